This design comes from an exercise in tuning for small area and a short achievable clock period on the open sky130 flow, not from production work.
Where RTL was checked, it was by simulation tests only, not by an equivalence proof against the original.
Runs are listed by start time; runs that overlapped did not see each other's results, and the first one shown may already differ from the original design.
Some runs may be left out. An edit can pass the tests and still lose a function that they never use.
Function not checked in run 20: the RTL went through the layout flow alone.
In runs 9 to 13 and 15 to 21 the design's own scripts or RTL, not TritonCTS, make the clock network.
The clock port is modelled as an ideal driver, which makes a skipped or thinned clock tree look cheaper than it is; a real chip needs a root buffer or a tree.
Power is estimated from default activity; no workload was simulated.

==> design.v <==
module fir_filter #(parameter N = 101) (
    input wire clk,
    input wire reset,
    input wire signed [15:0] x_in,
    output reg signed [15:0] y_out
);
    reg signed [15:0] delay_line [0:N-1];   
    reg signed [15:0] acc;
    integer i, j;
    always @(*) begin
        acc = 16'd0;
        for (j = 0; j < N; j = j + 1) begin
            if (j % 2 == 0) begin
                acc = acc + delay_line[j];   
            end else begin
                acc = acc - delay_line[j];   
            end
        end
    end
    always @(posedge clk or posedge reset) begin
        if (reset) begin
            for (i = 0; i < N; i = i + 1) begin
                delay_line[i] <= 16'd0;
            end
            y_out <= 16'd0;
        end else begin
            for (i = N-1; i > 0; i = i - 1) begin
                delay_line[i] <= delay_line[i-1];
            end
            delay_line[0] <= x_in;
            y_out <= acc;
        end
    end
endmodule
==> run.sh <==
#!/bin/bash
# synth_recipe.tcl (not shown) runs the flow's synth.tcl, then flattens the netlist and writes it again
# the make line also repeats each setting of config.mk as NAME=value (left out here)
make -C /OpenROAD-flow-scripts/flow DESIGN_CONFIG=/design/flow/config.mk WORK_HOME=/design/flow/orfs CLKGATE_MAP_FILE= SYNTH_SCRIPT=/design/flow/synth_recipe.tcl finish
==> config.mk <==
export PLATFORM = sky130hd
export DESIGN_NAME = fir_filter
export DESIGN_NICKNAME = fir_filter
export VERILOG_FILES = /design/flow/design.v
export SDC_FILE = /design/flow/constraint.sdc
export NUM_CORES = 4
export LEC_CHECK = 0
export CAP_MARGIN = 20
export CORE_MARGIN = 2
export CORE_UTILIZATION = 45
export SLEW_MARGIN = 20
==> constraint.sdc <==
create_clock -name core_clock -period 12.0 [get_ports {clk}]
set_input_delay 2.4000 -clock core_clock [delete_from_list [all_inputs] [get_ports {clk}]]
set_output_delay 2.4000 -clock core_clock [all_outputs]
set_load 0.01 [all_outputs]
==> results.ini, run 1 <==
[status]
status=no timing/DRC/antenna violations

[timing]
layout_worst_path_cycle_share_pct=76.8
final_max_slew_viol_count=0
grt_setup_unrepaired=no
fin_setup_tns_ns=0
fmax_ghz=0.108
setup_viol=0
finClkSkew_ns=0.0426
period_needed_ns=9.22
tightest_slew_ns=1.00
report.final.hold_viol_count=0
slew_margin_rel_pct=33.2

[clock_network]
cts-root-buf=sky130_fd_sc_hd__clkbuf_16
clk_transition_reported_paths_ns=0.06
cts_tree=built
cts_buffer_depth=3
cts.sink_count=1632
htree_num_levels=4
post-cts-setup-buffer-count=0
hold_bufs_inserted_after_cts=0
cts_resized=0
numCtsBuffers=172
skew_pair_late_insertion_delay_ns=0.81

[layout]
layout-area-overhead-vs-synth_pct=12.0
layout.nets=6826
share_of_cells_above_drive_strength_1_pct=5.44

[worst_setup_path]
criticalPathCategory=reg2reg
cpMaxStageDelayCell=sky130_fd_sc_hd__fa_1
capturing_element_type_of_the_critical_path=register
setup.worst_path.start_class=register
worst-endpoint-required_ns=12.65
reg2reg_from=delay_line[52][2]$_DFF_PP0_
crit_fanout=2
cpPeakStageDelay_ns=0.56
worstSetupStartpoint=delay_line[52][2]$_DFF_PP0_
arrival_ns=9.87
reg2reg_slack_ns=2.78
critical_path.most_common_cell=sky130_fd_sc_hd__fa_1

[drt]
drtIter0Drc=1523
detail-route-antenna-nets=0
first_pass_iters=4
wl_um=150000
avgViaCountPerCell=4.23
drc_violations_left=0
wl_per_cell_um=19.3
via_count=32900

[floorplan]
starting_density_of_the_core_pct=45.2
design.die.area_mm2=0.177
die_height_um=421
placement_rows=153
io_pins=34
fp.coreArea_mm2=0.173
floorplan.die.width_um=421

[synthesis]
yosys_register_bits=1632
synth_top_area_share_pct=52.1
xor_xnor_portion_of_the_synthesized_cell_area_pct=2.32
synth.yosys.warnings=2
most_frequent_cell_after_synthesis=sky130_fd_sc_hd__inv_1
mappedNetlistNets=6601
synth_area_mm2=0.0784
dominant_combinational_cell_family_by_area_after_synthesis=adder cells
post_synth_mux_area_share_pct=0.0128
sequential_element_share_of_the_synthesized_area_pct=52.1
ys_async_sr_fraction_pct=100
synth_cell_type_count=24
synth_area_in_simple_gates_pct=0.136
synth_area_per_cell_um2=15.4
ys_dominant_reg_cell=sky130_fd_sc_hd__dfrtp_1
netlist.top_cell.by_area=sky130_fd_sc_hd__dfrtp_1
yosys-top-cells-count=sky130_fd_sc_hd__inv_1 (1746), sky130_fd_sc_hd__dfrtp_1 (1632), sky130_fd_sc_hd__fa_1 (1389)
post_synth_edffs=0
number_of_cells_produced_by_synthesis=5104
synth-compound-area-share_pct=0.129
ys_top_cells_by_area=sky130_fd_sc_hd__dfrtp_1 (52%), sky130_fd_sc_hd__fa_1 (35%), sky130_fd_sc_hd__inv_1 (8.4%)
synth_fa_ha_area_share_pct=36.9

[place]
buffers_added_on_ports=33
post-dp-hpwl_um=121000
gp_congestion=0.814

[grt]
globalRouteMet1Util_pct=22.1
grt_busiest_layer=met2
global_route.overflow_total=0
grt.total_usage_pct=18.6
grtUsageMet2_pct=35.1
antenna_found_initial=0
pin_count_of_the_biggest_net_entering_global_routing=186
wire_length_of_the_first_global_routing_pass_um=246000
grt_use_met3_pct=2.68
first_global_vias=41600

[worst_hold_path]
hold_path_class=reg2reg
timing.hold.worst.start=delay_line[19][2]$_DFF_PP0_

[flow_run]
maxCapViolations=0

worst max-delay path, delay by kind of cell (launching register included):
family                     cells  cell delay (ns)
xor gates and xnor gates       1             0.13
DFF                            1             0.38
adders and majority gates     13             6.08
and+or+nand+nor                1             0.14
buffers and inverters          9             0.55
AOI/OAI and AO/OA              7             1.79
sequential cells by signal, summed over array words and instances, names as in the netlist:
name / count
delay_line: 1616
y_out: 16
cells in the final DEF (no fill, tap or decap), types with 3 or more instances in the layout:
master and n:
sky130_fd_sc_hd__buf_4 12, sky130_fd_sc_hd__fa_1 1389, sky130_fd_sc_hd__clkinv_8 5, sky130_fd_sc_hd__clkinvlp_4 5, sky130_fd_sc_hd__dfrtp_1 1632, sky130_fd_sc_hd__bufinv_16 15, sky130_fd_sc_hd__nor2_1 7, sky130_fd_sc_hd__clkinv_16 9
sky130_fd_sc_hd__xnor2_1 186, sky130_fd_sc_hd__xor2_1 22, sky130_fd_sc_hd__inv_1 1745, sky130_fd_sc_hd__clkinv_2 30, sky130_fd_sc_hd__clkbuf_1 31, sky130_fd_sc_hd__buf_12 6, sky130_fd_sc_hd__clkdlybuf4s50_1 33, sky130_fd_sc_hd__clkbuf_16 172
sky130_fd_sc_hd__o21ai_0 5, sky130_fd_sc_hd__a21oi_1 5, sky130_fd_sc_hd__nor4_1 3, sky130_fd_sc_hd__nand2_1 3, sky130_fd_sc_hd__ha_1 90, sky130_fd_sc_hd__clkbuf_8 39
path summary, 6_finish.rpt:
kind	endpoint	cells after the start
hold reg to reg	delay_line[20][2]$_DFF_PP0_	0
setup reg to reg	y_out[15]$_DFF_PP0_	31
min in group asynchronous	delay_line[0][12]$_DFF_PP0_	2
hold / removal	delay_line[20][2]$_DFF_PP0_	0
setup / recovery	y_out[15]$_DFF_PP0_	31
max in group asynchronous	delay_line[19][4]$_DFF_PP0_	5
cell type report:
type / count / area, µm²
Timing Repair Buffer: 51 / 541
Tap cell: 2325 / 2910
Fill cell: 14600 / 85700
Multi-Input combinational cell: 1726 / 31000
Inverter: 1746 / 6560
Sequential cell: 1632 / 40800
Antenna cell: 1 / 2.50
Clock buffer: 242 / 4960
Clock inverter: 66 / 1010
kinds of logic (layout without fill, tap and decap cells):
logic type | after synthesis | in the layout
buf+inv | 1746 | 2105
flops | 1632 | 1632
fa+ha+maj | 1479 | 1479
xor+xnor | 208 | 208
simple gates | 21 | 21
compound gates | 17 | 17
mux | 1 | 1
other cells | 0 | 1
through the flow:
| stage | instances | util (%) | setup WS [ns] | hold WS, ns | instance area (µm²) |
|---|---|---|---|---|---|
| CTS | 7788 | 50.6 | 2.64 | 0.347 | 87800 |
| floorplan | 5104 | - | -13.02 | 0.354 | 78400 |
| detailed placement | 7480 | 47.2 | 2.70 | 0.358 | 81800 |
| finish | 7789 | 50.6 | 2.78 | 0.351 | 87800 |
| global placement | 7480 | 47.2 | 2.71 | 0.355 | 81800 |
| global route | 7788 | 50.6 | 2.17 | 0.361 | 87800 |
per-layer routing:
metal  routed length [µm]  part of all wire [%]  up-vias
met3                 3570                   2.4      226
met1                56000                    37    17900
met4                 3940                   2.6        0
li1                     -                     -    14500
met2                87000                    58      312
met5                    0                     0        -
Power of run 1 is not shown: default switching activity piles up to over one toggle a cycle in this logic, so the estimate is an artifact.
==> run 2, diff against run 1 <==
==> design.v (replaced) <==
module fir_filter #(parameter N = 101) (
    input wire clk,
    input wire reset,
    input wire signed [15:0] x_in,
    output reg signed [15:0] y_out
);
    reg signed [15:0] d0;                   
    reg signed [15:0] dl [1:N-1];           
    reg signed [15:0] d101;                 
    reg [6:0] cnt;                          
    integer i;
    wire full = (cnt == N);
    always @(posedge clk) begin
        dl[1] <= d0;
        for (i = 2; i < N; i = i + 1)
            dl[i] <= dl[i-1];
    end
    always @(posedge clk or posedge reset) begin
        if (reset) begin
            d0 <= 16'd0;
            d101 <= 16'd0;
            y_out <= 16'd0;
            cnt <= 7'd0;
        end else begin
            d0 <= x_in;
            d101 <= full ? dl[N-1] : 16'd0;
            y_out <= d0 + d101 - y_out;
            if (!full)
                cnt <= cnt + 7'd1;
        end
    end
endmodule
==> run 2 against run 1 <==
Against the previous run: still clean on timing, DRC and antenna; global-route usage decreased by 8.2 points; critical path depth down 30; routed wire length shrank 74%; die area fell by 55%; clock-buffer cell count shrank 28; register-to-register slack gained 6.5 ns; highest routed layer unchanged.
==> results.ini, run 2 <==
[clock_network]
hold_bufs_inserted_after_cts=0
clk_transition_reported_paths_ns=0.06
post-cts-setup-buffer-count=0
cts_buffer_depth=3
cts.sink_count=1655
cts_resized=0
cts_tree=built
htree_num_levels=4
cts-root-buf=sky130_fd_sc_hd__clkbuf_16
numCtsBuffers=146
skew_pair_late_insertion_delay_ns=0.71

[timing]
tightest_slew_ns=0.973
slew_margin_rel_pct=35.1
setup_slack_ns=7.75
final_max_slew_viol_count=0
setup_viol=0
grt_setup_unrepaired=no
report.final.hold_viol_count=0
fin_setup_tns_ns=0
layout_worst_path_cycle_share_pct=35.4
finClkSkew_ns=0.0211
period_needed_ns=4.25
fmax_ghz=0.235

[synthesis]
ys_dominant_reg_cell=sky130_fd_sc_hd__dfxtp_1
netlist.top_cell.by_area=sky130_fd_sc_hd__dfxtp_1
post_synth_edffs=0
synth_cell_type_count=39
synth.yosys.warnings=2
number_of_cells_produced_by_synthesis=1870
yosys_register_bits=1655
ys_async_sr_fraction_pct=3.32
ys_top_cells_by_area=sky130_fd_sc_hd__dfxtp_1 (92%), sky130_fd_sc_hd__dfrtp_1 (3.9%), sky130_fd_sc_hd__fa_1 (0.86%)
most_frequent_cell_after_synthesis=sky130_fd_sc_hd__dfxtp_1
synth_area_per_cell_um2=18.7
synth_area_mm2=0.0350
mappedNetlistNets=1921
synth_top_area_share_pct=91.6
sequential_element_share_of_the_synthesized_area_pct=95.6
yosys-top-cells-count=sky130_fd_sc_hd__dfxtp_1 (1600), sky130_fd_sc_hd__inv_1 (62), sky130_fd_sc_hd__dfrtp_1 (55)

[place]
dpl-instance-area_mm2=0.0366
buffers_added_on_ports=33
pre_cts_ws_ns=8.41
post-dp-hpwl_um=19400
place_inst=2939
gp_congestion=0.733

[worst_setup_path]
reg2reg_slack_ns=9.28
crit_chain=clkdlybuf4s50_1
cpPeakStageDelay_ns=0.61
timing.critical_path.max_delay_family=buffers and inverters
worst-endpoint-required_ns=9.60
setup.worst_path.start_class=register
criticalPathCategory=reg2out
capturing_element_type_of_the_critical_path=output pin
cpMaxStageDelayCell=sky130_fd_sc_hd__clkdlybuf4s50_1
arrival_ns=1.85
crit_fanout=2
cp.buffers_inverters=1

[layout]
flip_flop_count_of_the_largest_register_after_layout=1600
final_area_mm2=0.0415
final_common_cell=sky130_fd_sc_hd__dfxtp_1
final_util_pct=53.8
top_register=dl
layout-area-overhead-vs-synth_pct=18.7
final_cell_mix=sky130_fd_sc_hd__dfxtp_1 (1600), sky130_fd_sc_hd__clkbuf_16 (147), sky130_fd_sc_hd__inv_1 (61)
share_of_cells_above_drive_strength_1_pct=11.3
layout.nets=2098
antenna_cells=0
final-instance-count-excl-fill=3207

[flow_run]
maxCapViolations=0

[drt]
wl_um=38900
via_count=12200
detail-route-antenna-nets=0
wl_per_cell_um=12.1
avgViaCountPerCell=3.81
first_pass_iters=4
drtIter0Drc=693
drc_violations_left=0

[grt]
antenna_found_initial=0
global_route.overflow_total=0
first_global_vias=12900
wire_length_of_the_first_global_routing_pass_um=65100
grt.total_usage_pct=10.4
pin_count_of_the_biggest_net_entering_global_routing=56

[power]
power.density_mw_per_mm2=262
leakage_nw=17.3
max-vdd-ir-drop_mv=0.153

[floorplan]
fp.coreArea_mm2=0.0772
die_height_um=283
starting_density_of_the_core_pct=45.3
io_pins=34
design.die.area_mm2=0.0799
floorplan.die.width_um=283
placement_rows=102

[worst_hold_path]
hold_path_class=reg2reg

[status]
status=no timing/DRC/antenna violations

==> run 2: cell count changes in the layout (fill, tap and decap cells not counted), moves of 8 or more <==
| cell | change |
|---|---|
| sky130_fd_sc_hd__buf_4 | -11 |
| sky130_fd_sc_hd__and2_1 | +16 |
| sky130_fd_sc_hd__a21oi_1 | +9 |
| sky130_fd_sc_hd__clkbuf_16 | -25 |
| sky130_fd_sc_hd__clkinv_16 | -8 |
| sky130_fd_sc_hd__ha_1 | -72 |
| sky130_fd_sc_hd__fa_1 | -1374 |
| sky130_fd_sc_hd__dfxtp_1 | +1600 |
| sky130_fd_sc_hd__dfrtp_1 | -1577 |
| sky130_fd_sc_hd__nand2_1 | +9 |
| sky130_fd_sc_hd__xnor2_1 | -170 |
| sky130_fd_sc_hd__inv_1 | -1684 |
| sky130_fd_sc_hd__xor2_1 | -16 |
==> run 2: cell families after synthesis <==
group | share of synthesized area [%]
buffers and inverters | 0.737
and+or+nand+nor | 0.841
adders and majority gates | 1.50
muxes | 0.0286
AOI/OAI and AO/OA | 0.787
DFF | 95.6
xor gates and xnor gates | 0.551
==> run 2: path summary, 6_finish.rpt <==
path	start	end	cells after the start
setup / recovery	y_out[12]$_DFF_PP0_	y_out[12]	1
hold / removal	dl[37][5]$_DFF_P_	dl[38][5]$_DFF_P_	0
setup reg to reg	d101[0]$_DFF_PP0_	y_out[8]$_DFF_PP0_	11
hold reg to reg	dl[37][5]$_DFF_P_	dl[38][5]$_DFF_P_	0
max in group asynchronous	reset	d0[5]$_DFF_PP0_	3
min in group asynchronous	reset	d0[14]$_DFF_PP0_	3
==> run 2: cell type report <==
class | count | area (µm²)
fill | 5995 | 35700
sequential | 1655 | 33400
clock buffer | 214 | 4260
multi-input combinational | 148 | 1310
tap | 1040 | 1300
clock inverter | 54 | 668
timing repair buffer | 34 | 338
inverter | 62 | 233
==> run 2: per-stage QoR <==
stage                     power (W)  hold WS [ns]
after floorplan             0.00615         0.310
after global placement      0.00635         0.310
after detailed placement    0.00637         0.312
after CTS                    0.0110         0.310
after global routing         0.0113         0.316
final                        0.0109         0.308
==> run 2: routing by layer <==
metal | global-route usage [%] | up-vias | share of wire, %
li1 | - | 6144 | -
met1 | 15.0 | 5764 | 53
met2 | 13.6 | 200 | 39
met3 | 3.41 | 100 | 5.2
met4 | 5.77 | 0 | 2.9
met5 | 0 | - | 0
==> run 2: where the power goes <==
part,total [W],switching [W],leakage (nW),internal (W)
clock,0.00461,0.00192,2.44,0.00269
sequential,0.00574,0.0000683,13.9,0.00567
combinational,0.000506,0.000294,0.942,0.000212
==> run 3, diff against run 2 <==
--- a/design.v
+++ b/design.v
@@ -7,6 +7,7 @@
     reg signed [15:0] d0;                   
     reg signed [15:0] dl [1:N-1];           
     reg signed [15:0] d101;                 
+    reg full_q;                             
     reg [6:0] cnt;                          
     integer i;
     wire full = (cnt == N);
@@ -14,17 +15,18 @@
         dl[1] <= d0;
         for (i = 2; i < N; i = i + 1)
             dl[i] <= dl[i-1];
+        d101 <= dl[N-1];
     end
     always @(posedge clk or posedge reset) begin
         if (reset) begin
             d0 <= 16'd0;
-            d101 <= 16'd0;
+            full_q <= 1'b0;
             y_out <= 16'd0;
             cnt <= 7'd0;
         end else begin
             d0 <= x_in;
-            d101 <= full ? dl[N-1] : 16'd0;
-            y_out <= d0 + d101 - y_out;
+            full_q <= full;
+            y_out <= d0 + (full_q ? d101 : 16'sd0) - y_out;
             if (!full)
                 cnt <= cnt + 7'd1;
         end
==> flow/run.sh (new file) <==
#!/bin/bash
set -euo pipefail
export CTS_ARGS="-sink_clustering_enable -repair_clock_nets -dont_use_dummy_load -buf_list {sky130_fd_sc_hd__clkbuf_8 sky130_fd_sc_hd__clkbuf_16} -sink_clustering_size 30 -sink_clustering_max_diameter 80"
export BUFFER_PORTS_ARGS="-buffer_cell sky130_fd_sc_hd__buf_4"
export SETUP_SLACK_MARGIN=8.6
bash standard.sh > flow_standard.log 2>&1
==> standard.sh (new file) <==
#!/bin/bash
# synth_recipe.tcl (not shown) runs the flow's synth.tcl, then flattens the netlist and writes it again
# the make line also repeats each setting of config.mk as NAME=value (left out here)
make -C /OpenROAD-flow-scripts/flow DESIGN_CONFIG=/design/flow/config.mk WORK_HOME=/design/flow/orfs CLKGATE_MAP_FILE= SYNTH_SCRIPT=/design/flow/synth_recipe.tcl "${@:-finish}"
removed: run.sh
==> run 3 against run 2 <==
Against the previous run: setup slack improved by 0.64 ns; sequential power barely moved; first-iteration DRC count down 29%; final cell count fell by 6.5%; synthesized area is 0.45% lower; non-clock buffer count rose by 18; total power is 21% lower; fmax is 18% higher; critical path type unchanged; critical endpoint is now y_out[1].
==> results.ini, run 3 <==
[status]
status=no timing/DRC/antenna violations

[layout]
flip_flop_count_of_the_largest_register_after_layout=1600
layout.nets=2019
final_common_cell=sky130_fd_sc_hd__dfxtp_1
layout-area-overhead-vs-synth_pct=9.34
final_util_pct=49.9
top_register=dl
final_cell_mix=sky130_fd_sc_hd__dfxtp_1 (1616), sky130_fd_sc_hd__clkbuf_16 (61), sky130_fd_sc_hd__inv_1 (45)
fillCellCount=6168
share_of_cells_above_drive_strength_1_pct=5.95

[clock_network]
htree_num_levels=2
cts.sink_count=1656
numCtsBuffers=61
hold_bufs_inserted_after_cts=0
cts-root-buf=sky130_fd_sc_hd__clkbuf_16
cts_buffer_depth=3
skew_pair_late_insertion_delay_ns=0.65
clk_transition_reported_paths_ns=0.10
cts_tree=built

[drt]
wl_per_cell_um=12.0
detail-route-antenna-nets=0
via_count=11500
drc_violations_left=0
avgViaCountPerCell=3.84
drtIter0Drc=489
first_pass_iters=4
wl_um=35900

[synthesis]
post_synth_mux_area_share_pct=0.0575
sequential_element_share_of_the_synthesized_area_pct=95.8
synth_fa_ha_area_share_pct=1.51
mappedNetlistNets=1908
synth-compound-area-share_pct=0.856
number_of_cells_produced_by_synthesis=1857
ys_dominant_reg_cell=sky130_fd_sc_hd__dfxtp_1
synth.yosys.warnings=2
ys_async_sr_fraction_pct=2.42
ys_top_cells_by_area=sky130_fd_sc_hd__dfxtp_1 (93%), sky130_fd_sc_hd__dfrtp_1 (2.9%), sky130_fd_sc_hd__fa_1 (0.86%)
dominant_combinational_cell_family_by_area_after_synthesis=adder cells
synth_area_per_cell_um2=18.7
most_frequent_cell_after_synthesis=sky130_fd_sc_hd__dfxtp_1
yosys_register_bits=1656
yosys-top-cells-count=sky130_fd_sc_hd__dfxtp_1 (1616), sky130_fd_sc_hd__inv_1 (46), sky130_fd_sc_hd__dfrtp_1 (40)
synth_top_area_share_pct=93.0
netlist.top_cell.by_area=sky130_fd_sc_hd__dfxtp_1
xor_xnor_portion_of_the_synthesized_cell_area_pct=0.493
synth_area_in_simple_gates_pct=0.705
synth_area_mm2=0.0348
synth_cell_type_count=39
post_synth_edffs=0

[timing]
grt_setup_unrepaired=yes
slew_margin_rel_pct=35.4
layout_worst_path_cycle_share_pct=30.1
fmax_ghz=0.277
setup_viol=0
finClkSkew_ns=0.0533
fin_setup_tns_ns=0
period_needed_ns=3.61
final_max_slew_viol_count=0
report.final.hold_viol_count=0
fin_hold_ws_ns=0.283
tightest_slew_ns=0.968

[flow_run]
maxCapViolations=0

[worst_setup_path]
worst-endpoint-required_ns=9.60
reg2reg_to=y_out[12]$_DFF_PP0_
crit_fanout=2
crit_chain=buf_6
reg2reg_from=full_q$_DFF_PP0_
cpPeakStageDelay_ns=0.42
arrival_ns=1.21
cpMaxStageDelayCell=sky130_fd_sc_hd__dfrtp_1
cp.buffers_inverters=1
setup.worst_path.start_class=register
reg2regPathDepth=9
capturing_element_type_of_the_critical_path=output pin
timing.critical_path.max_delay_family=flip-flops
criticalPathCategory=reg2out
reg2reg_slack_ns=8.95

[place]
buffers_added_on_ports=33
post-dp-hpwl_um=19100
gp_congestion=0.721

[floorplan]
floorplan.die.width_um=282
fp.coreArea_mm2=0.0762
die_height_um=282
starting_density_of_the_core_pct=45.7
io_pins=34
design.die.area_mm2=0.0796
placement_rows=101

[grt]
first_global_vias=11700
pin_count_of_the_biggest_net_entering_global_routing=41
grt.total_usage_pct=9.26
wire_length_of_the_first_global_routing_pass_um=59800
global_route.overflow_total=0
antenna_found_initial=0

[power]
power.density_mw_per_mm2=226
max-vdd-ir-drop_mv=0.127
leakage_nw=15.6

[worst_hold_path]
holdPathStages=0
hold_path_class=reg2reg
timing.hold.worst.start=dl[96][11]$_DFF_P_
hold_end=dl[97][11]$_DFF_P_

## run 3: changes by cell type after synthesis, sizes merged, moves of 3 or more
cell and delta:
o211ai -3, nand2 +18, and2 -16, a21o +3, dfrtp -15, inv -16
xnor2 -5, o21ai +4, a21oi -3, dfxtp +16
## run 3: how the worst max path moves through the flow
stage | start | end | slack (ns) | cells after the start
5_1_grt | y_out[10]$_DFF_PP0_ | y_out[10] | 8.32 | 1
6_report | y_out[1]$_DFF_PP0_ | y_out[1] | 8.39 | 1
4_1_cts | y_out[1]$_DFF_PP0_ | y_out[1] | 8.33 | 1
2_1_floorplan | reset | cnt[0]$_DFFE_PP0N_ | 8.68 | 1
3_3_place_gp | reset | y_out[5]$_DFF_PP0_ | 8.70 | 2
3_5_place_dp | reset | d0[6]$_DFF_PP0_ | 8.63 | 2
## run 3: layer usage
layer | vias up | wire length [µm] | GRT usage (%) | share of wire [%]
li1 | 5876 | - | - | -
met1 | 5443 | 20300 | 14.5 | 57
met2 | 125 | 12900 | 12.1 | 36
met3 | 77 | 1660 | 2.38 | 4.6
met4 | 0 | 960 | 3.40 | 2.7
met5 | - | 0 | 0 | 0
## run 3: cells by family (layout without fill, tap and decap cells)
logic type | count (synthesis) | after routing
buffers and inverters | 50 | 159
other | 0 | 1
flip-flops | 1656 | 1656
multiplexers | 2 | 2
adder cells (fa/ha/maj) | 33 | 33
XOR/XNOR | 18 | 18
AND/OR/NAND/NOR | 53 | 53
AO/OA/AOI/OAI | 45 | 45
## run 3: timing repair
| action | 4_1_cts | 5_1_grt |
|---|---|---|
| hold endpoints to repair | 0 | 0 |
| resized for setup | 16 | 0 |
| setup buffers | 16 | 3 |
| cloned | 0 | 0 |
| setup endpoints to repair | 16 | 16 |
| pin swaps | 0 | 0 |
## run 3: final cells by class
| cell class | count | area [µm²] | area share (%) |
|---|---|---|---|
| sequential | 1656 | 33400 | 87.6 |
| clock buffer | 61 | 1530 | 4.01 |
| tap | 1030 | 1290 | 3.39 |
| multi-input combinational | 151 | 1260 | 3.31 |
| timing repair buffer | 52 | 450 | 1.18 |
| inverter | 46 | 173 | 0.454 |
| antenna | 1 | 2.50 | 0.00658 |
## run 3: power by group
part	switching [W]	leakage, nW	internal, W	total [W]
registers	0.0000551	13.8	0.00567	0.00573
clock network	0.00143	0.752	0.000913	0.00234
logic	0.000300	1.07	0.000250	0.000551
## run 3: stage by stage
step	worst slack [ns]	std cells	total power (W)	cell area [µm²]
after CTS	8.33	2993	0.00871	38000
after floorplan	8.68	1857	0.00615	34800
after global routing	8.32	2996	0.00898	38100
final	8.39	2997	0.00862	38100
after global placement	8.70	2916	0.00632	36300
after detailed placement	8.63	2916	0.00633	36300
==> run 4, diff against run 3 <==
==> run.sh (new file) <==
#!/bin/bash
# synth_recipe.tcl (not shown) runs the flow's synth.tcl, then flattens the netlist and writes it again
# the make line also repeats each setting of config.mk as NAME=value (left out here)
make -C /OpenROAD-flow-scripts/flow DESIGN_CONFIG=/design/flow/config.mk WORK_HOME=/design/flow/orfs CLKGATE_MAP_FILE= SYNTH_SCRIPT=/design/flow/synth_recipe.tcl finish
--- a/config.mk
+++ b/config.mk
@@ -7,5 +7,8 @@
 export LEC_CHECK = 0
 export CAP_MARGIN = 20
 export CORE_MARGIN = 2
-export CORE_UTILIZATION = 45
+export CORE_UTILIZATION = 60
+export CTS_BUF_LIST = sky130_fd_sc_hd__clkbuf_8 sky130_fd_sc_hd__clkbuf_16
+export CTS_CLUSTER_DIAMETER = 80
+export CTS_CLUSTER_SIZE = 30
 export SLEW_MARGIN = 20
removed: flow/run.sh
removed: standard.sh
==> run 4 against run 3 <==
Against the previous run: sequential cell count is the same; sequential share of layout area rose by 0.74 points; clock-buffer cell count up 3; clock skew decreased by 0.040 ns; still clean on timing, DRC and antenna; routed wire length shrank 5.1%; largest power group unchanged; non-clock buffer count down 19; critical path depth unchanged.
==> results.ini, run 4 <==
[status]
status=no timing/DRC/antenna violations

[worst_setup_path]
crit_fanout=2
cp.buffers_inverters=1
worstSetupStartpoint=y_out[5]$_DFF_PP0_
timing.critical_path.max_delay_family=buffers and inverters
setup.worst_path.start_class=register
worst-endpoint-required_ns=9.60
crit_chain=clkdlybuf4s50_1
reg2reg_slack_ns=8.79
reg2reg_to=y_out[14]$_DFF_PP0_
reg2reg_from=full_q$_DFF_PP0_
capturing_element_type_of_the_critical_path=output pin
cpMaxStageDelayCell=sky130_fd_sc_hd__clkdlybuf4s50_1
reg2regPathDepth=9
arrival_ns=1.71
criticalPathCategory=reg2out
cpPeakStageDelay_ns=0.58

[timing]
period_needed_ns=4.11
slew_margin_rel_pct=38.9
setup_viol=0
finClkSkew_ns=0.0132
layout_worst_path_cycle_share_pct=34.2
report.final.hold_viol_count=0
tightest_slew_ns=0.916
fin_setup_tns_ns=0
fmax_ghz=0.244
grt_setup_unrepaired=no
final_max_slew_viol_count=0

[synthesis]
ys_async_sr_fraction_pct=2.42
post_synth_edffs=0
ys_top_cells_by_area=sky130_fd_sc_hd__dfxtp_1 (93%), sky130_fd_sc_hd__dfrtp_1 (2.9%), sky130_fd_sc_hd__fa_1 (0.86%)
sequential_element_share_of_the_synthesized_area_pct=95.8
yosys_register_bits=1656
ys_dominant_reg_cell=sky130_fd_sc_hd__dfxtp_1
number_of_cells_produced_by_synthesis=1857
netlist.top_cell.by_area=sky130_fd_sc_hd__dfxtp_1
synth_cell_type_count=39
yosys-top-cells-count=sky130_fd_sc_hd__dfxtp_1 (1616), sky130_fd_sc_hd__inv_1 (46), sky130_fd_sc_hd__dfrtp_1 (40)
mappedNetlistNets=1908
synth.yosys.warnings=2
synth_area_per_cell_um2=18.7
synth_area_mm2=0.0348
most_frequent_cell_after_synthesis=sky130_fd_sc_hd__dfxtp_1
synth_top_area_share_pct=93.0

[grt]
global_route.overflow_total=0
pin_count_of_the_biggest_net_entering_global_routing=41
wire_length_of_the_first_global_routing_pass_um=57700
first_global_vias=11400
antenna_found_initial=0
grt.total_usage_pct=11.9

[power]
leakage_nw=15.6
power.density_mw_per_mm2=228
max-vdd-ir-drop_mv=0.175

[floorplan]
design.die.area_mm2=0.0599
floorplan.die.width_um=245
fp.coreArea_mm2=0.0575
die_height_um=245
starting_density_of_the_core_pct=60.6
io_pins=34
placement_rows=88

[drt]
via_count=11400
first_pass_iters=4
drc_violations_left=0
avgViaCountPerCell=4.18
detail-route-antenna-nets=0
wl_per_cell_um=12.5
wl_um=34000
drtIter0Drc=445

[clock_network]
cts_resized=0
numCtsBuffers=61
htree_num_levels=2
skew_pair_late_insertion_delay_ns=0.63
cts.sink_count=1656
cts_tree=built
post-cts-setup-buffer-count=0
cts-root-buf=sky130_fd_sc_hd__clkbuf_16
cts_buffer_depth=3
clk_transition_reported_paths_ns=0.10
hold_bufs_inserted_after_cts=0

[layout]
final_common_cell=sky130_fd_sc_hd__dfxtp_1
final_cell_mix=sky130_fd_sc_hd__dfxtp_1 (1616), sky130_fd_sc_hd__clkbuf_16 (63), sky130_fd_sc_hd__inv_1 (55)
flip_flop_count_of_the_largest_register_after_layout=1600
antenna_cells=0
layout.nets=2000
top_register=dl
layout-area-overhead-vs-synth_pct=8.42
final_area_mm2=0.0377
share_of_cells_above_drive_strength_1_pct=3.62

[worst_hold_path]
holdPathStages=0
hold_end=dl[20][3]$_DFF_P_
timing.hold.worst.start=dl[19][3]$_DFF_P_
hold_path_class=reg2reg

[place]
gp_congestion=0.758
post-dp-hpwl_um=17900
buffers_added_on_ports=33
dpl-instance-area_mm2=0.0361

[flow_run]
maxCapViolations=0

[run 4: cells by family (layout without fill, tap and decap cells)]
family          after synthesis  after routing  synth area share (%)
xor+xnor                     18             18                 0.493
mux                           2              2                0.0575
buf+inv                      50            156                 0.550
flops                      1656           1656                  95.8
fa+ha+maj                    33             33                  1.51
simple gates                 53             53                 0.705
compound gates               45             45                 0.856
[run 4: layout make-up]
cell class / count / area (µm²)
Fill cell: 4040 / 19700
Tap cell: 765 / 957
Inverter: 46 / 173
Multi-Input combinational cell: 151 / 1260
Clock buffer: 64 / 1590
Clock inverter: 13 / 71.3
Sequential cell: 1656 / 33400
Timing Repair Buffer: 33 / 330
[run 4: through the flow]
stage               util [%]  hold WS [ns]  cells  power (W)  setup WS, ns
floorplan                  -         0.310   1857    0.00615          8.68
global placement        62.8         0.312   2651    0.00632          8.41
detailed placement      62.8         0.312   2651    0.00633          8.36
CTS                     65.7         0.321   2728    0.00871          7.84
global route            65.7         0.322   2728    0.00898          7.80
finish                  65.7         0.318   2728    0.00859          7.89
[run 4: worst max path at each step]
stage               cells past startpoint  slack (ns)                 end
finish                                  1        7.89            y_out[5]
global placement                        2        8.41    d0[14]$_DFF_PP0_
CTS                                     1        7.84            y_out[5]
detailed placement                      2        8.36    d0[14]$_DFF_PP0_
global route                            1        7.80            y_out[7]
floorplan                               1        8.68  cnt[0]$_DFFE_PP0N_
[run 4: worst register-to-register path, delay by kind of cell (launching register included)]
family,cells,cell delay [ns]
adders and majority gates,2,0.98
AOI/OAI and AO/OA,3,0.84
DFF,1,0.79
and+or+nand+nor,2,0.33
xor gates and xnor gates,1,0.15
buffers and inverters,1,0.07
[run 4: where the power goes]
| part | leakage [nW] | switching, W | internal [W] |
|---|---|---|---|
| Combinational | 0.930 | 0.000255 | 0.000208 |
| Sequential | 13.8 | 0.0000581 | 0.00567 |
| Clock | 0.853 | 0.00144 | 0.000958 |
| Total | 15.6 | 0.00176 | 0.00684 |
[run 4: per-layer routing]
layer  vias up  track usage, %  share of wire, %
met2       106            15.5                37
li1       5856               -                 -
met3        71            2.51               3.8
met1      5368            19.2                56
met5         -               0                 0
met4         0            4.61               3.1
==> run 5, diff against run 4 <==
==> flow/run.sh (new file) <==
#!/bin/bash
set -euo pipefail
export CTS_ARGS="-sink_clustering_enable -repair_clock_nets -dont_use_dummy_load -buf_list {sky130_fd_sc_hd__clkbuf_8} -sink_clustering_size 20 -sink_clustering_max_diameter 60"
export BUFFER_PORTS_ARGS="-buffer_cell sky130_fd_sc_hd__buf_4"
export SETUP_SLACK_MARGIN=9.0
bash standard.sh MATCH_CELL_FOOTPRINT=0 finish > flow_standard.log 2>&1
==> standard.sh (new file) <==
#!/bin/bash
# synth_recipe.tcl (not shown) runs the flow's synth.tcl, then flattens the netlist and writes it again
# the make line also repeats each setting of config.mk as NAME=value (left out here)
make -C /OpenROAD-flow-scripts/flow DESIGN_CONFIG=/design/flow/config.mk WORK_HOME=/design/flow/orfs CLKGATE_MAP_FILE= SYNTH_SCRIPT=/design/flow/synth_recipe.tcl "${@:-finish}"
--- a/config.mk
+++ b/config.mk
@@ -8,7 +8,4 @@
 export CAP_MARGIN = 20
 export CORE_MARGIN = 2
 export CORE_UTILIZATION = 60
-export CTS_BUF_LIST = sky130_fd_sc_hd__clkbuf_8 sky130_fd_sc_hd__clkbuf_16
-export CTS_CLUSTER_DIAMETER = 80
-export CTS_CLUSTER_SIZE = 30
 export SLEW_MARGIN = 20
removed: run.sh
==> run 5 against run 4 <==
Against the previous run: clock power decreased by 12%; sequential share of layout area rose by 0.48 points; first-iteration DRC count decreased by 0.45%; critical path depth stayed put; synthesized cell count unchanged; critical path type unchanged; highest routed layer unchanged; register-to-register slack better by 0.31 ns.
==> results.ini, run 5 <==
[status]
status=no timing/DRC/antenna violations

[worst_setup_path]
cp.buffers_inverters=1
crit_chain=buf_6
arrival_ns=1.24
worst-endpoint-required_ns=9.60
timing.critical_path.max_delay_family=flip-flops
setup.worst_path.start_class=register
crit_fanout=2
criticalPathCategory=reg2out
capturing_element_type_of_the_critical_path=output pin
cpPeakStageDelay_ns=0.42
cpMaxStageDelayCell=sky130_fd_sc_hd__dfrtp_1

[flow_run]
maxCapViolations=0

[place]
pre_cts_ws_ns=8.79
gp_congestion=0.718
buffers_added_on_ports=33
post-dp-hpwl_um=17700

[layout]
fillCellCount=4060
multi_input_comb_area_mm2=0.00127
layout.nets=2055
regArea_mm2=0.0334
top_register=dl
final_common_cell=sky130_fd_sc_hd__dfxtp_1
flip_flop_count_of_the_largest_register_after_layout=1600
final_cell_mix=sky130_fd_sc_hd__dfxtp_1 (1616), sky130_fd_sc_hd__clkbuf_8 (93), sky130_fd_sc_hd__inv_1 (45)
layout-area-overhead-vs-synth_pct=7.84
final_util_pct=65.3
share_of_cells_above_drive_strength_1_pct=7.79

[timing]
setup_slack_ns=8.36
grt_setup_unrepaired=yes
fmax_ghz=0.275
layout_worst_path_cycle_share_pct=30.3
setup_viol=0
tightest_slew_ns=0.392
report.final.hold_viol_count=0
final_max_slew_viol_count=0
slew_margin_rel_pct=73.7
finClkSkew_ns=0.0512
fin_setup_tns_ns=0
fin_hold_ws_ns=0.303
period_needed_ns=3.64

[synthesis]
synth_area_per_cell_um2=18.7
ys_top_cells_by_area=sky130_fd_sc_hd__dfxtp_1 (93%), sky130_fd_sc_hd__dfrtp_1 (2.9%), sky130_fd_sc_hd__fa_1 (0.86%)
netlist.top_cell.by_area=sky130_fd_sc_hd__dfxtp_1
sequential_element_share_of_the_synthesized_area_pct=95.8
yosys-top-cells-count=sky130_fd_sc_hd__dfxtp_1 (1616), sky130_fd_sc_hd__inv_1 (46), sky130_fd_sc_hd__dfrtp_1 (40)
synth_cell_type_count=39
yosys_register_bits=1656
ys_dominant_reg_cell=sky130_fd_sc_hd__dfxtp_1
most_frequent_cell_after_synthesis=sky130_fd_sc_hd__dfxtp_1
post_synth_edffs=0
synth_top_area_share_pct=93.0
synth_area_mm2=0.0348
ys_async_sr_fraction_pct=2.42
synth.yosys.warnings=2
number_of_cells_produced_by_synthesis=1857
mappedNetlistNets=1908

[clock_network]
cts_tree=built
skew_pair_late_insertion_delay_ns=0.70
hold_bufs_inserted_after_cts=0
cts-root-buf=sky130_fd_sc_hd__clkbuf_8
cts_buffer_depth=3
numCtsBuffers=93
cts.sink_count=1656
clk_transition_reported_paths_ns=0.10
htree_num_levels=3

[drt]
via_count=11700
drc_violations_left=0
avgViaCountPerCell=4.21
wl_per_cell_um=12.4
detail-route-antenna-nets=0
first_pass_iters=4
drtIter0Drc=443
wl_um=34300

[floorplan]
design.die.area_mm2=0.0599
floorplan.die.width_um=245
starting_density_of_the_core_pct=60.6
io_pins=34
fp.coreArea_mm2=0.0575
placement_rows=88
die_height_um=245

[grt]
grt.total_usage_pct=12.2
antenna_found_initial=1
first_global_vias=11600
pin_count_of_the_biggest_net_entering_global_routing=41
wire_length_of_the_first_global_routing_pass_um=58400
global_route.overflow_total=0

[worst_hold_path]
hold_path_class=reg2reg

[power]
p_sw_w=0.00176
cellInternalPower_w=0.00663
totalPowerFinal_w=0.00838
p_comb_share_pct=6.5
leakage_nw=15.6
clkPwrFrac_pct=25.2
power.share.switching_pct=20.9
max-vdd-ir-drop_mv=0.139
power_frac_seq_pct=68.3
power.density_mw_per_mm2=223

## run 5: cell types whose count changed in the layout (fill, tap and decap cells not counted), moves of 2 or more
cell / delta
sky130_fd_sc_hd__diode_2: +2
sky130_fd_sc_hd__buf_4: +39
sky130_fd_sc_hd__clkbuf_16: -63
sky130_fd_sc_hd__buf_6: +16
sky130_fd_sc_hd__clkbuf_8: +92
sky130_fd_sc_hd__clkdlybuf4s50_1: -33
sky130_fd_sc_hd__inv_1: -10
## run 5: cells by family (layout without fill, tap and decap cells)
logic type               after synthesis  after routing  share of synthesized area, %
multiplexers                           2              2                        0.0575
AND/OR/NAND/NOR                       53             53                         0.705
flip-flops                          1656           1656                          95.8
XOR/XNOR                              18             18                         0.493
adder cells (fa/ha/maj)               33             33                          1.51
other                                  0              2                             0
AO/OA/AOI/OAI                         45             45                         0.856
buffers and inverters                 50            195                         0.550
## run 5: power by group through the flow
| stage | Combinational [W] | Clock (W) | Sequential (W) |
|---|---|---|---|
| 4_1_cts | 0.000530 | 0.00223 | 0.00573 |
| 6_report | 0.000544 | 0.00211 | 0.00572 |
| 2_1_floorplan | 0.000299 | 0 | 0.00585 |
| 3_5_place_dp | 0.000463 | 0 | 0.00586 |
| 5_1_grt | 0.000605 | 0.00242 | 0.00575 |
| 3_3_place_gp | 0.000455 | 0 | 0.00585 |
## run 5: final timing paths
check                                    start                  end  slack, ns  cells past startpoint
setup reg to reg            y_out[1]$_DFF_PP0_  y_out[14]$_DFF_PP0_       9.10                     10
hold / removal               dl[24][4]$_DFF_P_    dl[25][4]$_DFF_P_       0.30                      0
max in group asynchronous                reset   y_out[6]$_DFF_PP0_       9.85                      3
hold reg to reg              dl[24][4]$_DFF_P_    dl[25][4]$_DFF_P_       0.30                      0
min in group asynchronous                reset     d0[12]$_DFF_PP0_       1.64                      2
setup / recovery           y_out[12]$_DFF_PP0_            y_out[12]       8.36                      1
## run 5: routing by layer
metal  GRT usage, %  routed length, µm  up-vias
met5              0                  0        -
met4           4.77               1090        0
met3           3.78               1730       87
met2           15.1              12100      157
met1           19.5              19300     5466
li1               -                  -     5941
## run 5: timing repair
item                                    4_1_cts  5_1_grt
buffers inserted                             15        7
endpoints found under the setup margin       20       20
resized for setup                            16        4
pin swaps                                     0        1
## run 5: stage by stage
stage | std cells | area, µm²
CTS | 2759 | 37400
detailed placement | 2651 | 36000
floorplan | 1857 | 34800
global placement | 2651 | 36000
finish | 2769 | 37500
global route | 2768 | 37500
## run 5: final cells by class
cell class	instances	area share (%)
diodes	2	0.0133
clock buffers	93	3.41
inverters	46	0.470
multi-input cells	151	3.37
flip-flops and latches	1656	88.9
well taps	765	2.55
repair buffers	56	1.31
==> run 6, diff against run 5 <==
==> flow/run.sh (replaced) <==
#!/bin/bash
set -euo pipefail
here=$(cd "$(dirname "$0")" && pwd)
export CTS_ARGS="-sink_clustering_enable -repair_clock_nets -dont_use_dummy_load -buf_list {sky130_fd_sc_hd__clkbuf_16} -sink_clustering_size 30 -sink_clustering_max_diameter 80"
export BUFFER_PORTS_ARGS="-buffer_cell sky130_fd_sc_hd__buf_4"
export SETUP_SLACK_MARGIN=${SETUP_SLACK_MARGIN:-9.0}
export POST_CTS_TCL=$here/post_cts.tcl
bash standard.sh MATCH_CELL_FOOTPRINT=0 finish > flow_standard.log 2>&1
==> flow/post_cts.tcl (new file) <==
# Runs at the end of ORFS's CTS step.

set clk_net [get_nets -of_objects [get_ports clk]]
set root_pins [get_pins -of_objects $clk_net -filter "direction == input"]
if {[llength $root_pins] == 1} {
  set root [get_cells -of_objects [lindex $root_pins 0]]
  set root_out [get_nets -of_objects [get_pins -of_objects $root -filter "direction == output"]]
  set loads [get_pins -of_objects $root_out -filter "direction == input"]
  puts "clock root [get_full_name $root] drives [llength $loads] pins"
  if {[llength $loads] <= 4} {
    set names {}
    foreach p $loads { lappend names [get_full_name $p] }
    set clk_name [get_full_name $clk_net]
    set out_name [get_full_name $root_out]
    foreach p $names {
      disconnect_pin $out_name $p
      connect_pin $clk_name $p
    }
    disconnect_pin $clk_name [get_full_name [lindex $root_pins 0]]
    delete_instance [get_full_name $root]
    delete_net $out_name
    puts "removed clock root buffer"
  }
}

# Faster flops on the output and the adder's mask.
foreach c [get_cells {y_out*}] {
  if {[get_property [get_lib_cells -of_objects $c] name] eq "sky130_fd_sc_hd__dfrtp_1"} {
    replace_cell [get_full_name $c] sky130_fd_sc_hd__dfrtp_4
  }
}
foreach c [get_cells {full_q*}] {
  replace_cell [get_full_name $c] sky130_fd_sc_hd__dfrtp_4
}

detailed_placement
estimate_parasitics -placement
repair_timing -setup -setup_margin $::env(SETUP_SLACK_MARGIN) -repair_tns 100 -verbose
detailed_placement
check_placement -verbose
estimate_parasitics -placement
report_clock_latency
report_checks -path_delay max -group_path_count 3
==> run 6 against run 5 <==
Against the previous run: the flow now stops in clock tree synthesis (4_1_cts); synthesized cell count is the same; synthesized area is the same.
==> results.ini, run 6 <==
[status]
status=did not finish
lastStage=clock tree synthesis (4_1_cts)
error=[ERROR STA-0100] unsupported object type Port.

[floorplan]
die_height_um=245
floorplan.die.width_um=245
io_pins=34
placement_rows=88
starting_density_of_the_core_pct=60.6

[synthesis]
ys_async_sr_fraction_pct=2.42
netlist.top_cell.by_area=sky130_fd_sc_hd__dfxtp_1
synth-compound-area-share_pct=0.856
xor_xnor_portion_of_the_synthesized_cell_area_pct=0.493
synth_fa_ha_area_share_pct=1.51
synth_cell_type_count=39
synth_area_in_simple_gates_pct=0.705
yosys_register_bits=1656
synth_area_per_cell_um2=18.7
post_synth_mux_area_share_pct=0.0575
sequential_element_share_of_the_synthesized_area_pct=95.8
ys_top_cells_by_area=sky130_fd_sc_hd__dfxtp_1 (93%), sky130_fd_sc_hd__dfrtp_1 (2.9%), sky130_fd_sc_hd__fa_1 (0.86%)
synth_top_area_share_pct=93.0
post_synth_edffs=0
most_frequent_cell_after_synthesis=sky130_fd_sc_hd__dfxtp_1
mappedNetlistNets=1908
number_of_cells_produced_by_synthesis=1857
dominant_combinational_cell_family_by_area_after_synthesis=adder cells
ys_dominant_reg_cell=sky130_fd_sc_hd__dfxtp_1
synth.yosys.warnings=2
yosys-top-cells-count=sky130_fd_sc_hd__dfxtp_1 (1616), sky130_fd_sc_hd__inv_1 (46), sky130_fd_sc_hd__dfrtp_1 (40)
synth_area_mm2=0.0348

[place]
buffers_added_on_ports=33
dpl-instance-area_mm2=0.0360
gp_congestion=0.718
pre_cts_ws_ns=8.79
post-dp-hpwl_um=17700

[clock_network]
cts.sink_count=1656

run 6: cell counts after synthesis:
No cell type changed its count.
run 6: stage by stage:
stage | hold slack [ns] | std cells | util, %
3_3_place_gp | 0.310 | 2651 | 62.6
2_1_floorplan | 0.310 | 1857 | -
3_5_place_dp | 0.312 | 2651 | 62.6
run 6: worst min-delay path by stage:
stage	start	end	slack (ns)
3_5_place_dp	dl[100][7]$_DFF_P_	d101[7]$_DFF_P_	0.31
2_1_floorplan	dl[100][0]$_DFF_P_	d101[0]$_DFF_P_	0.31
3_3_place_gp	dl[4][15]$_DFF_P_	dl[5][15]$_DFF_P_	0.31
run 6: cell families after synthesis:
| group | count (synthesis) |
|---|---|
| mux | 2 |
| buf+inv | 50 |
| simple gates | 53 |
| xor+xnor | 18 |
| compound gates | 45 |
| fa+ha+maj | 33 |
| flops | 1656 |
==> run 7, diff against run 6 <==
--- a/flow/post_cts.tcl
+++ b/flow/post_cts.tcl
@@ -1,6 +1,6 @@
 # Runs at the end of ORFS's CTS step.
 
-set clk_net [get_nets -of_objects [get_ports clk]]
+set clk_net [get_nets [[[[ord::get_db_block] findBTerm clk] getNet] getName]]
 set root_pins [get_pins -of_objects $clk_net -filter "direction == input"]
 if {[llength $root_pins] == 1} {
   set root [get_cells -of_objects [lindex $root_pins 0]]
@@ -23,16 +23,6 @@
   }
 }
 
-# Faster flops on the output and the adder's mask.
-foreach c [get_cells {y_out*}] {
-  if {[get_property [get_lib_cells -of_objects $c] name] eq "sky130_fd_sc_hd__dfrtp_1"} {
-    replace_cell [get_full_name $c] sky130_fd_sc_hd__dfrtp_4
-  }
-}
-foreach c [get_cells {full_q*}] {
-  replace_cell [get_full_name $c] sky130_fd_sc_hd__dfrtp_4
-}
-
 detailed_placement
 estimate_parasitics -placement
 repair_timing -setup -setup_margin $::env(SETUP_SLACK_MARGIN) -repair_tns 100 -verbose
==> run 7 against run 6 <==
Against the previous run: now clean on timing, DRC and antenna; synthesized area unchanged; synthesized cell count unchanged.
==> results.ini, run 7 <==
[power]
power.density_mw_per_mm2=227
leakage_nw=15.7
max-vdd-ir-drop_mv=0.142

[clock_network]
cts.sink_count=1656
skew_pair_late_insertion_delay_ns=0.46
clk_transition_reported_paths_ns=0.11

[drt]
via_count=11500
avgViaCountPerCell=4.19
drtIter0Drc=459
wl_per_cell_um=12.3
drc_violations_left=0
detail-route-antenna-nets=0
first_pass_iters=6
wl_um=33800

[layout]
final_common_cell=sky130_fd_sc_hd__dfxtp_1
share_of_cells_above_drive_strength_1_pct=6.48
top_register=dl
layout-area-overhead-vs-synth_pct=8.62
flip_flop_count_of_the_largest_register_after_layout=1600
layout.nets=2028
final_cell_mix=sky130_fd_sc_hd__dfxtp_1 (1616), sky130_fd_sc_hd__clkbuf_16 (60), sky130_fd_sc_hd__inv_1 (45), sky130_fd_sc_hd__buf_4 (45), sky130_fd_sc_hd__dfrtp_1 (39)

[synthesis]
mappedNetlistNets=1908
number_of_cells_produced_by_synthesis=1857
netlist.top_cell.by_area=sky130_fd_sc_hd__dfxtp_1
ys_async_sr_fraction_pct=2.42
post_synth_edffs=0
sequential_element_share_of_the_synthesized_area_pct=95.8
synth.yosys.warnings=2
yosys_register_bits=1656
synth_cell_type_count=39
ys_top_cells_by_area=sky130_fd_sc_hd__dfxtp_1 (93%), sky130_fd_sc_hd__dfrtp_1 (2.9%), sky130_fd_sc_hd__fa_1 (0.86%)
yosys-top-cells-count=sky130_fd_sc_hd__dfxtp_1 (1616), sky130_fd_sc_hd__inv_1 (46), sky130_fd_sc_hd__dfrtp_1 (40)
synth_top_area_share_pct=93.0
most_frequent_cell_after_synthesis=sky130_fd_sc_hd__dfxtp_1
ys_dominant_reg_cell=sky130_fd_sc_hd__dfxtp_1
synth_area_mm2=0.0348
synth_area_per_cell_um2=18.7

[worst_setup_path]
capturing_element_type_of_the_critical_path=output pin
cpPeakStageDelay_ns=0.43
reg2reg_slack_ns=9.09
arrival_ns=1.04
crit_chain=buf_6
timing.critical_path.max_delay_family=flip-flops
reg2reg_from=y_out[2]$_DFF_PP0_
crit_fanout=2
reg2reg_to=y_out[14]$_DFF_PP0_
reg2regPathDepth=11
cpMaxStageDelayCell=sky130_fd_sc_hd__dfrtp_1
cp.buffers_inverters=1
worst-endpoint-required_ns=9.60
setup.worst_path.start_class=register
criticalPathCategory=reg2out

[floorplan]
die_height_um=245
fp.coreArea_mm2=0.0575
floorplan.die.width_um=245
design.die.area_mm2=0.0599
io_pins=34
placement_rows=88
starting_density_of_the_core_pct=60.6

[timing]
tightest_slew_ns=0.408
final_max_slew_viol_count=0
fin_setup_tns_ns=0
finClkSkew_ns=0.0426
period_needed_ns=3.44
grt_setup_unrepaired=yes
setup_slack_ns=8.56
report.final.hold_viol_count=0
fmax_ghz=0.291
layout_worst_path_cycle_share_pct=28.6
slew_margin_rel_pct=72.7
setup_viol=0

[place]
gp_congestion=0.718
buffers_added_on_ports=33
pre_cts_ws_ns=8.79
post-dp-hpwl_um=17700

[worst_hold_path]
hold_path_class=reg2reg
hold_end=dl[50][4]$_DFF_P_
timing.hold.worst.start=dl[49][4]$_DFF_P_
holdPathStages=0

[grt]
antenna_found_initial=0
global_route.overflow_total=0
grt.total_usage_pct=11.7
first_global_vias=11300
wire_length_of_the_first_global_routing_pass_um=57300
pin_count_of_the_biggest_net_entering_global_routing=41

[flow_run]
maxCapViolations=0

[status]
status=no timing/DRC/antenna violations

[run 7: cell counts after synthesis]
No cell type changed its count.
[run 7: where the power goes]
group | internal (W) | total, W | switching (W)
clock network | 0.000898 | 0.00230 | 0.00140
logic | 0.000261 | 0.000552 | 0.000291
registers | 0.00567 | 0.00572 | 0.0000539
total | 0.00683 | 0.00857 | 0.00174
[run 7: metal layers]
layer / part of all wire [%] / GRT usage, % / vias up
met5: 0 / 0 / -
met4: 2.4 / 3.34 / 0
met3: 4.4 / 2.78 / 67
met2: 35 / 14.8 / 132
met1: 58 / 19.7 / 5394
li1: - / - / 5902
[run 7: cell families (layout without fill, tap and decap cells)]
| group | after synthesis | in the layout | synth area share (%) |
|---|---|---|---|
| flops | 1656 | 1656 | 95.8 |
| simple gates | 53 | 53 | 0.705 |
| xor+xnor | 18 | 18 | 0.493 |
| mux | 2 | 2 | 0.0575 |
| other cells | 0 | 3 | 0 |
| compound gates | 45 | 45 | 0.856 |
| buf+inv | 50 | 168 | 0.550 |
| fa+ha+maj | 33 | 33 | 1.51 |
[run 7: how the worst max path moves through the flow]
stage,from,cells after the start,endpoint,slack (ns)
global route,y_out[12]$_DFF_PP0_,1,y_out[12],8.50
floorplan,y_out[10]$_DFF_PP0_,0,y_out[10],9.20
global placement,reset,2,d0[1]$_DFF_PP0_,8.82
detailed placement,reset,2,y_out[11]$_DFF_PP0_,8.79
finish,y_out[12]$_DFF_PP0_,1,y_out[12],8.56
[run 7: per-stage QoR]
step	hold slack, ns	total power [W]	cells	instance area [µm²]	util, %
finish	0.298	0.00857	2743	37800	65.8
global route	0.299	0.00894	2740	37800	65.8
floorplan	0.310	0.00615	1857	34800	-
detailed placement	0.312	0.00632	2651	36000	62.6
global placement	0.310	0.00631	2651	36000	62.6
[run 7: final cells by class]
type	count	area, µm²
Sequential cell	1656	33400
Fill cell	4022	19700
Clock buffer	60	1500
Multi-Input combinational cell	151	1270
Tap cell	765	957
Timing Repair Buffer	62	538
Inverter	46	176
Antenna cell	3	7.51
==> run 8, diff against run 7 <==
==> flow/clock_inv.tcl (new file) <==
# Rebuild the clock tree's buffers as inverters (same topology, same places):
# one inverter stage is faster and smaller than a two-stage buffer. Only done
# when every register sees an even number of tree stages.
proc clk_tree_levels {} {
  # Returns a dict: buffer instance name -> level (1 = driven by the port),
  # or {} if the tree is not a plain buffer tree with even depth everywhere.
  set block [ord::get_db_block]
  set net [[$block findBTerm clk] getNet]
  set levels [dict create]
  set frontier [list [list $net 0]]
  while {[llength $frontier]} {
    set next {}
    foreach item $frontier {
      lassign $item n lvl
      foreach it [$n getITerms] {
        if {![$it isInputSignal] && [$it getIoType] ne "INPUT"} { continue }
        set inst [$it getInst]
        set m [[$inst getMaster] getName]
        if {[string match "sky130_fd_sc_hd__clkbuf_*" $m]} {
          dict set levels [$inst getName] [expr {$lvl + 1}]
          set out [[$inst findITerm X] getNet]
          lappend next [list $out [expr {$lvl + 1}]]
        } elseif {[$it getMTerm] ne "NULL" && [[$it getMTerm] getSigType] eq "CLOCK" || [[$it getMTerm] getName] eq "CLK"} {
          if {$lvl % 2 != 0} { puts "clock sink [$inst getName] at odd depth $lvl"; return {} }
        } else {
          puts "clock net feeds [$inst getName] ($m) pin [[$it getMTerm] getName]"
          return {}
        }
      }
    }
    set frontier $next
  }
  return $levels
}

proc clk_swap_inst {name cell} {
  set block [ord::get_db_block]
  set inst [$block findInst $name]
  set loc [$inst getLocation]
  set orient [$inst getOrient]
  set a_net [[$inst findITerm A] getNet]
  set x_net [[$inst findITerm X] getNet]
  odb::dbInst_destroy $inst
  set new [odb::dbInst_create $block [[ord::get_db] findMaster $cell] $name]
  [$new findITerm A] connect $a_net
  [$new findITerm Y] connect $x_net
  $new setOrient $orient
  $new setLocation [lindex $loc 0] [lindex $loc 1]
  $new setPlacementStatus PLACED
}

proc clk_tree_to_inverters {cells} {
  # cells: list of inverter cells by level (the last one is used for deeper levels)
  set levels [clk_tree_levels]
  if {[dict size $levels] == 0} { puts "clock tree left as buffers"; return 0 }
  dict for {name lvl} $levels {
    set i [expr {min($lvl, [llength $cells]) - 1}]
    clk_swap_inst $name [lindex $cells $i]
  }
  puts "clock tree: [dict size $levels] buffers replaced by inverters"
  return 1
}
==> run 8 against run 7 <==
Against the previous run: still clean; sequential cell count unchanged; worst hold slack unchanged; core utilization unchanged; combinational power about the same.
==> results.ini, run 8 <==
[status]
status=no timing/DRC/antenna violations

[synthesis]
post_synth_edffs=0
yosys-top-cells-count=sky130_fd_sc_hd__dfxtp_1 (1616), sky130_fd_sc_hd__inv_1 (46), sky130_fd_sc_hd__dfrtp_1 (40)
ys_dominant_reg_cell=sky130_fd_sc_hd__dfxtp_1
synth_top_area_share_pct=93.0
ys_async_sr_fraction_pct=2.42
number_of_cells_produced_by_synthesis=1857
most_frequent_cell_after_synthesis=sky130_fd_sc_hd__dfxtp_1
synth_cell_type_count=39
ys_top_cells_by_area=sky130_fd_sc_hd__dfxtp_1 (93%), sky130_fd_sc_hd__dfrtp_1 (2.9%), sky130_fd_sc_hd__fa_1 (0.86%)
netlist.top_cell.by_area=sky130_fd_sc_hd__dfxtp_1
synth.yosys.warnings=2
yosys_register_bits=1656
synth_area_mm2=0.0348
mappedNetlistNets=1908
sequential_element_share_of_the_synthesized_area_pct=95.8
synth_area_per_cell_um2=18.7

[power]
leakage_nw=15.7
max-vdd-ir-drop_mv=0.142
totalPowerFinal_w=0.00857
power.density_mw_per_mm2=227

[floorplan]
starting_density_of_the_core_pct=60.6
io_pins=34
fp.coreArea_mm2=0.0575
floorplan.die.width_um=245
design.die.area_mm2=0.0599
placement_rows=88
die_height_um=245

[place]
post-dp-hpwl_um=17700
gp_congestion=0.718
buffers_added_on_ports=33
dpl-instance-area_mm2=0.0360

[clock_network]
cts.sink_count=1656
skew_pair_late_insertion_delay_ns=0.46
clk_transition_reported_paths_ns=0.11

[drt]
wl_um=33800
wl_per_cell_um=12.3
detail-route-antenna-nets=0
via_count=11500
avgViaCountPerCell=4.19
first_pass_iters=6
drtIter0Drc=459
drc_violations_left=0

[worst_setup_path]
crit_chain=buf_6
criticalPathCategory=reg2out
timing.critical_path.max_delay_family=flip-flops
cp.buffers_inverters=1
capturing_element_type_of_the_critical_path=output pin
cpMaxStageDelayCell=sky130_fd_sc_hd__dfrtp_1
setup.worst_path.start_class=register
worst-endpoint-required_ns=9.60
arrival_ns=1.04
crit_fanout=2
cpPeakStageDelay_ns=0.43

[grt]
antenna_found_initial=0
wire_length_of_the_first_global_routing_pass_um=57300
first_global_vias=11300
global_route.overflow_total=0
grt.total_usage_pct=11.7
pin_count_of_the_biggest_net_entering_global_routing=41

[timing]
report.final.hold_viol_count=0
slew_margin_rel_pct=72.7
layout_worst_path_cycle_share_pct=28.6
period_needed_ns=3.44
grt_setup_unrepaired=yes
tightest_slew_ns=0.408
fin_setup_tns_ns=0
fmax_ghz=0.291
finClkSkew_ns=0.0426
final_max_slew_viol_count=0
setup_viol=0
fin_hold_ws_ns=0.298

[layout]
share_of_cells_above_drive_strength_1_pct=6.48
final_cell_mix=sky130_fd_sc_hd__dfxtp_1 (1616), sky130_fd_sc_hd__clkbuf_16 (60), sky130_fd_sc_hd__inv_1 (45), sky130_fd_sc_hd__buf_4 (45), sky130_fd_sc_hd__dfrtp_1 (39)
top_register=dl
final_common_cell=sky130_fd_sc_hd__dfxtp_1
final_util_pct=65.8
layout.nets=2028
final_area_mm2=0.0378
flip_flop_count_of_the_largest_register_after_layout=1600
layout-area-overhead-vs-synth_pct=8.62

[worst_hold_path]
hold_path_class=reg2reg

[flow_run]
maxCapViolations=0

==> run 8: cell counts in the layout (fill, tap and decap cells not counted) <==
Identical to the previous run, type by type.
==> run 8: logic make-up after synthesis <==
kind of cell	share of synthesized area, %
flip-flops	95.8
multiplexers	0.0575
AO/OA/AOI/OAI	0.856
XOR/XNOR	0.493
buffers and inverters	0.550
adder cells (fa/ha/maj)	1.51
AND/OR/NAND/NOR	0.705
==> run 8: worst paths after layout <==
kind / slack [ns] / cells past startpoint / startpoint / endpoint
setup reg to reg: 9.09 / 11 / y_out[2]$_DFF_PP0_ / y_out[14]$_DFF_PP0_
min in group asynchronous: 1.88 / 2 / reset / y_out[15]$_DFF_PP0_
hold reg to reg: 0.30 / 0 / dl[49][4]$_DFF_P_ / dl[50][4]$_DFF_P_
setup / recovery: 8.56 / 1 / y_out[12]$_DFF_PP0_ / y_out[12]
max in group asynchronous: 9.63 / 3 / reset / y_out[6]$_DFF_PP0_
hold / removal: 0.30 / 0 / dl[49][4]$_DFF_P_ / dl[50][4]$_DFF_P_
==> run 8: stage by stage <==
stage          instances  setup slack, ns
2_1_floorplan       1857             9.20
3_3_place_gp        2651             8.82
3_5_place_dp        2651             8.79
5_1_grt             2740             8.50
6_report            2743             8.56
==> run 8: power by group <==
group	leakage (nW)	switching [W]	internal, W	total [W]
combinational	1.12	0.000291	0.000261	0.000552
clock	0.739	0.00140	0.000898	0.00230
sequential	13.8	0.0000539	0.00567	0.00572
total	15.7	0.00174	0.00683	0.00857
==> run 8: routing by layer <==
| layer | vias to the layer above | routed length, µm | track usage [%] |
|---|---|---|---|
| li1 | 5902 | - | - |
| met1 | 5394 | 19600 | 19.7 |
| met2 | 132 | 11900 | 14.8 |
| met3 | 67 | 1470 | 2.78 |
| met4 | 0 | 821 | 3.34 |
| met5 | - | 0 | 0 |
==> run 8: cell type report, clock buffers not listed <==
cell class                 count  area (µm²)
sequential                  1656       33400
fill                        4022       19700
multi-input combinational    151        1270
tap                          765         957
timing repair buffer          62         538
inverter                      46         176
antenna                        3        7.51
==> run 9, diff against run 8 <==
==> flow/run.sh (replaced) <==
#!/bin/bash
set -euo pipefail
here=$(cd "$(dirname "$0")" && pwd)
export CTS_ARGS="-sink_clustering_enable -repair_clock_nets -dont_use_dummy_load -buf_list {sky130_fd_sc_hd__clkbuf_16} -sink_clustering_size 40 -sink_clustering_max_diameter 80"
export BUFFER_PORTS_ARGS="-buffer_cell sky130_fd_sc_hd__buf_4"
export SETUP_SLACK_MARGIN=${SETUP_SLACK_MARGIN:-8.6}
export SKIP_CTS_REPAIR_TIMING=1
export POST_CTS_TCL=$here/post_cts.tcl
bash standard.sh MATCH_CELL_FOOTPRINT=0 finish > flow_standard.log 2>&1
--- a/flow/clock_inv.tcl
+++ b/flow/clock_inv.tcl
@@ -60,3 +60,47 @@
   puts "clock tree: [dict size $levels] buffers replaced by inverters"
   return 1
 }
+
+proc clk_leaf_slew {name} {
+  # Largest slew at the clock pins the tree inverter $name drives.
+  set w 0
+  foreach it [[[[[ord::get_db_block] findInst $name] findITerm Y] getNet] getITerms] {
+    if {[$it isInputSignal] || [$it getIoType] eq "INPUT"} {
+      set s [get_property [get_pins [[$it getInst] getName]/[[$it getMTerm] getName]] slew_max]
+      if {$s > $w} { set w $s }
+    }
+  }
+  return $w
+}
+
+proc clk_size_leaves {ladder target rounds} {
+  # Resize the last-level tree inverters along $ladder (weakest first) so the
+  # slew at every register clock pin stays under $target (ns), using the
+  # smallest inverter that does.
+  set leaves {}
+  foreach inst [[ord::get_db_block] getInsts] {
+    set m [[$inst getMaster] getName]
+    if {[lsearch $ladder $m] < 0} continue
+    set drives_reg 0
+    foreach it [[[$inst findITerm Y] getNet] getITerms] {
+      if {[[$it getMTerm] getName] eq "CLK"} { set drives_reg 1; break }
+    }
+    if {$drives_reg} { lappend leaves [$inst getName] }
+  }
+  for {set r 0} {$r < $rounds} {incr r} {
+    estimate_parasitics -placement
+    set changed 0
+    foreach n $leaves {
+      set m [[[[ord::get_db_block] findInst $n] getMaster] getName]
+      set i [lsearch $ladder $m]
+      set s [clk_leaf_slew $n]
+      if {$s > $target && $i < [llength $ladder] - 1} {
+        replace_cell $n [lindex $ladder [expr {$i + 1}]]; incr changed
+      } elseif {$s < 0.8 * $target && $i > 0} {
+        replace_cell $n [lindex $ladder [expr {$i - 1}]]; incr changed
+      }
+    }
+    puts "clock leaf sizing round $r: $changed changed"
+    if {$changed == 0} break
+  }
+}
--- a/flow/post_cts.tcl
+++ b/flow/post_cts.tcl
@@ -23,9 +23,24 @@
   }
 }
 
+source [file join [file dirname [info script]] clock_inv.tcl]
+if {[clk_tree_to_inverters {sky130_fd_sc_hd__inv_16 sky130_fd_sc_hd__inv_12}]} {
+  clk_size_leaves {sky130_fd_sc_hd__inv_8 sky130_fd_sc_hd__inv_12 sky130_fd_sc_hd__inv_16} 0.11 6
+}
+
+# The input ports have plenty of slack: smaller buffers on x_in.
+foreach c [get_cells input*] {
+  set in_net [get_nets -of_objects [get_pins [get_full_name $c]/A]]
+  if {[string match "x_in*" [get_full_name $in_net]]} {
+    replace_cell [get_full_name $c] sky130_fd_sc_hd__buf_2
+  }
+}
+
 detailed_placement
 estimate_parasitics -placement
+repair_design
 repair_timing -setup -setup_margin $::env(SETUP_SLACK_MARGIN) -repair_tns 100 -verbose
+repair_timing -hold -verbose
 detailed_placement
 check_placement -verbose
 estimate_parasitics -placement
==> run 9 against run 8 <==
Against the previous run: synthesized cell count stayed put; global-route usage hardly changed; register-to-register slack worse by 0.12 ns; highest routed layer unchanged; still clean on timing, DRC and antenna.
==> results.ini, run 9 <==
[power]
leakage_nw=15.2
max-vdd-ir-drop_mv=0.208
power.density_mw_per_mm2=220

[drt]
wl_um=33500
wl_per_cell_um=12.4
first_pass_iters=4
drtIter0Drc=505
detail-route-antenna-nets=0
drc_violations_left=0
avgViaCountPerCell=4.17
via_count=11200

[synthesis]
sequential_element_share_of_the_synthesized_area_pct=95.8
ys_top_cells_by_area=sky130_fd_sc_hd__dfxtp_1 (93%), sky130_fd_sc_hd__dfrtp_1 (2.9%), sky130_fd_sc_hd__fa_1 (0.86%)
yosys-top-cells-count=sky130_fd_sc_hd__dfxtp_1 (1616), sky130_fd_sc_hd__inv_1 (46), sky130_fd_sc_hd__dfrtp_1 (40)
ys_dominant_reg_cell=sky130_fd_sc_hd__dfxtp_1
netlist.top_cell.by_area=sky130_fd_sc_hd__dfxtp_1
synth_top_area_share_pct=93.0
number_of_cells_produced_by_synthesis=1857
mappedNetlistNets=1908
synth_cell_type_count=39
yosys_register_bits=1656
most_frequent_cell_after_synthesis=sky130_fd_sc_hd__dfxtp_1
post_synth_edffs=0
synth_area_per_cell_um2=18.7
synth_area_mm2=0.0348
ys_async_sr_fraction_pct=2.42
synth.yosys.warnings=2

[timing]
grt_setup_unrepaired=no
slew_margin_rel_pct=38.2
report.final.hold_viol_count=0
tightest_slew_ns=0.926
finClkSkew_ns=0.0287
period_needed_ns=3.29
fmax_ghz=0.304
fin_setup_tns_ns=0
final_max_slew_viol_count=0
setup_viol=0
layout_worst_path_cycle_share_pct=27.4
setup_slack_ns=8.71

[place]
buffers_added_on_ports=33
pre_cts_ws_ns=8.68
gp_congestion=0.736
post-dp-hpwl_um=18000

[layout]
share_of_cells_above_drive_strength_1_pct=4.30
top_register=dl
final_cell_mix=sky130_fd_sc_hd__dfxtp_1 (1616), sky130_fd_sc_hd__inv_16 (46), sky130_fd_sc_hd__inv_1 (45)
antenna_cells=0
fillCellCount=4121
layout-area-overhead-vs-synth_pct=5.94
final_common_cell=sky130_fd_sc_hd__dfxtp_1
layout.nets=1985
flip_flop_count_of_the_largest_register_after_layout=1600

[worst_setup_path]
timing.critical_path.max_delay_family=flip-flops
reg2reg_from=full_q$_DFF_PP0_
crit_fanout=2
capturing_element_type_of_the_critical_path=output pin
crit_chain=buf_4
arrival_ns=0.89
reg2reg_slack_ns=8.97
setup.worst_path.start_class=register
criticalPathCategory=reg2out
worst-endpoint-required_ns=9.60
cpMaxStageDelayCell=sky130_fd_sc_hd__dfrtp_1
cp.buffers_inverters=1
worstSetupStartpoint=y_out[14]$_DFF_PP0_
cpPeakStageDelay_ns=0.42

[floorplan]
die_height_um=245
placement_rows=88
fp.coreArea_mm2=0.0575
design.die.area_mm2=0.0599
io_pins=34
starting_density_of_the_core_pct=60.6
floorplan.die.width_um=245

[clock_network]
skew_pair_late_insertion_delay_ns=0.29
clk_transition_reported_paths_ns=0.12
cts.sink_count=1656

[grt]
first_global_vias=11200
pin_count_of_the_biggest_net_entering_global_routing=41
grt.total_usage_pct=11.7
global_route.overflow_total=0
antenna_found_initial=0
wire_length_of_the_first_global_routing_pass_um=56900

[status]
status=no timing/DRC/antenna violations

[flow_run]
maxCapViolations=0

[worst_hold_path]
hold_path_class=reg2reg
timing.hold.worst.start=dl[2][1]$_DFF_P_

-- run 9: cell counts after synthesis --
No cell type changed its count.
-- run 9: cells by family after synthesis --
logic type               synth area share, %
multiplexers                          0.0575
AO/OA/AOI/OAI                          0.856
AND/OR/NAND/NOR                        0.705
XOR/XNOR                               0.493
buffers and inverters                  0.550
adder cells (fa/ha/maj)                 1.51
flip-flops                              95.8
-- run 9: path summary, 6_finish.rpt --
kind,end,depth (start not counted)
worst max-delay path,y_out[14],1
worst min-delay path,dl[3][1]$_DFF_P_,0
worst max register to register,y_out[14]$_DFF_PP0_,9
worst min register to register,dl[3][1]$_DFF_P_,0
max in group asynchronous,d0[3]$_DFF_PP0_,2
min in group asynchronous,d0[15]$_DFF_PP0_,2
-- run 9: cell type report --
class	count	area, µm²	area share (%)
inverters	92	1090	2.97
multi-input cells	151	1260	3.42
flip-flops and latches	1656	33400	90.5
well taps	765	957	2.60
repair buffers	33	208	0.563
-- run 9: metrics by stage --
stage	hold WS [ns]	instances	cell area, µm²	total power [W]	util (%)
floorplan	0.310	1857	34800	0.00615	-
global placement	0.311	2651	36000	0.00631	62.6
detailed placement	0.312	2651	36000	0.00632	62.6
global route	0.322	2697	36900	0.00847	64.2
finish	0.312	2697	36900	0.00810	64.2
-- run 9: power by group --
| group | switching (W) | total, W | internal, W |
|---|---|---|---|
| logic | 0.000264 | 0.000458 | 0.000194 |
| clock network | 0.00166 | 0.00191 | 0.000254 |
| registers | 0.0000553 | 0.00573 | 0.00568 |
| total | 0.00198 | 0.00810 | 0.00612 |
-- run 9: per-layer routing --
metal / share of wire (%) / track usage (%)
met5: 0 / 0
met3: 3.7 / 2.45
met2: 37 / 15.5
met4: 2.5 / 3.78
met1: 57 / 19.1
==> run 10, diff against run 9 <==
--- a/config.mk
+++ b/config.mk
@@ -7,5 +7,5 @@
 export LEC_CHECK = 0
 export CAP_MARGIN = 20
 export CORE_MARGIN = 2
-export CORE_UTILIZATION = 60
+export CORE_UTILIZATION = 70
 export SLEW_MARGIN = 20
==> run 10 against run 9 <==
Against the previous run: die area is 14% lower; setup slack gained 0.00077 ns; total power is 0.12% higher; clock skew is 0.0035 ns higher; register-to-register slack worse by 0.15 ns; sequential share of layout area increased by 0.32 points; via count is 0.45% higher; final cell count down 3.7%; synthesized area stayed put; synthesized cell count stayed put; global-route usage increased by 2.1 points; worst hold slack got worse by 0.0070 ns; critical path type unchanged; highest routed layer unchanged.
==> results.ini, run 10 <==
[clock_network]
skew_pair_late_insertion_delay_ns=0.29
clk_transition_reported_paths_ns=0.12
cts.sink_count=1656

[timing]
fin_hold_ws_ns=0.305
slew_margin_rel_pct=38.8
setup_viol=0
report.final.hold_viol_count=0
finClkSkew_ns=0.0322
final_max_slew_viol_count=0
grt_setup_unrepaired=no
tightest_slew_ns=0.918
layout_worst_path_cycle_share_pct=27.4
fmax_ghz=0.304
period_needed_ns=3.29
setup_slack_ns=8.71
fin_setup_tns_ns=0

[worst_setup_path]
worst-endpoint-required_ns=9.60
arrival_ns=0.89
reg2regPathDepth=9
crit_chain=buf_4
reg2reg_to=y_out[14]$_DFF_PP0_
cpPeakStageDelay_ns=0.42
reg2reg_from=full_q$_DFF_PP0_
worstSetupStartpoint=y_out[12]$_DFF_PP0_
cp.buffers_inverters=1
capturing_element_type_of_the_critical_path=output pin
timing.critical_path.max_delay_family=flip-flops
criticalPathCategory=reg2out
cpMaxStageDelayCell=sky130_fd_sc_hd__dfrtp_1
critical_path.endpoint=y_out[12]
crit_fanout=2
setup.worst_path.start_class=register
reg2reg_slack_ns=8.82
cp.depth=1

[floorplan]
design.die.area_mm2=0.0515
placement_rows=81
io_pins=34
floorplan.die.width_um=227
die_height_um=227
starting_density_of_the_core_pct=71.0
fp.coreArea_mm2=0.0491

[synthesis]
synth_area_mm2=0.0348
post_synth_edffs=0
yosys-top-cells-count=sky130_fd_sc_hd__dfxtp_1 (1616), sky130_fd_sc_hd__inv_1 (46), sky130_fd_sc_hd__dfrtp_1 (40)
synth_area_per_cell_um2=18.7
synth_top_area_share_pct=93.0
yosys_register_bits=1656
mappedNetlistNets=1908
sequential_element_share_of_the_synthesized_area_pct=95.8
ys_top_cells_by_area=sky130_fd_sc_hd__dfxtp_1 (93%), sky130_fd_sc_hd__dfrtp_1 (2.9%), sky130_fd_sc_hd__fa_1 (0.86%)
synth_cell_type_count=39
ys_async_sr_fraction_pct=2.42
synth.yosys.warnings=2
netlist.top_cell.by_area=sky130_fd_sc_hd__dfxtp_1
ys_dominant_reg_cell=sky130_fd_sc_hd__dfxtp_1
most_frequent_cell_after_synthesis=sky130_fd_sc_hd__dfxtp_1
number_of_cells_produced_by_synthesis=1857

[layout]
layout.nets=1985
share_of_cells_above_drive_strength_1_pct=4.30
layout-area-overhead-vs-synth_pct=5.57
final_common_cell=sky130_fd_sc_hd__dfxtp_1
final-instance-count-excl-fill=2596
fillCellCount=2964
regArea_mm2=0.0334
final_cell_mix=sky130_fd_sc_hd__dfxtp_1 (1616), sky130_fd_sc_hd__inv_1 (45), sky130_fd_sc_hd__inv_16 (45)
flip_flop_count_of_the_largest_register_after_layout=1600
top_register=dl
multi_input_comb_area_mm2=0.00126
antenna_cells=0

[drt]
drc_violations_left=0
first_pass_iters=4
wl_per_cell_um=13.5
detail-route-antenna-nets=0
drtIter0Drc=534
avgViaCountPerCell=4.35
wl_um=35000
via_count=11300

[grt]
grt.total_usage_pct=13.8
global_route.overflow_total=0
wire_length_of_the_first_global_routing_pass_um=56300
first_global_vias=10900
antenna_found_initial=1
pin_count_of_the_biggest_net_entering_global_routing=41

[worst_hold_path]
holdPathStages=0
hold_path_class=reg2reg

[place]
post-dp-hpwl_um=18500
place_inst=2550
buffers_added_on_ports=33
gp_congestion=0.778
pre_cts_ws_ns=8.72

[power]
leakage_nw=15.2
max-vdd-ir-drop_mv=0.194
power.density_mw_per_mm2=221

[flow_run]
maxCapViolations=0

[status]
status=no timing/DRC/antenna violations

run 10: cell types whose count changed in the layout (fill, tap and decap cells not counted):
cell / delta
sky130_fd_sc_hd__inv_12: +1
sky130_fd_sc_hd__inv_16: -1
run 10: worst min path at each step:
stage | startpoint | endpoint | slack, ns
after global routing | dl[9][0]$_DFF_P_ | dl[10][0]$_DFF_P_ | 0.31
after floorplan | dl[100][0]$_DFF_P_ | d101[0]$_DFF_P_ | 0.31
after detailed placement | dl[9][12]$_DFF_P_ | dl[10][12]$_DFF_P_ | 0.31
final | dl[16][5]$_DFF_P_ | dl[17][5]$_DFF_P_ | 0.31
after global placement | dl[40][8]$_DFF_P_ | dl[41][8]$_DFF_P_ | 0.31
run 10: area by class of cell:
class | count | share of cell area (%)
multi-input cells | 151 | 3.43
well taps | 664 | 2.26
repair buffers | 33 | 0.565
flip-flops and latches | 1656 | 90.8
inverters | 92 | 2.97
run 10: cells by family after synthesis:
logic type / after synthesis / share of synthesized area (%)
AO/OA/AOI/OAI: 45 / 0.856
XOR/XNOR: 18 / 0.493
adder cells (fa/ha/maj): 33 / 1.51
buffers and inverters: 50 / 0.550
flip-flops: 1656 / 95.8
multiplexers: 2 / 0.0575
AND/OR/NAND/NOR: 53 / 0.705
run 10: per-layer routing:
| layer | part of all wire (%) | global-route usage [%] | vias up |
|---|---|---|---|
| li1 | - | - | 5814 |
| met1 | 56 | 22.4 | 5304 |
| met3 | 3.7 | 2.65 | 56 |
| met2 | 38 | 18.9 | 113 |
| met4 | 2.3 | 4.26 | 0 |
| met5 | 0 | 0 | - |
run 10: stage by stage:
| step | area (µm²) | total power, W | utilization [%] |
|---|---|---|---|
| 6_report | 36700 | 0.00811 | 74.9 |
| 5_1_grt | 36700 | 0.00843 | 74.9 |
| 3_5_place_dp | 35900 | 0.00632 | 73.1 |
| 3_3_place_gp | 35900 | 0.00630 | 73.1 |
| 2_1_floorplan | 34800 | 0.00615 | - |
run 10: report_power, final:
group          switching, W  internal [W]  leakage, nW  total [W]
registers         0.0000601       0.00568         13.8    0.00574
clock network       0.00166      0.000252        0.448    0.00191
logic              0.000269      0.000194        0.946   0.000463
total               0.00199       0.00612         15.2    0.00811
==> run 11, diff against run 10 <==
==> design.v (replaced) <==
module fir_filter #(parameter N = 101) (
    input wire clk,
    input wire reset,
    input wire signed [15:0] x_in,
    output reg signed [15:0] y_out
);
    reg signed [15:0] d0;                   
    reg signed [15:0] dl [1:N-1];           
    reg signed [15:0] d101;                 
    reg full_q;                             
    reg [6:0] lfsr;                         
    integer i;
    localparam [6:0] LFSR_N = 7'd119;
    always @(posedge clk) begin
        dl[1] <= d0;
        for (i = 2; i < N; i = i + 1)
            dl[i] <= dl[i-1];
        d101 <= dl[N-1];
    end
    always @(posedge clk or posedge reset) begin
        if (reset) begin
            d0 <= 16'd0;
            full_q <= 1'b0;
            y_out <= 16'd0;
            lfsr <= 7'd1;
        end else begin
            d0 <= x_in;
            y_out <= d0 + (full_q ? d101 : 16'sd0) + ~y_out + 16'sd1;
            lfsr <= {lfsr[5:0], lfsr[6] ^ lfsr[5]};
            if (lfsr == LFSR_N)
                full_q <= 1'b1;
        end
    end
endmodule
==> run 11 against run 10 <==
Against the previous run: sequential power barely moved; via count fell by 2.7%; sequential cell count did not move; clock power barely moved; routed wire length rose by 2.8%; worst hold slack improved by 0.012 ns; setup slack improved by 0.0057 ns; combinational power fell by 2%; die area fell by 0.63%; fmax rose by 0.17%.
==> results.ini, run 11 <==
[synthesis]
number_of_cells_produced_by_synthesis=1800
synth_area_mm2=0.0346
synth.yosys.warnings=2
sequential_element_share_of_the_synthesized_area_pct=96.5
synth_cell_type_count=37
synth_top_area_share_pct=93.6
post_synth_edffs=0
mappedNetlistNets=1849
yosys-top-cells-count=sky130_fd_sc_hd__dfxtp_1 (1616), sky130_fd_sc_hd__dfrtp_1 (39), sky130_fd_sc_hd__inv_1 (24)
ys_top_cells_by_area=sky130_fd_sc_hd__dfxtp_1 (94%), sky130_fd_sc_hd__dfrtp_1 (2.8%), sky130_fd_sc_hd__fa_1 (0.87%)
yosys_register_bits=1656
most_frequent_cell_after_synthesis=sky130_fd_sc_hd__dfxtp_1
ys_async_sr_fraction_pct=2.42
ys_dominant_reg_cell=sky130_fd_sc_hd__dfxtp_1
synth_area_per_cell_um2=19.2
netlist.top_cell.by_area=sky130_fd_sc_hd__dfxtp_1

[drt]
drc_violations_left=0
detail-route-antenna-nets=0
drtIter0Drc=618
wl_um=35900
avgViaCountPerCell=4.32
first_pass_iters=4
wl_per_cell_um=14.1
via_count=11000

[grt]
pin_count_of_the_biggest_net_entering_global_routing=41
wire_length_of_the_first_global_routing_pass_um=57700
first_global_vias=10900
antenna_found_initial=0
global_route.overflow_total=0
grt.total_usage_pct=14.4

[worst_setup_path]
reg2reg_from=full_q$_DFFE_PP0N_
reg2regPathDepth=10
reg2reg_slack_ns=8.93
crit_chain=buf_4
crit_fanout=2
setup.worst_path.start_class=register
cp.buffers_inverters=1
reg2reg_to=y_out[14]$_DFF_PP0_
capturing_element_type_of_the_critical_path=output pin
cpMaxStageDelayCell=sky130_fd_sc_hd__dfrtp_1
criticalPathCategory=reg2out
timing.critical_path.max_delay_family=flip-flops
cpPeakStageDelay_ns=0.45
arrival_ns=0.88
worst-endpoint-required_ns=9.60

[power]
power.density_mw_per_mm2=222
totalPowerFinal_w=0.00811
power.share.switching_pct=24.5
power_frac_seq_pct=70.7
leakage_nw=15.1
p_comb_share_pct=5.6
max-vdd-ir-drop_mv=0.184
cellInternalPower_w=0.00612
clkPwrFrac_pct=23.7
p_sw_w=0.00199

[timing]
period_needed_ns=3.28
report.final.hold_viol_count=0
grt_setup_unrepaired=no
fin_setup_tns_ns=0
setup_viol=0
fmax_ghz=0.305
setup_slack_ns=8.72
slew_margin_rel_pct=37.8
layout_worst_path_cycle_share_pct=27.3
tightest_slew_ns=0.933
finClkSkew_ns=0.0304
final_max_slew_viol_count=0

[layout]
regArea_mm2=0.0334
layout.nets=1929
flip_flop_count_of_the_largest_register_after_layout=1600
share_of_cells_above_drive_strength_1_pct=4.74
fillCellCount=2889
multi_input_comb_area_mm2=0.00113
final_common_cell=sky130_fd_sc_hd__dfxtp_1
final_cell_mix=sky130_fd_sc_hd__dfxtp_1 (1616), sky130_fd_sc_hd__inv_16 (45), sky130_fd_sc_hd__dfrtp_1 (39)
layout-area-overhead-vs-synth_pct=5.64
top_register=dl

[clock_network]
skew_pair_late_insertion_delay_ns=0.29
cts.sink_count=1656
clk_transition_reported_paths_ns=0.12

[floorplan]
floorplan.die.width_um=226
placement_rows=81
die_height_um=226
starting_density_of_the_core_pct=70.8
design.die.area_mm2=0.0512
io_pins=34
fp.coreArea_mm2=0.0488

[place]
gp_congestion=0.756
pre_cts_ws_ns=8.70
buffers_added_on_ports=33
post-dp-hpwl_um=18800

[flow_run]
maxCapViolations=0

[worst_hold_path]
hold_path_class=reg2reg
timing.hold.worst.start=dl[1][6]$_DFF_P_
hold_end=dl[2][6]$_DFF_P_
holdPathStages=0

[status]
status=no timing/DRC/antenna violations

==> run 11: kinds of logic (layout without fill, tap and decap cells) <==
| kind of cell | count (synthesis) | after routing | share of synthesized area, % |
|---|---|---|---|
| xor+xnor | 16 | 16 | 0.405 |
| flops | 1656 | 1656 | 96.5 |
| fa+ha+maj | 31 | 31 | 1.45 |
| compound gates | 38 | 38 | 0.869 |
| buf+inv | 25 | 103 | 0.271 |
| other cells | 0 | 1 | 0 |
| simple gates | 34 | 34 | 0.550 |
==> run 11: power groups by stage <==
| stage | Combinational [W] | Sequential (W) | Clock, W |
|---|---|---|---|
| floorplan | 0.000280 | 0.00584 | 0 |
| global placement | 0.000448 | 0.00585 | 0 |
| finish | 0.000456 | 0.00573 | 0.00192 |
| global route | 0.000494 | 0.00575 | 0.00215 |
| detailed placement | 0.000454 | 0.00585 | 0 |
==> run 11: worst max path at each step <==
stage                         from              end  slack (ns)  depth (start not counted)
2_1_floorplan                reset  d0[0]$_DFF_PP0_        8.68                          1
3_3_place_gp                 reset  d0[4]$_DFF_PP0_        8.73                          2
3_5_place_dp                 reset  d0[1]$_DFF_PP0_        8.70                          2
5_1_grt         y_out[5]$_DFF_PP0_         y_out[5]        8.69                          1
6_report       y_out[14]$_DFF_PP0_        y_out[14]        8.72                          1
==> run 11: layout make-up <==
| class | instances | area share (%) |
|---|---|---|
| Antenna cell | 1 | 0.00685 |
| Inverter | 70 | 2.74 |
| Multi-Input combinational cell | 119 | 3.10 |
| Sequential cell | 1656 | 91.3 |
| Tap cell | 664 | 2.27 |
| Timing Repair Buffer | 33 | 0.569 |
==> run 11: metrics by stage <==
| step | instance area, µm² | std cells | hold slack, ns | util, % |
|---|---|---|---|---|
| after floorplan | 34600 | 1800 | 0.310 | - |
| after global placement | 35700 | 2496 | 0.310 | 73.0 |
| after detailed placement | 35700 | 2496 | 0.312 | 73.0 |
| after global routing | 36500 | 2542 | 0.328 | 74.8 |
| final | 36500 | 2543 | 0.317 | 74.8 |
==> run 11: routing by layer <==
metal | share of wire (%) | global-route usage (%) | vias to the layer above | wire length [µm]
met1 | 55 | 23.0 | 5148 | 19700
met2 | 39 | 20.4 | 108 | 14100
met4 | 2.1 | 3.63 | 0 | 769
met3 | 3.8 | 2.95 | 60 | 1380
met5 | 0 | 0 | - | 0
li1 | - | - | 5665 | -
==> run 12, diff against run 11 <==
--- a/flow/run.sh
+++ b/flow/run.sh
@@ -6,4 +6,5 @@
 export SETUP_SLACK_MARGIN=${SETUP_SLACK_MARGIN:-8.6}
 export SKIP_CTS_REPAIR_TIMING=1
 export POST_CTS_TCL=$here/post_cts.tcl
+export PRE_IO_PLACEMENT_TCL=$here/pre_io.tcl
 bash standard.sh MATCH_CELL_FOOTPRINT=0 finish > flow_standard.log 2>&1
==> flow/pre_io.tcl (new file) <==
# Keep the data ports together in the middle of the bottom edge, so the
# adder, the output registers and the port buffers sit next to their pins.
set die [[ord::get_db_block] getDieArea]
set w [expr {([$die xMax] - [$die xMin]) / 1000.0}]
set names {}
foreach p [get_ports {x_in[*] y_out[*] reset}] { lappend names [get_full_name $p] }
set_io_pin_constraint -pin_names $names -region "bottom:[expr {0.25 * $w}]-[expr {0.75 * $w}]"
==> run 12 against run 11 <==
Against the previous run: sequential share of layout area down 0.053 points; via count up 0.14%; fmax up 1.6%; combinational power down 12%; largest power group unchanged; synthesized cell count unchanged; critical path depth unchanged; register-to-register slack about the same; critical endpoint is now y_out[15]; highest routed layer unchanged; final cell count about the same; synthesized area unchanged; critical path type unchanged; core utilization about the same; design area about the same.
==> results.ini, run 12 <==
[worst_setup_path]
worst-endpoint-required_ns=9.60
cp.buffers_inverters=1
timing.critical_path.max_delay_family=flip-flops
arrival_ns=0.83
setup.worst_path.start_class=register
cpPeakStageDelay_ns=0.41
cpMaxStageDelayCell=sky130_fd_sc_hd__dfrtp_1
capturing_element_type_of_the_critical_path=output pin
criticalPathCategory=reg2out
crit_fanout=2
crit_chain=buf_4

[layout]
layout.nets=1931
final_cell_mix=sky130_fd_sc_hd__dfxtp_1 (1616), sky130_fd_sc_hd__inv_16 (45), sky130_fd_sc_hd__dfrtp_1 (39)
layout-area-overhead-vs-synth_pct=5.70
final_common_cell=sky130_fd_sc_hd__dfxtp_1
final-instance-count-excl-fill=2544
share_of_cells_above_drive_strength_1_pct=4.79
antenna_cells=0
top_register=dl
multi_input_comb_area_mm2=0.00113
regArea_mm2=0.0334
fillCellCount=2871
flip_flop_count_of_the_largest_register_after_layout=1600

[power]
leakage_nw=15.1
totalPowerFinal_w=0.00806
power.density_mw_per_mm2=220
max-vdd-ir-drop_mv=0.186

[timing]
finClkSkew_ns=0.0495
fin_hold_ws_ns=0.274
report.final.hold_viol_count=0
period_needed_ns=3.23
setup_slack_ns=8.77
final_max_slew_viol_count=0
grt_setup_unrepaired=no
fin_setup_tns_ns=0
layout_worst_path_cycle_share_pct=26.9
setup_viol=0
slew_margin_rel_pct=67.3
tightest_slew_ns=0.491
fmax_ghz=0.310

[synthesis]
yosys-top-cells-count=sky130_fd_sc_hd__dfxtp_1 (1616), sky130_fd_sc_hd__dfrtp_1 (39), sky130_fd_sc_hd__inv_1 (24)
synth_area_mm2=0.0346
synth_cell_type_count=37
most_frequent_cell_after_synthesis=sky130_fd_sc_hd__dfxtp_1
post_synth_edffs=0
synth_top_area_share_pct=93.6
number_of_cells_produced_by_synthesis=1800
ys_dominant_reg_cell=sky130_fd_sc_hd__dfxtp_1
synth_area_per_cell_um2=19.2
ys_async_sr_fraction_pct=2.42
sequential_element_share_of_the_synthesized_area_pct=96.5
ys_top_cells_by_area=sky130_fd_sc_hd__dfxtp_1 (94%), sky130_fd_sc_hd__dfrtp_1 (2.8%), sky130_fd_sc_hd__fa_1 (0.87%)
netlist.top_cell.by_area=sky130_fd_sc_hd__dfxtp_1
synth.yosys.warnings=2
mappedNetlistNets=1849
yosys_register_bits=1656

[place]
pre_cts_ws_ns=8.96
post-dp-hpwl_um=16700
buffers_added_on_ports=33
place_inst=2497
gp_congestion=0.762

[drt]
drc_violations_left=0
detail-route-antenna-nets=0
wl_um=34500
avgViaCountPerCell=4.32
drtIter0Drc=451
first_pass_iters=4
wl_per_cell_um=13.6
via_count=11000

[clock_network]
cts.sink_count=1656
clk_transition_reported_paths_ns=0.12
skew_pair_late_insertion_delay_ns=0.28

[floorplan]
io_pins=34
floorplan.die.width_um=226
die_height_um=226
placement_rows=81
starting_density_of_the_core_pct=70.8
fp.coreArea_mm2=0.0488
design.die.area_mm2=0.0512

[flow_run]
maxCapViolations=0

[grt]
grt.total_usage_pct=14.0
antenna_found_initial=0
pin_count_of_the_biggest_net_entering_global_routing=41
first_global_vias=11300
global_route.overflow_total=0
wire_length_of_the_first_global_routing_pass_um=57700

[status]
status=no timing/DRC/antenna violations

[worst_hold_path]
hold_path_class=reg2reg

[run 12: cell counts after synthesis]
Identical to the previous run, type by type.
[run 12: routing by layer]
metal	track usage [%]	vias to the layer above	part of all wire (%)
met5	0	-	0
met4	4.54	0	2.1
met3	2.20	50	2.5
met2	20.8	69	42
met1	21.4	5221	53
li1	-	5656	-
[run 12: kinds of logic after synthesis]
| kind of cell | share of synthesized area (%) |
|---|---|
| compound gates | 0.869 |
| xor+xnor | 0.405 |
| fa+ha+maj | 1.45 |
| buf+inv | 0.271 |
| flops | 96.5 |
| simple gates | 0.550 |
[run 12: layout make-up]
cell class,instances,area share (%)
Timing Repair Buffer,34,0.589
Multi-Input combinational cell,119,3.09
Inverter,71,2.79
Sequential cell,1656,91.3
Tap cell,664,2.27
[run 12: worst reg2reg max path, stage by stage (launching register included)]
cell and delay (ns):
sky130_fd_sc_hd__dfrtp_1 0.54, sky130_fd_sc_hd__and2_1 0.23, sky130_fd_sc_hd__fa_1 0.54, sky130_fd_sc_hd__inv_1 0.08, sky130_fd_sc_hd__fa_1 0.44, sky130_fd_sc_hd__nand2b_1 0.18
sky130_fd_sc_hd__a21oi_1 0.31, sky130_fd_sc_hd__o41ai_4 0.14, sky130_fd_sc_hd__o21bai_2 0.17, sky130_fd_sc_hd__a211oi_1 0.10, sky130_fd_sc_hd__a211oi_1 0.24
[run 12: final timing paths]
check | cells past startpoint | slack [ns] | from | endpoint
min in group asynchronous | 3 | 2.22 | reset | d0[6]$_DFF_PP0_
max in group asynchronous | 3 | 9.39 | reset | lfsr[0]$_DFF_PP1_
hold / removal | 0 | 0.27 | dl[6][10]$_DFF_P_ | dl[7][10]$_DFF_P_
setup reg to reg | 10 | 8.93 | full_q$_DFFE_PP0N_ | y_out[10]$_DFF_PP0_
setup / recovery | 1 | 8.77 | y_out[15]$_DFF_PP0_ | y_out[15]
hold reg to reg | 0 | 0.27 | dl[6][10]$_DFF_P_ | dl[7][10]$_DFF_P_
[run 12: power by group]
group	internal [W]	total (W)	switching, W	leakage, nW
combinational	0.000190	0.000403	0.000212	0.815
clock	0.000255	0.00192	0.00167	0.454
sequential	0.00568	0.00573	0.0000537	13.8
total	0.00612	0.00806	0.00194	15.1
[run 12: stage by stage]
step / util (%) / instance area [µm²]
2_1_floorplan: - / 34600
3_3_place_gp: 73.0 / 35700
3_5_place_dp: 73.0 / 35700
5_1_grt: 74.8 / 36500
6_report: 74.8 / 36500
==> run 13, diff against run 12 <==
--- a/flow/post_cts.tcl
+++ b/flow/post_cts.tcl
@@ -28,11 +28,14 @@
   clk_size_leaves {sky130_fd_sc_hd__inv_8 sky130_fd_sc_hd__inv_12 sky130_fd_sc_hd__inv_16} 0.11 6
 }
 
-# The input ports have plenty of slack: smaller buffers on x_in.
-foreach c [get_cells input*] {
-  set in_net [get_nets -of_objects [get_pins [get_full_name $c]/A]]
-  if {[string match "x_in*" [get_full_name $in_net]]} {
-    replace_cell [get_full_name $c] sky130_fd_sc_hd__buf_2
+# Port buffers: the smallest buffer is also the fastest one for the light
+# loads here (an output pin's 0.01 pF, an input's flop).
+foreach c [get_cells {input* output*}] {
+  set n [get_full_name $c]
+  if {[string match "output*" $n]} {
+    replace_cell $n sky130_fd_sc_hd__buf_1
+  } elseif {[string match "x_in*" [get_full_name [get_nets -of_objects [get_pins $n/A]]]]} {
+    replace_cell $n sky130_fd_sc_hd__buf_1
   }
 }
 
==> run 13 against run 12 <==
Against the previous run: sequential power barely moved; sequential share of layout area grew 0.20 points; synthesized area did not move; synthesized cell count unchanged; final cell count unchanged; clock skew about the same; setup slack gained 0.017 ns; sequential cell count is the same; first-iteration DRC count rose by 0.44%; core utilization is 0.16 points lower; register-to-register slack about the same; critical endpoint unchanged; largest power group unchanged.
==> results.ini, run 13 <==
[status]
status=no timing/DRC/antenna violations

[timing]
grt_setup_unrepaired=no
period_needed_ns=3.21
fin_setup_tns_ns=0
tightest_slew_ns=0.491
report.final.hold_viol_count=0
layout_worst_path_cycle_share_pct=26.8
slew_margin_rel_pct=67.3
finClkSkew_ns=0.0495
fmax_ghz=0.311
final_max_slew_viol_count=0
setup_viol=0

[power]
power.density_mw_per_mm2=220
power.share.switching_pct=24.1
p_comb_share_pct=4.7
cellInternalPower_w=0.00610
leakage_nw=15.0
clkPwrFrac_pct=24.0
max-vdd-ir-drop_mv=0.186
p_sw_w=0.00193
power_frac_seq_pct=71.3

[worst_setup_path]
crit_chain=buf_1
arrival_ns=0.81
cpPeakStageDelay_ns=0.39
timing.critical_path.max_delay_family=flip-flops
cp.buffers_inverters=1
setup.worst_path.start_class=register
cp.depth=1
reg2regPathDepth=10
worst-endpoint-required_ns=9.60
crit_fanout=2
criticalPathCategory=reg2out
capturing_element_type_of_the_critical_path=output pin
cpMaxStageDelayCell=sky130_fd_sc_hd__dfrtp_1

[floorplan]
io_pins=34
placement_rows=81
design.die.area_mm2=0.0512
floorplan.die.width_um=226
starting_density_of_the_core_pct=70.8
die_height_um=226
fp.coreArea_mm2=0.0488

[synthesis]
synth_area_per_cell_um2=19.2
synth_cell_type_count=37
ys_async_sr_fraction_pct=2.42
synth_area_mm2=0.0346
mappedNetlistNets=1849
synth.yosys.warnings=2
yosys-top-cells-count=sky130_fd_sc_hd__dfxtp_1 (1616), sky130_fd_sc_hd__dfrtp_1 (39), sky130_fd_sc_hd__inv_1 (24)
sequential_element_share_of_the_synthesized_area_pct=96.5
post_synth_edffs=0
number_of_cells_produced_by_synthesis=1800
netlist.top_cell.by_area=sky130_fd_sc_hd__dfxtp_1
synth_top_area_share_pct=93.6
ys_top_cells_by_area=sky130_fd_sc_hd__dfxtp_1 (94%), sky130_fd_sc_hd__dfrtp_1 (2.8%), sky130_fd_sc_hd__fa_1 (0.87%)
most_frequent_cell_after_synthesis=sky130_fd_sc_hd__dfxtp_1
ys_dominant_reg_cell=sky130_fd_sc_hd__dfxtp_1
yosys_register_bits=1656

[grt]
pin_count_of_the_biggest_net_entering_global_routing=41
global_route.overflow_total=0
wire_length_of_the_first_global_routing_pass_um=57700
antenna_found_initial=0
first_global_vias=11300
grt.total_usage_pct=14.0

[layout]
multi_input_comb_area_mm2=0.00113
top_register=dl
layout.nets=1931
flip_flop_count_of_the_largest_register_after_layout=1600
final_common_cell=sky130_fd_sc_hd__dfxtp_1
antenna_cells=0
share_of_cells_above_drive_strength_1_pct=3.09
fillCellCount=2892
layout-area-overhead-vs-synth_pct=5.47
regArea_mm2=0.0334
final_cell_mix=sky130_fd_sc_hd__dfxtp_1 (1616), sky130_fd_sc_hd__inv_16 (45), sky130_fd_sc_hd__dfrtp_1 (39)
final_area_mm2=0.0365

[place]
buffers_added_on_ports=33
dpl-instance-area_mm2=0.0357
gp_congestion=0.762
post-dp-hpwl_um=16700

[clock_network]
skew_pair_late_insertion_delay_ns=0.28
clk_transition_reported_paths_ns=0.12
cts.sink_count=1656

[drt]
drc_violations_left=0
detail-route-antenna-nets=0
via_count=11000
first_pass_iters=4
wl_per_cell_um=13.6
wl_um=34500
avgViaCountPerCell=4.32
drtIter0Drc=453

[worst_hold_path]
holdPathStages=0
hold_path_class=reg2reg

[flow_run]
maxCapViolations=0

run 13: cell counts after synthesis:
Identical to the previous run, type by type.
run 13: path summary, 6_finish.rpt:
path	endpoint	slack, ns	startpoint
max in group asynchronous	lfsr[0]$_DFF_PP1_	9.39	reset
hold / removal	dl[7][10]$_DFF_P_	0.27	dl[6][10]$_DFF_P_
setup / recovery	y_out[15]	8.79	y_out[15]$_DFF_PP0_
min in group asynchronous	d0[6]$_DFF_PP0_	2.22	reset
setup reg to reg	y_out[10]$_DFF_PP0_	8.93	full_q$_DFFE_PP0N_
hold reg to reg	dl[7][10]$_DFF_P_	0.27	dl[6][10]$_DFF_P_
run 13: cell type report:
cell class | count | share of cell area [%]
Sequential cell | 1656 | 91.5
Tap cell | 664 | 2.28
Timing Repair Buffer | 34 | 0.371
Inverter | 71 | 2.79
Multi-Input combinational cell | 119 | 3.10
run 13: cells by family (layout without fill, tap and decap cells):
kind of cell | after synthesis | after routing | share of synthesized area [%]
xor gates and xnor gates | 16 | 16 | 0.405
and+or+nand+nor | 34 | 34 | 0.550
adders and majority gates | 31 | 31 | 1.45
AOI/OAI and AO/OA | 38 | 38 | 0.869
buffers and inverters | 25 | 105 | 0.271
DFF | 1656 | 1656 | 96.5
run 13: layer usage:
metal	up-vias	wire, µm	track usage [%]	share of wire, %
met1	5220	18400	21.4	53
li1	5656	-	-	-
met2	69	14500	20.8	42
met5	-	0	0	0
met4	0	736	4.54	2.1
met3	50	871	2.20	2.5
run 13: power groups by stage:
stage	Clock, W	Sequential (W)	Combinational [W]
2_1_floorplan	0	0.00584	0.000280
3_3_place_gp	0	0.00585	0.000397
3_5_place_dp	0	0.00585	0.000405
5_1_grt	0.00217	0.00575	0.000419
6_report	0.00192	0.00573	0.000380
run 13: metrics by stage:
step           hold WS, ns  std cells  worst slack, ns  utilization [%]  power [W]
2_1_floorplan        0.310       1800             8.68                -    0.00612
3_3_place_gp         0.313       2497             9.08             73.0    0.00624
3_5_place_dp         0.312       2497             8.96             73.0    0.00625
5_1_grt              0.282       2544             8.75             74.7    0.00834
6_report             0.274       2544             8.79             74.7    0.00804
==> run 14, diff against run 13 <==
--- a/config.mk
+++ b/config.mk
@@ -7,5 +7,5 @@
 export LEC_CHECK = 0
 export CAP_MARGIN = 20
 export CORE_MARGIN = 2
-export CORE_UTILIZATION = 70
+export CORE_UTILIZATION = 80
 export SLEW_MARGIN = 20
==> run 14 against run 13 <==
Against the previous run: the run now fails in detailed placement (3_5_place_dp); synthesized cell count stayed put; synthesized area is the same.
==> results.ini, run 14 <==
[synthesis]
yosys_register_bits=1656
most_frequent_cell_after_synthesis=sky130_fd_sc_hd__dfxtp_1
synth_cell_type_count=37
xor_xnor_portion_of_the_synthesized_cell_area_pct=0.405
post_synth_mux_area_share_pct=0
synth.yosys.warnings=2
yosys-top-cells-count=sky130_fd_sc_hd__dfxtp_1 (1616), sky130_fd_sc_hd__dfrtp_1 (39), sky130_fd_sc_hd__inv_1 (24)
ys_async_sr_fraction_pct=2.42
dominant_combinational_cell_family_by_area_after_synthesis=adder cells
synth_fa_ha_area_share_pct=1.45
ys_top_cells_by_area=sky130_fd_sc_hd__dfxtp_1 (94%), sky130_fd_sc_hd__dfrtp_1 (2.8%), sky130_fd_sc_hd__fa_1 (0.87%)
synth_area_in_simple_gates_pct=0.550
post_synth_edffs=0
mappedNetlistNets=1849
ys_dominant_reg_cell=sky130_fd_sc_hd__dfxtp_1
number_of_cells_produced_by_synthesis=1800
synth_area_per_cell_um2=19.2
synth_area_mm2=0.0346
sequential_element_share_of_the_synthesized_area_pct=96.5
netlist.top_cell.by_area=sky130_fd_sc_hd__dfxtp_1
synth-compound-area-share_pct=0.868
synth_top_area_share_pct=93.6

[floorplan]
starting_density_of_the_core_pct=80.6
die_height_um=212
floorplan.die.width_um=212
io_pins=34
placement_rows=76

[status]
error=[ERROR DPL-0033] detailed placement checks failed during check placement.
lastStage=detailed placement (3_5_place_dp)
status=did not finish

[place]
buffers_added_on_ports=33
gp_congestion=0.778
post-dp-hpwl_um=35900

## run 14: cell counts after synthesis
No cell type changed its count.
## run 14: through the flow
stage	setup WS [ns]	instance area, µm²
2_1_floorplan	8.68	34600
3_3_place_gp	9.08	35600
## run 14: how the worst max path moves through the flow
| stage | startpoint | to | slack (ns) | cells after the start |
|---|---|---|---|---|
| floorplan | reset | d0[0]$_DFF_PP0_ | 8.68 | 1 |
| global placement | y_out[15]$_DFF_PP0_ | y_out[15] | 9.08 | 1 |
## run 14: cell families after synthesis
logic type,after synthesis
flops,1656
compound gates,38
simple gates,34
fa+ha+maj,31
buf+inv,25
xor+xnor,16
==> run 15, diff against run 14 <==
--- a/config.mk
+++ b/config.mk
@@ -7,5 +7,6 @@
 export LEC_CHECK = 0
 export CAP_MARGIN = 20
 export CORE_MARGIN = 2
-export CORE_UTILIZATION = 80
+export CORE_UTILIZATION = 70
+export PLACE_DENSITY = 0.85
 export SLEW_MARGIN = 20
==> run 15 against run 14 <==
Against the previous run: now clean on timing, DRC and antenna; synthesized cell count stayed put; synthesized area is the same.
==> results.ini, run 15 <==
[status]
status=no timing/DRC/antenna violations

[drt]
drtIter0Drc=612
top_layer_used=met4
wl_per_cell_um=19.4
met3WireLength_um=1220
wl_met1_um=19700
avgViaCountPerCell=4.49
drc_violations_left=0
detail-route-antenna-nets=0
via_count=11400
wl_um=49400
met2_length_um=27200
first_pass_iters=4

[timing]
fmax_ghz=0.305
period_needed_ns=3.27
finClkSkew_ns=0.0325
final_max_slew_viol_count=0
slew_margin_rel_pct=66.4
grt_setup_unrepaired=no
fin_setup_tns_ns=0
setup_viol=0
layout_worst_path_cycle_share_pct=27.3
tightest_slew_ns=0.504
report.final.hold_viol_count=0

[power]
power.density_mw_per_mm2=224
clkPwrFrac_pct=24.2
totalPowerFinal_w=0.00816
power.share.switching_pct=25.2
leakage_nw=15.0
p_comb_share_pct=5.3
cellInternalPower_w=0.00611
p_sw_w=0.00205
power_frac_seq_pct=70.5
max-vdd-ir-drop_mv=0.191

[floorplan]
floorplan.die.width_um=226
die_height_um=226
placement_rows=81
io_pins=34
fp.coreArea_mm2=0.0488
starting_density_of_the_core_pct=70.8
design.die.area_mm2=0.0512

[layout]
flip_flop_count_of_the_largest_register_after_layout=1600
share_of_cells_above_drive_strength_1_pct=3.03
final_common_cell=sky130_fd_sc_hd__dfxtp_1
final_cell_mix=sky130_fd_sc_hd__dfxtp_1 (1616), sky130_fd_sc_hd__inv_16 (46), sky130_fd_sc_hd__dfrtp_1 (39)
antenna_cells=0
layout-area-overhead-vs-synth_pct=5.45
layout.nets=1930
fillCellCount=2566
top_register=dl

[clock_network]
clk_transition_reported_paths_ns=0.12
skew_pair_late_insertion_delay_ns=0.30
cts.sink_count=1656

[worst_hold_path]
hold_path_class=reg2reg

[worst_setup_path]
arrival_ns=0.87
worst-endpoint-required_ns=9.60
crit_fanout=2
crit_chain=buf_1
capturing_element_type_of_the_critical_path=output pin
cpPeakStageDelay_ns=0.39
timing.critical_path.max_delay_family=flip-flops
setup.worst_path.start_class=register
criticalPathCategory=reg2out
cp.buffers_inverters=1
cpMaxStageDelayCell=sky130_fd_sc_hd__dfrtp_1

[synthesis]
most_frequent_cell_after_synthesis=sky130_fd_sc_hd__dfxtp_1
synth_cell_type_count=37
yosys-top-cells-count=sky130_fd_sc_hd__dfxtp_1 (1616), sky130_fd_sc_hd__dfrtp_1 (39), sky130_fd_sc_hd__inv_1 (24)
sequential_element_share_of_the_synthesized_area_pct=96.5
synth.yosys.warnings=2
netlist.top_cell.by_area=sky130_fd_sc_hd__dfxtp_1
post_synth_edffs=0
number_of_cells_produced_by_synthesis=1800
ys_top_cells_by_area=sky130_fd_sc_hd__dfxtp_1 (94%), sky130_fd_sc_hd__dfrtp_1 (2.8%), sky130_fd_sc_hd__fa_1 (0.87%)
yosys_register_bits=1656
ys_async_sr_fraction_pct=2.42
synth_area_per_cell_um2=19.2
synth_top_area_share_pct=93.6
ys_dominant_reg_cell=sky130_fd_sc_hd__dfxtp_1
mappedNetlistNets=1849
synth_area_mm2=0.0346

[grt]
antenna_found_initial=1
global_route.overflow_total=0
wire_length_of_the_first_global_routing_pass_um=77100
grt.total_usage_pct=20.4
first_global_vias=12700
pin_count_of_the_biggest_net_entering_global_routing=41

[flow_run]
maxCapViolations=0

[place]
buffers_added_on_ports=33
post-dp-hpwl_um=26000
gp_congestion=0.793

## run 15: kinds of logic (layout without fill, tap and decap cells)
group	Yosys count	after routing	share of synthesized area (%)
buffers and inverters	25	104	0.271
AOI/OAI and AO/OA	38	38	0.869
adders and majority gates	31	31	1.45
DFF	1656	1656	96.5
and+or+nand+nor	34	34	0.550
xor gates and xnor gates	16	16	0.405
## run 15: worst register-to-register path: cells and delay by family (launching register included)
family	cells	cell delay [ns]
adder cells (fa/ha/maj)	2	0.83
flip-flops	1	0.66
AND/OR/NAND/NOR	1	0.24
XOR/XNOR	1	0.16
AO/OA/AOI/OAI	5	1.21
## run 15: power by group through the flow
stage	Clock [W]	Sequential, W	Combinational, W
2_1_floorplan	0	0.00584	0.000280
3_3_place_gp	0	0.00585	0.000399
3_5_place_dp	0	0.00586	0.000426
5_1_grt	0.00218	0.00577	0.000464
6_report	0.00198	0.00575	0.000434
## run 15: final cells by class
type	count	area, µm²	share of cell area [%]
tap	664	831	2.28
inverter	70	1010	2.77
sequential	1656	33400	91.5
timing repair buffer	34	135	0.371
multi-input combinational	119	1130	3.10
## run 15: layer usage
layer	vias to the layer above	track usage, %
li1	5656	-
met1	5528	24.5
met2	156	38.5
met3	90	2.50
met4	0	5.79
met5	-	0
## run 15: path summary, 6_finish.rpt
path	from	to	slack, ns	depth (start not counted)
worst max register to register	full_q$_DFFE_PP0N_	y_out[13]$_DFF_PP0_	8.77	9
min in group asynchronous	reset	d0[7]$_DFF_PP0_	2.21	3
worst max-delay path	y_out[0]$_DFF_PP0_	y_out[0]	8.73	1
worst min-delay path	dl[8][15]$_DFF_P_	dl[9][15]$_DFF_P_	0.31	0
max in group asynchronous	reset	lfsr[0]$_DFF_PP1_	9.41	3
worst min register to register	dl[8][15]$_DFF_P_	dl[9][15]$_DFF_P_	0.31	0
## run 15: metrics by stage
| step | std cells | worst slack (ns) | util (%) | hold WS [ns] | area [µm²] |
|---|---|---|---|---|---|
| 2_1_floorplan | 1800 | 8.68 | - | 0.310 | 34600 |
| 3_3_place_gp | 2497 | 9.08 | 73.0 | 0.312 | 35700 |
| 3_5_place_dp | 2497 | 8.95 | 73.0 | 0.312 | 35700 |
| 5_1_grt | 2543 | 8.61 | 74.6 | 0.320 | 36500 |
| 6_report | 2543 | 8.73 | 74.6 | 0.313 | 36500 |
==> run 16, diff against run 15 <==
--- a/config.mk
+++ b/config.mk
@@ -8,5 +8,5 @@
 export CAP_MARGIN = 20
 export CORE_MARGIN = 2
 export CORE_UTILIZATION = 70
-export PLACE_DENSITY = 0.85
+export PLACE_DENSITY = 0.75
 export SLEW_MARGIN = 20
==> run 16 against run 15 <==
Against the previous run: first-iteration DRC count decreased by 17%; clock skew up 0.017 ns; sequential cell count stayed put; design area barely moved; clock power down 2%; final cell count is essentially flat; global-route usage decreased by 4.2 points; largest cell class unchanged; highest routed layer is now met5.
==> results.ini, run 16 <==
[place]
place_inst=2497
gp_congestion=0.757
buffers_added_on_ports=33
post-dp-hpwl_um=18900

[grt]
pin_count_of_the_biggest_net_entering_global_routing=41
antenna_found_initial=2
wire_length_of_the_first_global_routing_pass_um=64200
first_global_vias=11900
global_route.overflow_total=0
grt.total_usage_pct=16.2

[clock_network]
cts.sink_count=1656
clk_transition_reported_paths_ns=0.12
skew_pair_late_insertion_delay_ns=0.30

[timing]
grt_setup_unrepaired=no
report.final.hold_viol_count=0
setup_viol=0
final_max_slew_viol_count=0
fin_setup_tns_ns=0
period_needed_ns=3.23
layout_worst_path_cycle_share_pct=26.9
finClkSkew_ns=0.0491
tightest_slew_ns=0.488
slew_margin_rel_pct=67.5
fmax_ghz=0.309

[synthesis]
sequential_element_share_of_the_synthesized_area_pct=96.5
synth_area_mm2=0.0346
number_of_cells_produced_by_synthesis=1800
yosys_register_bits=1656
ys_top_cells_by_area=sky130_fd_sc_hd__dfxtp_1 (94%), sky130_fd_sc_hd__dfrtp_1 (2.8%), sky130_fd_sc_hd__fa_1 (0.87%)
synth_top_area_share_pct=93.6
netlist.top_cell.by_area=sky130_fd_sc_hd__dfxtp_1
yosys-top-cells-count=sky130_fd_sc_hd__dfxtp_1 (1616), sky130_fd_sc_hd__dfrtp_1 (39), sky130_fd_sc_hd__inv_1 (24)
ys_async_sr_fraction_pct=2.42
synth.yosys.warnings=2
synth_area_per_cell_um2=19.2
most_frequent_cell_after_synthesis=sky130_fd_sc_hd__dfxtp_1
mappedNetlistNets=1849
synth_cell_type_count=37
ys_dominant_reg_cell=sky130_fd_sc_hd__dfxtp_1
post_synth_edffs=0

[worst_setup_path]
worst-endpoint-required_ns=9.60
cp.depth=1
reg2regPathDepth=9
crit_chain=buf_1
timing.critical_path.max_delay_family=flip-flops
cp.buffers_inverters=1
setup.worst_path.start_class=register
cpMaxStageDelayCell=sky130_fd_sc_hd__dfrtp_1
arrival_ns=0.83
criticalPathCategory=reg2out
crit_fanout=2
cpPeakStageDelay_ns=0.42
capturing_element_type_of_the_critical_path=output pin

[layout]
layout-area-overhead-vs-synth_pct=5.44
flip_flop_count_of_the_largest_register_after_layout=1600
layout.nets=1931
final_common_cell=sky130_fd_sc_hd__dfxtp_1
top_register=dl
final-instance-count-excl-fill=2544
final_cell_mix=sky130_fd_sc_hd__dfxtp_1 (1616), sky130_fd_sc_hd__inv_16 (44), sky130_fd_sc_hd__dfrtp_1 (39)
share_of_cells_above_drive_strength_1_pct=3.09
antenna_cells=0

[drt]
drtIter0Drc=511
drc_violations_left=0
via_count=11200
first_pass_iters=4
wl_um=40000
detail-route-antenna-nets=0
wl_per_cell_um=15.7
avgViaCountPerCell=4.40

[floorplan]
placement_rows=81
design.die.area_mm2=0.0512
die_height_um=226
fp.coreArea_mm2=0.0488
io_pins=34
floorplan.die.width_um=226
starting_density_of_the_core_pct=70.8

[status]
status=no timing/DRC/antenna violations

[worst_hold_path]
hold_path_class=reg2reg
holdPathStages=0

[power]
max-vdd-ir-drop_mv=0.183
power.density_mw_per_mm2=221
leakage_nw=15.0

[flow_run]
maxCapViolations=0

==> run 16: changes by cell type in the layout (fill, tap and decap cells not counted), sizes merged <==
cell | before | now
inv | 70 | 71
==> run 16: path summary, 6_finish.rpt <==
| kind | from | end | slack, ns |
|---|---|---|---|
| max | y_out[12]$_DFF_PP0_ | y_out[12] | 8.77 |
| min | dl[22][1]$_DFF_P_ | dl[23][1]$_DFF_P_ | 0.30 |
| min in group asynchronous | reset | d0[6]$_DFF_PP0_ | 2.22 |
| max in group asynchronous | reset | lfsr[0]$_DFF_PP1_ | 9.39 |
| min reg2reg | dl[22][1]$_DFF_P_ | dl[23][1]$_DFF_P_ | 0.30 |
| max reg2reg | full_q$_DFFE_PP0N_ | y_out[13]$_DFF_PP0_ | 8.90 |
==> run 16: cell type report <==
type                    count  area (µm²)
multi-input cells         119        1130
well taps                 664         831
fillers                  2741       12400
inverters                  71        1010
flip-flops and latches   1656       33400
repair buffers             34         135
==> run 16: layer usage <==
metal	track usage, %	part of all wire (%)
met1	22.4	48
met2	26.7	47
met3	2.35	2.4
met4	5.52	2.8
met5	0	0.018
==> run 16: where the power goes <==
| group | switching (W) | internal, W |
|---|---|---|
| Sequential | 0.0000608 | 0.00568 |
| Clock | 0.00169 | 0.000253 |
| Combinational | 0.000225 | 0.000170 |
| Total | 0.00197 | 0.00610 |
==> run 16: metrics by stage <==
stage / hold WS [ns] / util [%] / power (W) / instance area (µm²) / setup WS, ns
detailed placement: 0.312 / 73.0 / 0.00627 / 35700 / 9.00
floorplan: 0.310 / - / 0.00612 / 34600 / 8.68
global route: 0.315 / 74.6 / 0.00836 / 36500 / 8.72
finish: 0.304 / 74.6 / 0.00807 / 36500 / 8.77
global placement: 0.311 / 73.0 / 0.00624 / 35700 / 9.08
==> run 16: worst register-to-register path, delay by kind of cell (launching register included) <==
family,cells,cell delay [ns]
XOR/XNOR,1,0.17
flip-flops,1,0.58
AO/OA/AOI/OAI,5,1.14
adder cells (fa/ha/maj),2,0.83
AND/OR/NAND/NOR,1,0.23
==> run 16: logic make-up after synthesis <==
group                    Yosys count  synth area share, %
AO/OA/AOI/OAI                     38                0.869
buffers and inverters             25                0.271
XOR/XNOR                          16                0.405
AND/OR/NAND/NOR                   34                0.550
flip-flops                      1656                 96.5
adder cells (fa/ha/maj)           31                 1.45
==> run 17, diff against run 16 <==
==> flow/run.sh (replaced) <==
#!/bin/bash
set -euo pipefail
here=$(cd "$(dirname "$0")" && pwd)
export CTS_ARGS="-sink_clustering_enable -repair_clock_nets -dont_use_dummy_load -buf_list {sky130_fd_sc_hd__clkbuf_16} -sink_clustering_size 45 -sink_clustering_max_diameter 80"
export BUFFER_PORTS_ARGS="-buffer_cell sky130_fd_sc_hd__buf_4"
export SETUP_SLACK_MARGIN=${SETUP_SLACK_MARGIN:-8.6}
export SKIP_CTS_REPAIR_TIMING=1
export POST_CTS_TCL=$here/post_cts.tcl
export PRE_IO_PLACEMENT_TCL=$here/pre_io.tcl
bash standard.sh MATCH_CELL_FOOTPRINT=0 finish > flow_standard.log 2>&1
--- a/config.mk
+++ b/config.mk
@@ -8,5 +8,4 @@
 export CAP_MARGIN = 20
 export CORE_MARGIN = 2
 export CORE_UTILIZATION = 70
-export PLACE_DENSITY = 0.75
 export SLEW_MARGIN = 20
==> run 17 against run 16 <==
Against the previous run: still clean on timing, DRC and antenna; synthesized cell count stayed put; final cell count shrank 0.20%; core utilization decreased by 0.18 points; setup slack better by 0.046 ns; largest cell class unchanged.
==> results.ini, run 17 <==
[status]
status=no timing/DRC/antenna violations

[grt]
global_route.overflow_total=0
pin_count_of_the_biggest_net_entering_global_routing=46
antenna_found_initial=0
first_global_vias=10900
grt.total_usage_pct=13.3
wire_length_of_the_first_global_routing_pass_um=55000

[synthesis]
synth_area_mm2=0.0346
ys_dominant_reg_cell=sky130_fd_sc_hd__dfxtp_1
post_synth_edffs=0
ys_top_cells_by_area=sky130_fd_sc_hd__dfxtp_1 (94%), sky130_fd_sc_hd__dfrtp_1 (2.8%), sky130_fd_sc_hd__fa_1 (0.87%)
ys_async_sr_fraction_pct=2.42
sequential_element_share_of_the_synthesized_area_pct=96.5
netlist.top_cell.by_area=sky130_fd_sc_hd__dfxtp_1
synth_cell_type_count=37
mappedNetlistNets=1849
synth.yosys.warnings=2
most_frequent_cell_after_synthesis=sky130_fd_sc_hd__dfxtp_1
number_of_cells_produced_by_synthesis=1800
synth_top_area_share_pct=93.6
yosys-top-cells-count=sky130_fd_sc_hd__dfxtp_1 (1616), sky130_fd_sc_hd__dfrtp_1 (39), sky130_fd_sc_hd__inv_1 (24)
yosys_register_bits=1656
synth_area_per_cell_um2=19.2

[clock_network]
skew_pair_late_insertion_delay_ns=0.27
clk_transition_reported_paths_ns=0.12
cts.sink_count=1656

[floorplan]
floorplan.die.width_um=226
design.die.area_mm2=0.0512
io_pins=34
fp.coreArea_mm2=0.0488
placement_rows=81
starting_density_of_the_core_pct=70.8
die_height_um=226

[layout]
top_register=dl
final_util_pct=74.5
final_cell_mix=sky130_fd_sc_hd__dfxtp_1 (1616), sky130_fd_sc_hd__inv_16 (40), sky130_fd_sc_hd__dfrtp_1 (39)
fillCellCount=2924
multi_input_comb_area_mm2=0.00113
antenna_cells=0
flip_flop_count_of_the_largest_register_after_layout=1600
layout-area-overhead-vs-synth_pct=5.19
share_of_cells_above_drive_strength_1_pct=2.83
final_common_cell=sky130_fd_sc_hd__dfxtp_1
regArea_mm2=0.0334
layout.nets=1926

[flow_run]
maxCapViolations=0

[worst_setup_path]
criticalPathCategory=reg2out
timing.critical_path.max_delay_family=flip-flops
crit_fanout=2
worst-endpoint-required_ns=9.60
crit_chain=buf_1
arrival_ns=0.79
capturing_element_type_of_the_critical_path=output pin
setup.worst_path.start_class=register
cpMaxStageDelayCell=sky130_fd_sc_hd__dfrtp_1
cpPeakStageDelay_ns=0.40
cp.buffers_inverters=1

[timing]
fin_hold_ws_ns=0.313
report.final.hold_viol_count=0
grt_setup_unrepaired=no
setup_viol=0
slew_margin_rel_pct=67.3
fin_setup_tns_ns=0
period_needed_ns=3.19
tightest_slew_ns=0.490
final_max_slew_viol_count=0
fmax_ghz=0.314
finClkSkew_ns=0.0352
setup_slack_ns=8.81
layout_worst_path_cycle_share_pct=26.5

[place]
buffers_added_on_ports=33
post-dp-hpwl_um=16700
gp_congestion=0.762
pre_cts_ws_ns=8.96

[drt]
first_pass_iters=4
drtIter0Drc=435
via_count=10900
drc_violations_left=0
wl_um=33000
detail-route-antenna-nets=0
wl_per_cell_um=13.0
avgViaCountPerCell=4.29

[power]
totalPowerFinal_w=0.00796
leakage_nw=14.9
max-vdd-ir-drop_mv=0.163
power.density_mw_per_mm2=219

[worst_hold_path]
hold_path_class=reg2reg

## run 17: cells by family (layout without fill, tap and decap cells)
group | Yosys count | in the layout | synth area share, %
buf+inv | 25 | 100 | 0.271
xor+xnor | 16 | 16 | 0.405
fa+ha+maj | 31 | 31 | 1.45
simple gates | 34 | 34 | 0.550
flops | 1656 | 1656 | 96.5
compound gates | 38 | 38 | 0.869
## run 17: per-stage QoR
step | instance area, µm² | instances
floorplan | 34600 | 1800
global placement | 35700 | 2497
detailed placement | 35700 | 2497
global route | 36400 | 2539
finish | 36400 | 2539
## run 17: metal layers
layer | up-vias | wire length [µm] | GRT usage [%]
li1 | 5637 | - | -
met1 | 5134 | 18400 | 21.2
met2 | 66 | 13100 | 18.7
met3 | 49 | 908 | 2.70
met4 | 0 | 651 | 3.50
met5 | - | 0 | 0
## run 17: worst paths after layout
kind | start | slack, ns | to | cells past startpoint
setup / recovery | y_out[7]$_DFF_PP0_ | 8.81 | y_out[7] | 1
hold / removal | dl[11][0]$_DFF_P_ | 0.31 | dl[12][0]$_DFF_P_ | 0
setup reg to reg | full_q$_DFFE_PP0N_ | 8.93 | y_out[10]$_DFF_PP0_ | 10
hold reg to reg | dl[11][0]$_DFF_P_ | 0.31 | dl[12][0]$_DFF_P_ | 0
max in group asynchronous | reset | 9.37 | lfsr[0]$_DFF_PP1_ | 3
min in group asynchronous | reset | 2.24 | d0[6]$_DFF_PP0_ | 3
## run 17: layout make-up
type / count / area share [%]
inverter: 66 / 2.54
multi-input combinational: 119 / 3.11
tap: 664 / 2.28
sequential: 1656 / 91.7
timing repair buffer: 34 / 0.372
## run 17: power by group
part / total, W / switching, W / internal [W]
registers: 0.00573 / 0.0000511 / 0.00568
logic: 0.000381 / 0.000213 / 0.000168
clock network: 0.00185 / 0.00162 / 0.000229
==> run 18, diff against run 17 <==
==> flow/run.sh (replaced) <==
#!/bin/bash
set -euo pipefail
here=$(cd "$(dirname "$0")" && pwd)
export CTS_ARGS="-sink_clustering_enable -repair_clock_nets -dont_use_dummy_load -buf_list {sky130_fd_sc_hd__clkbuf_16} -sink_clustering_size 40 -sink_clustering_max_diameter 60"
export BUFFER_PORTS_ARGS="-buffer_cell sky130_fd_sc_hd__buf_4"
export SETUP_SLACK_MARGIN=${SETUP_SLACK_MARGIN:-8.6}
export SKIP_CTS_REPAIR_TIMING=1
export POST_CTS_TCL=$here/post_cts.tcl
export PRE_IO_PLACEMENT_TCL=$here/pre_io.tcl
bash standard.sh MATCH_CELL_FOOTPRINT=0 finish > flow_standard.log 2>&1
==> run 18 against run 17 <==
Against the previous run: synthesized cell count stayed put; fmax down 0.44%; via count is 1.1% higher; total power grew 1.4%; highest routed layer unchanged; register-to-register slack hardly changed; design area rose by 0.39%; critical path depth stayed put; die area unchanged; largest power group unchanged; sequential share of layout area down 0.36 points; first-iteration DRC count up 11%; final cell count increased by 0.35%; largest cell class unchanged; core utilization is 0.29 points higher.
==> results.ini, run 18 <==
[layout]
layout.nets=1935
final_util_pct=74.8
layout-area-overhead-vs-synth_pct=5.61
final_cell_mix=sky130_fd_sc_hd__dfxtp_1 (1616), sky130_fd_sc_hd__inv_16 (43), sky130_fd_sc_hd__dfrtp_1 (39)
flip_flop_count_of_the_largest_register_after_layout=1600
share_of_cells_above_drive_strength_1_pct=3.29
final_common_cell=sky130_fd_sc_hd__dfxtp_1
top_register=dl
antenna_cells=0

[timing]
setup_viol=0
fmax_ghz=0.313
final_max_slew_viol_count=0
finClkSkew_ns=0.0571
period_needed_ns=3.20
layout_worst_path_cycle_share_pct=26.7
report.final.hold_viol_count=0
tightest_slew_ns=0.493
fin_setup_tns_ns=0
grt_setup_unrepaired=no
slew_margin_rel_pct=67.1

[worst_setup_path]
crit_chain=buf_1
reg2reg_from=full_q$_DFFE_PP0N_
reg2regPathDepth=10
reg2reg_to=y_out[10]$_DFF_PP0_
worst-endpoint-required_ns=9.60
timing.critical_path.max_delay_family=flip-flops
cpMaxStageDelayCell=sky130_fd_sc_hd__dfrtp_1
capturing_element_type_of_the_critical_path=output pin
criticalPathCategory=reg2out
setup.worst_path.start_class=register
arrival_ns=0.80
crit_fanout=2
cpPeakStageDelay_ns=0.41
reg2reg_slack_ns=8.92
cp.buffers_inverters=1

[worst_hold_path]
hold_path_class=reg2reg
timing.hold.worst.start=dl[3][3]$_DFF_P_
hold_end=dl[4][3]$_DFF_P_
holdPathStages=0

[synthesis]
most_frequent_cell_after_synthesis=sky130_fd_sc_hd__dfxtp_1
yosys-top-cells-count=sky130_fd_sc_hd__dfxtp_1 (1616), sky130_fd_sc_hd__dfrtp_1 (39), sky130_fd_sc_hd__inv_1 (24)
yosys_register_bits=1656
number_of_cells_produced_by_synthesis=1800
synth_area_mm2=0.0346
synth.yosys.warnings=2
sequential_element_share_of_the_synthesized_area_pct=96.5
ys_top_cells_by_area=sky130_fd_sc_hd__dfxtp_1 (94%), sky130_fd_sc_hd__dfrtp_1 (2.8%), sky130_fd_sc_hd__fa_1 (0.87%)
ys_dominant_reg_cell=sky130_fd_sc_hd__dfxtp_1
mappedNetlistNets=1849
ys_async_sr_fraction_pct=2.42
synth_top_area_share_pct=93.6
post_synth_edffs=0
netlist.top_cell.by_area=sky130_fd_sc_hd__dfxtp_1
synth_area_per_cell_um2=19.2
synth_cell_type_count=37

[drt]
detail-route-antenna-nets=0
drc_violations_left=0
via_count=11000
wl_um=34100
avgViaCountPerCell=4.32
first_pass_iters=4
drtIter0Drc=483
wl_per_cell_um=13.4

[status]
status=no timing/DRC/antenna violations

[power]
cellInternalPower_w=0.00611
leakage_nw=15.0
power_frac_seq_pct=71.0
p_sw_w=0.00196
max-vdd-ir-drop_mv=0.197
p_comb_share_pct=4.7
power.share.switching_pct=24.3
clkPwrFrac_pct=24.3
power.density_mw_per_mm2=221

[flow_run]
maxCapViolations=0

[floorplan]
starting_density_of_the_core_pct=70.8
design.die.area_mm2=0.0512
io_pins=34
die_height_um=226
floorplan.die.width_um=226
placement_rows=81
fp.coreArea_mm2=0.0488

[grt]
pin_count_of_the_biggest_net_entering_global_routing=41
first_global_vias=11100
global_route.overflow_total=0
wire_length_of_the_first_global_routing_pass_um=56500
antenna_found_initial=0
grt.total_usage_pct=13.7

[place]
gp_congestion=0.762
post-dp-hpwl_um=16700
buffers_added_on_ports=33

[clock_network]
skew_pair_late_insertion_delay_ns=0.29
cts.sink_count=1656
clk_transition_reported_paths_ns=0.12

run 18: cell counts after synthesis:
No cell type changed its count.
run 18: kinds of logic after synthesis:
group           synth area share [%]
buf+inv                        0.271
compound gates                 0.869
fa+ha+maj                       1.45
xor+xnor                       0.405
simple gates                   0.550
flops                           96.5
run 18: layout make-up:
type | count | area, µm²
well taps | 664 | 831
inverters | 75 | 1070
multi-input cells | 119 | 1130
flip-flops and latches | 1656 | 33400
repair buffers | 34 | 135
fillers | 2888 | 12300
run 18: power groups by stage:
stage               sequential [W]  clock (W)  combinational [W]
finish                     0.00573    0.00196           0.000381
global route               0.00575    0.00221           0.000420
detailed placement         0.00585          0           0.000405
global placement           0.00585          0           0.000397
floorplan                  0.00584          0           0.000280
run 18: how the worst max path moves through the flow:
stage,start,to,slack [ns],depth (start not counted)
floorplan,reset,d0[0]$_DFF_PP0_,8.68,1
global placement,y_out[15]$_DFF_PP0_,y_out[15],9.08,1
detailed placement,full_q$_DFFE_PP0N_,y_out[10]$_DFF_PP0_,8.96,10
global route,full_q$_DFFE_PP0N_,y_out[10]$_DFF_PP0_,8.74,10
finish,y_out[14]$_DFF_PP0_,y_out[14],8.80,1
run 18: per-layer routing:
layer | wire [µm] | up-vias | GRT usage, %
met5 | 0 | - | 0
met4 | 876 | 0 | 4.65
met3 | 962 | 69 | 2.42
met2 | 13800 | 81 | 19.7
met1 | 18400 | 5192 | 21.3
li1 | - | 5662 | -
run 18: per-stage QoR:
step | hold slack (ns) | std cells | instance area (µm²) | power, W | setup WS [ns]
2_1_floorplan | 0.310 | 1800 | 34600 | 0.00612 | 8.68
3_3_place_gp | 0.313 | 2497 | 35700 | 0.00624 | 9.08
3_5_place_dp | 0.312 | 2497 | 35700 | 0.00625 | 8.96
5_1_grt | 0.307 | 2548 | 36500 | 0.00838 | 8.74
6_report | 0.290 | 2548 | 36500 | 0.00807 | 8.80
==> run 19, diff against run 18 <==
==> flow/run.sh (replaced) <==
#!/bin/bash
set -euo pipefail
here=$(cd "$(dirname "$0")" && pwd)
export CTS_ARGS="-sink_clustering_enable -repair_clock_nets -dont_use_dummy_load -buf_list {sky130_fd_sc_hd__clkbuf_16} -sink_clustering_size 42 -sink_clustering_max_diameter 80"
export BUFFER_PORTS_ARGS="-buffer_cell sky130_fd_sc_hd__buf_4"
export SETUP_SLACK_MARGIN=${SETUP_SLACK_MARGIN:-8.6}
export SKIP_CTS_REPAIR_TIMING=1
export POST_CTS_TCL=$here/post_cts.tcl
export PRE_IO_PLACEMENT_TCL=$here/pre_io.tcl
bash standard.sh MATCH_CELL_FOOTPRINT=0 finish > flow_standard.log 2>&1
==> run 19 against run 18 <==
Against the previous run: largest power group unchanged; routed wire length shrank 3.0%; global-route usage down 0.22 points; via count down 0.51%.
==> results.ini, run 19 <==
[synthesis]
synth_top_area_share_pct=93.6
post_synth_mux_area_share_pct=0
yosys_register_bits=1656
yosys-top-cells-count=sky130_fd_sc_hd__dfxtp_1 (1616), sky130_fd_sc_hd__dfrtp_1 (39), sky130_fd_sc_hd__inv_1 (24)
synth_area_in_simple_gates_pct=0.550
synth_area_mm2=0.0346
sequential_element_share_of_the_synthesized_area_pct=96.5
post_synth_edffs=0
ys_top_cells_by_area=sky130_fd_sc_hd__dfxtp_1 (94%), sky130_fd_sc_hd__dfrtp_1 (2.8%), sky130_fd_sc_hd__fa_1 (0.87%)
xor_xnor_portion_of_the_synthesized_cell_area_pct=0.405
synth_fa_ha_area_share_pct=1.45
most_frequent_cell_after_synthesis=sky130_fd_sc_hd__dfxtp_1
synth_area_per_cell_um2=19.2
netlist.top_cell.by_area=sky130_fd_sc_hd__dfxtp_1
synth_cell_type_count=37
mappedNetlistNets=1849
number_of_cells_produced_by_synthesis=1800
synth-compound-area-share_pct=0.868
ys_dominant_reg_cell=sky130_fd_sc_hd__dfxtp_1
synth.yosys.warnings=2
dominant_combinational_cell_family_by_area_after_synthesis=adder cells
ys_async_sr_fraction_pct=2.42

[layout]
final_cell_mix=sky130_fd_sc_hd__dfxtp_1 (1616), sky130_fd_sc_hd__inv_16 (43), sky130_fd_sc_hd__dfrtp_1 (39)
fillCellCount=2911
final_common_cell=sky130_fd_sc_hd__dfxtp_1
layout.nets=1929
top_register=dl
antenna_cells=0
flip_flop_count_of_the_largest_register_after_layout=1600
final_util_pct=74.6
layout-area-overhead-vs-synth_pct=5.35
share_of_cells_above_drive_strength_1_pct=2.98

[worst_setup_path]
timing.critical_path.max_delay_family=flip-flops
cp.buffers_inverters=1
arrival_ns=0.80
cpPeakStageDelay_ns=0.41
criticalPathCategory=reg2out
worst-endpoint-required_ns=9.60
cpMaxStageDelayCell=sky130_fd_sc_hd__dfrtp_1
crit_chain=buf_1
crit_fanout=2
capturing_element_type_of_the_critical_path=output pin
setup.worst_path.start_class=register

[drt]
avgViaCountPerCell=4.31
wl_um=33000
drtIter0Drc=411
via_count=10900
wl_per_cell_um=13.0
detail-route-antenna-nets=0
drc_violations_left=0
first_pass_iters=4

[place]
buffers_added_on_ports=33
gp_congestion=0.762
post-dp-hpwl_um=16700
pre_cts_ws_ns=8.96

[clock_network]
skew_pair_late_insertion_delay_ns=0.28
clk_transition_reported_paths_ns=0.11
cts.sink_count=1656

[timing]
tightest_slew_ns=0.499
fin_setup_tns_ns=0
setup_viol=0
report.final.hold_viol_count=0
final_max_slew_viol_count=0
fmax_ghz=0.313
slew_margin_rel_pct=66.7
period_needed_ns=3.20
finClkSkew_ns=0.0490
grt_setup_unrepaired=no
setup_slack_ns=8.80
layout_worst_path_cycle_share_pct=26.7

[grt]
first_global_vias=11000
wire_length_of_the_first_global_routing_pass_um=55900
grt.total_usage_pct=13.5
pin_count_of_the_biggest_net_entering_global_routing=43
global_route.overflow_total=0
antenna_found_initial=0

[floorplan]
io_pins=34
design.die.area_mm2=0.0512
placement_rows=81
fp.coreArea_mm2=0.0488
die_height_um=226
starting_density_of_the_core_pct=70.8
floorplan.die.width_um=226

[worst_hold_path]
hold_path_class=reg2reg

[power]
leakage_nw=14.9
power.density_mw_per_mm2=219
max-vdd-ir-drop_mv=0.176

[flow_run]
maxCapViolations=0

[status]
status=no timing/DRC/antenna violations

[run 19: cell counts after synthesis]
Identical to the previous run, type by type.
[run 19: final cells by class]
| class | instances | area, µm² | area share, % |
|---|---|---|---|
| Timing Repair Buffer | 34 | 135 | 0.371 |
| Multi-Input combinational cell | 119 | 1130 | 3.10 |
| Sequential cell | 1656 | 33400 | 91.6 |
| Inverter | 69 | 978 | 2.69 |
| Tap cell | 664 | 831 | 2.28 |
[run 19: final timing paths]
path,start,to,slack (ns),depth (start not counted)
setup / recovery,y_out[15]$_DFF_PP0_,y_out[15],8.80,1
hold reg to reg,dl[3][3]$_DFF_P_,dl[4][3]$_DFF_P_,0.29,0
hold / removal,dl[3][3]$_DFF_P_,dl[4][3]$_DFF_P_,0.29,0
min in group asynchronous,reset,d0[6]$_DFF_PP0_,2.24,3
max in group asynchronous,reset,y_out[7]$_DFF_PP0_,9.37,3
setup reg to reg,full_q$_DFFE_PP0N_,y_out[10]$_DFF_PP0_,8.92,10
[run 19: routing by layer]
metal  track usage, %  vias to the layer above  share of wire, %
li1                 -                     5653                 -
met1             21.3                     5169                54
met2             19.1                       72                40
met3             2.81                       54               2.8
met4             3.74                        0               2.3
met5                0                        -                 0
[run 19: where the power goes]
part	switching (W)	total, W	internal [W]
sequential	0.0000511	0.00573	0.00568
combinational	0.000212	0.000379	0.000168
clock	0.00164	0.00188	0.000244
[run 19: kinds of logic after synthesis]
family / count (synthesis)
flops: 1656
compound gates: 38
simple gates: 34
fa+ha+maj: 31
buf+inv: 25
xor+xnor: 16
[run 19: per-stage QoR]
step | power [W] | instance area (µm²) | hold WS, ns | cells
after floorplan | 0.00612 | 34600 | 0.310 | 1800
after global placement | 0.00624 | 35700 | 0.313 | 2497
after detailed placement | 0.00625 | 35700 | 0.312 | 2497
after global routing | 0.00830 | 36400 | 0.297 | 2542
final | 0.00799 | 36400 | 0.287 | 2542
==> run 20, diff against run 19 <==
--- a/design.v
+++ b/design.v
@@ -10,6 +10,33 @@
     reg full_q;                             
     reg [6:0] lfsr;                         
     integer i;
+    wire [15:0] ca = d0;
+    wire [15:0] cb = full_q ? d101 : 16'd0;
+    wire [15:0] cc = ~y_out;
+    wire [15:0] ss = ca ^ cb ^ cc;
+    wire [15:0] kk = (ca & cb) | (ca & cc) | (cb & cc);
+    wire [15:0] tt = {kk[14:0], 1'b1};
+    wire [15:0] pg_p0 = ss ^ tt;
+    wire [15:0] pg_g0 = ss & tt;
+    reg  [15:0] G [0:4];
+    reg  [15:0] P [0:4];
+    integer l, b;
+    always @(*) begin
+        G[0] = pg_g0; P[0] = pg_p0;
+        for (l = 0; l < 4; l = l + 1) begin
+            for (b = 0; b < 16; b = b + 1) begin
+                if (b[l]) begin
+                    G[l+1][b] = G[l][b] | (P[l][b] & G[l][((b >> l) << l) - 1]);
+                    P[l+1][b] = P[l][b] & P[l][((b >> l) << l) - 1];
+                end else begin
+                    G[l+1][b] = G[l][b];
+                    P[l+1][b] = P[l][b];
+                end
+            end
+        end
+    end
+    wire [15:0] carry = {G[4][14:0], 1'b0};
+    wire [15:0] y_next = pg_p0 ^ carry;
     localparam [6:0] LFSR_N = 7'd119;
     always @(posedge clk) begin
         dl[1] <= d0;
@@ -25,7 +52,7 @@
             lfsr <= 7'd1;
         end else begin
             d0 <= x_in;
-            y_out <= d0 + (full_q ? d101 : 16'sd0) + ~y_out + 16'sd1;
+            y_out <= y_next;
             lfsr <= {lfsr[5:0], lfsr[6] ^ lfsr[5]};
             if (lfsr == LFSR_N)
                 full_q <= 1'b1;
==> run 20 against run 19 <==
Against the previous run: first-iteration DRC count is 15% higher; die area decreased by 0.34%; clock skew is 0.012 ns lower; design area decreased by 0.37%; total power shrank 0.55%; sequential share of layout area increased by 0.34 points; synthesized area shrank 0.35%; synthesized cell count decreased by 0.94%; still clean; critical path type unchanged; routed wire length down 1.4%; critical endpoint is now y_out[12]; register-to-register slack got worse by 0.02 ns; core utilization down 0.12 points.
==> results.ini, run 20 <==
[worst_hold_path]
timing.hold.worst.start=dl[19][5]$_DFF_P_
holdPathStages=0
hold_end=dl[20][5]$_DFF_P_
hold_path_class=reg2reg

[synthesis]
mappedNetlistNets=1833
ys_top_cells_by_area=sky130_fd_sc_hd__dfxtp_1 (94%), sky130_fd_sc_hd__dfrtp_1 (2.8%), sky130_fd_sc_hd__fa_1 (1.1%)
yosys_register_bits=1656
synth_top_area_share_pct=93.9
synth_cell_type_count=30
synth.yosys.warnings=4
sequential_element_share_of_the_synthesized_area_pct=96.8
netlist.top_cell.by_area=sky130_fd_sc_hd__dfxtp_1
synth_area_per_cell_um2=19.3
ys_dominant_reg_cell=sky130_fd_sc_hd__dfxtp_1
post_synth_edffs=0
most_frequent_cell_after_synthesis=sky130_fd_sc_hd__dfxtp_1
ys_async_sr_fraction_pct=2.42
synth_area_mm2=0.0345
yosys-top-cells-count=sky130_fd_sc_hd__dfxtp_1 (1616), sky130_fd_sc_hd__dfrtp_1 (39), sky130_fd_sc_hd__inv_1 (33)
number_of_cells_produced_by_synthesis=1783

[floorplan]
io_pins=34
design.die.area_mm2=0.0510
placement_rows=81
floorplan.die.width_um=226
starting_density_of_the_core_pct=70.7
fp.coreArea_mm2=0.0487
die_height_um=226

[timing]
setup_viol=0
fmax_ghz=0.307
report.final.hold_viol_count=0
fin_setup_tns_ns=0
fin_hold_ws_ns=0.312
final_max_slew_viol_count=0
slew_margin_rel_pct=67.5
tightest_slew_ns=0.488
finClkSkew_ns=0.0369
grt_setup_unrepaired=no
period_needed_ns=3.26
layout_worst_path_cycle_share_pct=27.1

[worst_setup_path]
criticalPathCategory=reg2out
timing.critical_path.max_delay_family=flip-flops
reg2reg_from=full_q$_DFFE_PP0N_
worst-endpoint-required_ns=9.60
reg2reg_slack_ns=8.90
arrival_ns=0.86
reg2reg_to=y_out[8]$_DFF_PP0_
cpMaxStageDelayCell=sky130_fd_sc_hd__dfrtp_1
setup.worst_path.start_class=register
cpPeakStageDelay_ns=0.42
reg2regPathDepth=9
capturing_element_type_of_the_critical_path=output pin
crit_chain=buf_1
crit_fanout=2
cp.buffers_inverters=1

[drt]
detail-route-antenna-nets=0
drc_violations_left=0
wl_per_cell_um=12.9
avgViaCountPerCell=4.31
drtIter0Drc=471
via_count=10900
wl_um=32600
first_pass_iters=4

[layout]
final_cell_mix=sky130_fd_sc_hd__dfxtp_1 (1616), sky130_fd_sc_hd__inv_16 (43), sky130_fd_sc_hd__dfrtp_1 (39)
final_area_mm2=0.0363
final_common_cell=sky130_fd_sc_hd__dfxtp_1
layout.nets=1912
antenna_cells=0
layout-area-overhead-vs-synth_pct=5.33
top_register=dl
share_of_cells_above_drive_strength_1_pct=2.80
final-instance-count-excl-fill=2524
flip_flop_count_of_the_largest_register_after_layout=1600

[power]
power.density_mw_per_mm2=219
leakage_nw=14.9
totalPowerFinal_w=0.00795
max-vdd-ir-drop_mv=0.193

[clock_network]
cts.sink_count=1656
skew_pair_late_insertion_delay_ns=0.29
clk_transition_reported_paths_ns=0.12

[place]
buffers_added_on_ports=33
dpl-instance-area_mm2=0.0355
post-dp-hpwl_um=16200
place_inst=2480
gp_congestion=0.756

[grt]
pin_count_of_the_biggest_net_entering_global_routing=43
first_global_vias=10900
grt.total_usage_pct=13.3
global_route.overflow_total=0
antenna_found_initial=2
wire_length_of_the_first_global_routing_pass_um=54800

[status]
status=no timing/DRC/antenna violations

[flow_run]
maxCapViolations=0

## run 20: cell count changes after synthesis, moves of 3 or more
cell | before | now
sky130_fd_sc_hd__nand2b_1 | 3 | 0
sky130_fd_sc_hd__ha_1 | 16 | 13
sky130_fd_sc_hd__xnor2_1 | 12 | 8
sky130_fd_sc_hd__fa_1 | 15 | 19
sky130_fd_sc_hd__inv_1 | 24 | 33
sky130_fd_sc_hd__a21oi_1 | 10 | 6
sky130_fd_sc_hd__and2_1 | 15 | 11
## run 20: kinds of logic after synthesis
group / Yosys count / share of synthesized area (%)
compound gates: 22 / 0.458
xor+xnor: 14 / 0.378
fa+ha+maj: 32 / 1.58
buf+inv: 34 / 0.374
flops: 1656 / 96.8
mux: 1 / 0.0436
simple gates: 24 / 0.374
## run 20: area by class of cell
type | count | area [µm²]
well taps | 664 | 831
repair buffers | 34 | 135
fillers | 2830 | 12500
multi-input cells | 93 | 975
inverters | 77 | 1000
flip-flops and latches | 1656 | 33400
## run 20: power breakdown
part	switching [W]	internal [W]	total, W	leakage (nW)
clock network	0.00164	0.000242	0.00188	0.428
logic	0.000188	0.000144	0.000333	0.665
registers	0.0000536	0.00568	0.00573	13.8
## run 20: how the worst max path moves through the flow
stage                                    from            endpoint  slack (ns)  depth (start not counted)
final                     y_out[12]$_DFF_PP0_           y_out[12]        8.74                          1
after global routing      y_out[12]$_DFF_PP0_           y_out[12]        8.70                          1
after floorplan                         reset     d0[0]$_DFF_PP0_        8.68                          1
after global placement     full_q$_DFFE_PP0N_  y_out[8]$_DFF_PP0_        9.01                          9
after detailed placement   full_q$_DFFE_PP0N_  y_out[8]$_DFF_PP0_        8.91                          9
## run 20: metrics by stage
stage / util (%) / worst slack, ns
finish: 74.5 / 8.74
global placement: 72.9 / 9.01
global route: 74.5 / 8.70
floorplan: - / 8.68
detailed placement: 72.9 / 8.91
## run 20: per-layer routing
metal  vias up  wire length (µm)  global-route usage (%)
li1       5561                 -                       -
met1      5178             18100                    21.3
met2        75             12600                    18.4
met3        71               914                    2.13
met4         2               914                    4.85
met5         -                14                       0
==> run 21, diff against run 20 <==
==> design.v (replaced) <==
module fir_filter #(parameter N = 101) (
    input wire clk,
    input wire reset,
    input wire signed [15:0] x_in,
    output reg signed [15:0] y_out
);
    reg signed [15:0] d0;                   
    reg signed [15:0] dl [1:N-1];           
    reg signed [15:0] d101;                 
    reg full_q;                             
    reg [6:0] lfsr;                         
    integer i;
    localparam [6:0] LFSR_N = 7'd119;
    always @(posedge clk) begin
        dl[1] <= d0;
        for (i = 2; i < N; i = i + 1)
            dl[i] <= dl[i-1];
        d101 <= dl[N-1];
    end
    always @(posedge clk or posedge reset) begin
        if (reset) begin
            d0 <= 16'd0;
            full_q <= 1'b0;
            y_out <= 16'd0;
            lfsr <= 7'd1;
        end else begin
            d0 <= x_in;
            y_out <= d0 + (full_q ? d101 : 16'sd0) + ~y_out + 16'sd1;
            lfsr <= {lfsr[5:0], lfsr[6] ^ lfsr[5]};
            if (lfsr == LFSR_N)
                full_q <= 1'b1;
        end
    end
endmodule
--- a/flow/post_cts.tcl
+++ b/flow/post_cts.tcl
@@ -25,7 +25,7 @@
 
 source [file join [file dirname [info script]] clock_inv.tcl]
 if {[clk_tree_to_inverters {sky130_fd_sc_hd__inv_16 sky130_fd_sc_hd__inv_12}]} {
-  clk_size_leaves {sky130_fd_sc_hd__inv_8 sky130_fd_sc_hd__inv_12 sky130_fd_sc_hd__inv_16} 0.11 6
+  clk_size_leaves {sky130_fd_sc_hd__inv_8 sky130_fd_sc_hd__inv_12 sky130_fd_sc_hd__inv_16} 0.12 6
 }
 
 # Port buffers: the smallest buffer is also the fastest one for the light
==> run 21 against run 20 <==
Against the previous run: still clean on timing, DRC and antenna; global-route usage up 0.21 points; setup slack better by 0.045 ns; first-iteration DRC count down 13%; combinational power up 14%; design area up 0.35%; critical endpoint is now y_out[15]; highest routed layer is now met4.
==> results.ini, run 21 <==
[status]
status=no timing/DRC/antenna violations

[synthesis]
synth_cell_type_count=37
ys_async_sr_fraction_pct=2.42
ys_dominant_reg_cell=sky130_fd_sc_hd__dfxtp_1
synth_area_mm2=0.0346
synth-compound-area-share_pct=0.868
netlist.top_cell.by_area=sky130_fd_sc_hd__dfxtp_1
yosys-top-cells-count=sky130_fd_sc_hd__dfxtp_1 (1616), sky130_fd_sc_hd__dfrtp_1 (39), sky130_fd_sc_hd__inv_1 (24)
post_synth_mux_area_share_pct=0
xor_xnor_portion_of_the_synthesized_cell_area_pct=0.405
synth_fa_ha_area_share_pct=1.45
post_synth_edffs=0
yosys_register_bits=1656
synth.yosys.warnings=2
synth_top_area_share_pct=93.6
ys_top_cells_by_area=sky130_fd_sc_hd__dfxtp_1 (94%), sky130_fd_sc_hd__dfrtp_1 (2.8%), sky130_fd_sc_hd__fa_1 (0.87%)
most_frequent_cell_after_synthesis=sky130_fd_sc_hd__dfxtp_1
synth_area_in_simple_gates_pct=0.550
number_of_cells_produced_by_synthesis=1800
dominant_combinational_cell_family_by_area_after_synthesis=adder cells
sequential_element_share_of_the_synthesized_area_pct=96.5
synth_area_per_cell_um2=19.2
mappedNetlistNets=1849

[drt]
wl_um=33000
drtIter0Drc=411
first_pass_iters=4
drc_violations_left=0
detail-route-antenna-nets=0
wl_per_cell_um=13.0
avgViaCountPerCell=4.31
via_count=10900

[layout]
antenna_cells=0
final_area_mm2=0.0364
regArea_mm2=0.0334
final_common_cell=sky130_fd_sc_hd__dfxtp_1
share_of_cells_above_drive_strength_1_pct=2.98
top_register=dl
layout-area-overhead-vs-synth_pct=5.33
final_cell_mix=sky130_fd_sc_hd__dfxtp_1 (1616), sky130_fd_sc_hd__inv_16 (41), sky130_fd_sc_hd__dfrtp_1 (39)
multi_input_comb_area_mm2=0.00113
layout.nets=1929
flip_flop_count_of_the_largest_register_after_layout=1600
fillCellCount=2915

[floorplan]
io_pins=34
design.die.area_mm2=0.0512
starting_density_of_the_core_pct=70.8
fp.coreArea_mm2=0.0488
floorplan.die.width_um=226
placement_rows=81
die_height_um=226

[timing]
setup_viol=0
grt_setup_unrepaired=no
fin_hold_ws_ns=0.282
layout_worst_path_cycle_share_pct=26.8
slew_margin_rel_pct=66.7
report.final.hold_viol_count=0
period_needed_ns=3.21
fin_setup_tns_ns=0
final_max_slew_viol_count=0
tightest_slew_ns=0.499
setup_slack_ns=8.79
fmax_ghz=0.311
finClkSkew_ns=0.0487

[worst_setup_path]
reg2reg_slack_ns=8.92
reg2reg_from=full_q$_DFFE_PP0N_
reg2reg_to=y_out[10]$_DFF_PP0_
worst-endpoint-required_ns=9.60
cpMaxStageDelayCell=sky130_fd_sc_hd__dfrtp_1
cp.depth=1
cpPeakStageDelay_ns=0.42
crit_fanout=2
reg2regPathDepth=10
timing.critical_path.max_delay_family=flip-flops
arrival_ns=0.81
capturing_element_type_of_the_critical_path=output pin
crit_chain=buf_1
setup.worst_path.start_class=register
worstSetupStartpoint=y_out[15]$_DFF_PP0_
critical_path.endpoint=y_out[15]
criticalPathCategory=reg2out
cp.buffers_inverters=1

[grt]
first_global_vias=11000
pin_count_of_the_biggest_net_entering_global_routing=43
grt.total_usage_pct=13.5
global_route.overflow_total=0
antenna_found_initial=0
wire_length_of_the_first_global_routing_pass_um=55900

[power]
totalPowerFinal_w=0.00798
leakage_nw=14.9
max-vdd-ir-drop_mv=0.174
power.density_mw_per_mm2=219

[worst_hold_path]
hold_path_class=reg2reg

[place]
buffers_added_on_ports=33
gp_congestion=0.762
post-dp-hpwl_um=16700
pre_cts_ws_ns=8.96
dpl-instance-area_mm2=0.0357

[clock_network]
clk_transition_reported_paths_ns=0.11
cts.sink_count=1656
skew_pair_late_insertion_delay_ns=0.27

[flow_run]
maxCapViolations=0

run 21: worst min-delay path by stage:
stage	cells past startpoint	from	slack, ns	end
after floorplan	0	dl[100][0]$_DFF_P_	0.31	d101[0]$_DFF_P_
after global placement	0	dl[93][1]$_DFF_P_	0.31	dl[94][1]$_DFF_P_
after detailed placement	0	dl[25][15]$_DFF_P_	0.31	dl[26][15]$_DFF_P_
after global routing	0	dl[1][2]$_DFF_P_	0.30	dl[2][2]$_DFF_P_
final	0	dl[1][4]$_DFF_P_	0.28	dl[2][4]$_DFF_P_
run 21: cells by family after synthesis:
| kind of cell | Yosys count |
|---|---|
| xor+xnor | 16 |
| compound gates | 38 |
| simple gates | 34 |
| buf+inv | 25 |
| fa+ha+maj | 31 |
| flops | 1656 |
run 21: power by group:
group	switching [W]	internal, W
Sequential	0.0000511	0.00568
Clock	0.00163	0.000242
Combinational	0.000212	0.000168
run 21: area by class of cell:
cell class	count	share of cell area (%)
flip-flops and latches	1656	91.6
well taps	664	2.28
multi-input cells	119	3.11
repair buffers	34	0.371
inverters	69	2.67
run 21: worst register-to-register path, stage by stage (launching register included):
cell	delay (ns)
sky130_fd_sc_hd__dfrtp_1	0.54
sky130_fd_sc_hd__and2_1	0.23
sky130_fd_sc_hd__fa_1	0.54
sky130_fd_sc_hd__inv_1	0.07
sky130_fd_sc_hd__fa_1	0.44
sky130_fd_sc_hd__nand2b_1	0.18
sky130_fd_sc_hd__a21oi_1	0.31
sky130_fd_sc_hd__o41ai_4	0.14
sky130_fd_sc_hd__o21bai_2	0.16
sky130_fd_sc_hd__a211oi_1	0.10
sky130_fd_sc_hd__a211oi_1	0.25
run 21: layer usage:
metal  track usage (%)  wire (µm)  vias up
li1                  -          -     5652
met1              21.3      18000     5169
met2              19.1      13400       72
met3              2.81        936       54
met4              3.74        760        0
met5                 0          0        -
run 21: per-stage QoR:
step                      utilization, %  cells
after floorplan                        -   1800
after global placement              73.0   2497
after detailed placement            73.0   2497
after global routing                74.6   2542
final                               74.6   2542

[port drivers added, routing unchanged]
The results above use ideal ports. As a check the final layouts listed here were re-extracted and re-timed, cells and wires unchanged. Step 1 assumes that a clkbuf_16 drives the clock port and a buf_2 every other input. Step 2 adds t to the input delays and takes it off the output delays; t is the mean of the earliest and latest rising clock arrival at the registers after step 1. Input paths then give back, and output paths get back, about the clock's delay inside the block. a / b / c = no drivers / after step 1 / after step 2; a / b = the first two.
run | t, ns | setup slack, ns | worst setup path after step 2 | clock arrival spread, ns | pins driven straight from the clock port
run 1 | 0.869 | 2.781 / 2.781 / 2.781 | register to register | 0.046 / 0.046 | 1
run 2 | 0.760 | 7.749 / 7.690 / 8.451 | register to output | 0.028 / 0.029 | 1
run 3 | 0.672 | 8.386 / 8.331 / 8.749 | input, reset recovery | 0.061 / 0.061 | 1
run 4 | 0.686 | 7.894 / 7.837 / 8.509 | input, reset recovery | 0.023 / 0.023 | 1
run 5 | 0.732 | 8.361 / 8.302 / 9.034 | register to output | 0.057 / 0.058 | 1
run 7 | 0.552 | 8.565 / 8.451 / 9.003 | register to output | 0.053 / 0.052 | 4
run 8 | 0.552 | 8.565 / 8.451 / 9.003 | register to output | 0.053 / 0.052 | 4
run 9 | 0.502 | 8.714 / 8.486 / 8.784 | input, reset recovery | 0.036 / 0.039 | 4
run 10 | 0.500 | 8.715 / 8.486 / 8.805 | input, reset recovery | 0.035 / 0.036 | 4
run 11 | 0.501 | 8.721 / 8.492 / 8.782 | input, reset recovery | 0.038 / 0.040 | 4
run 12 | 0.483 | 8.771 / 8.546 / 8.931 | register to register | 0.062 / 0.066 | 4
run 13 | 0.483 | 8.787 / 8.563 / 8.931 | register to register | 0.062 / 0.066 | 4
run 15 | 0.506 | 8.726 / 8.496 / 8.772 | register to register | 0.043 / 0.047 | 4
run 16 | 0.499 | 8.768 / 8.544 / 8.902 | register to register | 0.049 / 0.052 | 4
run 17 | 0.485 | 8.815 / 8.587 / 8.930 | register to register | 0.053 / 0.057 | 4
run 18 | 0.495 | 8.801 / 8.575 / 8.916 | register to register | 0.072 / 0.074 | 4
run 19 | 0.488 | 8.801 / 8.575 / 8.922 | register to register | 0.064 / 0.069 | 4
run 20 | 0.498 | 8.743 / 8.514 / 8.898 | register to register | 0.049 / 0.055 | 4
run 21 | 0.485 | 8.788 / 8.561 / 8.919 | register to register | 0.067 / 0.072 | 4
After both steps every run listed still meets setup and hold. The worst setup slack also covers recovery checks on asynchronous resets.
